Source: an optimization exercise on an open RTL-to-GDS flow (aim: small area). Production flows keep margins and buffers that such runs may drop.
RTL that was checked went through simulation tests only; none was proved equivalent to the original.
Runs are listed by start time; runs that overlapped did not see each other's results, and the first one shown may already differ from the original design.
The series may have gaps, and a smaller design here may also do less where the tests do not look.
Function not checked in runs 2, 3, 10, 13 and 20: the RTL went through the layout flow alone.
Power figures rest on the tool's default switching activity, not on a simulated workload.

[design/flow/config.mk]
export PLATFORM = sky130hd
export DESIGN_NAME = FIFO
export DESIGN_NICKNAME = FIFO
export VERILOG_FILES = /design/flow/design.v
export SDC_FILE = /design/flow/constraint.sdc
export NUM_CORES = 4
export LEC_CHECK = 0
export CAP_MARGIN = 20
export CORE_MARGIN = 2
export CORE_UTILIZATION = 40
export SLEW_MARGIN = 20
[design/flow/constraint.sdc]
create_clock -name core_clock -period 2.2 [get_ports {clk}]
set_input_delay 0.4400 -clock core_clock [delete_from_list [all_inputs] [get_ports {clk}]]
set_output_delay 0.4400 -clock core_clock [all_outputs]
set_load 0.01 [all_outputs]
[design/flow/design.v]
`timescale 1ns / 1ps
module FIFO 
#(parameter data_width =32,parameter addr_width=4)
(input clk, 
input rd_en, 
input wr_en, 
input [data_width-1:0] data_in,  
input reset , 
output reg [data_width-1:0] data_out ,
output reg empty,
output reg full,
output reg [addr_width-1:0] data_counter 
);
reg [data_width-1:0] memory [2**addr_width-1:0]; 
reg [addr_width-1:0] rd_counter;
reg [addr_width-1:0] wr_counter;
reg add; 
reg sub; 
always @(posedge clk)
begin
     if(reset)
	  begin
	       rd_counter=0;
			 wr_counter=0;
			 data_counter=0;
			 full=0;
			 empty=1;
	  end
	  else if(rd_en&&(!empty))
	  begin
	       data_out=memory[rd_counter];
			 rd_counter=rd_counter+1;
			 data_counter=data_counter-1;
			 if(data_counter==0)
			 begin
			 empty=1'b1;
	       full=0;
			 end
			 else
			 begin
			 full=1'b0;
			 empty=0;
			 end
		end
	  else if((wr_en)&&(!full))
	  begin
	       memory[wr_counter]=data_in;
			 wr_counter=wr_counter+1;
			 data_counter=data_counter+1;
			 if(data_counter==0)
			 begin
	       full=1'b1;
			 empty=0;
			 end
			 else
			 begin
			 full=1'b0;
			 empty=0;
			 end
	  	end
end
endmodule 
[design/flow/run.sh]
#!/bin/bash
# synth_recipe.tcl (not shown) runs the flow's synth.tcl, then flattens the netlist and writes it again
# the make line also repeats each setting of config.mk as NAME=value (left out here)
make -C /OpenROAD-flow-scripts/flow DESIGN_CONFIG=/design/flow/config.mk WORK_HOME=/design/flow/orfs CLKGATE_MAP_FILE= SYNTH_SCRIPT=/design/flow/synth_recipe.tcl finish
==> results of run 1 <==
==> stage by stage <==
step	utilization, %	setup TNS [ns]
6_report	49.38	0
2_1_floorplan	-	-53.41
3_5_place_dp	45.78	-75.23
5_1_grt	49.38	0
3_3_place_gp	45.72	-66.88
4_1_cts	49.38	0
==> cell families after synthesis <==
kind of cell	Yosys count	synth area share (%)
mux	128	13.79
simple gates	93	1.921
buf+inv	55	1.299
compound gates	75	2.621
fa+ha+maj	8	0.4788
flops	558	79.47
xor+xnor	10	0.4189
==> power by group <==
group          total [mW]  leakage [nW]  switching (mW)  internal [mW]
Clock                9.59         0.905            3.87           5.73
Combinational        1.12          1.95           0.584          0.536
Sequential           11.8          5.02          0.0437           11.8
Total                22.5          7.87            4.49           18.0
==> tightest hold or removal path, delay by kind of cell, from the launching register on <==
family	cells	cell delay [ns]
AND/OR/NAND/NOR	1	0.07
AO/OA/AOI/OAI	1	0.06
flip-flops	1	0.35
==> registers in the layout (all words and copies together), names as in the netlist <==
register	count
memory	512
full	1
empty	1
rd_counter	4
wr_counter	4
data_out	32
data_counter	4
==> cell usage in the layout, fill, tap and decap left out, types with 3 or more instances in the layout <==
cell type          n
a21oi_1            5
a22oi_1           64
buf_12            40
buf_4             43
bufinv_16          8
clkbuf_1          11
clkbuf_16         58
clkdlybuf4s50_1   73
clkinv_1           9
clkinv_2          10
dfxtp_1           12
edfxtp_1         544
ha_1               8
inv_1              4
mux4_2           128
nand2_1           42
nand2b_1           3
nand3_1            6
nor2_1             8
nor2_4            14
nor2b_4            3
nor3_1             5
nor3_4             4
xnor2_1            5
xor2_1             5
==> area by class of cell <==
class                   count  area share [%]
flip-flops and latches    558           65.35
inverters                   4         0.05903
well taps                 680           3.345
clock buffers              69           5.868
repair buffers            157           7.398
multi-input cells         314           16.55
clock inverters            31           1.431
==> worst paths after layout <==
check	startpoint	to	slack (ns)	cells after the start
worst min register to register	wr_counter[1]$_SDFFE_PP0N_	wr_counter[1]$_SDFFE_PP0N_	0.52	2
worst min-delay path	wr_counter[1]$_SDFFE_PP0N_	wr_counter[1]$_SDFFE_PP0N_	0.52	2
worst max-delay path	data_counter[2]$_SDFFE_PP0P_	data_counter[2]	0.12	1
worst max register to register	rd_counter[0]$_SDFFE_PP0P_	data_out[31]$_DFFE_PP_	0.20	5
==> metal layers <==
metal	GRT usage, %	vias up	part of all wire [%]	wire length, µm
li1	-	4232	-	-
met1	23.99	5207	43	19660
met2	28.84	326	50	23120
met3	2.684	60	5.0	2324
met4	5.354	0	2.1	991
met5	0	-	0	0
==> results.yml, run 1 <==
setup_path:
  worstSetupPathType: "reg -> out"
  endpoint_kind: "primary output"
  cp_num_buf_inv: 1
  cp_max_fo: 6
  slowest_stage: "clkdlybuf4s50_1"
  crit_arrival_ns: 1.64
  path_cells: "clkdlybuf4s50_1"
  required_ns: 1.76
  start_kind: "flip-flop"
  cp_slowest_stage_delay_ns: 0.59
  cp_top_family: "buffers and inverters"
place:
  dp_hpwl_um: 28500
  place_ws_ns: -0.2134
  dp_cells: 1713
  io_buffers: 73
  gp_congestion: 0.7704
  placed_area_um2: 23580
clock_tree:
  cts_tree: "built"
  ctsResizeCount: 0
  clk_latency_ns: 0.60
  cts_made_buffers: 56
  holdBufCountCts: 0
  root_buffer: "clkbuf_16"
  h-tree-depth: 2
  clockBufferDepth: 3
  clock-sinks: 558
  path_clk_slew_ns: 0.06
  postCtsSetupBuffers: 0
yosys:
  synth-edff-count: 544
  ys_seq_area_share_pct: 79.47
  async_flop_share_pct: 0
  ys_top_cells_by_count: "544 x edfxtp_1, 128 x mux4_2, 64 x a22oi_1"
  ys_types: 29
  netlist.top_cell.by_area: "edfxtp_1"
  syn_avg_cell_area_um2: 22.55
  synth.net_count: 971
  ys_ff_latch: 558
  netlist_area_um2: 20910
  postSynthCellCount: 927
  synth_most_common_cell: "edfxtp_1"
  ys.flop_type: "edfxtp_1"
  yosysWarnings: 1
  synthTopCellsByArea: "edfxtp_1 78%, mux4_2 14%, a22oi_1 2.3%"
  yosysTopAreaCellShare_pct: 78.13
worst_hold_path:
  hp-class: "reg -> reg"
layout:
  drive_above_1_share_pct: 28.16
  multi_input_area_um2: 4209
  nets: 1135
  diodes: 0
  instances_no_fill: 1813
  area_delta_synth_final_pct: 21.66
  fillers: 4160
  final_area_um2: 25440
  ff_latch_area_um2: 16620
global_routing:
  antenna_found_initial: 0
  grt_max_degree: 37
  grt_pass1_wl_um: 68130
  grtUsageTotal_pct: 17.44
  overflow: 0
  grt_pass1_vias: 10310
detailed_routing:
  drc: 0
  wl_per_cell_um: 25.42
  vias: 9825
  drt-initial-drc-count: 833
  wirelength_um: 46090
  antenna_left: 0
  drt-pass1-iter-count: 7
  viasPerCell: 5.419
pwr:
  finalPower_mw: 22.53
  ir_drop_v: 0.0005608
  p_leak_nw: 7.870
  p_per_area_nw_per_um2: 885.5
timing:
  relSlewSlack_pct: 45.25
  timing.final.hold_violations: 0
  fin_skew_ns: 0.01872
  hold_ws_ns: 0.5188
  fin_crit_sh_pct: 94.74
  layout_setup_ws_ns: 0.1156
  rsz0062_at_grt: "no"
  drv_slew: 0
  worstMarginPinSlew_ns: 0.8212
  timing.fmax_ghz: 0.4798
  setup_viol: 0
  post-route-min-period_ns: 2.084
flow_run:
  drv_cap: 0
die:
  core_area_um2: 51510
  fp.dieH_um: 232.6
  initial_core_util_pct: 40.59
  die_w_um: 232.6
  die_area_um2: 54110
  io_pins: 74
  fp-row-count: 83
status:
  outcome: "complete, no violations"
==> inputs of run 2 (changes only) <==
==> design/flow/design.v (replaced) <==
`timescale 1ns / 1ps
module FIFO
#(parameter data_width =32,parameter addr_width=4)
(input clk,
input rd_en,
input wr_en,
input [data_width-1:0] data_in,
input reset,
output reg [data_width-1:0] data_out,
output reg empty,
output reg full,
output reg [addr_width-1:0] data_counter
);
localparam depth = 2**addr_width;
reg [data_width-1:0] memory [depth-1:0];
wire rd_ok = rd_en & ~empty;
wire wr_ok = wr_en & ~full & ~rd_ok;
wire [addr_width-1:0] rd_idx = data_counter - 1'b1;
integer i;
always @(posedge clk) begin
    if (wr_ok) begin
        memory[0] <= data_in;
        for (i = 1; i < depth; i = i + 1)
            memory[i] <= memory[i-1];
    end
end
wire [depth-1:0] sel;
genvar g;
generate
  for (g = 0; g < depth-1; g = g + 1) begin : s
    assign sel[g] = (data_counter == g+1);
  end
endgenerate
assign sel[depth-1] = full;
reg [data_width-1:0] rd_data;
always @* begin
    rd_data = 0;
    for (i = 0; i < depth; i = i + 1)
        rd_data = rd_data | (memory[i] & {data_width{sel[i]}});
end
always @(posedge clk)
    if (rd_ok)
        data_out <= rd_data;
always @(posedge clk) begin
    if (reset) begin
        data_counter <= 0;
        full <= 1'b0;
        empty <= 1'b1;
    end else if (rd_ok) begin
        data_counter <= data_counter - 1'b1;
        full <= 1'b0;
        empty <= (data_counter == 1);
    end else if (wr_ok) begin
        data_counter <= data_counter + 1'b1;
        full <= (data_counter == depth-1);
        empty <= 1'b0;
    end
end
endmodule
--- a/design/flow/config.mk
+++ b/design/flow/config.mk
@@ -7,5 +7,6 @@
 export LEC_CHECK = 0
 export CAP_MARGIN = 20
 export CORE_MARGIN = 2
-export CORE_UTILIZATION = 40
+export CORE_UTILIZATION = 70
+export CTS_BUF_LIST = sky130_fd_sc_hd__clkbuf_4 sky130_fd_sc_hd__clkbuf_8
 export SLEW_MARGIN = 20
==> run 2 against run 1 <==
Net effect: critical path depth rose by 1; clock power fell by 17%; non-clock buffer count rose by 14; first-iteration DRC count rose by 100%; highest routed layer is now met5; largest cell class unchanged; routed wire length rose by 0.44%.
==> results.yml, run 2 <==
status:
  outcome: "complete, no violations"
setup_path:
  endpoint_kind: "primary output"
  r2r_cells: 6
  cp_slowest_stage_delay_ns: 0.55
  r2r_start: "data_counter[0]$_SDFFE_PP0P_"
  cp_max_fo: 17
  reg2reg_to: "data_out[14]$_DFFE_PP_"
  path_cells: "buf_12, clkdlybuf4s50_1"
  r2r_slack_ns: 0.11
  crit_arrival_ns: 1.70
  worstSetupPathType: "reg -> out"
  start_kind: "flip-flop"
  cp_top_family: "buffers and inverters"
  slowest_stage: "clkdlybuf4s50_1"
  cp_num_buf_inv: 2
  required_ns: 1.76
timing:
  relSlewSlack_pct: 64.45
  drv_slew: 0
  post-route-min-period_ns: 2.135
  fin_crit_sh_pct: 97.07
  fin_skew_ns: 0.02742
  rsz0062_at_grt: "no"
  worstMarginPinSlew_ns: 0.5320
  timing.fmax_ghz: 0.4683
  timing.final.hold_violations: 0
  setup_viol: 0
clock_tree:
  h-tree-depth: 3
  clock-sinks: 550
  holdBufCountCts: 0
  cts_made_buffers: 83
  root_buffer: "clkbuf_8"
  path_clk_slew_ns: 0.06
  clk_latency_ns: 0.61
  cts_tree: "built"
  clockBufferDepth: 3
yosys:
  synth.net_count: 1180
  synth_fa_ha_area_share_pct: 0.3045
  ys_ff_latch: 550
  async_flop_share_pct: 0
  synth-edff-count: 544
  ys_seq_area_share_pct: 80.09
  synth_most_common_cell: "edfxtp_1"
  syn_avg_cell_area_um2: 18.04
  netlist.top_cell.by_area: "edfxtp_1"
  synthTopCellsByArea: "edfxtp_1 80%, a22oi_1 2.4%, a221oi_1 1.6%"
  synth_xor_area_share_pct: 0.08526
  ys_top_cells_by_count: "544 x edfxtp_1, 68 x nand2_1, 65 x a22oi_1"
  synth_top_family_by_area: "compound AO/OA/AOI/OAI gates"
  postSynthCellCount: 1139
  netlist_area_um2: 20550
  synth.mux.area_fraction_pct: 1.949
  yosys.area_share.simple_pct: 3.416
  ys_types: 52
  yosysTopAreaCellShare_pct: 79.51
  ys.flop_type: "edfxtp_1"
  synth_compound_area_share_pct: 11.78
  yosysWarnings: 2
pwr:
  pwr-share-seq_pct: 55.3
  power_frac_clock_pct: 34.5
  p_per_area_nw_per_um2: 964.6
  ir_drop_v: 0.0007877
  p_sw_mw: 5.486
  finalPower_mw: 23.15
  power.share.combinational_pct: 10.2
  power.share.switching_pct: 23.69
  p_int_mw: 17.67
  p_leak_nw: 8.072
layout:
  fillers: 1354
  ff_latch_area_um2: 16470
  area_delta_synth_final_pct: 16.83
  multi_input_area_um2: 3662
  diodes: 0
  mostFrequentLayoutCells: "544 x edfxtp_1, 87 x clkbuf_8, 73 x clkdlybuf4s50_1"
  final_common_cell: "edfxtp_1"
  drive_above_1_share_pct: 18.86
  largest_reg_flops: 512
  nets: 1354
  instances_no_fill: 1752
worst_hold_path:
  holdPathStages: 1
  hp-class: "in -> reg"
  whs_endpoint: "memory[0][17]$_DFFE_PP_"
  hold_start: "data_in[17]"
global_routing:
  grt_max_degree: 90
  grt_pass1_vias: 12180
  grt_util_met2_pct: 47.69
  grt_pass1_wl_um: 69620
  overflow: 0
  grt.met3_usage_pct: 5.801
  met1_usage_pct: 43.55
  busiest_layer: "met2"
  antenna_found_initial: 1
  grtUsageTotal_pct: 30.34
die:
  initial_core_util_pct: 71.39
  io_pins: 74
  die_w_um: 175.3
  core_area_um2: 28780
  fp.dieH_um: 175.3
  die_area_um2: 30740
  fp-row-count: 62
detailed_routing:
  viasPerCell: 6.820
  drt-pass1-iter-count: 8
  wirelength_um: 46300
  wl_per_cell_um: 26.43
  vias: 11950
  drc: 0
  drt-initial-drc-count: 1664
  antenna_left: 0
place:
  io_buffers: 73
  dp_hpwl_um: 26810
  dp_cells: 1605
  gp_congestion: 0.8137
flow_run:
  drv_cap: 0
-- run 2: worst reg2reg max path, stage by stage (launching register included) --
cell and delay (ns):
dfxtp_1 0.33, inv_1 0.12, ha_4 0.21, buf_4 0.21
a222oi_1 0.46, nand3_1 0.14, a311o_1 0.37
-- run 2: logic make-up after synthesis --
family | count (synthesis)
AO/OA/AOI/OAI | 312
multiplexers | 34
adder cells (fa/ha/maj) | 5
flip-flops | 550
XOR/XNOR | 2
AND/OR/NAND/NOR | 149
buffers and inverters | 87
-- run 2: how the worst max path moves through the flow --
stage / to / startpoint / cells past startpoint / slack, ns
finish: data_counter[3] / data_counter[3]$_SDFFE_PP0P_ / 2 / 0.06
global route: data_out[14]$_DFFE_PP_ / data_counter[0]$_SDFFE_PP0P_ / 6 / 0.003
CTS: data_out[8]$_DFFE_PP_ / data_counter[0]$_SDFFE_PP0P_ / 6 / 0.02
detailed placement: memory[13][11]$_DFFE_PP_ / rd_en / 5 / -0.01
global placement: memory[9][11]$_DFFE_PP_ / rd_en / 5 / 0.01
floorplan: data_counter[1]$_SDFFE_PP0P_ / rd_en / 5 / -7.40
-- run 2: layer usage --
layer / up-vias / wire (µm)
met2: 756 / 22350
li1: 5113 / -
met5: - / 16
met3: 109 / 4655
met1: 5968 / 18040
met4: 2 / 1228
-- run 2: metrics by stage --
| step | setup slack (ns) | hold WS (ns) | utilization [%] | cell area [µm²] | TNS (ns) |
|---|---|---|---|---|---|
| 2_1_floorplan | -7.401 | 0.4174 | - | 20570 | -3577.34 |
| 4_1_cts | 0.01630 | 0.3642 | 83.36 | 23990 | 0 |
| 5_1_grt | 0.002830 | 0.3724 | 83.41 | 24000 | 0 |
| 3_5_place_dp | -0.009994 | 0.4308 | 77.64 | 22350 | -0.6588 |
| 3_3_place_gp | 0.01388 | 0.4218 | 77.64 | 22350 | 0 |
| 6_report | 0.06456 | 0.3848 | 83.41 | 24000 | 0 |
-- run 2: what timing repair did --
item / in CTS / in global routing
buffers inserted: 7 / 0
cloned: 0 / 0
endpoints found under the hold margin: 0 / 0
endpoints found under the setup margin: 2 / 15
pin swaps: 0 / 2
resized for setup: 0 / 3
-- run 2: layout make-up --
class / count / share of cell area [%]
inverters: 5 / 0.09382
flip-flops and latches: 550 / 68.60
multi-input cells: 502 / 15.26
clock inverters: 15 / 0.3336
clock buffers: 125 / 6.177
well taps: 384 / 2.002
repair buffers: 171 / 7.542
-- run 2: power groups by stage --
stage	clock network, mW	logic (mW)	registers (mW)
2_1_floorplan	0	1.32	13.0
3_3_place_gp	0	2.16	13.0
3_5_place_dp	0	2.22	13.0
4_1_cts	8.11	2.33	12.8
5_1_grt	8.53	2.51	12.9
6_report	8.00	2.36	12.8
==> inputs of run 3 (changes only) <==
--- a/design/flow/config.mk
+++ b/design/flow/config.mk
@@ -7,6 +7,5 @@
 export LEC_CHECK = 0
 export CAP_MARGIN = 20
 export CORE_MARGIN = 2
-export CORE_UTILIZATION = 70
-export CTS_BUF_LIST = sky130_fd_sc_hd__clkbuf_4 sky130_fd_sc_hd__clkbuf_8
+export CORE_UTILIZATION = 40
 export SLEW_MARGIN = 20
==> run 3 against run 2 <==
Net effect: highest routed layer is now met4; die area rose by 73%; still clean on timing, DRC and antenna; critical endpoint is now data_out[5]$_DFFE_PP_; largest power group unchanged; setup slack worse by 0.011 ns; sequential share of layout area decreased by 2.6 points; synthesized cell count stayed put; critical path type is now reg -> reg.
==> results.yml, run 3 <==
detailed_routing:
  antenna_left: 0
  drt-pass1-iter-count: 7
  drt-initial-drc-count: 1307
  vias: 11610
  wl_per_cell_um: 23.71
  drc: 0
  wirelength_um: 47990
  viasPerCell: 5.737
global_routing:
  overflow: 0
  grt_pass1_vias: 11690
  antenna_found_initial: 0
  grt_pass1_wl_um: 72280
  grt_max_degree: 43
  grtUsageTotal_pct: 17.87
setup_path:
  path_cells: "buf_4, buf_4, nand2b_1, a221oi_1, a21oi_1, a211o_1"
  slowest_stage: "a221oi_1"
  cp_top_family: "compound AO/OA/AOI/OAI gates"
  endpoint_kind: "flip-flop"
  cp_slowest_stage_delay_ns: 0.38
  worstSetupPathType: "reg -> reg"
  crit_top_cell: "buf_4"
  cp_num_buf_inv: 2
  required_ns: 2.56
  crit_arrival_ns: 2.51
  cp_max_fo: 21
  start_kind: "flip-flop"
yosys:
  synth_top_family_by_area: "compound AO/OA/AOI/OAI gates"
  synth_fa_ha_area_share_pct: 0.3045
  ys_ff_latch: 550
  synth-edff-count: 544
  yosysTopAreaCellShare_pct: 79.51
  synth.net_count: 1180
  syn_avg_cell_area_um2: 18.04
  ys.flop_type: "edfxtp_1"
  ys_seq_area_share_pct: 80.09
  synth_xor_area_share_pct: 0.08526
  synth.mux.area_fraction_pct: 1.949
  yosys.area_share.simple_pct: 3.416
  ys_types: 52
  synth_most_common_cell: "edfxtp_1"
  synth_compound_area_share_pct: 11.78
  netlist.top_cell.by_area: "edfxtp_1"
  ys_top_cells_by_count: "544 x edfxtp_1, 68 x nand2_1, 65 x a22oi_1"
  yosysWarnings: 2
  postSynthCellCount: 1139
  async_flop_share_pct: 0
  synthTopCellsByArea: "edfxtp_1 80%, a22oi_1 2.4%, a221oi_1 1.6%"
  netlist_area_um2: 20550
die:
  fp-row-count: 83
  core_area_um2: 51090
  die_area_um2: 53190
  die_w_um: 230.6
  initial_core_util_pct: 40.21
  fp.dieH_um: 230.6
  io_pins: 74
pwr:
  pwr-share-seq_pct: 50.6
  p_per_area_nw_per_um2: 1013
  power.share.switching_pct: 22.96
  power.share.combinational_pct: 9.7
  power_frac_clock_pct: 39.7
  p_sw_mw: 5.806
  p_leak_nw: 8.291
  p_int_mw: 19.48
  ir_drop_v: 0.0006411
place:
  io_buffers: 73
  gp_congestion: 0.8063
  dp_hpwl_um: 28510
  place_ws_ns: -0.03245
layout:
  mostFrequentLayoutCells: "544 x edfxtp_1, 77 x buf_4, 72 x clkdlybuf4s50_1"
  area_delta_synth_final_pct: 21.51
  nets: 1341
  diodes: 0
  drive_above_1_share_pct: 17.34
  largest_reg_flops: 512
  fin_util_pct: 48.86
  final_common_cell: "edfxtp_1"
timing:
  rsz0062_at_grt: "no"
  fin_crit_sh_pct: 97.54
  post-route-min-period_ns: 2.146
  hold_ws_ns: 0.3788
  drv_slew: 0
  fin_skew_ns: 0.01866
  timing.final.hold_violations: 0
  timing.fmax_ghz: 0.4660
  relSlewSlack_pct: 43.59
  worstMarginPinSlew_ns: 0.8423
  setup_viol: 0
  setup-tns-final_ns: 0
  layout_setup_ws_ns: 0.05403
worst_hold_path:
  hp-class: "in -> reg"
clock_tree:
  h-tree-depth: 2
  clockBufferDepth: 3
  holdBufCountCts: 0
  cts_made_buffers: 56
  clock-sinks: 550
  path_clk_slew_ns: 0.06
  clk_latency_ns: 0.62
  cts_tree: "built"
  root_buffer: "clkbuf_16"
status:
  outcome: "complete, no violations"
flow_run:
  drv_cap: 0
-- run 3: cell types whose count changed in the layout (fill, tap and decap cells not counted), moves of 3 or more --
cell,change
clkbuf_8,-86
buf_12,+7
clkinv_2,+9
clkbuf_4,-38
clkbuf_1,+7
clkbuf_16,+58
bufinv_16,+10
clkinvlp_4,+3
buf_4,+7
-- run 3: layer usage --
metal	vias up	routed length (µm)	GRT usage, %
li1	5088	-	-
met4	0	1042	5.665
met5	-	0	0
met3	78	3634	3.150
met2	496	21410	26.84
met1	5949	21900	26.51
-- run 3: path summary, 6_finish.rpt --
| check | from | slack (ns) | end | cells past startpoint |
|---|---|---|---|---|
| worst max-delay path | data_counter[2]$_SDFFE_PP0P_ | 0.05 | data_out[5]$_DFFE_PP_ | 6 |
| worst min register to register | memory[8][20]$_DFFE_PP_ | 0.44 | memory[9][20]$_DFFE_PP_ | 0 |
| worst max register to register | data_counter[2]$_SDFFE_PP0P_ | 0.05 | data_out[5]$_DFFE_PP_ | 6 |
| worst min-delay path | data_in[26] | 0.38 | memory[0][26]$_DFFE_PP_ | 1 |
-- run 3: logic make-up after synthesis --
| family | after synthesis |
|---|---|
| buf+inv | 87 |
| mux | 34 |
| compound gates | 312 |
| flops | 550 |
| fa+ha+maj | 5 |
| simple gates | 149 |
| xor+xnor | 2 |
-- run 3: through the flow --
| step | cells | instance area [µm²] | power (mW) |
|---|---|---|---|
| floorplan | 1139 | 20570 | 14.33 |
| global placement | 1915 | 22910 | 15.34 |
| detailed placement | 1915 | 22910 | 15.38 |
| CTS | 2022 | 24920 | 25.46 |
| global route | 2024 | 24970 | 26.12 |
| finish | 2024 | 24970 | 25.28 |
-- run 3: timing repair --
| action | CTS | global route |
|---|---|---|
| pin swaps | 0 | 3 |
| buffers inserted | 4 | 2 |
| endpoints found under the setup margin | 3 | 13 |
| gates resized for setup | 2 | 5 |
| gates cloned | 1 | 0 |
| endpoints found under the hold margin | 0 | 0 |
-- run 3: area by class of cell --
type	instances	area (µm²)
flip-flops and latches	550	16470
repair buffers	185	2003
clock buffers	66	1491
multi-input cells	502	3676
clock inverters	36	454.2
inverters	5	22.52
fillers	4217	26130
well taps	680	850.8
-- run 3: power by group through the flow --
| stage | sequential, mW | combinational (mW) | clock, mW |
|---|---|---|---|
| after floorplan | 13.0 | 1.32 | 0 |
| after global placement | 13.0 | 2.34 | 0 |
| after detailed placement | 13.0 | 2.36 | 0 |
| after CTS | 12.8 | 2.43 | 10.2 |
| after global routing | 12.9 | 2.64 | 10.6 |
| final | 12.8 | 2.46 | 10.0 |
==> inputs of run 4 (changes only) <==
--- a/design/flow/design.v
+++ b/design/flow/design.v
@@ -36,11 +36,11 @@
 always @* begin
     rd_data = 0;
     for (i = 0; i < depth; i = i + 1)
-        rd_data = rd_data | (memory[i] & {data_width{sel[i]}});
+        rd_data = rd_data | (memory[i] & {data_width{sel[i] & rd_ok}});
+    rd_data = rd_data | (data_out & {data_width{~rd_ok}});
 end
 always @(posedge clk)
-    if (rd_ok)
-        data_out <= rd_data;
+    data_out <= rd_data;
 always @(posedge clk) begin
     if (reset) begin
         data_counter <= 0;
==> design/flow/flow/run.sh (new file) <==
#!/bin/bash
# Own layout flow: the standard ORFS flow, with two changes.
#  1. Synthesis is the standard one (synth_recipe.tcl via standard.sh), but ABC
#     maps the combinational logic with an area-oriented script
#     (flow/abc_area.script) instead of ORFS's delay-oriented abc_speed.script.
#     Flip-flops are mapped by dfflibmap before ABC runs, so the registers,
#     their names and cell types are exactly the standard synthesis's.
#  2. Ports are buffered with buf_1 instead of ORFS's default pick, clock tree
#     without dummy loads.
# Each step's full output goes to a log file of its own in the work folder.
set -euo pipefail
cd "$(dirname "$0")/.."
W=$PWD

rm -rf "$W/scripts_abc"
cp -r "$FLOW_HOME/scripts" "$W/scripts_abc"
cp "$W/flow/abc_area.script" "$W/scripts_abc/abc_speed.script"

bash standard.sh synth SCRIPTS_DIR="$W/scripts_abc" > "$W/synth.log" 2>&1

bash standard.sh finish \
  BUFFER_PORTS_ARGS="-buffer_cell sky130_fd_sc_hd__buf_1" \
  CTS_ARGS="-sink_clustering_enable -repair_clock_nets -buf_list {sky130_fd_sc_hd__clkbuf_4 sky130_fd_sc_hd__clkbuf_8} -sink_clustering_size 16 -sink_clustering_max_diameter 60 -dont_use_dummy_load" \
  > "$W/layout.log" 2>&1
==> design/flow/flow/abc_area.script (new file) <==
&get -n
&st
&dch
&nf -R 1000
&put
==> design/flow/standard.sh (new file) <==
#!/bin/bash
# synth_recipe.tcl (not shown) runs the flow's synth.tcl, then flattens the netlist and writes it again
# the make line also repeats each setting of config.mk as NAME=value (left out here)
make -C /OpenROAD-flow-scripts/flow DESIGN_CONFIG=/design/flow/config.mk WORK_HOME=/design/flow/orfs CLKGATE_MAP_FILE= SYNTH_SCRIPT=/design/flow/synth_recipe.tcl "${@:-finish}"
--- a/design/flow/config.mk
+++ b/design/flow/config.mk
@@ -7,5 +7,5 @@
 export LEC_CHECK = 0
 export CAP_MARGIN = 20
 export CORE_MARGIN = 2
-export CORE_UTILIZATION = 40
+export CORE_UTILIZATION = 75
 export SLEW_MARGIN = 20
removed: design/flow/run.sh
==> run 4 against run 3 <==
Net effect: final cell count decreased by 30%; largest cell class unchanged; die area fell by 50%; sequential share of layout area increased by 11 points.
==> results.yml, run 4 <==
timing:
  relSlewSlack_pct: 75.02
  worstMarginPinSlew_ns: 0.3747
  post-route-min-period_ns: 2.104
  timing.fmax_ghz: 0.4753
  rsz0062_at_grt: "no"
  setup_viol: 0
  fin_skew_ns: 0.04790
  hold_ws_ns: 0.02293
  timing.final.hold_violations: 0
  setup-tns-final_ns: 0
  fin_crit_sh_pct: 95.62
  drv_slew: 0
clock_tree:
  path_clk_slew_ns: 0.10
  clock-sinks: 550
  cts_made_buffers: 40
  h-tree-depth: 2
  cts_tree: "built"
  clk_latency_ns: 0.58
  holdBufCountCts: 0
  root_buffer: "clkbuf_8"
  clockBufferDepth: 3
  postCtsSetupBuffers: 0
yosys:
  netlist_area_um2: 19030
  async_flop_share_pct: 0
  postSynthCellCount: 921
  ys_ff_latch: 550
  yosysTopAreaCellShare_pct: 80.77
  syn_avg_cell_area_um2: 20.67
  ys.flop_type: "edfxtp_1"
  ys_top_cells_by_count: "512 x edfxtp_1, 97 x a22oi_1, 65 x a221oi_1"
  synth.net_count: 962
  synth_most_common_cell: "edfxtp_1"
  synthTopCellsByArea: "edfxtp_1 81%, dfxtp_1 4.0%, a22oi_1 3.8%"
  ys_types: 24
  yosysWarnings: 2
  ys_seq_area_share_pct: 84.77
  netlist.top_cell.by_area: "edfxtp_1"
  synth-edff-count: 512
worst_hold_path:
  holdPathStages: 1
  hp-class: "in -> reg"
  whs_endpoint: "memory[0][10]$_DFFE_PP_"
  hold_start: "data_in[10]"
layout:
  fin_util_pct: 84.21
  drive_above_1_share_pct: 10.32
  nets: 1128
  fillers: 1120
  area_delta_synth_final_pct: 10.77
  mostFrequentLayoutCells: "512 x edfxtp_1, 97 x a22oi_1, 73 x buf_1"
  final_common_cell: "edfxtp_1"
  largest_reg_flops: 512
  diodes: 0
status:
  outcome: "complete, no violations"
die:
  fp.dieH_um: 163.3
  die_area_um2: 26670
  io_pins: 74
  fp-row-count: 58
  initial_core_util_pct: 76.03
  die_w_um: 163.3
  core_area_um2: 25040
detailed_routing:
  viasPerCell: 7.437
  drt-pass1-iter-count: 6
  wl_per_cell_um: 29.41
  antenna_left: 0
  vias: 10520
  drc: 0
  drt-initial-drc-count: 1769
  wirelength_um: 41620
setup_path:
  r2r_cells: 8
  r2r_start: "data_counter[1]$_SDFFE_PP0P_"
  r2r_slack_ns: 0.1
  cp_max_fo: 32
  required_ns: 2.64
  slowest_stage: "dfxtp_2"
  worstSetupPathType: "reg -> reg"
  endpoint_kind: "flip-flop"
  path_cells: "clkinv_1, ha_1, nand2_1, nor2_2, buf_12, a22o_1, a221oi_1, nand3_1"
  reg2reg_to: "data_out[8]$_DFF_P_"
  crit_arrival_ns: 2.54
  cp_slowest_stage_delay_ns: 0.43
  start_kind: "flip-flop"
flow_run:
  drv_cap: 0
global_routing:
  overflow: 0
  grt_pass1_wl_um: 61930
  antenna_found_initial: 0
  grtUsageTotal_pct: 31.82
  grt_max_degree: 65
  grt_pass1_vias: 10570
place:
  gp_congestion: 0.8212
  dp_hpwl_um: 24100
  io_buffers: 73
pwr:
  p_per_area_nw_per_um2: 888.0
  p_leak_nw: 6.683
  ir_drop_v: 0.0007639
run 4: cell types whose count changed after synthesis, moves of 13 or more:
| cell | previous run | this run |
|---|---|---|
| a21oi_1 | 31 | 2 |
| o211ai_1 | 13 | 0 |
| a22o_1 | 25 | 64 |
| clkbuf_1 | 19 | 0 |
| and4_1 | 0 | 32 |
| o21ai_0 | 20 | 0 |
| dfxtp_1 | 6 | 38 |
| edfxtp_1 | 544 | 512 |
| a221oi_1 | 37 | 65 |
| nand2_1 | 68 | 6 |
| mux2i_1 | 22 | 0 |
| o22ai_1 | 13 | 0 |
| a22oi_1 | 65 | 97 |
| buf_2 | 44 | 0 |
run 4: worst max path at each step:
stage | cells past startpoint | start | to
6_report | 8 | data_counter[1]$_SDFFE_PP0P_ | data_out[8]$_DFF_P_
4_1_cts | 8 | data_counter[0]$_SDFFE_PP0P_ | data_out[5]$_DFF_P_
5_1_grt | 8 | data_counter[1]$_SDFFE_PP0P_ | data_out[27]$_DFF_P_
3_5_place_dp | 8 | data_counter[1]$_SDFFE_PP0P_ | data_out[8]$_DFF_P_
2_1_floorplan | 5 | rd_en | data_counter[2]$_SDFFE_PP0P_
3_3_place_gp | 8 | data_counter[1]$_SDFFE_PP0P_ | data_out[18]$_DFF_P_
run 4: area by class of cell:
| type | count | area (µm²) | share of cell area [%] |
|---|---|---|---|
| clock buffers | 40 | 550.5 | 2.611 |
| repair buffers | 124 | 994.7 | 4.718 |
| multi-input cells | 368 | 2977 | 14.12 |
| flip-flops and latches | 550 | 16140 | 76.54 |
| inverters | 3 | 11.26 | 0.05341 |
| well taps | 330 | 412.9 | 1.958 |
run 4: kinds of logic (layout without fill, tap and decap cells):
kind of cell / Yosys count / count (layout) / synth area share, %
adders and majority gates: 5 / 5 / 0.3287
DFF: 550 / 550 / 84.77
and+or+nand+nor: 97 / 97 / 3.083
AOI/OAI and AO/OA: 265 / 265 / 11.71
xor gates and xnor gates: 1 / 1 / 0.04602
buffers and inverters: 3 / 167 / 0.05916
run 4: stage by stage:
| stage | area [µm²] | total power, mW | worst slack, ns | std cells |
|---|---|---|---|---|
| floorplan | 19110 | 13.83 | -6.864 | 921 |
| detailed placement | 20530 | 14.39 | -0.03050 | 1375 |
| global placement | 20530 | 14.25 | 0.1632 | 1375 |
| global route | 21080 | 19.26 | 0.01178 | 1415 |
| CTS | 21080 | 18.78 | 0.01744 | 1415 |
| finish | 21080 | 18.72 | 0.09628 | 1415 |
run 4: timing repair:
item | CTS | global route
setup endpoints to repair | 2 | 31
cloned | 0 | 0
resized for setup | 1 | 2
run 4: routing by layer:
layer,routed length [µm],vias to the layer above,GRT usage [%]
met4,1230,0,10.98
met1,15420,5259,45.86
li1,-,4383,-
met2,19960,785,49.94
met5,0,-,0
met3,5008,97,6.805
run 4: critical path: cells and delay by family, from the launching register on:
family | cells | cell delay, ns
buf+inv | 2 | 0.33
fa+ha+maj | 1 | 0.22
compound gates | 2 | 0.56
simple gates | 3 | 0.43
flops | 1 | 0.43
run 4: where the power goes:
group | switching (mW) | internal, mW
clock network | 2.89 | 1.64
registers | 0.516 | 12.4
logic | 0.761 | 0.481
==> inputs of run 5 (changes only) <==
--- a/design/flow/flow/run.sh
+++ b/design/flow/flow/run.sh
@@ -6,7 +6,8 @@
 #     Flip-flops are mapped by dfflibmap before ABC runs, so the registers,
 #     their names and cell types are exactly the standard synthesis's.
 #  2. Ports are buffered with buf_1 instead of ORFS's default pick, clock tree
-#     without dummy loads.
+#     without dummy loads, and non-critical gates are downsized after global
+#     routing (RECOVER_POWER).
 # Each step's full output goes to a log file of its own in the work folder.
 set -euo pipefail
 cd "$(dirname "$0")/.."
@@ -21,4 +22,5 @@
 bash standard.sh finish \
   BUFFER_PORTS_ARGS="-buffer_cell sky130_fd_sc_hd__buf_1" \
   CTS_ARGS="-sink_clustering_enable -repair_clock_nets -buf_list {sky130_fd_sc_hd__clkbuf_4 sky130_fd_sc_hd__clkbuf_8} -sink_clustering_size 16 -sink_clustering_max_diameter 60 -dont_use_dummy_load" \
+  RECOVER_POWER=100 \
   > "$W/layout.log" 2>&1
--- a/design/flow/config.mk
+++ b/design/flow/config.mk
@@ -8,4 +8,5 @@
 export CAP_MARGIN = 20
 export CORE_MARGIN = 2
 export CORE_UTILIZATION = 75
+export SETUP_SLACK_MARGIN = 0.05
 export SLEW_MARGIN = 20
==> run 5 against run 4 <==
Net effect: design area down 0.58%; clock power is essentially flat; sequential cell count stayed put; setup slack improved by 0.015 ns; synthesized area unchanged; register-to-register slack better by 0.02 ns; utilization down 0.49 points; via count is 0.12% lower; critical path type unchanged.
==> results.yml, run 5 <==
clock_tree:
  clock-sinks: 550
  cts_made_buffers: 40
  cts_tree: "built"
  root_buffer: "clkbuf_8"
  h-tree-depth: 2
  path_clk_slew_ns: 0.09
  postCtsSetupBuffers: 0
  clk_latency_ns: 0.57
  clockBufferDepth: 3
detailed_routing:
  drc: 0
  drt-pass1-iter-count: 8
  viasPerCell: 7.397
  antenna_left: 0
  drt-initial-drc-count: 1822
  vias: 10510
  wl_per_cell_um: 28.92
  wirelength_um: 41100
layout:
  instances_no_fill: 1421
  fin_util_pct: 83.72
  final_common_cell: "edfxtp_1"
  mostFrequentLayoutCells: "512 x edfxtp_1, 97 x a22oi_1, 72 x buf_1"
  largest_reg_flops: 512
  area_delta_synth_final_pct: 10.12
  nets: 1134
  drive_above_1_share_pct: 10.36
  diodes: 0
yosys:
  postSynthCellCount: 921
  synth_most_common_cell: "edfxtp_1"
  netlist.top_cell.by_area: "edfxtp_1"
  synthTopCellsByArea: "edfxtp_1 81%, dfxtp_1 4.0%, a22oi_1 3.8%"
  ys_ff_latch: 550
  syn_avg_cell_area_um2: 20.67
  ys_types: 24
  ys.flop_type: "edfxtp_1"
  synth.net_count: 962
  yosysWarnings: 2
  yosysTopAreaCellShare_pct: 80.77
  synth-edff-count: 512
  ys_seq_area_share_pct: 84.77
  ys_top_cells_by_count: "512 x edfxtp_1, 97 x a22oi_1, 65 x a221oi_1"
  netlist_area_um2: 19030
  async_flop_share_pct: 0
timing:
  timing.final.hold_violations: 0
  setup-tns-final_ns: 0
  fin_skew_ns: 0.04049
  worstMarginPinSlew_ns: 0.6593
  drv_slew: 0
  rsz0062_at_grt: "yes"
  relSlewSlack_pct: 56.05
  post-route-min-period_ns: 2.088
  fin_crit_sh_pct: 94.93
  setup_viol: 0
  timing.fmax_ghz: 0.4788
global_routing:
  grt_pass1_vias: 10700
  grt_pass1_wl_um: 61470
  grt_max_degree: 60
  grtUsageTotal_pct: 31.23
  antenna_found_initial: 0
  overflow: 0
pwr:
  pwr-share-seq_pct: 69.2
  power.share.switching_pct: 22.23
  ir_drop_v: 0.0007873
  p_sw_mw: 4.156
  power.share.combinational_pct: 6.5
  p_leak_nw: 6.668
  power_frac_clock_pct: 24.3
  p_per_area_nw_per_um2: 891.8
  finalPower_mw: 18.69
  p_int_mw: 14.54
setup_path:
  cp_slowest_stage_delay_ns: 0.34
  crit_arrival_ns: 2.54
  path_cells: "buf_4, ha_1, nand2_1, nor2_2, buf_8, a22o_1, a221oi_1, nand3_1"
  slowest_stage: "dfxtp_1"
  required_ns: 2.65
  cp_max_fo: 24
  worstSetupPathType: "reg -> reg"
  start_kind: "flip-flop"
  endpoint_kind: "flip-flop"
die:
  die_w_um: 163.3
  fp-row-count: 58
  fp.dieH_um: 163.3
  initial_core_util_pct: 76.03
  io_pins: 74
  core_area_um2: 25040
  die_area_um2: 26670
worst_hold_path:
  hp-class: "in -> reg"
place:
  io_buffers: 73
  dp_cells: 1381
  gp_congestion: 0.8499
  dp_hpwl_um: 24060
flow_run:
  drv_cap: 0
status:
  outcome: "complete, no violations"
run 5: cell counts after synthesis:
Identical to the previous run, type by type.
run 5: power groups by stage:
stage	registers [mW]	logic [mW]	clock network (mW)
global route	13.0	1.33	4.95
floorplan	13.2	0.623	0
CTS	12.9	1.25	4.60
finish	12.9	1.22	4.54
global placement	13.1	1.18	0
detailed placement	13.1	1.25	0
run 5: timing repair:
action / 4_1_cts / 5_1_grt
endpoints found under the hold margin: 0 / 0
hold buffers: 0 / 0
resized for setup: 0 / 3
endpoints found under the setup margin: 0 / 10
run 5: logic make-up (layout without fill, tap and decap cells):
family | Yosys count | after routing | share of synthesized area (%)
xor gates and xnor gates | 1 | 1 | 0.04602
buffers and inverters | 3 | 173 | 0.05916
and+or+nand+nor | 97 | 97 | 3.083
adders and majority gates | 5 | 5 | 0.3287
DFF | 550 | 550 | 84.77
AOI/OAI and AO/OA | 265 | 265 | 11.71
run 5: layout make-up:
type / instances / area, µm²
multi-input cells: 368 / 2960
inverters: 3 / 11.26
fillers: 1124 / 4075
repair buffers: 130 / 890.9
well taps: 330 / 412.9
flip-flops and latches: 550 / 16140
clock buffers: 40 / 550.5
run 5: per-layer routing:
layer | up-vias | GRT usage (%) | wire length, µm
li1 | 4396 | - | -
met1 | 5246 | 46.50 | 15410
met2 | 751 | 47.20 | 19120
met3 | 118 | 6.399 | 5321
met4 | 0 | 11.83 | 1243
met5 | - | 0 | 0
run 5: worst paths after layout:
| path | slack (ns) | cells past startpoint | endpoint | startpoint |
|---|---|---|---|---|
| min reg2reg | 0.42 | 0 | memory[10][0]$_DFFE_PP_ | memory[9][0]$_DFFE_PP_ |
| min | 0.03 | 1 | memory[0][22]$_DFFE_PP_ | data_in[22] |
| max reg2reg | 0.11 | 8 | data_out[9]$_DFF_P_ | data_counter[0]$_SDFFE_PP0P_ |
| max | 0.11 | 8 | data_out[9]$_DFF_P_ | data_counter[0]$_SDFFE_PP0P_ |
run 5: stage by stage:
stage / worst slack, ns / hold WS [ns] / instance area (µm²)
4_1_cts: 0.1000 / 0.01359 / 21060
3_3_place_gp: 0.1120 / 0.4301 / 20510
6_report: 0.1116 / 0.02959 / 20960
2_1_floorplan: -6.864 / 0.4264 / 19120
3_5_place_dp: -0.01206 / 0.4318 / 20510
5_1_grt: 0.02843 / 0.02404 / 20960
run 5: critical path, delay by kind of cell (launching register included):
kind	cells	cell delay [ns]
AO/OA/AOI/OAI	2	0.57
AND/OR/NAND/NOR	3	0.50
buffers and inverters	2	0.37
flip-flops	1	0.34
adder cells (fa/ha/maj)	1	0.20
==> inputs of run 6 (changes only) <==
--- a/design/flow/flow/run.sh
+++ b/design/flow/flow/run.sh
@@ -21,6 +21,6 @@
 
 bash standard.sh finish \
   BUFFER_PORTS_ARGS="-buffer_cell sky130_fd_sc_hd__buf_1" \
-  CTS_ARGS="-sink_clustering_enable -repair_clock_nets -buf_list {sky130_fd_sc_hd__clkbuf_4 sky130_fd_sc_hd__clkbuf_8} -sink_clustering_size 16 -sink_clustering_max_diameter 60 -dont_use_dummy_load" \
+  CTS_ARGS="-sink_clustering_enable -repair_clock_nets -buf_list {sky130_fd_sc_hd__clkbuf_8 sky130_fd_sc_hd__clkbuf_16} -sink_clustering_size 30 -sink_clustering_max_diameter 60 -dont_use_dummy_load" \
   RECOVER_POWER=100 \
   > "$W/layout.log" 2>&1
--- a/design/flow/config.mk
+++ b/design/flow/config.mk
@@ -7,6 +7,6 @@
 export LEC_CHECK = 0
 export CAP_MARGIN = 20
 export CORE_MARGIN = 2
-export CORE_UTILIZATION = 75
+export CORE_UTILIZATION = 85
 export SETUP_SLACK_MARGIN = 0.05
 export SLEW_MARGIN = 20
==> run 6 against run 5 <==
Net effect: the run now fails in clock tree synthesis (4_1_cts); synthesized cell count is the same; synthesized area is the same.
==> results.yml, run 6 <==
status:
  outcome: "aborted with a tool error"
  lastStage: "clock tree synthesis (4_1_cts)"
  firstError: "[ERROR DPL-0033] detailed placement checks failed during check placement."
yosys:
  ys_seq_area_share_pct: 84.77
  synth_top_family_by_area: "compound AO/OA/AOI/OAI gates"
  ys_types: 24
  synthTopCellsByArea: "edfxtp_1 81%, dfxtp_1 4.0%, a22oi_1 3.8%"
  synth_most_common_cell: "edfxtp_1"
  yosys.area_share.simple_pct: 3.083
  synth_compound_area_share_pct: 11.71
  yosysWarnings: 2
  synth_fa_ha_area_share_pct: 0.3287
  netlist.top_cell.by_area: "edfxtp_1"
  synth.mux.area_fraction_pct: 0
  ys.flop_type: "edfxtp_1"
  syn_avg_cell_area_um2: 20.67
  async_flop_share_pct: 0
  synth_xor_area_share_pct: 0.04601
  synth-edff-count: 512
  yosysTopAreaCellShare_pct: 80.77
  ys_top_cells_by_count: "512 x edfxtp_1, 97 x a22oi_1, 65 x a221oi_1"
  postSynthCellCount: 921
  synth.net_count: 962
  netlist_area_um2: 19030
  ys_ff_latch: 550
clock_tree:
  holdBufCountCts: 0
  h-tree-depth: 1
  ctsResizeCount: 30
  root_buffer: "clkbuf_16"
  clockBufferDepth: 3
  clock-sinks: 550
  cts_made_buffers: 28
  postCtsSetupBuffers: 0
place:
  placed_area_um2: 20480
  place_ws_ns: -0.3151
  dp_hpwl_um: 29160
  dp_cells: 1325
  io_buffers: 73
  gp_congestion: 0.8402
die:
  fp-row-count: 54
  initial_core_util_pct: 86.95
  die_w_um: 153.6
  io_pins: 74
  fp.dieH_um: 153.6
[run 6: cell counts after synthesis]
Identical to the previous run, type by type.
[run 6: power groups by stage]
stage	clock network, mW	registers [mW]	logic (mW)
floorplan	0	13.2	0.623
global placement	0	13.1	1.17
detailed placement	0	13.2	1.34
[run 6: through the flow]
stage	hold WS (ns)	total power [mW]
2_1_floorplan	0.4264	13.84
3_3_place_gp	0.4313	14.24
3_5_place_dp	0.4334	14.58
[run 6: worst max-delay path by stage]
stage / from / to / slack (ns) / cells past startpoint
2_1_floorplan: rd_en / data_counter[2]$_SDFFE_PP0P_ / -6.86 / 5
3_5_place_dp: data_counter[0]$_SDFFE_PP0P_ / data_out[20]$_DFF_P_ / -0.32 / 8
3_3_place_gp: data_counter[1]$_SDFFE_PP0P_ / data_out[16]$_DFF_P_ / 0.21 / 8
[run 6: cell families after synthesis]
logic type	after synthesis
xor gates and xnor gates	1
adders and majority gates	5
DFF	550
buffers and inverters	3
and+or+nand+nor	97
AOI/OAI and AO/OA	265
==> inputs of run 7 (changes only) <==
--- a/design/flow/config.mk
+++ b/design/flow/config.mk
@@ -7,6 +7,6 @@
 export LEC_CHECK = 0
 export CAP_MARGIN = 20
 export CORE_MARGIN = 2
-export CORE_UTILIZATION = 85
+export CORE_UTILIZATION = 80
 export SETUP_SLACK_MARGIN = 0.05
 export SLEW_MARGIN = 20
==> run 7 against run 6 <==
Net effect: the run now finishes clean; synthesized cell count unchanged; synthesized area unchanged.
==> results.yml, run 7 <==
place:
  gp_congestion: 0.8117
  io_buffers: 73
  dp_hpwl_um: 24730
  dp_cells: 1360
flow_run:
  drv_cap: 0
yosys:
  synth.net_count: 962
  postSynthCellCount: 921
  synth_most_common_cell: "edfxtp_1"
  async_flop_share_pct: 0
  ys.flop_type: "edfxtp_1"
  ys_ff_latch: 550
  yosysWarnings: 2
  ys_types: 24
  netlist.top_cell.by_area: "edfxtp_1"
  netlist_area_um2: 19030
  ys_top_cells_by_count: "512 x edfxtp_1, 97 x a22oi_1, 65 x a221oi_1"
  synthTopCellsByArea: "edfxtp_1 81%, dfxtp_1 4.0%, a22oi_1 3.8%"
  yosysTopAreaCellShare_pct: 80.77
  ys_seq_area_share_pct: 84.77
  syn_avg_cell_area_um2: 20.67
  synth-edff-count: 512
layout:
  instances_no_fill: 1389
  mostFrequentLayoutCells: "512 x edfxtp_1, 97 x a22oi_1, 73 x buf_1"
  final_common_cell: "edfxtp_1"
  diodes: 0
  area_delta_synth_final_pct: 11.44
  fin_util_pct: 90.64
  nets: 1113
  drive_above_1_share_pct: 9.533
  largest_reg_flops: 512
pwr:
  p_leak_nw: 6.722
  p_per_area_nw_per_um2: 933.9
  finalPower_mw: 19.81
  ir_drop_v: 0.0009318
clock_tree:
  path_clk_slew_ns: 0.11
  postCtsSetupBuffers: 0
  clk_latency_ns: 0.60
  h-tree-depth: 1
  holdBufCountCts: 0
  cts_made_buffers: 29
  clockBufferDepth: 3
  cts_tree: "built"
  root_buffer: "clkbuf_16"
  clock-sinks: 550
setup_path:
  r2r_cells: 8
  cp_max_fo: 32
  worstSetupPathType: "reg -> reg"
  r2r_start: "data_counter[1]$_SDFFE_PP0P_"
  cp_num_buf_inv: 2
  endpoint_kind: "flip-flop"
  cp.depth: 8
  start_kind: "flip-flop"
  crit_arrival_ns: 2.61
  cp_slowest_stage_delay_ns: 0.40
  r2r_slack_ns: 0.05
  cp_top_family: "compound AO/OA/AOI/OAI gates"
  endpoint: "data_out[1]$_DFF_P_"
  path_cells: "clkinv_1, ha_1, nand2_2, nor2_1, buf_6, a22o_1, a221oi_1, nand3_1"
  reg2reg_to: "data_out[1]$_DFF_P_"
  critPathLaunch: "data_counter[1]$_SDFFE_PP0P_"
  slowest_stage: "a221oi_1"
  required_ns: 2.66
timing:
  timing.final.hold_violations: 0
  relSlewSlack_pct: 55.80
  post-route-min-period_ns: 2.148
  worstMarginPinSlew_ns: 0.6606
  fin_skew_ns: 0.05406
  hold_ws_ns: 0.005074
  drv_slew: 0
  timing.fmax_ghz: 0.4656
  setup_viol: 0
  fin_crit_sh_pct: 97.62
  rsz0062_at_grt: "no"
die:
  initial_core_util_pct: 81.34
  io_pins: 74
  die_w_um: 158.3
  fp-row-count: 56
  core_area_um2: 23400
  die_area_um2: 25040
  fp.dieH_um: 158.3
detailed_routing:
  drt-initial-drc-count: 2064
  wl_per_cell_um: 34.81
  wirelength_um: 48350
  vias: 11180
  drt-pass1-iter-count: 6
  antenna_left: 0
  viasPerCell: 8.045
  drc: 0
global_routing:
  antenna_found_initial: 0
  overflow: 0
  grt_pass1_vias: 11370
  grt_max_degree: 85
  grtUsageTotal_pct: 39.12
  grt_pass1_wl_um: 69680
worst_hold_path:
  hp-class: "in -> reg"
status:
  outcome: "complete, no violations"
-- run 7: worst reg2reg max path, cell delays in order, from the launching register on --
cell      delay [ns]
dfxtp_1         0.35
clkinv_1        0.13
ha_1            0.21
nand2_2         0.17
nor2_1          0.08
buf_6           0.25
a22o_1          0.34
a221oi_1        0.40
nand3_1         0.14
-- run 7: what timing repair did --
| item | 4_1_cts | 5_1_grt |
|---|---|---|
| setup endpoints to repair | 8 | 18 |
| resized for setup | 3 | 8 |
| gates cloned | 0 | 0 |
| pin swaps | 0 | 2 |
-- run 7: cell type report --
class                           count  area (µm²)
Fill cell                         743        2190
Sequential cell                   550       16140
Clock buffer                       29       725.7
Inverter                            3       11.26
Timing Repair Buffer              120       887.1
Tap cell                          319       399.1
Multi-Input combinational cell    368        3053
-- run 7: worst min path at each step --
stage | from | slack [ns] | to | depth (start not counted)
floorplan | memory[11][0]$_DFFE_PP_ | 0.43 | memory[12][0]$_DFFE_PP_ | 0
global placement | memory[1][6]$_DFFE_PP_ | 0.43 | memory[2][6]$_DFFE_PP_ | 0
detailed placement | memory[5][4]$_DFFE_PP_ | 0.43 | memory[6][4]$_DFFE_PP_ | 0
CTS | data_in[3] | 0.002 | memory[0][3]$_DFFE_PP_ | 1
global route | data_in[0] | 0.007 | memory[0][0]$_DFFE_PP_ | 1
finish | data_in[3] | 0.005 | memory[0][3]$_DFFE_PP_ | 1
-- run 7: through the flow --
step           worst slack (ns)  cell area, µm²  TNS [ns]
3_3_place_gp             0.1659           20530         0
6_report                0.05236           21210         0
4_1_cts                 0.05062           21270         0
2_1_floorplan            -6.864           19120  -3316.08
5_1_grt                 0.03617           21210         0
3_5_place_dp            0.05912           20530         0
-- run 7: cell families (layout without fill, tap and decap cells) --
logic type	Yosys count	count (layout)	share of synthesized area [%]
AOI/OAI and AO/OA	265	265	11.71
and+or+nand+nor	97	97	3.083
buffers and inverters	3	152	0.05916
xor gates and xnor gates	1	1	0.04602
DFF	550	550	84.77
adders and majority gates	5	5	0.3287
-- run 7: per-layer routing --
layer	GRT usage (%)	share of wire, %
met3	7.322	13
met1	52.70	32
met4	22.18	6.2
met2	62.01	48
met5	0	0
-- run 7: report_power, final --
| part | internal (mW) | leakage [nW] | total, mW | switching, mW |
|---|---|---|---|---|
| logic | 0.482 | 1.11 | 1.37 | 0.885 |
| clock network | 2.34 | 0.357 | 5.41 | 3.07 |
| registers | 12.4 | 5.25 | 13.0 | 0.589 |
==> inputs of run 8 (changes only) <==
--- a/design/flow/flow/run.sh
+++ b/design/flow/flow/run.sh
@@ -21,6 +21,7 @@
 
 bash standard.sh finish \
   BUFFER_PORTS_ARGS="-buffer_cell sky130_fd_sc_hd__buf_1" \
-  CTS_ARGS="-sink_clustering_enable -repair_clock_nets -buf_list {sky130_fd_sc_hd__clkbuf_8 sky130_fd_sc_hd__clkbuf_16} -sink_clustering_size 30 -sink_clustering_max_diameter 60 -dont_use_dummy_load" \
+  CTS_ARGS="-sink_clustering_enable -repair_clock_nets -buf_list {sky130_fd_sc_hd__clkbuf_4 sky130_fd_sc_hd__clkbuf_8} -sink_clustering_size 16 -sink_clustering_max_diameter 60 -dont_use_dummy_load" \
   RECOVER_POWER=100 \
+  REMOVE_ABC_BUFFERS=1 \
   > "$W/layout.log" 2>&1
--- a/design/flow/config.mk
+++ b/design/flow/config.mk
@@ -7,6 +7,6 @@
 export LEC_CHECK = 0
 export CAP_MARGIN = 20
 export CORE_MARGIN = 2
-export CORE_UTILIZATION = 80
+export CORE_UTILIZATION = 75
 export SETUP_SLACK_MARGIN = 0.05
 export SLEW_MARGIN = 20
==> run 8 against run 7 <==
Net effect: still clean; clock skew fell by 0.0096 ns; clock power is 16% lower; register-to-register slack improved by 0.06 ns; setup slack better by 0.061 ns; combinational power fell by 9%; sequential share of layout area up 0.31 points; total power shrank 5.3%; synthesized cell count is the same; final cell count rose by 3.6%; critical path type unchanged; highest routed layer unchanged.
==> results.yml, run 8 <==
clock_tree:
  clock-sinks: 550
  clockBufferDepth: 3
  cts_tree: "built"
  postCtsSetupBuffers: 0
  clk_latency_ns: 0.58
  h-tree-depth: 2
  path_clk_slew_ns: 0.10
  root_buffer: "clkbuf_8"
  holdBufCountCts: 0
  cts_made_buffers: 40
yosys:
  ys_ff_latch: 550
  ys_seq_area_share_pct: 84.77
  synth-edff-count: 512
  yosysWarnings: 2
  yosysTopAreaCellShare_pct: 80.77
  netlist_area_um2: 19030
  async_flop_share_pct: 0
  ys_types: 24
  ys_top_cells_by_count: "512 x edfxtp_1, 97 x a22oi_1, 65 x a221oi_1"
  ys.flop_type: "edfxtp_1"
  syn_avg_cell_area_um2: 20.67
  netlist.top_cell.by_area: "edfxtp_1"
  synthTopCellsByArea: "edfxtp_1 81%, dfxtp_1 4.0%, a22oi_1 3.8%"
  synth_most_common_cell: "edfxtp_1"
  postSynthCellCount: 921
die:
  fp.dieH_um: 163.3
  core_area_um2: 25040
  io_pins: 74
  die_area_um2: 26670
  fp-row-count: 58
  die_w_um: 163.3
  initial_core_util_pct: 76.03
global_routing:
  grt_pass1_wl_um: 63770
  antenna_found_initial: 0
  grtUsageTotal_pct: 32.66
  overflow: 0
  grt_pass1_vias: 10910
  grt_max_degree: 49
detailed_routing:
  drt-pass1-iter-count: 9
  drc: 0
  vias: 10760
  wirelength_um: 42620
  antenna_left: 0
  viasPerCell: 7.475
  drt-initial-drc-count: 1922
  wl_per_cell_um: 29.62
worst_hold_path:
  hp-class: "in -> reg"
  holdPathStages: 1
  hold_start: "data_in[26]"
timing:
  timing.fmax_ghz: 0.4793
  timing.final.hold_violations: 0
  setup_viol: 0
  relSlewSlack_pct: 55.50
  fin_skew_ns: 0.04443
  hold_ws_ns: 0.02240
  drv_slew: 0
  fin_crit_sh_pct: 94.83
  rsz0062_at_grt: "no"
  worstMarginPinSlew_ns: 0.6676
  layout_setup_ws_ns: 0.1138
  post-route-min-period_ns: 2.086
flow_run:
  drv_cap: 0
layout:
  instances_no_fill: 1439
  fillers: 1086
  area_delta_synth_final_pct: 11.00
  drive_above_1_share_pct: 12.18
  mostFrequentLayoutCells: "512 x edfxtp_1, 97 x a22oi_1, 72 x buf_1"
  largest_reg_flops: 512
  multi_input_area_um2: 3008
  nets: 1151
  ff_latch_area_um2: 16140
  final_common_cell: "edfxtp_1"
place:
  place_ws_ns: -0.1326
  dp_hpwl_um: 26030
  dp_cells: 1398
  gp_congestion: 0.8538
  io_buffers: 73
setup_path:
  r2r_start: "data_counter[0]$_SDFFE_PP0P_"
  r2r_cells: 9
  start_kind: "flip-flop"
  critPathLaunch: "data_counter[0]$_SDFFE_PP0P_"
  endpoint_kind: "flip-flop"
  crit_arrival_ns: 2.52
  required_ns: 2.64
  cp_max_fo: 7
  worstSetupPathType: "reg -> reg"
pwr:
  ir_drop_v: 0.0006736
  finalPower_mw: 18.75
  p_leak_nw: 6.749
  p_per_area_nw_per_um2: 887.6
status:
  outcome: "complete, no violations"
## run 8: worst paths after layout
path | slack (ns) | end
setup / recovery | 0.11 | data_out[7]$_DFF_P_
hold / removal | 0.02 | memory[0][26]$_DFFE_PP_
setup reg to reg | 0.11 | data_out[7]$_DFF_P_
hold reg to reg | 0.42 | memory[11][28]$_DFFE_PP_
## run 8: metal layers
| layer | share of wire [%] | global-route usage (%) | up-vias |
|---|---|---|---|
| met2 | 47 | 50.25 | 784 |
| met5 | 0 | 0 | - |
| li1 | - | - | 4433 |
| met1 | 37 | 47.19 | 5407 |
| met3 | 13 | 7.339 | 133 |
| met4 | 3.5 | 12.43 | 0 |
## run 8: cells by family after synthesis
| group | synth area share, % |
|---|---|
| XOR/XNOR | 0.04602 |
| adder cells (fa/ha/maj) | 0.3287 |
| buffers and inverters | 0.05916 |
| flip-flops | 84.77 |
| AO/OA/AOI/OAI | 11.71 |
| AND/OR/NAND/NOR | 3.083 |
## run 8: repair_timing
item	in CTS	in global routing
gates cloned	0	0
resized for setup	2	5
endpoints found under the setup margin	23	29
## run 8: where the power goes
group	internal (mW)	switching, mW	leakage [nW]
clock network	1.64	2.91	0.288
logic	0.460	0.782	1.21
registers	12.4	0.519	5.25
total	14.5	4.21	6.75
## run 8: layout make-up
cell class	count	share of cell area (%)
multi-input combinational	368	14.24
clock buffer	40	2.606
timing repair buffer	147	4.761
antenna	1	0.01184
inverter	3	0.05330
sequential	550	76.38
tap	330	1.954
## run 8: per-stage QoR
step	setup TNS, ns	instance area (µm²)	utilization (%)
finish	0	21130	84.39
detailed placement	-2.241	20890	83.45
floorplan	-	19030	-
global placement	0	20890	83.45
global route	0	21130	84.38
CTS	0	21450	85.67
## run 8: worst max-delay path, cell delays in order, from the launching register on
cell and delay [ns]:
dfxtp_1 0.33, buf_4 0.15, ha_1 0.23, nand2_1 0.13, buf_4 0.17, nor2_4 0.05, clkbuf_2 0.23, a222oi_1 0.33
and4_1 0.25, nand3_1 0.08
==> inputs of run 9 (changes only) <==
--- a/design/flow/flow/run.sh
+++ b/design/flow/flow/run.sh
@@ -21,7 +21,6 @@
 
 bash standard.sh finish \
   BUFFER_PORTS_ARGS="-buffer_cell sky130_fd_sc_hd__buf_1" \
-  CTS_ARGS="-sink_clustering_enable -repair_clock_nets -buf_list {sky130_fd_sc_hd__clkbuf_4 sky130_fd_sc_hd__clkbuf_8} -sink_clustering_size 16 -sink_clustering_max_diameter 60 -dont_use_dummy_load" \
+  CTS_ARGS="-sink_clustering_enable -repair_clock_nets -buf_list {sky130_fd_sc_hd__clkbuf_4} -sink_clustering_size 10 -sink_clustering_max_diameter 40 -dont_use_dummy_load" \
   RECOVER_POWER=100 \
-  REMOVE_ABC_BUFFERS=1 \
   > "$W/layout.log" 2>&1
==> run 9 against run 8 <==
Net effect: routed wire length rose by 1.6%; design area rose by 0.70%; sequential cell count did not move; combinational power rose by 5%; largest power group unchanged; clock skew rose by 0.029 ns; critical path type unchanged; synthesized cell count did not move; total power fell by 0.63%; largest cell class unchanged; non-clock buffer count rose by 15; die area did not move.
==> results.yml, run 9 <==
global_routing:
  busiest_layer: "met2"
  antenna_found_initial: 1
  grtUsageTotal_pct: 33.28
  overflow: 0
  grt_pass1_wl_um: 64720
  grt_util_met2_pct: 50.61
  grt_max_degree: 60
  grt_pass1_vias: 11150
  grt.met3_usage_pct: 7.186
  met1_usage_pct: 47.60
clock_tree:
  h-tree-depth: 3
  cts_made_buffers: 66
  clock-sinks: 550
  postCtsSetupBuffers: 0
  path_clk_slew_ns: 0.09
  root_buffer: "clkbuf_4"
  cts_tree: "built"
  clockBufferDepth: 3
  clk_latency_ns: 0.70
pwr:
  ir_drop_v: 0.0005868
  p_leak_nw: 6.821
  p_per_area_nw_per_um2: 875.8
  finalPower_mw: 18.63
die:
  fp.dieH_um: 163.3
  die_w_um: 163.3
  io_pins: 74
  initial_core_util_pct: 76.03
  fp-row-count: 58
  core_area_um2: 25040
  die_area_um2: 26670
place:
  gp_congestion: 0.8499
  place_ws_ns: -0.01206
  dp_hpwl_um: 24060
  io_buffers: 73
detailed_routing:
  wl_per_cell_um: 29.27
  viasPerCell: 7.409
  antenna_left: 0
  wirelength_um: 43320
  drt-initial-drc-count: 1784
  drc: 0
  drt-pass1-iter-count: 6
  vias: 10970
status:
  outcome: "complete, no violations"
yosys:
  netlist.top_cell.by_area: "edfxtp_1"
  ys_types: 24
  synth-edff-count: 512
  synthTopCellsByArea: "edfxtp_1 81%, dfxtp_1 4.0%, a22oi_1 3.8%"
  ys_seq_area_share_pct: 84.77
  ys.flop_type: "edfxtp_1"
  syn_avg_cell_area_um2: 20.67
  async_flop_share_pct: 0
  postSynthCellCount: 921
  ys_top_cells_by_count: "512 x edfxtp_1, 97 x a22oi_1, 65 x a221oi_1"
  synth_most_common_cell: "edfxtp_1"
  yosysTopAreaCellShare_pct: 80.77
  yosysWarnings: 2
  synth.net_count: 962
  ys_ff_latch: 550
  netlist_area_um2: 19030
layout:
  final_common_cell: "edfxtp_1"
  largest_reg_flops: 512
  nets: 1192
  fin_util_pct: 84.98
  area_delta_synth_final_pct: 11.78
  mostFrequentLayoutCells: "512 x edfxtp_1, 97 x a22oi_1, 72 x buf_1"
  drive_above_1_share_pct: 12.01
setup_path:
  endpoint_kind: "flip-flop"
  worstSetupPathType: "reg -> reg"
  start_kind: "flip-flop"
  cp_max_fo: 21
  crit_arrival_ns: 2.64
  critPathLaunch: "data_counter[0]$_SDFFE_PP0P_"
  r2r_start: "data_counter[0]$_SDFFE_PP0P_"
  required_ns: 2.77
worst_hold_path:
  hp-class: "in -> reg"
  hold_start: "reset"
timing:
  layout_setup_ws_ns: 0.1312
  post-route-min-period_ns: 2.069
  fin_crit_sh_pct: 94.04
  setup_viol: 0
  timing.fmax_ghz: 0.4834
  rsz0062_at_grt: "no"
  timing.final.hold_violations: 0
  relSlewSlack_pct: 53.78
  worstMarginPinSlew_ns: 0.6933
  fin_skew_ns: 0.07335
  drv_slew: 0
flow_run:
  drv_cap: 0
## run 9: changes by cell type in the layout (fill, tap and decap cells not counted), sizes merged
cell / delta
clkbuf: +15
buf: -6
dlygate4sd3: +32
clkinv: -1
inv: +1
## run 9: cells by family after synthesis
group | Yosys count | share of synthesized area (%)
flops | 550 | 84.77
compound gates | 265 | 11.71
buf+inv | 3 | 0.05916
fa+ha+maj | 5 | 0.3287
xor+xnor | 1 | 0.04602
simple gates | 97 | 3.083
## run 9: layout make-up
class,instances,area (µm²)
sequential,550,16140
fill,1088,3760
multi-input combinational,368,2969
timing repair buffer,162,1250
clock buffer,66,495.5
tap,330,412.9
inverter,3,11.26
antenna,1,2.502
## run 9: routing by layer
metal	wire (µm)	vias to the layer above
met3	5816	148
met1	15570	5414
li1	-	4547
met4	1610	0
met2	20330	857
met5	0	-
## run 9: through the flow
| step | hold WS (ns) | cells | area [µm²] | setup TNS, ns |
|---|---|---|---|---|
| 2_1_floorplan | 0.4264 | 921 | 19120 | -3316.08 |
| 3_5_place_dp | 0.4318 | 1381 | 20510 | -0.01206 |
| 3_3_place_gp | 0.4301 | 1381 | 20510 | 0 |
| 6_report | 0.08620 | 1480 | 21280 | 0 |
| 5_1_grt | 0.08623 | 1480 | 21280 | 0 |
| 4_1_cts | 0.05409 | 1479 | 21330 | 0 |
## run 9: timing repair
item / 4_1_cts / 5_1_grt
endpoints found under the hold margin: 32 / 0
hold buffers: 32 / 0
setup endpoints to repair: 0 / 14
resized for setup: 0 / 5
## run 9: power by group
group          internal, mW  switching [mW]  leakage, nW  total, mW
clock network          1.39            3.00        0.304       4.39
registers              12.4           0.514         5.25       12.9
logic                 0.508           0.788         1.27       1.30
total                  14.3            4.30         6.82       18.6
## run 9: critical path, stage by stage, from the launching register on
cell and delay (ns):
dfxtp_1 0.34, clkbuf_1 0.16, ha_1 0.27, nand2_2 0.16, nor2_1 0.09, buf_4 0.26, a22o_1 0.24, a221oi_1 0.30
nand3_1 0.12
## run 9: worst paths after layout
| kind | to | slack, ns | cells after the start |
|---|---|---|---|
| min reg2reg | memory[7][0]$_DFFE_PP_ | 0.42 | 0 |
| min | data_counter[1]$_SDFFE_PP0P_ | 0.09 | 2 |
| max | data_out[1]$_DFF_P_ | 0.13 | 8 |
| max reg2reg | data_out[1]$_DFF_P_ | 0.13 | 8 |
==> inputs of run 10 (changes only) <==
--- a/design/flow/design.v
+++ b/design/flow/design.v
@@ -25,20 +25,29 @@
     end
 end
 wire [depth-1:0] sel;
-genvar g;
+genvar g0;
 generate
-  for (g = 0; g < depth-1; g = g + 1) begin : s
-    assign sel[g] = (data_counter == g+1);
+  for (g0 = 0; g0 < depth-1; g0 = g0 + 1) begin : s
+    assign sel[g0] = (data_counter == g0+1);
   end
 endgenerate
 assign sel[depth-1] = full;
-reg [data_width-1:0] rd_data;
-always @* begin
-    rd_data = 0;
-    for (i = 0; i < depth; i = i + 1)
-        rd_data = rd_data | (memory[i] & {data_width{sel[i] & rd_ok}});
-    rd_data = rd_data | (data_out & {data_width{~rd_ok}});
-end
+wire [depth:0] g;
+generate
+  for (g0 = 0; g0 < depth; g0 = g0 + 1) begin : gs
+    assign g[g0] = sel[g0] & rd_ok;
+  end
+endgenerate
+assign g[depth] = ~rd_ok;
+wire [data_width-1:0] t0, t1, t2, t3, t4, t5, u;
+assign t0 = ~((memory[0]  & {data_width{g[0]}})  | (memory[1]  & {data_width{g[1]}})  | (memory[2]  & {data_width{g[2]}}));
+assign t1 = ~((memory[3]  & {data_width{g[3]}})  | (memory[4]  & {data_width{g[4]}})  | (memory[5]  & {data_width{g[5]}}));
+assign t2 = ~((memory[6]  & {data_width{g[6]}})  | (memory[7]  & {data_width{g[7]}})  | (memory[8]  & {data_width{g[8]}}));
+assign t3 = ~((memory[9]  & {data_width{g[9]}})  | (memory[10] & {data_width{g[10]}}) | (memory[11] & {data_width{g[11]}}));
+assign t4 = ~((memory[12] & {data_width{g[12]}}) | (memory[13] & {data_width{g[13]}}) | (memory[14] & {data_width{g[14]}}));
+assign t5 = ~((memory[15] & {data_width{g[15]}}) | (data_out  & {data_width{g[16]}}));
+assign u = t0 & t1 & t2 & t3;
+wire [data_width-1:0] rd_data = ~(u & t4 & t5);
 always @(posedge clk)
     data_out <= rd_data;
 always @(posedge clk) begin
--- a/design/flow/flow/run.sh
+++ b/design/flow/flow/run.sh
@@ -21,6 +21,6 @@
 
 bash standard.sh finish \
   BUFFER_PORTS_ARGS="-buffer_cell sky130_fd_sc_hd__buf_1" \
-  CTS_ARGS="-sink_clustering_enable -repair_clock_nets -buf_list {sky130_fd_sc_hd__clkbuf_4} -sink_clustering_size 10 -sink_clustering_max_diameter 40 -dont_use_dummy_load" \
+  CTS_ARGS="-sink_clustering_enable -repair_clock_nets -buf_list {sky130_fd_sc_hd__clkbuf_4 sky130_fd_sc_hd__clkbuf_8} -sink_clustering_size 16 -sink_clustering_max_diameter 60 -dont_use_dummy_load" \
   RECOVER_POWER=100 \
   > "$W/layout.log" 2>&1
==> run 10 against run 9 <==
Net effect: sequential power hardly changed; register-to-register slack lost 0.06 ns; clock-buffer cell count decreased by 26; still clean on timing, DRC and antenna; sequential cell count unchanged; final cell count down 8.0%; die area shrank 1.6%; critical path depth grew 2; clock power increased by 3%.
==> results.yml, run 10 <==
status:
  outcome: "complete, no violations"
pwr:
  power.share.combinational_pct: 6.1
  p_per_area_nw_per_um2: 894.6
  pwr-share-seq_pct: 69.5
  ir_drop_v: 0.0007060
  power.share.switching_pct: 22.26
  finalPower_mw: 18.61
  power_frac_clock_pct: 24.4
  p_sw_mw: 4.142
  p_int_mw: 14.47
  p_leak_nw: 6.586
die:
  die_w_um: 162.0
  core_area_um2: 24390
  fp.dieH_um: 162.0
  io_pins: 74
  fp-row-count: 57
  die_area_um2: 26230
  initial_core_util_pct: 76.73
worst_hold_path:
  hold_start: "data_in[14]"
  hp-class: "in -> reg"
timing:
  timing.final.hold_violations: 0
  setup-tns-final_ns: 0
  hold_ws_ns: 0.03199
  fin_skew_ns: 0.04969
  rsz0062_at_grt: "no"
  drv_slew: 0
  timing.fmax_ghz: 0.4693
  relSlewSlack_pct: 52.12
  worstMarginPinSlew_ns: 0.7182
  fin_crit_sh_pct: 96.85
  layout_setup_ws_ns: 0.06926
  setup_viol: 0
  post-route-min-period_ns: 2.131
layout:
  instances_no_fill: 1361
  drive_above_1_share_pct: 11.48
  largest_reg_flops: 512
  nets: 1080
  area_delta_synth_final_pct: 11.15
  final_common_cell: "edfxtp_1"
  mostFrequentLayoutCells: "512 x edfxtp_1, 160 x a222oi_1, 73 x buf_1"
  diodes: 0
yosys:
  ys.flop_type: "edfxtp_1"
  synthTopCellsByArea: "edfxtp_1 82%, a222oi_1 8.6%, dfxtp_1 4.1%"
  synth.net_count: 898
  syn_avg_cell_area_um2: 21.84
  netlist_area_um2: 18710
  async_flop_share_pct: 0
  ys_seq_area_share_pct: 86.22
  synth-edff-count: 512
  synth_xor_area_share_pct: 0.04680
  synth_fa_ha_area_share_pct: 0.3343
  ys_ff_latch: 550
  yosys.area_share.simple_pct: 3.136
  synth_compound_area_share_pct: 10.20
  synth_most_common_cell: "edfxtp_1"
  synth_top_family_by_area: "compound AO/OA/AOI/OAI gates"
  netlist.top_cell.by_area: "edfxtp_1"
  postSynthCellCount: 857
  yosysTopAreaCellShare_pct: 82.16
  yosysWarnings: 2
  ys_top_cells_by_count: "512 x edfxtp_1, 160 x a222oi_1, 38 x dfxtp_1"
  synth.mux.area_fraction_pct: 0
  ys_types: 23
clock_tree:
  clockBufferDepth: 3
  clk_latency_ns: 0.57
  root_buffer: "clkbuf_8"
  cts_made_buffers: 40
  path_clk_slew_ns: 0.10
  clock-sinks: 550
  cts_tree: "built"
  h-tree-depth: 2
detailed_routing:
  viasPerCell: 7.654
  drt-initial-drc-count: 1849
  wirelength_um: 42440
  drt-pass1-iter-count: 9
  antenna_left: 0
  drc: 0
  wl_per_cell_um: 31.18
  vias: 10420
setup_path:
  path_cells: "inv_1, clkbuf_1, ha_2, nand2_2, buf_6, nor2_4, buf_12, a222oi_1, and4_1, nand3_1"
  required_ns: 2.63
  cp_top_family: "simple AND/OR/NAND/NOR gates"
  cp_max_fo: 8
  r2r_slack_ns: 0.07
  endpoint_kind: "flip-flop"
  slowest_stage: "a222oi_1"
  crit_arrival_ns: 2.56
  cp_slowest_stage_delay_ns: 0.43
  r2r_start: "data_counter[0]$_SDFFE_PP0P_"
  worstSetupPathType: "reg -> reg"
  cp_num_buf_inv: 4
  start_kind: "flip-flop"
  critPathLaunch: "data_counter[0]$_SDFFE_PP0P_"
global_routing:
  grt_pass1_wl_um: 63330
  grt_max_degree: 44
  grt_pass1_vias: 10750
  overflow: 0
  grtUsageTotal_pct: 32.88
  antenna_found_initial: 0
place:
  io_buffers: 73
  gp_congestion: 0.8094
  dp_hpwl_um: 24030
  place_ws_ns: -0.1787
  dp_cells: 1317
flow_run:
  drv_cap: 0
[run 10: through the flow]
step                utilization (%)  area, µm²
finish                        85.28      20800
global route                  85.28      20800
CTS                           85.97      20970
detailed placement            83.37      20340
global placement              83.31      20320
floorplan                         -      18800
[run 10: cell families (layout without fill, tap and decap cells)]
logic type	Yosys count	count (layout)
DFF	550	550
AOI/OAI and AO/OA	201	201
and+or+nand+nor	97	97
adders and majority gates	5	5
buffers and inverters	3	183
xor gates and xnor gates	1	1
[run 10: per-layer routing]
layer,global-route usage (%),routed length (µm),vias up
li1,-,-,4283
met1,44.81,14670,5202
met2,53.66,21090,799
met3,6.435,5020,133
met4,13.80,1651,0
met5,0,0,-
[run 10: worst paths after layout]
| check | end | cells after the start |
|---|---|---|
| worst max-delay path | data_out[26]$_DFF_P_ | 10 |
| worst min-delay path | memory[0][14]$_DFFE_PP_ | 1 |
| worst max register to register | data_out[26]$_DFF_P_ | 10 |
| worst min register to register | memory[10][9]$_DFFE_PP_ | 0 |
[run 10: power groups by stage]
stage	sequential (mW)	combinational (mW)	clock, mW
finish	12.9	1.13	4.53
global route	13.0	1.22	4.92
CTS	12.9	1.19	4.56
detailed placement	13.2	1.17	0
global placement	13.1	1.10	0
floorplan	13.2	0.510	0
[run 10: timing repair]
action,in CTS,in global routing
endpoints found under the setup margin,22,26
gates cloned,2,0
setup buffers,0,2
pin swaps,17,9
endpoints found under the hold margin,0,0
hold buffers,0,0
resized for setup,9,9
[run 10: final cells by class]
class	instances	area [µm²]
multi-input combinational	304	2679
tap	324	405.4
sequential	550	16140
fill	1057	3591
inverter	3	12.51
clock buffer	40	550.5
timing repair buffer	140	1016
==> inputs of run 11 (changes only) <==
==> design/flow/design.v (replaced) <==
`timescale 1ns / 1ps
module FIFO
#(parameter data_width =32,parameter addr_width=4)
(input clk,
input rd_en,
input wr_en,
input [data_width-1:0] data_in,
input reset,
output reg [data_width-1:0] data_out,
output reg empty,
output reg full,
output reg [addr_width-1:0] data_counter
);
localparam depth = 2**addr_width;
reg [data_width-1:0] memory [depth-1:0];
wire rd_ok = rd_en & ~empty;
wire wr_ok = wr_en & ~full & ~rd_ok;
wire [addr_width-1:0] rd_idx = data_counter - 1'b1;
integer i;
always @(posedge clk) begin
    if (wr_ok) begin
        memory[0] <= data_in;
        for (i = 1; i < depth; i = i + 1)
            memory[i] <= memory[i-1];
    end
end
wire [depth-1:0] sel;
genvar g;
generate
  for (g = 0; g < depth-1; g = g + 1) begin : s
    assign sel[g] = (data_counter == g+1);
  end
endgenerate
assign sel[depth-1] = full;
reg [data_width-1:0] rd_data;
always @* begin
    rd_data = 0;
    for (i = 0; i < depth; i = i + 1)
        rd_data = rd_data | (memory[i] & {data_width{sel[i] & rd_ok}});
    rd_data = rd_data | (data_out & {data_width{~rd_ok}});
end
always @(posedge clk)
    data_out <= rd_data;
always @(posedge clk) begin
    if (reset) begin
        data_counter <= 0;
        full <= 1'b0;
        empty <= 1'b1;
    end else if (rd_ok) begin
        data_counter <= data_counter - 1'b1;
        full <= 1'b0;
        empty <= (data_counter == 1);
    end else if (wr_ok) begin
        data_counter <= data_counter + 1'b1;
        full <= (data_counter == depth-1);
        empty <= 1'b0;
    end
end
endmodule
--- a/design/flow/flow/run.sh
+++ b/design/flow/flow/run.sh
@@ -21,6 +21,6 @@
 
 bash standard.sh finish \
   BUFFER_PORTS_ARGS="-buffer_cell sky130_fd_sc_hd__buf_1" \
-  CTS_ARGS="-sink_clustering_enable -repair_clock_nets -buf_list {sky130_fd_sc_hd__clkbuf_4 sky130_fd_sc_hd__clkbuf_8} -sink_clustering_size 16 -sink_clustering_max_diameter 60 -dont_use_dummy_load" \
+  CTS_ARGS="-sink_clustering_enable -repair_clock_nets -buf_list {sky130_fd_sc_hd__clkbuf_8} -sink_clustering_size 22 -sink_clustering_max_diameter 50 -dont_use_dummy_load" \
   RECOVER_POWER=100 \
   > "$W/layout.log" 2>&1
==> run 11 against run 10 <==
Net effect: sequential cell count did not move; critical endpoint is now data_counter[1]$_SDFFE_PP0P_; synthesized area rose by 1.7%; largest power group unchanged; combinational power rose by 9.7%; maximum frequency rose by 1.0%; largest cell class unchanged; clock skew fell by 0.0086 ns; critical path type unchanged; routed wire length fell by 4.2%; design area rose by 0.83%; worst hold slack got worse by 0.011 ns; total power fell by 0.55%; final cell count rose by 4.2%; sequential share of layout area fell by 0.64 points; sequential power barely moved.
==> results.yml, run 11 <==
status:
  outcome: "complete, no violations"
place:
  gp_congestion: 0.8499
  dp_hpwl_um: 24060
  io_buffers: 73
  placed_area_um2: 20510
  dp_cells: 1381
yosys:
  netlist_area_um2: 19030
  syn_avg_cell_area_um2: 20.67
  synth-edff-count: 512
  ys_top_cells_by_count: "512 x edfxtp_1, 97 x a22oi_1, 65 x a221oi_1"
  ys.flop_type: "edfxtp_1"
  netlist.top_cell.by_area: "edfxtp_1"
  ys_ff_latch: 550
  yosysWarnings: 2
  synth_most_common_cell: "edfxtp_1"
  ys_types: 24
  postSynthCellCount: 921
  ys_seq_area_share_pct: 84.77
  synth.net_count: 962
  synthTopCellsByArea: "edfxtp_1 81%, dfxtp_1 4.0%, a22oi_1 3.8%"
  async_flop_share_pct: 0
  yosysTopAreaCellShare_pct: 80.77
layout:
  fillers: 1099
  mostFrequentLayoutCells: "512 x edfxtp_1, 97 x a22oi_1, 72 x buf_1"
  area_delta_synth_final_pct: 10.18
  instances_no_fill: 1418
  final_common_cell: "edfxtp_1"
  drive_above_1_share_pct: 10.29
  largest_reg_flops: 512
  fin_util_pct: 83.77
  final_area_um2: 20970
  nets: 1131
  diodes: 0
detailed_routing:
  wirelength_um: 40640
  drc: 0
  drt-initial-drc-count: 1829
  antenna_left: 0
  drt-pass1-iter-count: 8
  vias: 10500
  wl_per_cell_um: 28.66
  viasPerCell: 7.406
setup_path:
  crit_arrival_ns: 2.59
  cp_max_fo: 35
  required_ns: 2.68
  endpoint_kind: "flip-flop"
  slowest_stage: "buf_2"
  start_kind: "flip-flop"
  path_cells: "nand2b_1, buf_2, and2_0, a221oi_1, nor2_1"
  cp_slowest_stage_delay_ns: 0.85
  worstSetupPathType: "reg -> reg"
  cp_top_family: "buffers and inverters"
  cp_num_buf_inv: 1
die:
  die_w_um: 163.3
  fp.dieH_um: 163.3
  core_area_um2: 25040
  io_pins: 74
  die_area_um2: 26670
  initial_core_util_pct: 76.03
  fp-row-count: 58
timing:
  relSlewSlack_pct: 25.95
  timing.fmax_ghz: 0.4740
  hold_ws_ns: 0.02115
  setup_viol: 0
  rsz0062_at_grt: "no"
  fin_crit_sh_pct: 95.89
  worstMarginPinSlew_ns: 1.111
  fin_skew_ns: 0.04114
  post-route-min-period_ns: 2.110
  setup-tns-final_ns: 0
  drv_slew: 0
  timing.final.hold_violations: 0
clock_tree:
  cts_made_buffers: 37
  clock-sinks: 550
  cts_tree: "built"
  holdBufCountCts: 0
  root_buffer: "clkbuf_8"
  clk_latency_ns: 0.57
  clockBufferDepth: 3
  path_clk_slew_ns: 0.12
  h-tree-depth: 2
  postCtsSetupBuffers: 0
global_routing:
  grtUsageTotal_pct: 31.13
  grt_pass1_vias: 10650
  grt_pass1_wl_um: 61180
  grt_max_degree: 60
  overflow: 0
  antenna_found_initial: 0
pwr:
  p_per_area_nw_per_um2: 882.4
  ir_drop_v: 0.0008243
  p_leak_nw: 6.655
flow_run:
  drv_cap: 0
worst_hold_path:
  hp-class: "in -> reg"
-- run 11: per-layer routing --
metal / global-route usage (%) / part of all wire, % / routed length (µm) / vias up
li1: - / - / - / 4392
met1: 46.35 / 38 / 15430 / 5274
met2: 47.10 / 46 / 18840 / 719
met3: 6.145 / 12 / 5056 / 116
met4: 12.03 / 3.2 / 1316 / 0
met5: 0 / 0 / 0 / -
-- run 11: area by class of cell --
class	count	area, µm²	area share [%]
timing repair buffer	130	930.9	4.439
sequential	550	16140	76.94
multi-input combinational	368	2973	14.17
tap	330	412.9	1.969
clock buffer	37	509.2	2.428
inverter	3	11.26	0.05369
-- run 11: worst paths after layout --
path / to / startpoint / slack (ns) / depth (start not counted)
max: data_counter[1]$_SDFFE_PP0P_ / empty$_SDFFE_PP1P_ / 0.09 / 5
max reg2reg: data_counter[1]$_SDFFE_PP0P_ / empty$_SDFFE_PP1P_ / 0.09 / 5
min: memory[0][30]$_DFFE_PP_ / data_in[30] / 0.02 / 1
min reg2reg: memory[10][2]$_DFFE_PP_ / memory[9][2]$_DFFE_PP_ / 0.42 / 0
-- run 11: metrics by stage --
| stage | power, mW | setup WS [ns] |
|---|---|---|
| after floorplan | 13.84 | -6.864 |
| after global placement | 14.25 | 0.1120 |
| after detailed placement | 14.40 | -0.01206 |
| after CTS | 18.59 | 0.09904 |
| after global routing | 19.09 | 0.03943 |
| final | 18.51 | 0.09042 |
-- run 11: logic make-up (layout without fill, tap and decap cells) --
kind of cell / count (synthesis) / after routing / synth area share (%)
AOI/OAI and AO/OA: 265 / 265 / 11.71
xor gates and xnor gates: 1 / 1 / 0.04602
adders and majority gates: 5 / 5 / 0.3287
buffers and inverters: 3 / 170 / 0.05916
DFF: 550 / 550 / 84.77
and+or+nand+nor: 97 / 97 / 3.083
-- run 11: what timing repair did --
action	CTS	global route
pin swaps	0	0
setup endpoints to repair	1	6
endpoints found under the hold margin	0	0
cloned	0	0
gates resized for setup	1	4
-- run 11: power by group --
group,total (mW),internal [mW],leakage (nW),switching [mW]
clock network,4.34,1.52,0.266,2.81
logic,1.24,0.472,1.14,0.765
registers,12.9,12.4,5.25,0.497
total,18.5,14.4,6.65,4.08
==> inputs of run 12 (changes only) <==
--- a/design/flow/design.v
+++ b/design/flow/design.v
@@ -15,7 +15,6 @@
 reg [data_width-1:0] memory [depth-1:0];
 wire rd_ok = rd_en & ~empty;
 wire wr_ok = wr_en & ~full & ~rd_ok;
-wire [addr_width-1:0] rd_idx = data_counter - 1'b1;
 integer i;
 always @(posedge clk) begin
     if (wr_ok) begin
@@ -25,20 +24,29 @@
     end
 end
 wire [depth-1:0] sel;
-genvar g;
+genvar g0;
 generate
-  for (g = 0; g < depth-1; g = g + 1) begin : s
-    assign sel[g] = (data_counter == g+1);
+  for (g0 = 0; g0 < depth-1; g0 = g0 + 1) begin : s
+    assign sel[g0] = (data_counter == g0+1);
   end
 endgenerate
 assign sel[depth-1] = full;
-reg [data_width-1:0] rd_data;
-always @* begin
-    rd_data = 0;
-    for (i = 0; i < depth; i = i + 1)
-        rd_data = rd_data | (memory[i] & {data_width{sel[i] & rd_ok}});
-    rd_data = rd_data | (data_out & {data_width{~rd_ok}});
-end
+wire [depth:0] g;
+generate
+  for (g0 = 0; g0 < depth; g0 = g0 + 1) begin : gs
+    assign g[g0] = sel[g0] & rd_ok;
+  end
+endgenerate
+assign g[depth] = ~rd_ok;
+wire [data_width-1:0] t0, t1, t2, t3, t4, t5, u;
+assign t0 = ~((memory[0]  & {data_width{g[0]}})  | (memory[1]  & {data_width{g[1]}})  | (memory[2]  & {data_width{g[2]}}));
+assign t1 = ~((memory[3]  & {data_width{g[3]}})  | (memory[4]  & {data_width{g[4]}})  | (memory[5]  & {data_width{g[5]}}));
+assign t2 = ~((memory[6]  & {data_width{g[6]}})  | (memory[7]  & {data_width{g[7]}})  | (memory[8]  & {data_width{g[8]}}));
+assign t3 = ~((memory[9]  & {data_width{g[9]}})  | (memory[10] & {data_width{g[10]}}) | (memory[11] & {data_width{g[11]}}));
+assign t4 = ~((memory[12] & {data_width{g[12]}}) | (memory[13] & {data_width{g[13]}}) | (memory[14] & {data_width{g[14]}}));
+assign t5 = ~((memory[15] & {data_width{g[15]}}) | (data_out  & {data_width{g[16]}}));
+assign u = t0 & t1 & t2 & t3;
+wire [data_width-1:0] rd_data = ~(u & t4 & t5);
 always @(posedge clk)
     data_out <= rd_data;
 always @(posedge clk) begin
--- a/design/flow/flow/run.sh
+++ b/design/flow/flow/run.sh
@@ -21,6 +21,6 @@
 
 bash standard.sh finish \
   BUFFER_PORTS_ARGS="-buffer_cell sky130_fd_sc_hd__buf_1" \
-  CTS_ARGS="-sink_clustering_enable -repair_clock_nets -buf_list {sky130_fd_sc_hd__clkbuf_8} -sink_clustering_size 22 -sink_clustering_max_diameter 50 -dont_use_dummy_load" \
+  CTS_ARGS="-sink_clustering_enable -repair_clock_nets -buf_list {sky130_fd_sc_hd__clkbuf_4 sky130_fd_sc_hd__clkbuf_8} -sink_clustering_size 16 -sink_clustering_max_diameter 60 -dont_use_dummy_load" \
   RECOVER_POWER=100 \
   > "$W/layout.log" 2>&1
==> run 12 against run 11 <==
Net effect: via count down 0.80%; sequential power about the same; worst hold slack better by 0.011 ns; setup slack worse by 0.021 ns; synthesized area down 1.7%; synthesized cell count down 6.9%; utilization up 1.5 points; design area down 0.82%; largest cell class unchanged.
==> results.yml, run 12 <==
clock_tree:
  clock-sinks: 550
  cts_made_buffers: 40
  clockBufferDepth: 3
  h-tree-depth: 2
  path_clk_slew_ns: 0.10
  clk_latency_ns: 0.57
  root_buffer: "clkbuf_8"
  cts_tree: "built"
pwr:
  ir_drop_v: 0.0007060
  p_leak_nw: 6.586
  finalPower_mw: 18.61
  p_per_area_nw_per_um2: 894.6
yosys:
  synth.net_count: 898
  async_flop_share_pct: 0
  synth_most_common_cell: "edfxtp_1"
  ys_types: 23
  ys.flop_type: "edfxtp_1"
  netlist.top_cell.by_area: "edfxtp_1"
  ys_top_cells_by_count: "512 x edfxtp_1, 160 x a222oi_1, 38 x dfxtp_1"
  yosysTopAreaCellShare_pct: 82.16
  postSynthCellCount: 857
  netlist_area_um2: 18710
  ys_ff_latch: 550
  synthTopCellsByArea: "edfxtp_1 82%, a222oi_1 8.6%, dfxtp_1 4.1%"
  synth-edff-count: 512
  ys_seq_area_share_pct: 86.22
  syn_avg_cell_area_um2: 21.84
  yosysWarnings: 2
layout:
  largest_reg_flops: 512
  drive_above_1_share_pct: 11.48
  area_delta_synth_final_pct: 11.15
  fin_util_pct: 85.28
  final_common_cell: "edfxtp_1"
  nets: 1080
  diodes: 0
  mostFrequentLayoutCells: "512 x edfxtp_1, 160 x a222oi_1, 73 x buf_1"
timing:
  hold_ws_ns: 0.03199
  fin_crit_sh_pct: 96.85
  rsz0062_at_grt: "no"
  layout_setup_ws_ns: 0.06926
  drv_slew: 0
  post-route-min-period_ns: 2.131
  relSlewSlack_pct: 52.12
  fin_skew_ns: 0.04969
  timing.final.hold_violations: 0
  timing.fmax_ghz: 0.4693
  setup_viol: 0
  worstMarginPinSlew_ns: 0.7182
die:
  fp-row-count: 57
  die_area_um2: 26230
  initial_core_util_pct: 76.73
  core_area_um2: 24390
  die_w_um: 162.0
  fp.dieH_um: 162.0
  io_pins: 74
setup_path:
  path_cells: "inv_1, clkbuf_1, ha_2, nand2_2, buf_6, nor2_4, buf_12, a222oi_1, and4_1, nand3_1"
  cp_max_fo: 8
  cp_slowest_stage_delay_ns: 0.43
  worstSetupPathType: "reg -> reg"
  start_kind: "flip-flop"
  crit_arrival_ns: 2.56
  slowest_stage: "a222oi_1"
  required_ns: 2.63
  endpoint_kind: "flip-flop"
global_routing:
  met1_usage_pct: 44.81
  grt.met3_usage_pct: 6.435
  grt_pass1_wl_um: 63330
  grt_max_degree: 44
  busiest_layer: "met2"
  grtUsageTotal_pct: 32.88
  grt_pass1_vias: 10750
  overflow: 0
  antenna_found_initial: 0
  grt_util_met2_pct: 53.66
status:
  outcome: "complete, no violations"
detailed_routing:
  antenna_left: 0
  vias: 10420
  drc: 0
  drt-pass1-iter-count: 9
  wirelength_um: 42440
  wl_per_cell_um: 31.18
  drt-initial-drc-count: 1849
  viasPerCell: 7.654
place:
  io_buffers: 73
  dp_hpwl_um: 24030
  place_ws_ns: -0.1787
  gp_congestion: 0.8094
worst_hold_path:
  hp-class: "in -> reg"
flow_run:
  drv_cap: 0
## run 12: repair_timing
item / in CTS / in global routing
hold buffers: 0 / 0
hold endpoints to repair: 0 / 0
setup endpoints to repair: 22 / 26
resized for setup: 9 / 9
cloned: 2 / 0
pin swaps: 17 / 9
setup buffers: 0 / 2
## run 12: through the flow
stage | cells | instance area [µm²] | TNS [ns]
detailed placement | 1317 | 20340 | -3.746
global route | 1361 | 20800 | 0
CTS | 1359 | 20970 | 0
floorplan | 857 | 18800 | -3316.08
global placement | 1316 | 20320 | -8.251
finish | 1361 | 20800 | 0
## run 12: worst paths after layout
check	from	end	slack [ns]	depth (start not counted)
setup / recovery	data_counter[0]$_SDFFE_PP0P_	data_out[26]$_DFF_P_	0.07	10
hold / removal	data_in[14]	memory[0][14]$_DFFE_PP_	0.03	1
setup reg to reg	data_counter[0]$_SDFFE_PP0P_	data_out[26]$_DFF_P_	0.07	10
hold reg to reg	memory[9][9]$_DFFE_PP_	memory[10][9]$_DFFE_PP_	0.43	0
## run 12: area by class of cell
class	instances	area [µm²]
Multi-Input combinational cell	304	2679
Tap cell	324	405.4
Clock buffer	40	550.5
Sequential cell	550	16140
Inverter	3	12.51
Timing Repair Buffer	140	1016
Fill cell	1057	3591
## run 12: critical path, delay by kind of cell (launching register included)
family / cells / cell delay (ns)
AO/OA/AOI/OAI: 1 / 0.43
adder cells (fa/ha/maj): 1 / 0.20
buffers and inverters: 4 / 0.50
flip-flops: 1 / 0.36
AND/OR/NAND/NOR: 4 / 0.51
## run 12: power breakdown
part	internal, mW	switching, mW
combinational	0.386	0.748
sequential	12.4	0.503
clock	1.64	2.89
## run 12: routing by layer
metal / up-vias / part of all wire [%]
met2: 799 / 50
met1: 5202 / 35
met4: 0 / 3.9
met5: - / 0
li1: 4283 / -
met3: 133 / 12
## run 12: cell families after synthesis
family,synth area share [%]
xor gates and xnor gates,0.04681
AOI/OAI and AO/OA,10.20
adders and majority gates,0.3343
buffers and inverters,0.06017
DFF,86.22
and+or+nand+nor,3.136
==> inputs of run 13 (changes only) <==
--- a/design/flow/design.v
+++ b/design/flow/design.v
@@ -34,7 +34,7 @@
 wire [depth:0] g;
 generate
   for (g0 = 0; g0 < depth; g0 = g0 + 1) begin : gs
-    assign g[g0] = sel[g0] & rd_ok;
+    assign g[g0] = sel[g0] & rd_en;
   end
 endgenerate
 assign g[depth] = ~rd_ok;
==> run 13 against run 12 <==
Net effect: routed wire length up 2.5%; largest cell class unchanged; register-to-register slack about the same; critical path type unchanged; worst hold slack worse by 0.020 ns; critical path depth down 1; global-route usage up 0.26 points; still clean on timing, DRC and antenna; synthesized area about the same; first-iteration DRC count up 22%.
==> results.yml, run 13 <==
die:
  core_area_um2: 24390
  initial_core_util_pct: 76.75
  die_area_um2: 26240
  fp-row-count: 57
  die_w_um: 162.0
  fp.dieH_um: 162.0
  io_pins: 74
setup_path:
  required_ns: 2.68
  r2r_cells: 9
  endpoint_kind: "flip-flop"
  reg2reg_to: "data_out[26]$_DFF_P_"
  cp_max_fo: 9
  crit_arrival_ns: 2.62
  worstSetupPathType: "reg -> reg"
  r2r_slack_ns: 0.06
  start_kind: "flip-flop"
  r2r_start: "data_counter[1]$_SDFFE_PP0P_"
detailed_routing:
  wl_per_cell_um: 31.79
  drt-pass1-iter-count: 10
  viasPerCell: 7.753
  drc: 0
  wirelength_um: 43500
  antenna_left: 0
  drt-initial-drc-count: 2256
  vias: 10610
clock_tree:
  clock-sinks: 550
  clk_latency_ns: 0.59
  path_clk_slew_ns: 0.09
  clockBufferDepth: 3
  h-tree-depth: 2
  root_buffer: "clkbuf_8"
  cts_tree: "built"
  cts_made_buffers: 40
flow_run:
  drv_cap: 0
yosys:
  ys_types: 23
  ys_seq_area_share_pct: 86.20
  yosysTopAreaCellShare_pct: 82.13
  async_flop_share_pct: 0
  ys_top_cells_by_count: "512 x edfxtp_1, 160 x a222oi_1, 38 x dfxtp_1"
  netlist_area_um2: 18720
  synth.net_count: 900
  syn_avg_cell_area_um2: 21.79
  synth_most_common_cell: "edfxtp_1"
  synth_top_family_by_area: "compound AO/OA/AOI/OAI gates"
  netlist.top_cell.by_area: "edfxtp_1"
  synth-edff-count: 512
  synth_compound_area_share_pct: 10.21
  yosysWarnings: 2
  postSynthCellCount: 859
  synth_fa_ha_area_share_pct: 0.3342
  synthTopCellsByArea: "edfxtp_1 82%, a222oi_1 8.6%, dfxtp_1 4.1%"
  ys.flop_type: "edfxtp_1"
  synth.mux.area_fraction_pct: 0
  synth_xor_area_share_pct: 0.04679
  ys_ff_latch: 550
  yosys.area_share.simple_pct: 3.135
layout:
  multi_input_area_um2: 2731
  instances_no_fill: 1368
  diodes: 0
  drive_above_1_share_pct: 13.03
  fillers: 1014
  mostFrequentLayoutCells: "512 x edfxtp_1, 160 x a222oi_1, 73 x buf_1"
  fin_util_pct: 86.20
  final_common_cell: "edfxtp_1"
  area_delta_synth_final_pct: 12.31
  nets: 1087
  final_area_um2: 21020
  ff_latch_area_um2: 16140
  largest_reg_flops: 512
global_routing:
  grtUsageTotal_pct: 33.14
  grt_pass1_vias: 10680
  grt_pass1_wl_um: 63930
  antenna_found_initial: 0
  grt_max_degree: 57
  overflow: 0
place:
  gp_congestion: 0.8266
  io_buffers: 73
  placed_area_um2: 20360
  place_ws_ns: -0.1911
  dp_hpwl_um: 24720
  dp_cells: 1312
timing:
  fin_crit_sh_pct: 97.38
  rsz0062_at_grt: "yes"
  worstMarginPinSlew_ns: 1.017
  hold_ws_ns: 0.01220
  relSlewSlack_pct: 32.19
  post-route-min-period_ns: 2.142
  layout_setup_ws_ns: 0.05764
  timing.final.hold_violations: 0
  fin_skew_ns: 0.05249
  timing.fmax_ghz: 0.4668
  setup_viol: 0
  setup-tns-final_ns: 0
  drv_slew: 0
worst_hold_path:
  holdPathStages: 1
  hold_start: "data_in[18]"
  whs_endpoint: "memory[0][18]$_DFFE_PP_"
  hp-class: "in -> reg"
pwr:
  ir_drop_v: 0.0006828
  p_leak_nw: 6.677
  p_per_area_nw_per_um2: 909.3
  finalPower_mw: 19.12
status:
  outcome: "complete, no violations"
-- run 13: power breakdown --
group,total [mW],switching [mW],internal (mW)
logic,1.48,0.946,0.537
registers,13.1,0.574,12.5
clock network,4.58,2.94,1.64
-- run 13: repair_timing --
item                       in CTS  in global routing
setup buffers                   5                  9
hold endpoints to repair        1                  1
setup endpoints to repair      32                 32
resized for setup               8                  7
hold buffers                    1                  1
pin swaps                       6                 11
-- run 13: metal layers --
layer / up-vias / wire (µm) / track usage [%] / share of wire (%)
li1: 4304 / - / - / -
met1: 5229 / 14800 / 46.90 / 34
met2: 934 / 21280 / 51.76 / 49
met3: 139 / 5962 / 8.069 / 14
met4: 0 / 1454 / 12.67 / 3.3
met5: - / 0 / 0 / 0
-- run 13: critical path, stage by stage, from the launching register on --
cell	delay [ns]
dfxtp_4	0.39
inv_2	0.07
ha_1	0.21
nand2_2	0.14
buf_4	0.18
nor3_4	0.06
buf_4	0.19
a222oi_1	0.40
and4_1	0.29
nand3_1	0.08
-- run 13: worst max-delay path by stage --
stage | start | to | slack [ns] | cells after the start
CTS | data_counter[1]$_SDFFE_PP0P_ | data_out[26]$_DFF_P_ | 0.05 | 9
detailed placement | data_counter[0]$_SDFFE_PP0P_ | data_out[26]$_DFF_P_ | -0.19 | 9
finish | data_counter[1]$_SDFFE_PP0P_ | data_out[26]$_DFF_P_ | 0.06 | 9
global placement | rd_en | data_out[8]$_DFF_P_ | -0.37 | 7
global route | data_counter[1]$_SDFFE_PP0P_ | data_out[26]$_DFF_P_ | 0.01 | 9
floorplan | rd_en | data_counter[2]$_SDFFE_PP0P_ | -6.83 | 5
-- run 13: cells by family (layout without fill, tap and decap cells) --
family,Yosys count,count (layout)
compound gates,202,202
xor+xnor,1,1
fa+ha+maj,5,5
buf+inv,4,189
flops,550,550
simple gates,97,97
-- run 13: cell type report --
cell class              count  share of cell area [%]
inverters                   4                 0.07737
repair buffers            145                   5.600
multi-input cells         305                   12.99
flip-flops and latches    550                   76.78
well taps                 324                   1.928
clock buffers              40                   2.619
==> inputs of run 14 (changes only) <==
--- a/design/flow/design.v
+++ b/design/flow/design.v
@@ -49,17 +49,22 @@
 wire [data_width-1:0] rd_data = ~(u & t4 & t5);
 always @(posedge clk)
     data_out <= rd_data;
+wire [addr_width-1:0] dc = data_counter;
+wire [addr_width-1:0] dc_inc = {dc[3] ^ (dc[2] & dc[1] & dc[0]), dc[2] ^ (dc[1] & dc[0]),
+                               dc[1] ^ dc[0], ~dc[0]};
+wire [addr_width-1:0] dc_dec = {dc[3] ^ ~(dc[2] | dc[1] | dc[0]), dc[2] ^ ~(dc[1] | dc[0]),
+                               dc[1] ^ ~dc[0], ~dc[0]};
 always @(posedge clk) begin
     if (reset) begin
         data_counter <= 0;
         full <= 1'b0;
         empty <= 1'b1;
     end else if (rd_ok) begin
-        data_counter <= data_counter - 1'b1;
+        data_counter <= dc_dec;
         full <= 1'b0;
         empty <= (data_counter == 1);
     end else if (wr_ok) begin
-        data_counter <= data_counter + 1'b1;
+        data_counter <= dc_inc;
         full <= (data_counter == depth-1);
         empty <= 1'b0;
     end
--- a/design/flow/config.mk
+++ b/design/flow/config.mk
@@ -8,5 +8,4 @@
 export CAP_MARGIN = 20
 export CORE_MARGIN = 2
 export CORE_UTILIZATION = 75
-export SETUP_SLACK_MARGIN = 0.05
 export SLEW_MARGIN = 20
==> run 14 against run 13 <==
Net effect: register-to-register slack gained 0.04 ns; first-iteration DRC count shrank 10%; highest routed layer unchanged; synthesized area down 0.29%; via count fell by 5.0%; total power decreased by 1.7%; still clean; combinational power down 11%; largest cell class unchanged; clock skew decreased by 0.022 ns; global-route usage shrank 3.3 points; critical path type unchanged; setup slack better by 0.042 ns; sequential power is essentially flat.
==> results.yml, run 14 <==
setup_path:
  crit_arrival_ns: 2.29
  start_kind: "flip-flop"
  cp_num_buf_inv: 2
  cp_top_family: "buffers and inverters"
  slowest_stage: "dfxtp_1"
  cp_max_fo: 65
  endpoint_kind: "flip-flop"
  path_cells: "nor2b_4, nor2_1, buf_12, buf_8"
  r2r_slack_ns: 0.1
  cp_slowest_stage_delay_ns: 0.44
  required_ns: 2.39
  worstSetupPathType: "reg -> reg"
yosys:
  syn_avg_cell_area_um2: 21.86
  async_flop_share_pct: 0
  ys.flop_type: "edfxtp_1"
  ys_ff_latch: 550
  yosysTopAreaCellShare_pct: 82.37
  ys_seq_area_share_pct: 86.45
  ys_top_cells_by_count: "512 x edfxtp_1, 160 x a222oi_1, 38 x dfxtp_1"
  synth.net_count: 890
  synth-edff-count: 512
  postSynthCellCount: 854
  synth_most_common_cell: "edfxtp_1"
  netlist_area_um2: 18670
  ys_types: 21
  synthTopCellsByArea: "edfxtp_1 82%, a222oi_1 8.6%, dfxtp_1 4.1%"
  yosysWarnings: 2
  netlist.top_cell.by_area: "edfxtp_1"
timing:
  fin_skew_ns: 0.03095
  timing.fmax_ghz: 0.4761
  rsz0062_at_grt: "no"
  setup_viol: 0
  post-route-min-period_ns: 2.100
  layout_setup_ws_ns: 0.09956
  worstMarginPinSlew_ns: 0.7376
  drv_slew: 0
  relSlewSlack_pct: 50.78
  timing.final.hold_violations: 0
  hold_ws_ns: 0.02711
  fin_crit_sh_pct: 95.47
place:
  dp_cells: 1301
  gp_congestion: 0.8535
  dp_hpwl_um: 23250
  place_ws_ns: -0.1260
  io_buffers: 73
clock_tree:
  path_clk_slew_ns: 0.10
  clock-sinks: 550
  cts_made_buffers: 40
  root_buffer: "clkbuf_8"
  h-tree-depth: 2
  holdBufCountCts: 0
  postCtsSetupBuffers: 0
  cts_tree: "built"
  clk_latency_ns: 0.57
  clockBufferDepth: 3
detailed_routing:
  viasPerCell: 7.518
  drt-initial-drc-count: 2031
  vias: 10080
  wl_per_cell_um: 28.73
  wirelength_um: 38530
  antenna_left: 0
  drc: 0
  drt-pass1-iter-count: 10
flow_run:
  drv_cap: 0
global_routing:
  grt_pass1_wl_um: 58530
  grtUsageTotal_pct: 29.86
  grt_pass1_vias: 10300
  antenna_found_initial: 0
  overflow: 0
  grt_max_degree: 73
die:
  fp-row-count: 57
  die_area_um2: 26160
  fp.dieH_um: 161.8
  core_area_um2: 24390
  io_pins: 74
  die_w_um: 161.8
  initial_core_util_pct: 76.53
layout:
  area_delta_synth_final_pct: 10.01
  instances_no_fill: 1341
  mostFrequentLayoutCells: "512 x edfxtp_1, 160 x a222oi_1, 73 x buf_1"
  final_common_cell: "edfxtp_1"
  drive_above_1_share_pct: 10.23
  largest_reg_flops: 512
  diodes: 0
  nets: 1055
pwr:
  p_per_area_nw_per_um2: 915.2
  finalPower_mw: 18.79
  ir_drop_v: 0.0006623
  p_leak_nw: 6.491
status:
  outcome: "complete, no violations"
worst_hold_path:
  hp-class: "in -> reg"
==> run 14: layer usage <==
| metal | part of all wire (%) | vias up | track usage [%] |
|---|---|---|---|
| li1 | - | 4240 | - |
| met1 | 35 | 5048 | 40.84 |
| met2 | 52 | 703 | 50.49 |
| met3 | 10 | 90 | 4.265 |
| met4 | 2.6 | 0 | 11.34 |
| met5 | 0 | - | 0 |
==> run 14: repair_timing <==
item,CTS,global route
pin swaps,0,1
setup endpoints to repair,2,24
gates resized for setup,1,4
==> run 14: final timing paths <==
| path | to | cells past startpoint | startpoint |
|---|---|---|---|
| worst max-delay path | memory[1][1]$_DFFE_PP_ | 4 | empty$_SDFFE_PP1P_ |
| worst min-delay path | memory[0][10]$_DFFE_PP_ | 1 | data_in[10] |
| worst max register to register | memory[1][1]$_DFFE_PP_ | 4 | empty$_SDFFE_PP1P_ |
| worst min register to register | memory[11][2]$_DFFE_PP_ | 0 | memory[10][2]$_DFFE_PP_ |
==> run 14: power by group <==
group          switching [mW]  internal (mW)  leakage (nW)  total, mW
Clock                    2.85           1.64         0.288       4.49
Combinational           0.832          0.483         0.941       1.32
Sequential              0.530           12.5          5.26       13.0
==> run 14: kinds of logic (layout without fill, tap and decap cells) <==
family                 Yosys count  after routing  synth area share, %
AO/OA/AOI/OAI                  201            201                10.16
buffers and inverters            1            164              0.02009
multiplexers                     1              1              0.06033
AND/OR/NAND/NOR                100            100                3.271
XOR/XNOR                         1              1              0.04693
flip-flops                     550            550                86.45
==> run 14: worst reg2reg max path, cell delays in order (launching register included) <==
cell     delay [ns]
dfxtp_1        0.44
nor2b_4        0.06
nor2_1         0.44
buf_12         0.32
buf_8          0.43
==> run 14: through the flow <==
stage	cell area [µm²]	TNS, ns	utilization (%)
after floorplan	18690	-3310.40	-
after global placement	20050	0	82.20
after detailed placement	20050	-1.195	82.20
after CTS	20610	0	84.48
after global routing	20530	0	84.19
final	20530	0	84.19
==> run 14: cell type report <==
class	instances	area (µm²)
fill	1080	3856
sequential	550	16140
tap	324	405.4
clock buffer	40	550.5
multi-input combinational	303	2589
timing repair buffer	123	848.3
inverter	1	3.754
==> inputs of run 15 (changes only) <==
--- a/design/flow/config.mk
+++ b/design/flow/config.mk
@@ -8,4 +8,5 @@
 export CAP_MARGIN = 20
 export CORE_MARGIN = 2
 export CORE_UTILIZATION = 75
+export SETUP_SLACK_MARGIN = 0.05
 export SLEW_MARGIN = 20
==> run 15 against run 14 <==
Net effect: largest cell class unchanged; clock power is essentially flat; routed wire length grew 0.12%; die area is the same; setup slack better by 0.030 ns; design area up 0.13%; maximum frequency rose by 1.5%; highest routed layer unchanged; critical path type unchanged; total power is essentially flat; register-to-register slack improved by 0.03 ns; sequential share of layout area shrank 0.095 points; global-route usage is essentially flat.
==> results.yml, run 15 <==
yosys:
  yosysTopAreaCellShare_pct: 82.37
  async_flop_share_pct: 0
  ys_types: 21
  ys_top_cells_by_count: "512 x edfxtp_1, 160 x a222oi_1, 38 x dfxtp_1"
  synth-edff-count: 512
  netlist_area_um2: 18670
  synthTopCellsByArea: "edfxtp_1 82%, a222oi_1 8.6%, dfxtp_1 4.1%"
  synth.net_count: 890
  ys_seq_area_share_pct: 86.45
  postSynthCellCount: 854
  ys.flop_type: "edfxtp_1"
  synth_most_common_cell: "edfxtp_1"
  ys_ff_latch: 550
  syn_avg_cell_area_um2: 21.86
  netlist.top_cell.by_area: "edfxtp_1"
  yosysWarnings: 2
timing:
  setup_viol: 0
  setup-tns-final_ns: 0
  relSlewSlack_pct: 63.50
  drv_slew: 0
  timing.fmax_ghz: 0.4831
  timing.final.hold_violations: 0
  post-route-min-period_ns: 2.070
  fin_crit_sh_pct: 94.09
  rsz0062_at_grt: "no"
  worstMarginPinSlew_ns: 0.5454
  hold_ws_ns: 0.02471
  layout_setup_ws_ns: 0.1300
  fin_skew_ns: 0.03040
global_routing:
  grt_pass1_wl_um: 58560
  grt_max_degree: 73
  antenna_found_initial: 0
  grtUsageTotal_pct: 29.87
  overflow: 0
  grt_pass1_vias: 10320
setup_path:
  r2r_cells: 7
  required_ns: 2.70
  worstSetupPathType: "reg -> reg"
  slowest_stage: "dfxtp_2"
  cp_num_buf_inv: 2
  cp_slowest_stage_delay_ns: 0.38
  r2r_slack_ns: 0.13
  crit_arrival_ns: 2.57
  path_cells: "nand3b_1, clkbuf_1, nor3_1, buf_4, a222oi_1, and4_1, nand3_1"
  reg2reg_to: "data_out[9]$_DFF_P_"
  cp_top_family: "simple AND/OR/NAND/NOR gates"
  cp_max_fo: 13
  start_kind: "flip-flop"
  r2r_start: "data_counter[1]$_SDFFE_PP0P_"
  endpoint_kind: "flip-flop"
status:
  outcome: "complete, no violations"
pwr:
  ir_drop_v: 0.0006591
  power.share.switching_pct: 22.48
  p_per_area_nw_per_um2: 914.8
  pwr-share-seq_pct: 69.0
  power_frac_clock_pct: 23.9
  p_leak_nw: 6.498
  power.share.combinational_pct: 7.0
  p_int_mw: 14.58
  p_sw_mw: 4.228
flow_run:
  drv_cap: 0
layout:
  final_common_cell: "edfxtp_1"
  area_delta_synth_final_pct: 10.16
  mostFrequentLayoutCells: "512 x edfxtp_1, 160 x a222oi_1, 73 x buf_1"
  fin_util_pct: 84.30
  final_area_um2: 20560
  drive_above_1_share_pct: 10.42
  largest_reg_flops: 512
  diodes: 0
  nets: 1055
clock_tree:
  clock-sinks: 550
  clk_latency_ns: 0.58
  postCtsSetupBuffers: 0
  cts_made_buffers: 40
  clockBufferDepth: 3
  h-tree-depth: 2
  root_buffer: "clkbuf_8"
  cts_tree: "built"
  path_clk_slew_ns: 0.10
die:
  die_w_um: 161.8
  fp.dieH_um: 161.8
  io_pins: 74
  die_area_um2: 26160
  initial_core_util_pct: 76.53
  core_area_um2: 24390
  fp-row-count: 57
place:
  io_buffers: 73
  placed_area_um2: 20050
  place_ws_ns: -0.1260
  dp_hpwl_um: 23250
  gp_congestion: 0.8535
detailed_routing:
  wl_per_cell_um: 28.76
  drt-pass1-iter-count: 8
  wirelength_um: 38570
  vias: 10040
  antenna_left: 0
  drt-initial-drc-count: 2080
  drc: 0
  viasPerCell: 7.487
worst_hold_path:
  whs_endpoint: "memory[0][10]$_DFFE_PP_"
  hp-class: "in -> reg"
  hold_start: "data_in[10]"
  holdPathStages: 1
run 15: how the worst max path moves through the flow:
stage                                       startpoint                           end  slack [ns]  depth (start not counted)
after floorplan                                  rd_en  data_counter[3]$_SDFFE_PP0P_       -6.95                          6
after detailed placement                         rd_en          data_out[22]$_DFF_P_       -0.13                          7
final                     data_counter[1]$_SDFFE_PP0P_           data_out[9]$_DFF_P_        0.13                          7
after CTS                 data_counter[0]$_SDFFE_PP0P_           data_out[1]$_DFF_P_        0.09                          6
after global placement                           rd_en           data_out[1]$_DFF_P_        0.04                          7
after global routing      data_counter[3]$_SDFFE_PP0P_          data_out[22]$_DFF_P_        0.05                          7
run 15: per-layer routing:
layer | track usage (%) | vias to the layer above | wire (µm)
met2 | 50.51 | 695 | 19820
met5 | 0 | - | 0
met3 | 4.137 | 105 | 3966
met4 | 11.46 | 0 | 1139
li1 | - | 4239 | -
met1 | 40.90 | 5001 | 13650
run 15: logic make-up (layout without fill, tap and decap cells):
kind of cell,count (synthesis),count (layout),share of synthesized area (%)
buffers and inverters,1,164,0.02009
muxes,1,1,0.06033
xor gates and xnor gates,1,1,0.04693
AOI/OAI and AO/OA,201,201,10.16
DFF,550,550,86.45
and+or+nand+nor,100,100,3.271
run 15: area by class of cell:
| class | count | area (µm²) |
|---|---|---|
| fill | 1079 | 3830 |
| clock buffer | 40 | 550.5 |
| sequential | 550 | 16140 |
| inverter | 1 | 3.754 |
| tap | 324 | 405.4 |
| timing repair buffer | 123 | 860.8 |
| multi-input combinational | 303 | 2601 |
run 15: repair_timing:
action                                  CTS  global route
resized for setup                         3             6
hold buffers                              0             0
endpoints found under the setup margin    7            22
run 15: power groups by stage:
| stage | combinational, mW | sequential, mW | clock, mW |
|---|---|---|---|
| detailed placement | 1.35 | 13.2 | 0 |
| finish | 1.32 | 13.0 | 4.50 |
| CTS | 1.35 | 13.0 | 4.57 |
| floorplan | 0.628 | 13.3 | 0 |
| global placement | 1.26 | 13.1 | 0 |
| global route | 1.44 | 13.1 | 4.94 |
run 15: per-stage QoR:
| stage | std cells | power, mW |
|---|---|---|
| 2_1_floorplan | 854 | 13.89 |
| 3_3_place_gp | 1301 | 14.37 |
| 3_5_place_dp | 1301 | 14.55 |
| 4_1_cts | 1341 | 18.90 |
| 5_1_grt | 1341 | 19.44 |
| 6_report | 1341 | 18.81 |
==> inputs of run 16 (changes only) <==
==> design/flow/config.mk (replaced) <==
export PLATFORM = sky130hd
export DESIGN_NAME = FIFO
export DESIGN_NICKNAME = FIFO
export VERILOG_FILES = /design/flow/design.v
export SDC_FILE = /design/flow/constraint.sdc
export NUM_CORES = 4
export LEC_CHECK = 0
export CAP_MARGIN = 5
export CORE_MARGIN = 2
export CORE_UTILIZATION = 75
export SETUP_SLACK_MARGIN = 0.05
export SLEW_MARGIN = 5
==> run 16 against run 15 <==
Net effect: final cell count unchanged; non-clock buffer count unchanged; setup slack unchanged; sequential power about the same; sequential cell count unchanged; critical endpoint unchanged; die area unchanged; design area unchanged; largest cell class unchanged; still clean on timing, DRC and antenna; total power unchanged; worst hold slack unchanged; synthesized cell count unchanged; routed wire length unchanged.
==> results.yml, run 16 <==
status:
  outcome: "complete, no violations"
timing:
  fin_skew_ns: 0.03040
  fin_crit_sh_pct: 94.09
  rsz0062_at_grt: "no"
  post-route-min-period_ns: 2.070
  drv_slew: 0
  timing.final.hold_violations: 0
  worstMarginPinSlew_ns: 0.5454
  hold_ws_ns: 0.02471
  timing.fmax_ghz: 0.4831
  relSlewSlack_pct: 63.50
  setup_viol: 0
layout:
  drive_above_1_share_pct: 10.42
  multi_input_area_um2: 2601
  diodes: 0
  mostFrequentLayoutCells: "512 x edfxtp_1, 160 x a222oi_1, 73 x buf_1"
  fin_util_pct: 84.30
  area_delta_synth_final_pct: 10.16
  fillers: 1079
  ff_latch_area_um2: 16140
  largest_reg_flops: 512
  nets: 1055
  final_common_cell: "edfxtp_1"
die:
  io_pins: 74
  die_area_um2: 26160
  initial_core_util_pct: 76.53
  fp-row-count: 57
  fp.dieH_um: 161.8
  die_w_um: 161.8
  core_area_um2: 24390
yosys:
  yosysTopAreaCellShare_pct: 82.37
  ys_ff_latch: 550
  yosysWarnings: 2
  ys_seq_area_share_pct: 86.45
  ys.flop_type: "edfxtp_1"
  async_flop_share_pct: 0
  synth-edff-count: 512
  netlist_area_um2: 18670
  syn_avg_cell_area_um2: 21.86
  synth.net_count: 890
  ys_types: 21
  netlist.top_cell.by_area: "edfxtp_1"
  synth_most_common_cell: "edfxtp_1"
  synthTopCellsByArea: "edfxtp_1 82%, a222oi_1 8.6%, dfxtp_1 4.1%"
  ys_top_cells_by_count: "512 x edfxtp_1, 160 x a222oi_1, 38 x dfxtp_1"
  postSynthCellCount: 854
place:
  gp_congestion: 0.8535
  io_buffers: 73
  dp_hpwl_um: 23250
clock_tree:
  ctsResizeCount: 3
  clock-sinks: 550
  postCtsSetupBuffers: 0
  clockBufferDepth: 3
  holdBufCountCts: 0
  h-tree-depth: 2
  cts_made_buffers: 40
  root_buffer: "clkbuf_8"
  clk_latency_ns: 0.58
  path_clk_slew_ns: 0.10
  cts_tree: "built"
setup_path:
  r2r_start: "data_counter[1]$_SDFFE_PP0P_"
  endpoint_kind: "flip-flop"
  critPathLaunch: "data_counter[1]$_SDFFE_PP0P_"
  crit_arrival_ns: 2.57
  worstSetupPathType: "reg -> reg"
  cp_max_fo: 13
  start_kind: "flip-flop"
  required_ns: 2.70
detailed_routing:
  drt-initial-drc-count: 2080
  vias: 10040
  wl_per_cell_um: 28.76
  drt-pass1-iter-count: 8
  viasPerCell: 7.487
  drc: 0
  wirelength_um: 38570
  antenna_left: 0
worst_hold_path:
  hp-class: "in -> reg"
  hold_start: "data_in[10]"
flow_run:
  drv_cap: 0
pwr:
  p_leak_nw: 6.498
  p_per_area_nw_per_um2: 914.8
  ir_drop_v: 0.0006591
global_routing:
  antenna_found_initial: 0
  grtUsageTotal_pct: 29.87
  grt_max_degree: 73
  grt_pass1_wl_um: 58560
  grt_pass1_vias: 10320
  overflow: 0
==> run 16: cell counts after synthesis <==
Identical to the previous run, type by type.
==> run 16: cells by family after synthesis <==
| kind of cell | count (synthesis) | share of synthesized area, % |
|---|---|---|
| flops | 550 | 86.45 |
| compound gates | 201 | 10.16 |
| simple gates | 100 | 3.271 |
| xor+xnor | 1 | 0.04693 |
| mux | 1 | 0.06033 |
| buf+inv | 1 | 0.02009 |
==> run 16: critical path, stage by stage (launching register included) <==
cell,delay (ns)
dfxtp_2,0.38
nand3b_1,0.26
clkbuf_1,0.20
nor3_1,0.38
buf_4,0.32
a222oi_1,0.12
and4_1,0.24
nand3_1,0.11
==> run 16: stage by stage <==
step / instances / total power, mW / setup TNS, ns / area (µm²) / worst slack (ns)
finish: 1341 / 18.81 / 0 / 20560 / 0.1300
global route: 1341 / 19.44 / 0 / 20560 / 0.04983
CTS: 1341 / 18.90 / 0 / 20620 / 0.09339
detailed placement: 1301 / 14.55 / -1.195 / 20050 / -0.1260
global placement: 1301 / 14.37 / 0 / 20050 / 0.03842
floorplan: 854 / 13.89 / -3310.40 / 18690 / -6.948
==> run 16: path summary, 6_finish.rpt <==
path                        endpoint  depth (start not counted)  slack [ns]
max              data_out[9]$_DFF_P_                          7        0.13
min          memory[0][10]$_DFFE_PP_                          1        0.02
max reg2reg      data_out[9]$_DFF_P_                          7        0.13
min reg2reg  memory[11][2]$_DFFE_PP_                          0        0.42
==> run 16: per-layer routing <==
layer	track usage [%]	vias up	share of wire (%)
li1	-	4239	-
met1	40.90	5001	35
met2	50.51	695	51
met3	4.137	105	10
met4	11.46	0	3.0
met5	0	-	0
==> run 16: final cells by class <==
type                       count  area share, %
multi-input combinational    303          12.65
sequential                   550          78.49
clock buffer                  40          2.678
tap                          324          1.972
timing repair buffer         123          4.187
inverter                       1        0.01826
==> run 16: power by group <==
group / switching (mW) / internal (mW)
registers: 0.530 / 12.5
clock network: 2.86 / 1.64
logic: 0.835 / 0.485
total: 4.23 / 14.6
==> inputs of run 17 (changes only) <==
==> design/flow/flow/abc_area.script (replaced) <==
&get -n
&st
&dch
&nf -R 1000
&put
topo
stime -c
upsize -c
dnsize -c
--- a/design/flow/config.mk
+++ b/design/flow/config.mk
@@ -5,8 +5,8 @@
 export SDC_FILE = /design/flow/constraint.sdc
 export NUM_CORES = 4
 export LEC_CHECK = 0
-export CAP_MARGIN = 5
+export CAP_MARGIN = 20
 export CORE_MARGIN = 2
 export CORE_UTILIZATION = 75
 export SETUP_SLACK_MARGIN = 0.05
-export SLEW_MARGIN = 5
+export SLEW_MARGIN = 20
==> run 17 against run 16 <==
Net effect: synthesized cell count unchanged; register-to-register slack got worse by 0.07 ns; die area is 0.82% higher; worst hold slack worse by 0.0040 ns; setup slack lost 0.070 ns; combinational power rose by 5%; first-iteration DRC count about the same; global-route usage up 2.2 points; still clean.
==> results.yml, run 17 <==
layout:
  area_delta_synth_final_pct: 9.917
  drive_above_1_share_pct: 11.38
  ff_latch_area_um2: 16140
  nets: 1066
  largest_reg_flops: 512
  instances_no_fill: 1352
  mostFrequentLayoutCells: "512 x edfxtp_1, 160 x a222oi_1, 72 x buf_1"
  final_common_cell: "edfxtp_1"
  multi_input_area_um2: 2776
  fillers: 1068
  diodes: 0
timing:
  timing.fmax_ghz: 0.4673
  fin_skew_ns: 0.04864
  timing.final.hold_violations: 0
  fin_crit_sh_pct: 97.27
  setup_viol: 0
  drv_slew: 0
  layout_setup_ws_ns: 0.06011
  relSlewSlack_pct: 39.12
  worstMarginPinSlew_ns: 0.9111
  post-route-min-period_ns: 2.140
  rsz0062_at_grt: "no"
detailed_routing:
  drc: 0
  drt-initial-drc-count: 2081
  viasPerCell: 7.740
  wl_per_cell_um: 30.92
  wirelength_um: 41810
  antenna_left: 0
  drt-pass1-iter-count: 9
  vias: 10460
yosys:
  ys_types: 28
  async_flop_share_pct: 0
  netlist_area_um2: 18820
  yosysTopAreaCellShare_pct: 81.68
  postSynthCellCount: 854
  synth_most_common_cell: "edfxtp_1"
  synthTopCellsByArea: "edfxtp_1 82%, a222oi_1 8.5%, dfxtp_1 4.0%"
  ys_ff_latch: 550
  synth-edff-count: 512
  ys_seq_area_share_pct: 85.72
  syn_avg_cell_area_um2: 22.04
  ys.flop_type: "edfxtp_1"
  netlist.top_cell.by_area: "edfxtp_1"
  ys_top_cells_by_count: "512 x edfxtp_1, 160 x a222oi_1, 38 x dfxtp_1"
  yosysWarnings: 2
  synth.net_count: 890
pwr:
  p_int_mw: 14.60
  p_sw_mw: 4.347
  power.share.combinational_pct: 7.3
  power.share.switching_pct: 22.95
  p_per_area_nw_per_um2: 915.6
  ir_drop_v: 0.0007755
  power_frac_clock_pct: 24.1
  p_leak_nw: 6.514
  finalPower_mw: 18.94
  pwr-share-seq_pct: 68.6
global_routing:
  grt_pass1_vias: 10530
  grt_pass1_wl_um: 61960
  antenna_found_initial: 0
  overflow: 0
  grt_max_degree: 78
  grtUsageTotal_pct: 32.12
clock_tree:
  clock-sinks: 550
  root_buffer: "clkbuf_8"
  h-tree-depth: 2
  clk_latency_ns: 0.59
  path_clk_slew_ns: 0.10
  clockBufferDepth: 3
  cts_tree: "built"
  cts_made_buffers: 40
die:
  fp-row-count: 57
  io_pins: 74
  die_w_um: 162.4
  core_area_um2: 24460
  fp.dieH_um: 162.4
  die_area_um2: 26380
  initial_core_util_pct: 76.95
place:
  io_buffers: 73
  dp_hpwl_um: 22530
  gp_congestion: 0.7915
  place_ws_ns: -0.3109
  dp_cells: 1298
setup_path:
  critPathLaunch: "data_counter[0]$_SDFFE_PP0P_"
  required_ns: 2.70
  reg2reg_to: "data_out[1]$_DFF_P_"
  worstSetupPathType: "reg -> reg"
  start_kind: "flip-flop"
  crit_arrival_ns: 2.64
  cp_max_fo: 22
  r2r_cells: 6
  r2r_start: "data_counter[0]$_SDFFE_PP0P_"
  r2r_slack_ns: 0.06
  endpoint_kind: "flip-flop"
flow_run:
  drv_cap: 0
worst_hold_path:
  hold_start: "data_in[20]"
  holdPathStages: 1
  hp-class: "in -> reg"
  whs_endpoint: "memory[0][20]$_DFFE_PP_"
status:
  outcome: "complete, no violations"
-- run 17: cell types whose count changed after synthesis --
cell	delta
nand3b_1	-2
nand3_1	-1
nand2_4	+1
nor3_4	+3
nand2b_4	+2
nor2_1	-12
nor2_4	+10
nor3_1	-3
nand3_2	+1
nor2_2	+2
nand2b_1	-2
nand3b_4	+1
nand2_1	-1
nand3b_2	+1
-- run 17: layer usage --
layer / part of all wire [%] / vias up / GRT usage (%)
met5: 0 / - / 0
met4: 3.9 / 0 / 13.03
met3: 12 / 148 / 5.500
met2: 50 / 848 / 53.79
met1: 34 / 5202 / 43.18
li1: - / 4266 / -
-- run 17: repair_timing --
action,4_1_cts,5_1_grt
hold buffers,6,0
hold endpoints to repair,6,0
gates cloned,6,0
setup endpoints to repair,32,32
pin swaps,6,1
setup buffers,0,2
resized for setup,7,3
-- run 17: cell families (layout without fill, tap and decap cells) --
kind of cell | Yosys count | after routing | share of synthesized area (%)
multiplexers | 1 | 1 | 0.05982
AO/OA/AOI/OAI | 201 | 201 | 10.07
XOR/XNOR | 1 | 1 | 0.04654
buffers and inverters | 1 | 169 | 0.01992
flip-flops | 550 | 550 | 85.72
AND/OR/NAND/NOR | 100 | 106 | 4.081
-- run 17: final cells by class --
type                            count  area share, %
Sequential cell                   550          77.99
Timing Repair Buffer              128          3.949
Inverter                            1        0.01814
Tap cell                          324          1.959
Multi-Input combinational cell    309          13.42
Clock buffer                       40          2.661
-- run 17: worst max-delay path by stage --
stage                                              end  slack (ns)  depth (start not counted)
after global placement            data_out[20]$_DFF_P_       -0.25                          7
after detailed placement          data_out[30]$_DFF_P_       -0.31                          6
after floorplan           data_counter[3]$_SDFFE_PP0P_       -6.97                          6
final                              data_out[1]$_DFF_P_        0.06                          6
after global routing              data_out[28]$_DFF_P_        0.05                          6
after CTS                         data_out[12]$_DFF_P_        0.08                          8
-- run 17: critical path, stage by stage (launching register included) --
cell      delay (ns)
dfxtp_1         0.40
nand3b_4        0.24
nor2_4          0.74
buf_4           0.28
a222oi_1        0.10
and4_1          0.22
nand3_1         0.08
-- run 17: power by group through the flow --
stage / combinational (mW) / sequential (mW) / clock, mW
floorplan: 0.652 / 13.3 / 0
global placement: 1.31 / 13.1 / 0
detailed placement: 1.39 / 13.2 / 0
CTS: 1.42 / 13.0 / 4.63
global route: 1.50 / 13.1 / 4.94
finish: 1.38 / 13.0 / 4.57
-- run 17: stage by stage --
stage	util, %	setup TNS, ns	hold WS, ns	cell area (µm²)
finish	84.58	0	0.02074	20690
floorplan	-	-3283.96	0.4252	18850
global route	84.58	0	0.02164	20690
global placement	82.23	-6.623	0.4294	20120
detailed placement	82.23	-8.762	0.4313	20120
CTS	85.01	0	0.0004039	20790
==> inputs of run 18 (changes only) <==
--- a/design/flow/flow/run.sh
+++ b/design/flow/flow/run.sh
@@ -21,6 +21,6 @@
 
 bash standard.sh finish \
   BUFFER_PORTS_ARGS="-buffer_cell sky130_fd_sc_hd__buf_1" \
-  CTS_ARGS="-sink_clustering_enable -repair_clock_nets -buf_list {sky130_fd_sc_hd__clkbuf_4 sky130_fd_sc_hd__clkbuf_8} -sink_clustering_size 16 -sink_clustering_max_diameter 60 -dont_use_dummy_load" \
+  CTS_ARGS="-sink_clustering_enable -repair_clock_nets -buf_list {sky130_fd_sc_hd__clkbuf_4 sky130_fd_sc_hd__clkbuf_8} -sink_clustering_size 19 -sink_clustering_max_diameter 45 -dont_use_dummy_load" \
   RECOVER_POWER=100 \
   > "$W/layout.log" 2>&1
==> design/flow/flow/abc_area.script (replaced) <==
&get -n
&st
&dch
&nf -R 1000
&put
==> run 18 against run 17 <==
Net effect: still clean; combinational power shrank 4%; die area fell by 0.82%; first-iteration DRC count fell by 3.1%; clock power decreased by 2%; clock skew grew 0.0031 ns; non-clock buffer count shrank 5; utilization decreased by 0.19 points; total power down 0.82%; sequential cell count is the same; final cell count down 0.81%; design area down 0.52%; critical endpoint is now data_out[28]$_DFF_P_; largest cell class unchanged.
==> results.yml, run 18 <==
setup_path:
  r2r_cells: 7
  start_kind: "flip-flop"
  r2r_slack_ns: 0.09
  endpoint_kind: "flip-flop"
  reg2reg_to: "data_out[28]$_DFF_P_"
  cp_max_fo: 22
  r2r_start: "data_counter[2]$_SDFFE_PP0P_"
  worstSetupPathType: "reg -> reg"
  crit_arrival_ns: 2.53
  required_ns: 2.63
yosys:
  synthTopCellsByArea: "edfxtp_1 82%, a222oi_1 8.6%, dfxtp_1 4.1%"
  postSynthCellCount: 854
  synth_most_common_cell: "edfxtp_1"
  ys_types: 21
  synth-edff-count: 512
  netlist_area_um2: 18670
  yosysWarnings: 2
  ys_ff_latch: 550
  ys_top_cells_by_count: "512 x edfxtp_1, 160 x a222oi_1, 38 x dfxtp_1"
  yosysTopAreaCellShare_pct: 82.37
  ys_seq_area_share_pct: 86.45
  ys.flop_type: "edfxtp_1"
  synth.net_count: 890
  netlist.top_cell.by_area: "edfxtp_1"
  async_flop_share_pct: 0
  syn_avg_cell_area_um2: 21.86
timing:
  setup_viol: 0
  timing.final.hold_violations: 0
  rsz0062_at_grt: "no"
  worstMarginPinSlew_ns: 0.5439
  hold_ws_ns: 0.03716
  fin_crit_sh_pct: 95.76
  drv_slew: 0
  layout_setup_ws_ns: 0.09329
  relSlewSlack_pct: 63.61
  setup-tns-final_ns: 0
  post-route-min-period_ns: 2.107
  timing.fmax_ghz: 0.4747
  fin_skew_ns: 0.05169
clock_tree:
  path_clk_slew_ns: 0.09
  cts_tree: "built"
  holdBufCountCts: 0
  clk_latency_ns: 0.56
  root_buffer: "clkbuf_8"
  cts_made_buffers: 40
  clockBufferDepth: 3
  clock-sinks: 550
  h-tree-depth: 2
die:
  fp-row-count: 57
  die_area_um2: 26160
  initial_core_util_pct: 76.53
  io_pins: 74
  die_w_um: 161.8
  fp.dieH_um: 161.8
  core_area_um2: 24390
place:
  gp_congestion: 0.8535
  dp_hpwl_um: 23250
  io_buffers: 73
  place_ws_ns: -0.1260
global_routing:
  overflow: 0
  antenna_found_initial: 0
  grt_max_degree: 73
  grt_pass1_wl_um: 58470
  grtUsageTotal_pct: 29.83
  grt_pass1_vias: 10200
layout:
  diodes: 0
  largest_reg_flops: 512
  area_delta_synth_final_pct: 10.27
  final_common_cell: "edfxtp_1"
  drive_above_1_share_pct: 10.52
  fillers: 1074
  mostFrequentLayoutCells: "512 x edfxtp_1, 160 x a222oi_1, 73 x buf_1"
  nets: 1055
flow_run:
  drv_cap: 0
pwr:
  ir_drop_v: 0.0006857
  p_per_area_nw_per_um2: 912.8
  p_leak_nw: 6.508
  finalPower_mw: 18.79
detailed_routing:
  drc: 0
  wl_per_cell_um: 28.72
  wirelength_um: 38520
  viasPerCell: 7.536
  wl_met3_um: 3894
  drt-initial-drc-count: 2016
  wl_met1_um: 13760
  drt-pass1-iter-count: 8
  vias: 10110
  wl_met2_um: 19820
  antenna_left: 0
  dr.max_layer_used: "met4"
worst_hold_path:
  whs_endpoint: "memory[0][9]$_DFFE_PP_"
  hp-class: "in -> reg"
  holdPathStages: 1
  hold_start: "data_in[9]"
status:
  outcome: "complete, no violations"
## run 18: cell types whose count changed in the layout (fill, tap and decap cells not counted), moves of 3 or more
cell	delta
nand2b_1	+3
buf_6	-3
buf_12	+9
nor2_4	-13
clkbuf_2	-5
nor3_4	-3
nor2_2	+7
dlygate4sd3_1	-6
## run 18: stage by stage
| stage | instance area [µm²] | std cells | util (%) |
|---|---|---|---|
| detailed placement | 20050 | 1301 | 82.20 |
| floorplan | 18690 | 854 | - |
| CTS | 20620 | 1341 | 84.52 |
| global route | 20580 | 1341 | 84.38 |
| finish | 20580 | 1341 | 84.38 |
| global placement | 20050 | 1301 | 82.20 |
## run 18: timing repair
action,in CTS,in global routing
pin swaps,0,0
buffers inserted,0,0
setup endpoints to repair,11,29
gates resized for setup,3,5
## run 18: how the worst max path moves through the flow
stage	from	endpoint	slack, ns	depth (start not counted)
2_1_floorplan	rd_en	data_counter[3]$_SDFFE_PP0P_	-6.95	6
3_3_place_gp	rd_en	data_out[1]$_DFF_P_	0.04	7
3_5_place_dp	rd_en	data_out[22]$_DFF_P_	-0.13	7
4_1_cts	data_counter[0]$_SDFFE_PP0P_	data_out[15]$_DFF_P_	0.08	6
5_1_grt	data_counter[2]$_SDFFE_PP0P_	data_out[31]$_DFF_P_	0.03	7
6_report	data_counter[2]$_SDFFE_PP0P_	data_out[28]$_DFF_P_	0.09	7
## run 18: cell families (layout without fill, tap and decap cells)
family / after synthesis / count (layout) / share of synthesized area (%)
AOI/OAI and AO/OA: 201 / 201 / 10.16
xor gates and xnor gates: 1 / 1 / 0.04693
buffers and inverters: 1 / 164 / 0.02009
DFF: 550 / 550 / 86.45
muxes: 1 / 1 / 0.06033
and+or+nand+nor: 100 / 100 / 3.271
## run 18: critical path, stage by stage (launching register included)
cell and delay (ns):
dfxtp_1 0.50, nand2b_1 0.24, buf_4 0.17, nor2_2 0.05
buf_6 0.20, a222oi_1 0.45, and4_1 0.26, nand3_1 0.08
## run 18: cell type report
cell class,instances,area (µm²),area share (%)
Sequential cell,550,16140,78.41
Timing Repair Buffer,123,882.1,4.286
Inverter,1,3.754,0.01824
Tap cell,324,405.4,1.970
Multi-Input combinational cell,303,2601,12.64
Clock buffer,40,550.5,2.675
## run 18: routing by layer
| layer | vias up | track usage (%) |
|---|---|---|
| met4 | 0 | 11.46 |
| met1 | 5056 | 40.63 |
| met5 | - | 0 |
| li1 | 4238 | - |
| met3 | 94 | 5.056 |
| met2 | 718 | 49.92 |
## run 18: power breakdown
part / switching, mW / internal [mW] / total, mW
Combinational: 0.837 / 0.493 / 1.33
Sequential: 0.530 / 12.5 / 13.0
Clock: 2.83 / 1.64 / 4.47
==> inputs of run 19 (changes only) <==
--- a/design/flow/flow/run.sh
+++ b/design/flow/flow/run.sh
@@ -21,6 +21,6 @@
 
 bash standard.sh finish \
   BUFFER_PORTS_ARGS="-buffer_cell sky130_fd_sc_hd__buf_1" \
-  CTS_ARGS="-sink_clustering_enable -repair_clock_nets -buf_list {sky130_fd_sc_hd__clkbuf_4 sky130_fd_sc_hd__clkbuf_8} -sink_clustering_size 19 -sink_clustering_max_diameter 45 -dont_use_dummy_load" \
+  CTS_ARGS="-sink_clustering_enable -repair_clock_nets -buf_list {sky130_fd_sc_hd__clkbuf_4 sky130_fd_sc_hd__clkbuf_8} -sink_clustering_size 16 -sink_clustering_max_diameter 60 -dont_use_dummy_load" \
   RECOVER_POWER=100 \
   > "$W/layout.log" 2>&1
--- a/design/flow/config.mk
+++ b/design/flow/config.mk
@@ -7,6 +7,6 @@
 export LEC_CHECK = 0
 export CAP_MARGIN = 20
 export CORE_MARGIN = 2
-export CORE_UTILIZATION = 75
+export CORE_UTILIZATION = 80
 export SETUP_SLACK_MARGIN = 0.05
 export SLEW_MARGIN = 20
==> run 19 against run 18 <==
Net effect: non-clock buffer count down 1; clock power up 2%; worst hold slack better by 0.0010 ns; sequential power about the same; still clean on timing, DRC and antenna; largest power group unchanged; via count up 4.5%; synthesized cell count unchanged.
==> results.yml, run 19 <==
die:
  die_w_um: 156.7
  die_area_um2: 24570
  initial_core_util_pct: 81.94
  io_pins: 74
  fp.dieH_um: 156.7
  core_area_um2: 22780
  fp-row-count: 55
pwr:
  finalPower_mw: 18.95
  p_leak_nw: 6.461
  ir_drop_v: 0.0008442
  p_per_area_nw_per_um2: 926.7
clock_tree:
  clk_latency_ns: 0.58
  clock-sinks: 550
  h-tree-depth: 2
  root_buffer: "clkbuf_8"
  cts_tree: "built"
  clockBufferDepth: 3
  holdBufCountCts: 0
  path_clk_slew_ns: 0.09
  cts_made_buffers: 40
yosys:
  syn_avg_cell_area_um2: 21.86
  ys.flop_type: "edfxtp_1"
  netlist.top_cell.by_area: "edfxtp_1"
  ys_ff_latch: 550
  synthTopCellsByArea: "edfxtp_1 82%, a222oi_1 8.6%, dfxtp_1 4.1%"
  synth-edff-count: 512
  async_flop_share_pct: 0
  yosysTopAreaCellShare_pct: 82.37
  postSynthCellCount: 854
  synth.net_count: 890
  netlist_area_um2: 18670
  ys_seq_area_share_pct: 86.45
  yosysWarnings: 2
  ys_types: 21
  ys_top_cells_by_count: "512 x edfxtp_1, 160 x a222oi_1, 38 x dfxtp_1"
  synth_most_common_cell: "edfxtp_1"
place:
  dp_cells: 1289
  io_buffers: 73
  gp_congestion: 0.8531
  dp_hpwl_um: 23790
  placed_area_um2: 20090
global_routing:
  antenna_found_initial: 0
  overflow: 0
  grt_pass1_vias: 10760
  grt_pass1_wl_um: 62550
  grt_max_degree: 61
  grtUsageTotal_pct: 35.23
timing:
  drv_slew: 0
  fin_skew_ns: 0.02303
  setup_viol: 0
  post-route-min-period_ns: 2.101
  rsz0062_at_grt: "no"
  relSlewSlack_pct: 39.19
  worstMarginPinSlew_ns: 0.9121
  timing.final.hold_violations: 0
  fin_crit_sh_pct: 95.50
  timing.fmax_ghz: 0.4759
setup_path:
  cp_max_fo: 20
  required_ns: 2.70
  cp_num_buf_inv: 1
  slowest_stage: "dfxtp_1"
  crit_arrival_ns: 2.60
  cp_top_family: "simple AND/OR/NAND/NOR gates"
  worstSetupPathType: "reg -> reg"
  endpoint_kind: "flip-flop"
  path_cells: "nand3b_1, nor3_1, buf_4, a222oi_1, and4_1, nand3_1"
  cp_slowest_stage_delay_ns: 0.48
  start_kind: "flip-flop"
detailed_routing:
  wl_per_cell_um: 31.92
  wirelength_um: 42420
  drc: 0
  vias: 10560
  drt-pass1-iter-count: 9
  drt-initial-drc-count: 2186
  antenna_left: 0
  viasPerCell: 7.943
layout:
  nets: 1054
  largest_reg_flops: 512
  diodes: 0
  instances_no_fill: 1329
  area_delta_synth_final_pct: 9.579
  fin_util_pct: 89.79
  mostFrequentLayoutCells: "512 x edfxtp_1, 160 x a222oi_1, 73 x buf_1"
  final_common_cell: "edfxtp_1"
  drive_above_1_share_pct: 10.24
  final_area_um2: 20450
status:
  outcome: "complete, no violations"
worst_hold_path:
  hp-class: "in -> reg"
flow_run:
  drv_cap: 0
run 19: changes by cell type in the layout (fill, tap and decap cells not counted), moves of 2 or more:
cell / change
buf_12: -6
dfxtp_1: +2
buf_2: +3
dfxtp_2: -2
nor2_2: +4
clkbuf_2: +2
nor2_4: -3
buf_4: -4
clkbuf_4: +4
run 19: what timing repair did:
| item | CTS | global route |
|---|---|---|
| pin swaps | 1 | 1 |
| endpoints found under the hold margin | 0 | 0 |
| endpoints found under the setup margin | 1 | 8 |
| buffers inserted | 0 | 0 |
| gates resized for setup | 0 | 1 |
run 19: power by group:
group / switching, mW / leakage (nW) / internal, mW
Combinational: 0.874 / 0.912 / 0.460
Clock: 2.93 / 0.288 / 1.64
Sequential: 0.581 / 5.26 / 12.5
run 19: final timing paths:
| kind | to | cells past startpoint | startpoint | slack [ns] |
|---|---|---|---|---|
| max | data_out[6]$_DFF_P_ | 6 | data_counter[1]$_SDFFE_PP0P_ | 0.1 |
| min | memory[0][18]$_DFFE_PP_ | 1 | data_in[18] | 0.04 |
| max reg2reg | data_out[6]$_DFF_P_ | 6 | data_counter[1]$_SDFFE_PP0P_ | 0.1 |
| min reg2reg | memory[6][28]$_DFFE_PP_ | 0 | memory[5][28]$_DFFE_PP_ | 0.45 |
run 19: cell type report:
cell class,count,area [µm²]
Clock buffer,40,550.5
Fill cell,811,2325
Inverter,1,3.754
Multi-Input combinational cell,303,2576
Sequential cell,550,16140
Tap cell,313,391.6
Timing Repair Buffer,122,794.5
run 19: stage by stage:
step	setup TNS (ns)	hold WS [ns]	setup WS (ns)
2_1_floorplan	-3310.40	0.4252	-6.948
3_3_place_gp	0	0.4304	0.1089
3_5_place_dp	-0.01435	0.4319	-0.01435
4_1_cts	0	0.01738	0.05351
5_1_grt	0	0.02320	0.05092
6_report	0	0.03819	0.09892
run 19: per-layer routing:
| layer | global-route usage (%) | part of all wire, % |
|---|---|---|
| met5 | 0 | 0 |
| met4 | 18.87 | 4.9 |
| met2 | 56.83 | 49 |
| met1 | 46.07 | 33 |
| met3 | 7.616 | 13 |
run 19: kinds of logic (layout without fill, tap and decap cells):
family / Yosys count / after routing / synth area share [%]
AO/OA/AOI/OAI: 201 / 201 / 10.16
XOR/XNOR: 1 / 1 / 0.04693
buffers and inverters: 1 / 163 / 0.02009
flip-flops: 550 / 550 / 86.45
multiplexers: 1 / 1 / 0.06033
AND/OR/NAND/NOR: 100 / 100 / 3.271
==> inputs of run 20 (changes only) <==
--- a/design/flow/design.v
+++ b/design/flow/design.v
@@ -31,20 +31,28 @@
   end
 endgenerate
 assign sel[depth-1] = full;
-wire [depth:0] g;
+localparam half = data_width/2;
+wire [depth-1:0] gl, gh;
 generate
   for (g0 = 0; g0 < depth; g0 = g0 + 1) begin : gs
-    assign g[g0] = sel[g0] & rd_en;
+    assign gl[g0] = sel[g0] & rd_en;
+    assign gh[g0] = sel[g0] & rd_ok;
   end
 endgenerate
-assign g[depth] = ~rd_ok;
+wire [data_width-1:0] G [depth:0];
+generate
+  for (g0 = 0; g0 < depth; g0 = g0 + 1) begin : gw
+    assign G[g0] = {{(data_width-half){gh[g0]}}, {half{gl[g0]}}};
+  end
+endgenerate
+assign G[depth] = {data_width{~rd_ok}};
 wire [data_width-1:0] t0, t1, t2, t3, t4, t5, u;
-assign t0 = ~((memory[0]  & {data_width{g[0]}})  | (memory[1]  & {data_width{g[1]}})  | (memory[2]  & {data_width{g[2]}}));
-assign t1 = ~((memory[3]  & {data_width{g[3]}})  | (memory[4]  & {data_width{g[4]}})  | (memory[5]  & {data_width{g[5]}}));
-assign t2 = ~((memory[6]  & {data_width{g[6]}})  | (memory[7]  & {data_width{g[7]}})  | (memory[8]  & {data_width{g[8]}}));
-assign t3 = ~((memory[9]  & {data_width{g[9]}})  | (memory[10] & {data_width{g[10]}}) | (memory[11] & {data_width{g[11]}}));
-assign t4 = ~((memory[12] & {data_width{g[12]}}) | (memory[13] & {data_width{g[13]}}) | (memory[14] & {data_width{g[14]}}));
-assign t5 = ~((memory[15] & {data_width{g[15]}}) | (data_out  & {data_width{g[16]}}));
+assign t0 = ~((memory[0]  & G[0])  | (memory[1]  & G[1])  | (memory[2]  & G[2]));
+assign t1 = ~((memory[3]  & G[3])  | (memory[4]  & G[4])  | (memory[5]  & G[5]));
+assign t2 = ~((memory[6]  & G[6])  | (memory[7]  & G[7])  | (memory[8]  & G[8]));
+assign t3 = ~((memory[9]  & G[9])  | (memory[10] & G[10]) | (memory[11] & G[11]));
+assign t4 = ~((memory[12] & G[12]) | (memory[13] & G[13]) | (memory[14] & G[14]));
+assign t5 = ~((memory[15] & G[15]) | (data_out   & G[16]));
 assign u = t0 & t1 & t2 & t3;
 wire [data_width-1:0] rd_data = ~(u & t4 & t5);
 always @(posedge clk)
==> run 20 against run 19 <==
Net effect: critical path type unchanged; global-route usage down 2.2 points; sequential power barely moved; setup slack about the same; largest power group unchanged; first-iteration DRC count fell by 6.8%.
==> results.yml, run 20 <==
worst_hold_path:
  hp-class: "in -> reg"
  holdPathStages: 1
  whs_endpoint: "memory[0][22]$_DFFE_PP_"
  hold_start: "data_in[22]"
yosys:
  ys_seq_area_share_pct: 85.81
  synthTopCellsByArea: "edfxtp_1 82%, a222oi_1 8.5%, dfxtp_1 4.0%"
  ys_types: 20
  async_flop_share_pct: 0
  synth.mux.area_fraction_pct: 0
  synth.net_count: 911
  syn_avg_cell_area_um2: 21.49
  synth_xor_area_share_pct: 0.04658
  synth_top_family_by_area: "compound AO/OA/AOI/OAI gates"
  synth_most_common_cell: "edfxtp_1"
  yosysTopAreaCellShare_pct: 81.77
  ys_ff_latch: 550
  synth_fa_ha_area_share_pct: 0
  synth_compound_area_share_pct: 10.17
  ys.flop_type: "edfxtp_1"
  yosysWarnings: 2
  yosys.area_share.simple_pct: 3.973
  postSynthCellCount: 875
  netlist_area_um2: 18800
  ys_top_cells_by_count: "512 x edfxtp_1, 160 x a222oi_1, 38 x dfxtp_1"
  synth-edff-count: 512
  netlist.top_cell.by_area: "edfxtp_1"
timing:
  drv_slew: 0
  fin_crit_sh_pct: 95.49
  timing.final.hold_violations: 0
  worstMarginPinSlew_ns: 0.9035
  timing.fmax_ghz: 0.4760
  setup_viol: 0
  rsz0062_at_grt: "no"
  relSlewSlack_pct: 39.77
  post-route-min-period_ns: 2.101
  fin_skew_ns: 0.04832
  setup-tns-final_ns: 0
clock_tree:
  clk_latency_ns: 0.57
  h-tree-depth: 2
  clockBufferDepth: 3
  root_buffer: "clkbuf_8"
  path_clk_slew_ns: 0.10
  cts_made_buffers: 40
  cts_tree: "built"
  clock-sinks: 550
pwr:
  power.share.combinational_pct: 6.5
  power_frac_clock_pct: 24.1
  pwr-share-seq_pct: 69.3
  p_int_mw: 14.52
  ir_drop_v: 0.0006107
  p_leak_nw: 6.567
  p_sw_mw: 4.228
  finalPower_mw: 18.75
  power.share.switching_pct: 22.55
  p_per_area_nw_per_um2: 912.1
die:
  die_w_um: 157.3
  initial_core_util_pct: 80.83
  io_pins: 74
  fp-row-count: 56
  die_area_um2: 24750
  fp.dieH_um: 157.3
  core_area_um2: 23260
setup_path:
  endpoint_kind: "flip-flop"
  reg2reg_to: "memory[4][26]$_DFFE_PP_"
  cp_max_fo: 43
  crit_arrival_ns: 2.33
  r2r_cells: 4
  required_ns: 2.43
  r2r_slack_ns: 0.1
  worstSetupPathType: "reg -> reg"
  start_kind: "flip-flop"
  r2r_start: "empty$_SDFFE_PP1P_"
place:
  io_buffers: 73
  gp_congestion: 0.8164
  dp_hpwl_um: 23980
detailed_routing:
  drc: 0
  drt-initial-drc-count: 2037
  antenna_left: 0
  vias: 10560
  viasPerCell: 7.780
  wl_per_cell_um: 29.92
  drt-pass1-iter-count: 10
  wirelength_um: 40600
global_routing:
  grtUsageTotal_pct: 33.04
  grt_max_degree: 57
  grt_pass1_vias: 10360
  overflow: 0
  antenna_found_initial: 1
  grt_pass1_wl_um: 59530
layout:
  fillers: 926
  multi_input_area_um2: 2705
  area_delta_synth_final_pct: 9.323
  diodes: 0
  mostFrequentLayoutCells: "512 x edfxtp_1, 160 x a222oi_1, 73 x buf_1"
  drive_above_1_share_pct: 9.827
  final_common_cell: "edfxtp_1"
  largest_reg_flops: 512
  ff_latch_area_um2: 16140
  nets: 1076
flow_run:
  drv_cap: 0
status:
  outcome: "complete, no violations"
-- run 20: cells by family (layout without fill, tap and decap cells) --
kind of cell           after synthesis  count (layout)
AO/OA/AOI/OAI                      202             202
XOR/XNOR                             1               1
buffers and inverters                0             163
flip-flops                         550             550
AND/OR/NAND/NOR                    122             122
-- run 20: worst max path at each step --
| stage | start | endpoint | slack (ns) | cells after the start |
|---|---|---|---|---|
| 2_1_floorplan | rd_en | data_counter[1]$_SDFFE_PP0P_ | -2.80 | 4 |
| 4_1_cts | data_counter[0]$_SDFFE_PP0P_ | data_out[9]$_DFF_P_ | 0.05 | 5 |
| 5_1_grt | empty$_SDFFE_PP1P_ | memory[15][27]$_DFFE_PP_ | 0.04 | 4 |
| 3_3_place_gp | rd_en | data_out[23]$_DFF_P_ | 0.09 | 8 |
| 6_report | empty$_SDFFE_PP1P_ | memory[4][26]$_DFFE_PP_ | 0.1 | 4 |
| 3_5_place_dp | rd_en | data_out[23]$_DFF_P_ | 0.001 | 8 |
-- run 20: what timing repair did --
item,4_1_cts,5_1_grt
pin swaps,0,4
setup buffers,0,0
gates cloned,0,0
endpoints found under the setup margin,4,22
gates resized for setup,2,9
hold buffers,0,0
hold endpoints to repair,0,0
-- run 20: cell type report --
type	instances	share of cell area, %
clock buffer	40	2.678
multi-input combinational	325	13.16
sequential	550	78.52
tap	319	1.942
timing repair buffer	123	3.701
-- run 20: power by group through the flow --
stage | Sequential [mW] | Clock [mW] | Combinational [mW]
2_1_floorplan | 13.2 | 0 | 0.574
3_3_place_gp | 13.1 | 0 | 1.17
3_5_place_dp | 13.2 | 0 | 1.25
4_1_cts | 13.0 | 4.56 | 1.25
5_1_grt | 13.1 | 4.85 | 1.32
6_report | 13.0 | 4.52 | 1.22
-- run 20: critical path, stage by stage, from the launching register on --
cell and delay [ns]:
dfxtp_1 0.40, nand2b_4 0.28, and2_0 0.49, buf_12 0.28
buf_8 0.31
-- run 20: metrics by stage --
step | hold WS (ns) | util (%) | std cells | instance area [µm²] | setup slack [ns]
6_report | 0.03000 | 88.37 | 1357 | 20560 | 0.09915
5_1_grt | 0.02180 | 88.37 | 1357 | 20560 | 0.04129
4_1_cts | 0.004779 | 88.68 | 1357 | 20630 | 0.05202
3_5_place_dp | 0.4313 | 86.30 | 1317 | 20080 | 0.0009994
3_3_place_gp | 0.4282 | 86.30 | 1317 | 20080 | 0.08916
2_1_floorplan | 0.4252 | - | 875 | 18810 | -2.798
-- run 20: per-layer routing --
layer / wire, µm / vias up / global-route usage [%]
li1: - / 4322 / -
met1: 14170 / 5173 / 47.46
met2: 19190 / 931 / 50.07
met3: 5806 / 131 / 8.728
met4: 1426 / 0 / 13.33
met5: 0 / - / 0
==> inputs of run 21 (changes only) <==
--- a/design/flow/design.v
+++ b/design/flow/design.v
@@ -31,28 +31,20 @@
   end
 endgenerate
 assign sel[depth-1] = full;
-localparam half = data_width/2;
-wire [depth-1:0] gl, gh;
+wire [depth:0] g;
 generate
   for (g0 = 0; g0 < depth; g0 = g0 + 1) begin : gs
-    assign gl[g0] = sel[g0] & rd_en;
-    assign gh[g0] = sel[g0] & rd_ok;
+    assign g[g0] = sel[g0] & rd_en;
   end
 endgenerate
-wire [data_width-1:0] G [depth:0];
-generate
-  for (g0 = 0; g0 < depth; g0 = g0 + 1) begin : gw
-    assign G[g0] = {{(data_width-half){gh[g0]}}, {half{gl[g0]}}};
-  end
-endgenerate
-assign G[depth] = {data_width{~rd_ok}};
+assign g[depth] = ~rd_ok;
 wire [data_width-1:0] t0, t1, t2, t3, t4, t5, u;
-assign t0 = ~((memory[0]  & G[0])  | (memory[1]  & G[1])  | (memory[2]  & G[2]));
-assign t1 = ~((memory[3]  & G[3])  | (memory[4]  & G[4])  | (memory[5]  & G[5]));
-assign t2 = ~((memory[6]  & G[6])  | (memory[7]  & G[7])  | (memory[8]  & G[8]));
-assign t3 = ~((memory[9]  & G[9])  | (memory[10] & G[10]) | (memory[11] & G[11]));
-assign t4 = ~((memory[12] & G[12]) | (memory[13] & G[13]) | (memory[14] & G[14]));
-assign t5 = ~((memory[15] & G[15]) | (data_out   & G[16]));
+assign t0 = ~((memory[0]  & {data_width{g[0]}})  | (memory[1]  & {data_width{g[1]}})  | (memory[2]  & {data_width{g[2]}}));
+assign t1 = ~((memory[3]  & {data_width{g[3]}})  | (memory[4]  & {data_width{g[4]}})  | (memory[5]  & {data_width{g[5]}}));
+assign t2 = ~((memory[6]  & {data_width{g[6]}})  | (memory[7]  & {data_width{g[7]}})  | (memory[8]  & {data_width{g[8]}}));
+assign t3 = ~((memory[9]  & {data_width{g[9]}})  | (memory[10] & {data_width{g[10]}}) | (memory[11] & {data_width{g[11]}}));
+assign t4 = ~((memory[12] & {data_width{g[12]}}) | (memory[13] & {data_width{g[13]}}) | (memory[14] & {data_width{g[14]}}));
+assign t5 = ~((memory[15] & {data_width{g[15]}}) | (data_out  & {data_width{g[16]}}));
 assign u = t0 & t1 & t2 & t3;
 wire [data_width-1:0] rd_data = ~(u & t4 & t5);
 always @(posedge clk)
--- a/design/flow/config.mk
+++ b/design/flow/config.mk
@@ -8,5 +8,6 @@
 export CAP_MARGIN = 20
 export CORE_MARGIN = 2
 export CORE_UTILIZATION = 80
+export GPL_ROUTABILITY_DRIVEN = 0
 export SETUP_SLACK_MARGIN = 0.05
 export SLEW_MARGIN = 20
==> run 21 against run 20 <==
Net effect: highest routed layer unchanged; sequential cell count is the same; still clean on timing, DRC and antenna; register-to-register slack about the same; clock power is 1% higher; setup slack about the same; largest cell class unchanged; design area down 0.50%; utilization grew 1.4 points; die area fell by 0.72%; routed wire length increased by 4.5%; worst hold slack better by 0.0082 ns; synthesized cell count decreased by 2.4%; synthesized area decreased by 0.73%.
==> results.yml, run 21 <==
detailed_routing:
  wl_met2_um: 20810
  drt-initial-drc-count: 2186
  dr.max_layer_used: "met4"
  vias: 10560
  viasPerCell: 7.943
  wirelength_um: 42420
  drc: 0
  wl_met1_um: 13870
  wl_per_cell_um: 31.92
  antenna_left: 0
  drt-pass1-iter-count: 9
  wl_met3_um: 5649
worst_hold_path:
  hp-class: "in -> reg"
global_routing:
  grt_pass1_vias: 10760
  grt_pass1_wl_um: 62550
  grt_max_degree: 61
  overflow: 0
  grtUsageTotal_pct: 35.23
  antenna_found_initial: 0
die:
  fp-row-count: 55
  initial_core_util_pct: 81.94
  core_area_um2: 22780
  die_w_um: 156.7
  fp.dieH_um: 156.7
  die_area_um2: 24570
  io_pins: 74
place:
  dp_cells: 1289
  place_ws_ns: -0.01435
  io_buffers: 73
  dp_hpwl_um: 23790
  placed_area_um2: 20090
setup_path:
  crit_arrival_ns: 2.60
  cp_max_fo: 20
  required_ns: 2.70
  worstSetupPathType: "reg -> reg"
  endpoint_kind: "flip-flop"
  start_kind: "flip-flop"
yosys:
  synth.mux.area_fraction_pct: 0.06033
  ys_types: 21
  synth.net_count: 890
  yosysTopAreaCellShare_pct: 82.37
  synth_xor_area_share_pct: 0.04692
  synth_compound_area_share_pct: 10.16
  async_flop_share_pct: 0
  netlist_area_um2: 18670
  synthTopCellsByArea: "edfxtp_1 82%, a222oi_1 8.6%, dfxtp_1 4.1%"
  ys.flop_type: "edfxtp_1"
  ys_ff_latch: 550
  ys_seq_area_share_pct: 86.45
  synth_top_family_by_area: "compound AO/OA/AOI/OAI gates"
  netlist.top_cell.by_area: "edfxtp_1"
  postSynthCellCount: 854
  ys_top_cells_by_count: "512 x edfxtp_1, 160 x a222oi_1, 38 x dfxtp_1"
  synth_most_common_cell: "edfxtp_1"
  syn_avg_cell_area_um2: 21.86
  yosys.area_share.simple_pct: 3.271
  synth_fa_ha_area_share_pct: 0
  yosysWarnings: 2
  synth-edff-count: 512
layout:
  mostFrequentLayoutCells: "512 x edfxtp_1, 160 x a222oi_1, 73 x buf_1"
  fin_util_pct: 89.79
  instances_no_fill: 1329
  nets: 1054
  diodes: 0
  final_common_cell: "edfxtp_1"
  area_delta_synth_final_pct: 9.579
  final_area_um2: 20450
  drive_above_1_share_pct: 10.24
  largest_reg_flops: 512
pwr:
  ir_drop_v: 0.0008442
  p_int_mw: 14.57
  pwr-share-seq_pct: 68.8
  power.share.combinational_pct: 7.0
  p_per_area_nw_per_um2: 926.7
  power.share.switching_pct: 23.14
  p_sw_mw: 4.387
  p_leak_nw: 6.461
  power_frac_clock_pct: 24.1
  finalPower_mw: 18.95
status:
  outcome: "complete, no violations"
timing:
  setup_viol: 0
  relSlewSlack_pct: 39.19
  setup-tns-final_ns: 0
  timing.final.hold_violations: 0
  timing.fmax_ghz: 0.4759
  hold_ws_ns: 0.03819
  fin_crit_sh_pct: 95.50
  post-route-min-period_ns: 2.101
  fin_skew_ns: 0.02303
  drv_slew: 0
  worstMarginPinSlew_ns: 0.9121
  layout_setup_ws_ns: 0.09892
  rsz0062_at_grt: "no"
clock_tree:
  cts_made_buffers: 40
  path_clk_slew_ns: 0.09
  clk_latency_ns: 0.58
  clock-sinks: 550
  cts_tree: "built"
  root_buffer: "clkbuf_8"
  h-tree-depth: 2
  clockBufferDepth: 3
flow_run:
  drv_cap: 0
## run 21: layout make-up
class | instances | area, µm²
Sequential cell | 550 | 16140
Tap cell | 313 | 391.6
Timing Repair Buffer | 122 | 794.5
Fill cell | 811 | 2325
Multi-Input combinational cell | 303 | 2576
Clock buffer | 40 | 550.5
Inverter | 1 | 3.754
## run 21: critical path, cell delays in order, from the launching register on
cell and delay [ns]:
dfxtp_1 0.48, nand3b_1 0.26, nor3_1 0.29, buf_4 0.42
a222oi_1 0.22, and4_1 0.26, nand3_1 0.09
## run 21: final timing paths
check	depth (start not counted)	start	end	slack (ns)
worst max-delay path	6	data_counter[1]$_SDFFE_PP0P_	data_out[6]$_DFF_P_	0.1
worst min-delay path	1	data_in[18]	memory[0][18]$_DFFE_PP_	0.04
worst max register to register	6	data_counter[1]$_SDFFE_PP0P_	data_out[6]$_DFF_P_	0.1
worst min register to register	0	memory[5][28]$_DFFE_PP_	memory[6][28]$_DFFE_PP_	0.45
## run 21: kinds of logic (layout without fill, tap and decap cells)
family / Yosys count / count (layout)
xor gates and xnor gates: 1 / 1
and+or+nand+nor: 100 / 100
AOI/OAI and AO/OA: 201 / 201
DFF: 550 / 550
buffers and inverters: 1 / 163
muxes: 1 / 1
## run 21: layer usage
layer | track usage [%] | vias to the layer above
met3 | 7.616 | 201
met5 | 0 | -
met2 | 56.83 | 968
met4 | 18.87 | 0
li1 | - | 4237
met1 | 46.07 | 5150
## run 21: power groups by stage
stage                     registers, mW  clock network, mW  logic, mW
after floorplan                    13.3                  0      0.628
after global placement             13.1                  0       1.27
after detailed placement           13.2                  0       1.37
after CTS                          13.0               4.59       1.39
after global routing               13.1               4.86       1.43
final                              13.0               4.57       1.33
## run 21: timing repair
| action | CTS | global route |
|---|---|---|
| pin swaps | 1 | 1 |
| setup endpoints to repair | 1 | 8 |
| hold buffers | 0 | 0 |
| buffers inserted | 0 | 0 |
| resized for setup | 0 | 1 |
==> inputs of run 22 (changes only) <==
--- a/design/flow/config.mk
+++ b/design/flow/config.mk
@@ -8,6 +8,6 @@
 export CAP_MARGIN = 20
 export CORE_MARGIN = 2
 export CORE_UTILIZATION = 80
-export GPL_ROUTABILITY_DRIVEN = 0
 export SETUP_SLACK_MARGIN = 0.05
 export SLEW_MARGIN = 20
+export TNS_END_PERCENT = 0
==> run 22 against run 21 <==
Net effect: total power shrank 0.43%; design area about the same; synthesized cell count stayed put; sequential share of layout area increased by 0.058 points; register-to-register slack got worse by 0.04 ns; largest power group unchanged; global-route usage fell by 2.0 points; non-clock buffer count shrank 6; critical path type unchanged; clock power shrank 0.9%; highest routed layer unchanged; first-iteration DRC count down 7.8%; sequential cell count unchanged; die area did not move; setup slack lost 0.037 ns.
==> results.yml, run 22 <==
status:
  outcome: "complete, no violations"
layout:
  fin_util_pct: 89.73
  mostFrequentLayoutCells: "512 x edfxtp_1, 160 x a222oi_1, 73 x buf_1"
  nets: 1048
  area_delta_synth_final_pct: 9.499
  diodes: 0
  final_common_cell: "edfxtp_1"
  instances_no_fill: 1323
  largest_reg_flops: 512
  drive_above_1_share_pct: 9.505
  final_area_um2: 20440
detailed_routing:
  vias: 10390
  viasPerCell: 7.853
  wl_met3_um: 5282
  wirelength_um: 40590
  wl_met1_um: 14060
  antenna_left: 0
  wl_per_cell_um: 30.68
  drt-pass1-iter-count: 8
  drt-initial-drc-count: 2016
  drc: 0
  dr.max_layer_used: "met4"
  wl_met2_um: 19880
clock_tree:
  clockBufferDepth: 3
  cts_tree: "built"
  holdBufCountCts: 0
  clock-sinks: 550
  cts_made_buffers: 40
  h-tree-depth: 2
  clk_latency_ns: 0.55
  path_clk_slew_ns: 0.10
  root_buffer: "clkbuf_8"
setup_path:
  crit_arrival_ns: 2.58
  path_cells: "clkbuf_1, nor3_1, buf_2, a222oi_1, and4_1, nand3_1"
  required_ns: 2.64
  start_kind: "flip-flop"
  endpoint_kind: "flip-flop"
  cp_slowest_stage_delay_ns: 0.51
  worstSetupPathType: "reg -> reg"
  cp_max_fo: 15
  slowest_stage: "a222oi_1"
yosys:
  ys_ff_latch: 550
  postSynthCellCount: 854
  yosysWarnings: 2
  netlist.top_cell.by_area: "edfxtp_1"
  synth_most_common_cell: "edfxtp_1"
  ys_seq_area_share_pct: 86.45
  ys_top_cells_by_count: "512 x edfxtp_1, 160 x a222oi_1, 38 x dfxtp_1"
  synth.net_count: 890
  ys.flop_type: "edfxtp_1"
  netlist_area_um2: 18670
  synth-edff-count: 512
  syn_avg_cell_area_um2: 21.86
  ys_types: 21
  synthTopCellsByArea: "edfxtp_1 82%, a222oi_1 8.6%, dfxtp_1 4.1%"
  yosysTopAreaCellShare_pct: 82.37
  async_flop_share_pct: 0
timing:
  timing.fmax_ghz: 0.4676
  drv_slew: 0
  timing.final.hold_violations: 0
  fin_skew_ns: 0.03981
  post-route-min-period_ns: 2.139
  worstMarginPinSlew_ns: 0.9102
  relSlewSlack_pct: 39.32
  fin_crit_sh_pct: 97.21
  rsz0062_at_grt: "yes"
  setup_viol: 0
place:
  placed_area_um2: 19930
  gp_congestion: 0.8253
  dp_hpwl_um: 23360
  dp_cells: 1280
  io_buffers: 73
die:
  io_pins: 74
  die_w_um: 156.7
  die_area_um2: 24570
  fp-row-count: 55
  initial_core_util_pct: 81.94
  fp.dieH_um: 156.7
  core_area_um2: 22780
global_routing:
  grt_pass1_vias: 10630
  antenna_found_initial: 0
  grt_pass1_wl_um: 59690
  grtUsageTotal_pct: 33.27
  grt_max_degree: 120
  overflow: 0
pwr:
  p_per_area_nw_per_um2: 923.4
  ir_drop_v: 0.0008273
  p_leak_nw: 6.430
worst_hold_path:
  hp-class: "in -> reg"
flow_run:
  drv_cap: 0
[run 22: cell types whose count changed in the layout (fill, tap and decap cells not counted), moves of 2 or more]
cell / change
buf_2: -2
clkbuf_4: -3
buf_4: -4
nor2_2: -4
nor2_4: +4
buf_6: +2
[run 22: kinds of logic (layout without fill, tap and decap cells)]
group	count (synthesis)	after routing	share of synthesized area, %
compound gates	201	201	10.16
xor+xnor	1	1	0.04693
buf+inv	1	157	0.02009
flops	550	550	86.45
mux	1	1	0.06033
simple gates	100	100	3.271
[run 22: worst max-delay path: cells and delay by family, from the launching register on]
kind	cells	cell delay [ns]
AO/OA/AOI/OAI	1	0.51
buffers and inverters	2	0.59
flip-flops	1	0.46
AND/OR/NAND/NOR	3	0.46
[run 22: final cells by class]
cell class                 count  area [µm²]
sequential                   550       16140
multi-input combinational    303        2589
fill                         816        2340
timing repair buffer         116       767.0
clock buffer                  40       550.5
tap                          313       391.6
inverter                       1       3.754
[run 22: timing repair]
action | CTS | global route
pin swaps | 0 | 2
endpoints found under the setup margin | 18 | 30
setup buffers | 0 | 3
resized for setup | 2 | 3
[run 22: where the power goes]
part / internal (mW) / leakage (nW) / switching [mW] / total, mW
combinational: 0.463 / 0.880 / 0.860 / 1.32
sequential: 12.5 / 5.26 / 0.558 / 13.0
clock: 1.64 / 0.288 / 2.89 / 4.53
total: 14.6 / 6.43 / 4.31 / 18.9
[run 22: worst paths after layout]
path | cells after the start | start | end | slack, ns
worst max register to register | 6 | data_counter[3]$_SDFFE_PP0P_ | data_out[0]$_DFF_P_ | 0.06
worst max-delay path | 6 | data_counter[3]$_SDFFE_PP0P_ | data_out[0]$_DFF_P_ | 0.06
worst min register to register | 0 | memory[1][7]$_DFFE_PP_ | memory[2][7]$_DFFE_PP_ | 0.42
worst min-delay path | 1 | data_in[28] | memory[0][28]$_DFFE_PP_ | 0.04
[run 22: layer usage]
metal / vias to the layer above / GRT usage (%)
met3: 139 / 7.671
met5: - / 0
met4: 0 / 16.43
li1: 4234 / -
met1: 5097 / 45.78
met2: 919 / 51.78
[run 22: through the flow]
| stage | TNS (ns) | hold slack (ns) | power (mW) | setup WS (ns) |
|---|---|---|---|---|
| finish | 0 | 0.03849 | 18.87 | 0.06146 |
| global route | 0 | 0.01490 | 19.38 | 0.02053 |
| CTS | 0 | 0.009406 | 18.88 | 0.03940 |
| detailed placement | -5.451 | 0.4321 | 14.55 | -0.2708 |
| global placement | -0.8674 | 0.4284 | 14.35 | -0.06105 |
| floorplan | -3340.44 | 0.4252 | 13.89 | -7.008 |

## separate check: timing with driven ports
Ports are ideal in the flow. The routed layouts listed here were re-timed in OpenROAD. Step 1: set_driving_cell puts a clkbuf_16 on clk and a buf_2 on each other input, an assumption about the parent block. Step 2 also shifts input and output timing later by t, the mid clock arrival at the registers, as if the neighbouring blocks saw the same clock. Slacks: no drivers / after step 1 / after step 2; pairs: no drivers / after step 1.
run	shift t [ns]	slack for setup (ns)	hold slack, ns	worst register clock-pin slew, ns	worst data-port slew with drivers (ns)
run 1	0.645	0.116 / 0.059 / -0.219	0.519 / 0.519 / 0.519	0.06 / 0.06	0.08
run 2	0.639	0.065 / 0.017 / -0.060	0.385 / 0.361 / 0.439	0.07 / 0.07	0.09
run 3	0.661	0.054 / 0.019 / -0.068	0.379 / 0.347 / 0.437	0.07 / 0.07	0.04
run 4	0.607	0.096 / 0.096 / 0.066	0.023 / -0.001 / 0.432	0.10 / 0.10	0.03
run 5	0.599	0.112 / 0.112 / -0.035	0.030 / 0.009 / 0.415	0.10 / 0.10	0.04
run 7	0.623	0.052 / 0.052 / -0.069	0.005 / -0.014 / 0.436	0.12 / 0.12	0.05
run 8	0.607	0.114 / 0.114 / -0.165	0.022 / 0.004 / 0.419	0.11 / 0.11	0.08
run 9	0.711	0.131 / 0.131 / -0.090	0.086 / 0.062 / 0.415	0.12 / 0.12	0.04
run 10	0.585	0.069 / 0.069 / -0.193	0.032 / 0.014 / 0.429	0.10 / 0.10	0.04
run 11	0.597	0.090 / 0.090 / -0.069	0.021 / 0.003 / 0.423	0.12 / 0.12	0.04
run 12	0.585	0.069 / 0.069 / -0.193	0.032 / 0.014 / 0.429	0.10 / 0.10	0.04
run 13	0.617	0.058 / 0.058 / -0.327	0.012 / -0.011 / 0.424	0.10 / 0.10	0.04
run 14	0.609	0.100 / 0.100 / -0.293	0.027 / 0.000 / 0.419	0.10 / 0.10	0.04
run 15	0.613	0.130 / 0.130 / -0.266	0.025 / -0.003 / 0.421	0.10 / 0.10	0.04
run 16	0.613	0.130 / 0.130 / -0.266	0.025 / -0.003 / 0.421	0.10 / 0.10	0.04
run 17	0.617	0.060 / 0.060 / -0.425	0.021 / -0.002 / 0.425	0.10 / 0.10	0.04
run 18	0.595	0.093 / 0.093 / -0.260	0.037 / 0.014 / 0.415	0.11 / 0.11	0.04
run 19	0.609	0.099 / 0.099 / -0.170	0.038 / 0.017 / 0.449	0.11 / 0.11	0.05
run 20	0.591	0.099 / 0.099 / -0.125	0.030 / 0.012 / 0.431	0.10 / 0.10	0.04
run 21	0.609	0.099 / 0.099 / -0.170	0.038 / 0.017 / 0.449	0.11 / 0.11	0.05
run 22	0.584	0.061 / 0.061 / -0.123	0.038 / 0.022 / 0.419	0.10 / 0.10	0.04
Met with ideal ports but missed after step 2: setup timing in 20 of these runs. The setup slack of run 17, which loses most, moves by 0.000 ns with the drivers and by -0.485 ns with both steps.
